Context: an optimization exercise on an open-source flow, tuned for a short achievable clock period and few clock cycles per item. The choices shown serve that exercise and are no tape-out recipe. RTL that was checked went through simulation tests only; none was proved equivalent to the original. The runs stand in the order in which they began. Some may have run side by side, so a run need not build on the results above it, and the first need not be the original design. The series may have gaps, and a smaller design here may also do less where the tests do not look. Only the layout flow was run in runs 2, 4 to 6, 8, 11 to 17 and 19; the RTL was not checked for function there. The clock port is modelled as an ideal driver; clocking choices that lean on that would not hold on a real chip. Power is estimated from default activity; no workload was simulated.

File: design/flow/config.mk
export PLATFORM = sky130hd
export DESIGN_NAME = risc_processor
export DESIGN_NICKNAME = risc_processor
export VERILOG_FILES = /design/flow/design.v
export SDC_FILE = /design/flow/constraint.sdc
export NUM_CORES = 4
export LEC_CHECK = 0
export CAP_MARGIN = 20
export CORE_MARGIN = 2
export CORE_UTILIZATION = 40
export SLEW_MARGIN = 20
File: design/flow/run.sh
#!/bin/bash
# synth_recipe.tcl (not shown) runs the flow's synth.tcl, then flattens the netlist and writes it again
# the make line also repeats each setting of config.mk as NAME=value (left out here)
make -C /OpenROAD-flow-scripts/flow DESIGN_CONFIG=/design/flow/config.mk WORK_HOME=/design/flow/orfs CLKGATE_MAP_FILE= SYNTH_SCRIPT=/design/flow/synth_recipe.tcl finish
File: design/flow/design.v
module risc_processor (
    input clk,
    input reset,
    output [7:0] imem_addr,       
    input  [7:0] imem_data,       
    output reg [7:0] result,
    output reg result_valid       
    );
    parameter ADD = 4'b0000;  
    parameter SUB = 4'b0001;  
    parameter AND = 4'b0010;  
    parameter OR  = 4'b0011;  
    parameter LD  = 4'b0100;  
    parameter ST  = 4'b0101;  
    reg [7:0] reg_file [0:3];  
    reg [7:0] memory [0:15];   
    reg [7:0] pc;              
    reg [7:0] ir;              
    reg [7:0] alu_out;         
    reg [1:0] state;
    parameter FETCH = 2'b00, DECODE = 2'b01, EXECUTE = 2'b10, WRITE_BACK = 2'b11;
    assign imem_addr = pc;
    wire [3:0] opcode = ir[7:4];
    wire [1:0] rs = ir[3:2];
    wire [1:0] rt = ir[1:0];
    wire [1:0] rd = (opcode == LD) ? rt : rs;
    integer i;
    always @(posedge clk or posedge reset) begin
        if (reset) begin
            pc <= 0;
            state <= FETCH;
            result <= 0;
            result_valid <= 0;
            alu_out <= 0;
            ir <= 0;
            reg_file[0] <= 8'h05;  
            reg_file[1] <= 8'h00;  
            reg_file[2] <= 8'h03;  
            reg_file[3] <= 8'h00;  
            for (i = 0; i < 16; i = i + 1)
                memory[i] <= (i == 5) ? 8'h0A : 8'h00;    
        end else begin
            result_valid <= 0;
            case (state)
                FETCH: begin
                    ir <= imem_data;
                    pc <= pc + 1;
                    state <= DECODE;
                end
                DECODE: begin
                    state <= EXECUTE;
                end
                EXECUTE: begin
                    case (opcode)
                        ADD: alu_out <= reg_file[rs] + reg_file[rt];
                        SUB: alu_out <= reg_file[rs] - reg_file[rt];
                        AND: alu_out <= reg_file[rs] & reg_file[rt];
                        OR:  alu_out <= reg_file[rs] | reg_file[rt];
                        LD:  alu_out <= memory[reg_file[rs][3:0]];
                        ST:  memory[reg_file[rt][3:0]] <= reg_file[rs];
                        default: alu_out <= 0;
                    endcase
                    state <= WRITE_BACK;
                end
                WRITE_BACK: begin
                    if (opcode != ST)
                        reg_file[rd] <= alu_out;
                    result <= alu_out;
                    result_valid <= 1;
                    state <= FETCH;
                end
            endcase
        end
    end
endmodule
File: design/flow/constraint.sdc
create_clock -name core_clock -period 4.0 [get_ports {clk}]
set_input_delay 0.8000 -clock core_clock [delete_from_list [all_inputs] [get_ports {clk}]]
set_output_delay 0.8000 -clock core_clock [all_outputs]
set_load 0.01 [all_outputs]
==> results.ini, run 1 <==
[status]
outcome=no timing/DRC/antenna violations

[floorplan]
die_h_um=162
fp.dieArea_sq_mm=0.0261
rows=57
coreArea_sq_mm=0.0243
die_w_um=162
start_util=0.408
io_pins=27

[sta]
skew_ns=0.0108
relSlewSlack=0.263
finalMaxSlewViolations=0
finalHoldViolations=0
setup_viol=0
period_share=0.871
max_clock_freq_mhz=287
worst-slew-pin-transition_ns=1.10
rsz0062_at_grt=no
finalSetupTns_ns=0
period_minus_slack_ns=3.48

[yosys]
synth.top_cells.by_area=dfrtp_1, mux2_2, mux4_2
syn_nets=829
synth-seq-cells=195
synth_top_area_cell=dfrtp_1
yosysWarnings=3
synth.top_cell.area_share=0.476
synthCells=801
async_flop_share=1.00
syn_avg_cell_area_sq_um=12.4
synth-edff-count=0
synth_cell_types=68
ys.flop_type=dfrtp_1
syn_area_sq_mm=0.00993
yosysSeqAreaShare=0.492

[routing]
drt.antenna.violating_nets=0
viasPerCell=5.69
avgRoutedWirePerCell_um=22.1
drtPass1Iterations=5
drtIter0Drc=578
vias=6655
drcViolationCount=0
drt-total-wl_um=25900

[layout]
n_antenna_cell=0
multiInputGateArea_sq_mm=0.00476
postLayoutCellArea_sq_mm=0.0113
seq_area_sq_mm=0.00489
layout_common_cells=dfrtp_1, mux2_2, nand2_1
fin_cells=1170
fillers=2181
mostFrequentLayoutCell=dfrtp_1
final_nets=861
drive_above_1_share=0.332
area_growth_pct=13.9

[setup_path]
path_cells=mux4_2 -> or2_1 -> or3_4 -> nand2_1 -> xor2_1 -> ha_1 -> or4_1 -> a31oi_1 -> xnor2_1 -> xnor2_1 -> o211ai_2
cp_common_cell=xnor2_1
crit_type=reg2reg
path_max_fanout=6
cpPeakStageDelay_ns=0.60
worstSetupStartpointType=register
cpMaxStageDelayCell=mux4_2
rr_worst_depth=11
cp.required_ns=4.30
setup.worst_path.end_class=register
crit_arrival_ns=3.78

[power_and_ir_drop]
p_per_area_mw_per_mm2=456
power.switching_uw=1600
vdd_ir_drop_max_mv=0.268
sequentialPowerShare=0.426
share_comb_of_total_power=0.231
p_clk_frac=0.343
cell_internal_pwr_uw=3560
leakagePower_uw=0.00511
p_sw_frac=0.309

[min_path]
worstHoldPathType=reg2reg
hold_path_depth=1

[cts]
ctsRootBufferMaster=clkbuf_16
clk_pin_slew_worst_paths_ns=0.07
numCtsBuffers=17
post_cts_buffers=0
ctsHtreeMaxLevel=4
clock_path_buffers=2
ctsHoldBuffers=0
cts.repair.resized=0
cts_num_sinks=195
insertion_delay_ns=0.44
cts_tree=done

[flow_run]
maxCapViolCount=0

[grt]
grt_pass1_wl_um=40500
antenna_found_initial=0
grtUsageTotal=0.205
grt_max_degree=48
grt_pass1_vias=6621
overflow=0

[placed_design]
dp_hpwl_um=17400
port_buffers=26
gp_congestion=0.842
placedCellCount=1138
post_dp_cell_area_sq_mm=0.0107

## state kept, by name (all words and copies together) (netlist names)
| name | count |
|---|---|
| alu_out | 8 |
| ir | 8 |
| memory | 128 |
| pc | 8 |
| reg_file | 32 |
| result | 8 |
| result_valid | 1 |
| state | 2 |
## worst max-delay path, delay by kind of cell, from the launching register on
family	cells	cell delay, ns
AND/OR/NAND/NOR	4	1.38
adder cells (fa/ha/maj)	1	0.22
flip-flops	1	0.44
AO/OA/AOI/OAI	2	0.31
XOR/XNOR	3	0.39
multiplexers	1	0.60
## routing by layer
metal,global-route usage,vias to the layer above,part of all wire
met5,0,-,0
met4,0.0507,0,0.016
met3,0.0344,26,0.046
met2,0.314,155,0.46
met1,0.303,3437,0.47
li1,-,3037,-
## logic make-up (layout without fill, tap and decap cells)
logic type	Yosys count	after routing	share of synthesized area
xor gates and xnor gates	19	19	0.0168
buffers and inverters	62	107	0.0281
muxes	212	212	0.259
DFF	195	195	0.492
AOI/OAI and AO/OA	139	139	0.0967
adders and majority gates	23	23	0.0285
and+or+nand+nor	151	151	0.0784
## layout make-up
type                            instances  area share
Sequential cell                       195       0.432
Multi-Input combinational cell        544       0.421
Timing Repair Buffer                   59      0.0516
Clock buffer                           18      0.0388
Tap cell                              324      0.0359
Clock inverter                         14      0.0149
Inverter                               16     0.00564
## final timing paths
kind	slack, ns	to	startpoint
min	0.47	pc[7]$_DFFE_PP0N_	pc[7]$_DFFE_PP0N_
max	0.52	alu_out[7]$_DFFE_PP0P_	ir[0]$_DFFE_PP0N_
min reg2reg	0.47	pc[7]$_DFFE_PP0N_	pc[7]$_DFFE_PP0N_
max in group asynchronous	2.33	reg_file[0][2]$_DFFE_PP1P_	reset
min in group asynchronous	0.88	result[5]$_DFFE_PP0P_	reset
max reg2reg	0.52	alu_out[7]$_DFFE_PP0P_	ir[0]$_DFFE_PP0N_
## per-stage QoR
step                hold WS (ns)  setup WS [ns]  utilization  total power, uW
floorplan                  0.445          0.476            -             3050
CTS                        0.487          0.517        0.465             5190
detailed placement         0.470          0.526        0.440             3420
global placement           0.459          0.557        0.440             3410
finish                     0.474          0.517        0.465             5160
global route               0.511          0.359        0.465             5380
## power groups by stage
stage	sequential (uW)	clock (uW)	combinational (uW)
5_1_grt	2210	1890	1280
2_1_floorplan	2190	0	861
3_3_place_gp	2230	0	1180
3_5_place_dp	2230	0	1190
6_report	2200	1770	1190
4_1_cts	2190	1810	1190
## synthesized netlist by cell type (6+ instances only)
| cell | n |
|---|---|
| a32o_1 | 6 |
| ha_1 | 17 |
| inv_1 | 13 |
| nand3_1 | 14 |
| buf_2 | 10 |
| a31oi_1 | 16 |
| a22oi_1 | 11 |
| xnor2_1 | 10 |
| nand2b_1 | 8 |
| dfstp_2 | 6 |
| a32oi_1 | 6 |
| o21ai_0 | 33 |
| mux4_2 | 11 |
| a21oi_1 | 13 |
| nor3_1 | 11 |
| nor2_1 | 25 |
| mux2_2 | 177 |
| nor2b_1 | 11 |
| clkbuf_1 | 31 |
| nand2_1 | 44 |
| and3_1 | 6 |
| mux2i_1 | 17 |
| dfrtp_1 | 189 |
| o22ai_1 | 6 |
| o21ai_1 | 10 |
| xor2_1 | 9 |
Testbench counts, summed over its fixed seeds: cycles 115,200, instructions 28,800.
==> run 2, diff against run 1 <==
==> design/flow/design.v (replaced) <==
module risc_processor (
    input clk,
    input reset,
    output [7:0] imem_addr,
    input  [7:0] imem_data,
    output reg [7:0] result,   
    output reg result_valid
    );
    reg [7:0] pc;
    reg [7:0] rf [0:3];
    reg [7:0] mem [0:15];
    reg        if_valid;       
    reg [3:0]  if_rsh, if_rth; 
    reg        if_add, if_sub, if_and, if_or, if_ld, if_st;
    reg        ex_valid;
    reg [3:0]  ex_we;          
    reg        ex_wres;        
    reg [15:0] ex_sth;         
    reg        ex_stf;         
    reg [3:0]  wb_we;          
    reg [7:0]  fw;             
    reg [3:0]  fwm;            
    reg [7:0]  p0, p1, g0, g1; 
    reg [7:0]  y00, y01;       
    reg [7:0]  y10, y11;       
    reg        cin;
    reg [15:0] ex_lah;         
    reg        ex_ldf;         
    reg        ex_sfa;         
    reg [7:0]  ex_sd;          
    assign imem_addr = pc;
    wire f_ar = if_add | if_sub;
    wire [3:0] f_we = {4{if_valid & ~if_st}} & (if_ld ? if_rth : if_rsh);
    wire f_fwa = |(ex_we & if_rsh);
    wire f_fwb = |(ex_we & if_rth);
    wire [3:0] wa = wb_we & if_rsh;
    wire [3:0] wb = wb_we & if_rth;
    wire [7:0] ra = (|wa) ? fw :
                    (({8{if_rsh[0]}} & rf[0]) | ({8{if_rsh[1]}} & rf[1]) |
                     ({8{if_rsh[2]}} & rf[2]) | ({8{if_rsh[3]}} & rf[3]));
    wire [7:0] rb = (|wb) ? fw :
                    (({8{if_rth[0]}} & rf[0]) | ({8{if_rth[1]}} & rf[1]) |
                     ({8{if_rth[2]}} & rf[2]) | ({8{if_rth[3]}} & rf[3]));
    wire [7:0] a0 = f_fwa ? 8'h00 : ra;
    wire [7:0] a1 = f_fwa ? 8'hff : ra;
    wire [7:0] bl0 = f_fwb ? 8'h00 : rb;
    wire [7:0] bl1 = f_fwb ? 8'hff : rb;
    wire [7:0] b0 = bl0 ^ {8{if_sub}};
    wire [7:0] b1 = bl1 ^ {8{if_sub}};
    wire [7:0] q0 = f_ar ? (a0 ^ b0) : if_and ? (a0 & bl0) : if_or ? (a0 | bl0) : 8'h00;
    wire [7:0] q1 = f_ar ? (a1 ^ b1) : if_and ? (a1 & bl1) : if_or ? (a1 | bl1) : 8'h00;
    wire [15:0] rah = 16'd1 << ra[3:0];
    wire [15:0] rbh = 16'd1 << rb[3:0];
    wire f_fwm = (if_ld & f_fwa) | (if_st & f_fwb);
    wire [7:0] p = (fw & p1) | (~fw & p0);
    wire [7:0] g = (fw & g1) | (~fw & g0);
    wire [8:0] G0 = {g, cin};
    wire [8:0] P0 = {p, 1'b0};
    wire [8:0] G1 = G0 | (P0 & {G0[7:0], 1'b0});
    wire [8:0] P1 = P0 & {P0[7:0], 1'b0};
    wire [8:0] G2 = G1 | (P1 & {G1[6:0], 2'b0});
    wire [8:0] P2 = P1 & {P1[6:0], 2'b0};
    wire [8:0] G3 = G2 | (P2 & {G2[4:0], 4'b0});
    wire [7:0] c = G3[7:0];
    reg  [7:0] ldn;
    integer j;
    always @* begin
        ldn = 8'h00;
        for (j = 0; j < 16; j = j + 1)
            ldn = ldn | ({8{ex_lah[j]}} & mem[j]);
    end
    wire [7:0] ldf = ex_ldf ? mem[fwm] : 8'h00;
    wire [7:0] y0 = ((fw & y01) | (~fw & y00)) | ldn | ldf;
    wire [7:0] y1 = (fw & y11) | (~fw & y10);
    wire [7:0] res = (c & y1) | (~c & y0);
    wire [7:0] y0r = ex_wres ? y0 : result;
    wire [7:0] y1r = ex_wres ? y1 : result;
    wire [7:0] resr = (c & y1r) | (~c & y0r);
    wire [15:0] fwh = 16'd1 << fwm;
    wire [15:0] mwe = ex_sth | ({16{ex_stf}} & fwh);
    wire [7:0]  sd = ex_sfa ? fw : ex_sd;
    integer i;
    always @(posedge clk or posedge reset) begin
        if (reset) begin
            pc <= 8'd0;
            if_valid <= 1'b0;
            result_valid <= 1'b0;
            result <= 8'd0;
            ex_valid <= 1'b0;
            ex_we <= 4'b0000;
            ex_wres <= 1'b0;
            ex_sth <= 16'd0;
            ex_stf <= 1'b0;
            wb_we <= 4'b0000;
            rf[0] <= 8'h05;
            rf[1] <= 8'h00;
            rf[2] <= 8'h03;
            rf[3] <= 8'h00;
            for (i = 0; i < 16; i = i + 1)
                mem[i] <= (i == 5) ? 8'h0A : 8'h00;
        end else begin
            pc <= pc + 8'd1;
            if_valid <= 1'b1;
            ex_valid <= if_valid;
            ex_we <= f_we;
            ex_wres <= if_valid && !if_st;
            ex_sth <= (if_valid && if_st && !f_fwb) ? rbh : 16'd0;
            ex_stf <= if_valid && if_st && f_fwb;
            result_valid <= ex_valid;
            result <= resr;
            wb_we <= ex_we;
            for (i = 0; i < 16; i = i + 1)
                if (mwe[i])
                    mem[i] <= sd;
            for (i = 0; i < 4; i = i + 1)
                if (wb_we[i])
                    rf[i] <= fw;
        end
    end
    always @(posedge clk) begin
        if_rsh <= 4'b0001 << imem_data[3:2];
        if_rth <= 4'b0001 << imem_data[1:0];
        if_add <= imem_data[7:4] == 4'd0;
        if_sub <= imem_data[7:4] == 4'd1;
        if_and <= imem_data[7:4] == 4'd2;
        if_or  <= imem_data[7:4] == 4'd3;
        if_ld  <= imem_data[7:4] == 4'd4;
        if_st  <= imem_data[7:4] == 4'd5;
        fw  <= res;
        fwm <= f_fwm ? res[3:0] : 4'd0;
        p0  <= a0 ^ b0;
        p1  <= a1 ^ b1;
        g0  <= {8{f_ar}} & a0 & b0;
        g1  <= {8{f_ar}} & a1 & b1;
        cin <= if_sub;
        y00 <= q0;
        y01 <= q1;
        y10 <= ~q0;
        y11 <= ~q1;
        ex_lah <= (if_ld && !f_fwa) ? rah : 16'd0;
        ex_ldf <= if_ld && f_fwa;
        ex_sfa <= f_fwa;
        ex_sd  <= ra;
    end
endmodule
--- a/design/flow/config.mk
+++ b/design/flow/config.mk
@@ -5,7 +5,9 @@
 export SDC_FILE = /design/flow/constraint.sdc
 export NUM_CORES = 4
 export LEC_CHECK = 0
+export ABC_CLOCK_PERIOD_IN_PS = 1500
 export CAP_MARGIN = 20
 export CORE_MARGIN = 2
 export CORE_UTILIZATION = 40
+export SETUP_SLACK_MARGIN = 2.5
 export SLEW_MARGIN = 20
==> results.ini, run 2 <==
[status]
outcome=no timing/DRC/antenna violations  ; unchanged

[setup_path]
rr_worst_depth=7  ; was 11
cp.required_ns=4.42  ; was 4.30 ns
worstSetupStartpointType=register  ; unchanged
rr_startpoint=fwm[1]$_SDFF_PN0_  ; was ir[0]$_DFFE_PP0N_
crit_arrival_ns=2.57  ; was 3.78 ns
path_max_fanout=8  ; was 6
crit_type=reg2reg  ; unchanged
r2r_setup_slack_ns=1.85  ; was 0.52 ns
setup.worst_path.end_class=register  ; unchanged
crit_start=fwm[1]$_SDFF_PN0_  ; was ir[0]$_DFFE_PP0N_

[sta]
skew_ns=0.0213  ; was 0.0108 ns
period_share=0.537  ; was 0.871
finalMaxSlewViolations=0  ; unchanged
worst-slew-pin-transition_ns=0.703  ; was 1.10 ns
relSlewSlack=0.531  ; was 0.263
rsz0062_at_grt=yes  ; was no
max_clock_freq_mhz=466  ; was 287 MHz
period_minus_slack_ns=2.15  ; was 3.48 ns
setup_viol=0  ; unchanged
finalSetupTns_ns=0  ; unchanged
finalHoldViolations=0  ; unchanged

[grt]
grt_max_degree=52  ; was 48
grt_pass1_wl_um=79000  ; was 40500 um
overflow=0  ; unchanged
grt_pass1_vias=12300  ; was 6621
grtUsageMet3=0.0476  ; was 0.0344
antenna_found_initial=0  ; unchanged
use_met2=0.433  ; was 0.314
grt_use_met1=0.343  ; was 0.303
grt-busiest-layer=met2  ; unchanged
grtUsageTotal=0.269  ; was 0.205

[floorplan]
die_h_um=198  ; was 162 um
start_util=0.404  ; was 0.408
rows=71  ; was 57
io_pins=27  ; unchanged
die_w_um=198  ; was 162 um
fp.dieArea_sq_mm=0.0394  ; was 0.0261 sq mm
coreArea_sq_mm=0.0374  ; was 0.0243 sq mm

[yosys]
syn_avg_cell_area_sq_um=11.3  ; was 12.4 sq um
synth-seq-cells=318  ; was 195
synth.top_cells.by_area=dfrtp_1, dfxtp_1, mux2_2  ; was dfrtp_1, mux2_2, mux4_2
synthCells=1340  ; was 801
synth-edff-count=0  ; unchanged
syn_area_sq_mm=0.0151  ; was 0.00993 sq mm
synth_commonest_cells=dfrtp_1, mux2_2, dfxtp_1  ; was dfrtp_1, mux2_2, nand2_1
async_flop_share=0.645  ; was 1.00
syn_nets=1351  ; was 829
ys.flop_type=dfrtp_1  ; unchanged
synth_top_area_cell=dfrtp_1  ; unchanged
yosysSeqAreaShare=0.490  ; was 0.492
synth_most_common_cell=dfrtp_1  ; unchanged
synth_cell_types=92  ; was 68
synth.top_cell.area_share=0.329  ; was 0.476
yosysWarnings=3  ; unchanged

[cts]
cts_tree=done  ; unchanged
ctsHoldBuffers=0  ; unchanged
clk_pin_slew_worst_paths_ns=0.06  ; was 0.07 ns
cts_num_sinks=318  ; was 195
ctsRootBufferMaster=clkbuf_16  ; unchanged
ctsHtreeMaxLevel=2  ; was 4
insertion_delay_ns=0.55  ; was 0.44 ns
clock_path_buffers=3  ; was 2
numCtsBuffers=36  ; was 17

[power_and_ir_drop]
leakagePower_uw=0.00915  ; was 0.00511 uW
sequentialPowerShare=0.398  ; was 0.426
vdd_ir_drop_max_mv=0.348  ; was 0.268 mV
p_clk_frac=0.337  ; was 0.343
p_sw_frac=0.309  ; about the same
cell_internal_pwr_uw=6940  ; was 3560 uW
share_comb_of_total_power=0.265  ; was 0.231
power.switching_uw=3100  ; was 1600 uW
p_per_area_mw_per_mm2=481  ; was 456 mW/mm^2

[placed_design]
port_buffers=26  ; unchanged
gp_congestion=0.926  ; was 0.842
dp_hpwl_um=33500  ; was 17400 um
placedCellCount=1794  ; was 1138

[routing]
drtPass1Iterations=6  ; was 5
drcViolationCount=0  ; unchanged
avgRoutedWirePerCell_um=25.8  ; was 22.1 um
viasPerCell=6.02  ; was 5.69
drtIter0Drc=1085  ; was 578
drt.antenna.violating_nets=0  ; unchanged
drt-total-wl_um=53000  ; was 25900 um
vias=12400  ; was 6655

[min_path]
worstHoldPathType=reg2reg  ; unchanged

[layout]
utilization=0.558  ; was 0.465
area_growth_pct=38.1  ; was 13.9%
final_nets=1523  ; was 861
top_regs=mem (128), rf (32)  ; was memory (128), reg_file (32)
drive_above_1_share=0.476  ; was 0.332
fin_cells=2052  ; was 1170
largest_register=mem  ; was memory
mostFrequentLayoutCell=dfrtp_1  ; unchanged
largest_reg_flops=128  ; unchanged
layout_common_cells=dfrtp_1, buf_4, mux2_4  ; was dfrtp_1, mux2_2, nand2_1

[flow_run]
maxCapViolCount=0  ; unchanged

-- run 2: changes by cell type after synthesis, sizes merged, moves of 17 or more --
cell	before	now
a221oi	4	25
a21oi	13	55
nor2	29	77
nor2b	11	30
clkbuf	31	57
a22oi	11	74
dfxtp	0	113
buf	15	45
a22o	4	31
nand2	44	27
-- run 2: final cells by class --
cell class	instances	area [sq um]
inverter	20	111
fill	3061	16500
clock buffer	55	1060
timing repair inverter	1	5.00
tap	511	639
antenna	1	2.50
clock inverter	11	141
multi-input combinational	900	8960
timing repair buffer	235	2490
sequential	318	7460
-- run 2: worst min-delay path by stage --
| stage | slack [ns] | startpoint | endpoint | cells past startpoint |
|---|---|---|---|---|
| after global routing | 0.37 | ex_valid$_DFF_PP0_ | result_valid$_DFF_PP0_ | 0 |
| after detailed placement | 0.34 | ex_valid$_DFF_PP0_ | result_valid$_DFF_PP0_ | 0 |
| after floorplan | 0.33 | ex_valid$_DFF_PP0_ | result_valid$_DFF_PP0_ | 0 |
| after global placement | 0.34 | ex_valid$_DFF_PP0_ | result_valid$_DFF_PP0_ | 0 |
| after CTS | 0.35 | ex_valid$_DFF_PP0_ | result_valid$_DFF_PP0_ | 0 |
| final | 0.35 | ex_valid$_DFF_PP0_ | result_valid$_DFF_PP0_ | 0 |
-- run 2: through the flow --
stage	hold slack (ns)	setup slack, ns	cell area [sq um]	power (uW)
after global placement	0.337	1.20	16600	5950
after global routing	0.368	1.79	20900	10400
final	0.347	1.85	20900	10000
after CTS	0.348	1.90	20000	9780
after floorplan	0.331	0.547	16200	5440
after detailed placement	0.336	1.18	16600	5970
-- run 2: repair_timing --
| item | 4_1_cts | 5_1_grt |
|---|---|---|
| endpoints found under the setup margin | 269 | 267 |
| resized for setup | 273 | 105 |
| setup buffers | 140 | 46 |
| cloned | 5 | 0 |
| pin swaps | 85 | 58 |
-- run 2: worst max-delay path, stage by stage, from the launching register on --
cell	delay [ns]
dfxtp_4	0.43
buf_8	0.17
mux2_2	0.37
nand3_1	0.08
o21ai_1	0.08
a311oi_2	0.42
a32oi_2	0.18
mux2_4	0.28
-- run 2: kinds of logic after synthesis --
family	count (synthesis)	synth area share
flip-flops	318	0.490
other	1	0.000248
multiplexers	221	0.162
AND/OR/NAND/NOR	283	0.102
AO/OA/AOI/OAI	366	0.192
buffers and inverters	122	0.0368
XOR/XNOR	28	0.0162
adder cells (fa/ha/maj)	1	0.000828
-- run 2: power groups by stage --
stage / logic, uW / clock network, uW / registers, uW
floorplan: 1600 / 0 / 3840
global placement: 1870 / 0 / 4080
detailed placement: 1900 / 0 / 4080
CTS: 2360 / 3430 / 3980
global route: 2840 / 3570 / 4030
finish: 2660 / 3380 / 3990
-- run 2: per-layer routing --
layer | share of wire | wire length, um | vias to the layer above
li1 | - | - | 5418
met5 | 0 | 0 | -
met3 | 0.067 | 3540 | 197
met1 | 0.41 | 21600 | 6172
met4 | 0.063 | 3330 | 0
met2 | 0.46 | 24500 | 569
==> run 3, diff against run 2 <==
==> design/flow/design.v (replaced) <==
module risc_processor (
    input clk,
    input reset,
    output [7:0] imem_addr,
    input  [7:0] imem_data,
    output reg [7:0] result,   
    output reg result_valid
    );
    reg [7:0] pc;
    reg [7:0] rf [0:3];
    reg [7:0] mem [0:15];
    reg        ex_valid;
    reg [3:0]  ex_we;          
    reg        ex_wres;        
    reg [15:0] ex_sth;         
    reg        ex_stf;         
    reg [7:0]  fw;             
    reg [7:0]  p0, p1, g0, g1; 
    reg [7:0]  y00, y01;       
    reg [7:0]  y10, y11;       
    reg        cin;
    reg [15:0] ex_lah;         
    reg        ex_ldf;         
    reg        ex_sfa;         
    reg [7:0]  ex_sd;          
    assign imem_addr = pc;
    wire [3:0] f_op = imem_data[7:4];
    wire [1:0] f_rs = imem_data[3:2];
    wire [1:0] f_rt = imem_data[1:0];
    wire f_add = (f_op == 4'd0);
    wire f_sub = (f_op == 4'd1);
    wire f_and = (f_op == 4'd2);
    wire f_or  = (f_op == 4'd3);
    wire f_ld  = (f_op == 4'd4);
    wire f_st  = (f_op == 4'd5);
    wire f_ar  = f_add | f_sub;
    wire [1:0] f_rd = f_ld ? f_rt : f_rs;
    wire [3:0] f_we = f_st ? 4'b0000 : (4'b0001 << f_rd);
    wire f_fwa = ex_we[f_rs];
    wire f_fwb = ex_we[f_rt];
    wire [7:0] ra = rf[f_rs];
    wire [7:0] rb = rf[f_rt];
    wire [7:0] a0 = f_fwa ? 8'h00 : ra;
    wire [7:0] a1 = f_fwa ? 8'hff : ra;
    wire [7:0] b0 = (f_fwb ? 8'h00 : rb) ^ {8{f_sub}};
    wire [7:0] b1 = (f_fwb ? 8'hff : rb) ^ {8{f_sub}};
    wire [7:0] bl0 = f_fwb ? 8'h00 : rb;
    wire [7:0] bl1 = f_fwb ? 8'hff : rb;
    wire [7:0] q0 = f_ar ? (a0 ^ b0) : f_and ? (a0 & bl0) : f_or ? (a0 | bl0) : 8'h00;
    wire [7:0] q1 = f_ar ? (a1 ^ b1) : f_and ? (a1 & bl1) : f_or ? (a1 | bl1) : 8'h00;
    wire [15:0] rah = 16'd1 << ra[3:0];
    wire [15:0] rbh = 16'd1 << rb[3:0];
    wire [7:0] p = (fw & p1) | (~fw & p0);
    wire [7:0] g = (fw & g1) | (~fw & g0);
    wire [8:0] G0 = {g, cin};
    wire [8:0] P0 = {p, 1'b0};
    wire [8:0] G1 = G0 | (P0 & {G0[7:0], 1'b0});
    wire [8:0] P1 = P0 & {P0[7:0], 1'b0};
    wire [8:0] G2 = G1 | (P1 & {G1[6:0], 2'b0});
    wire [8:0] P2 = P1 & {P1[6:0], 2'b0};
    wire [8:0] G3 = G2 | (P2 & {G2[4:0], 4'b0});
    wire [7:0] c = G3[7:0];
    reg  [7:0] ldn;
    integer j;
    always @* begin
        ldn = 8'h00;
        for (j = 0; j < 16; j = j + 1)
            ldn = ldn | ({8{ex_lah[j]}} & mem[j]);
    end
    wire [7:0] ldf = ex_ldf ? mem[fw[3:0]] : 8'h00;
    wire [7:0] y0 = ((fw & y01) | (~fw & y00)) | ldn | ldf;
    wire [7:0] y1 = (fw & y11) | (~fw & y10);
    wire [7:0] res = (c & y1) | (~c & y0);
    wire [15:0] fwh = 16'd1 << fw[3:0];
    wire [15:0] mwe = ex_sth | ({16{ex_stf}} & fwh);
    wire [7:0]  sd = ex_sfa ? fw : ex_sd;
    integer i;
    always @(posedge clk or posedge reset) begin
        if (reset) begin
            pc <= 8'd0;
            result_valid <= 1'b0;
            result <= 8'd0;
            ex_valid <= 1'b0;
            ex_we <= 4'b0000;
            ex_wres <= 1'b0;
            ex_sth <= 16'd0;
            ex_stf <= 1'b0;
            rf[0] <= 8'h05;
            rf[1] <= 8'h00;
            rf[2] <= 8'h03;
            rf[3] <= 8'h00;
            for (i = 0; i < 16; i = i + 1)
                mem[i] <= (i == 5) ? 8'h0A : 8'h00;
        end else begin
            pc <= pc + 8'd1;
            ex_valid <= 1'b1;
            ex_we <= f_we;
            ex_wres <= !f_st;
            ex_sth <= (f_st && !f_fwb) ? rbh : 16'd0;
            ex_stf <= f_st && f_fwb;
            result_valid <= ex_valid;
            if (ex_wres)
                result <= res;
            for (i = 0; i < 4; i = i + 1)
                if (ex_we[i])
                    rf[i] <= res;
            for (i = 0; i < 16; i = i + 1)
                if (mwe[i])
                    mem[i] <= sd;
        end
    end
    always @(posedge clk) begin
        fw  <= res;
        p0  <= a0 ^ b0;
        p1  <= a1 ^ b1;
        g0  <= {8{f_ar}} & a0 & b0;
        g1  <= {8{f_ar}} & a1 & b1;
        cin <= f_sub;
        y00 <= q0;
        y01 <= q1;
        y10 <= ~q0;
        y11 <= ~q1;
        ex_lah <= (f_ld && !f_fwa) ? rah : 16'd0;
        ex_ldf <= f_ld && f_fwa;
        ex_sfa <= f_fwa;
        ex_sd  <= ra;
    end
endmodule
==> results.ini, run 3 <==
[layout]
layout_common_cells=dfrtp_1, mux2_4, buf_4  ; was dfrtp_1, buf_4, mux2_4
mostFrequentLayoutCell=dfrtp_1  ; unchanged
drive_above_1_share=0.504  ; was 0.476
area_growth_pct=43.6  ; was 38.1%
top_regs=mem (128), rf (32)  ; unchanged
utilization=0.580  ; was 0.558
largest_register=mem  ; unchanged
final_nets=1455  ; was 1523
n_antenna_cell=0  ; was 1
largest_reg_flops=128  ; unchanged
postLayoutCellArea_sq_mm=0.0205  ; was 0.0209 sq mm

[sta]
period_share=0.588  ; was 0.537
skew_ns=0.0297  ; was 0.0213 ns
whs_ns=0.351  ; was 0.347 ns
finalSetupTns_ns=0  ; unchanged
max_clock_freq_mhz=425  ; was 466 MHz
relSlewSlack=0.485  ; was 0.531
period_minus_slack_ns=2.35  ; was 2.15 ns
worst-slew-pin-transition_ns=0.771  ; was 0.703 ns
finalMaxSlewViolations=0  ; unchanged
rsz0062_at_grt=yes  ; unchanged
setup_viol=0  ; unchanged
finalHoldViolations=0  ; unchanged

[cts]
numCtsBuffers=35  ; was 36
cts_num_sinks=295  ; was 318
insertion_delay_ns=0.55  ; about the same
clk_pin_slew_worst_paths_ns=0.06  ; about the same
ctsRootBufferMaster=clkbuf_16  ; unchanged
ctsHtreeMaxLevel=2  ; unchanged
cts_tree=done  ; unchanged
clock_path_buffers=3  ; unchanged
ctsHoldBuffers=0  ; unchanged

[floorplan]
rows=69  ; was 71
io_pins=27  ; unchanged
coreArea_sq_mm=0.0354  ; was 0.0374 sq mm
die_w_um=193  ; was 198 um
start_util=0.404  ; about the same
die_h_um=193  ; was 198 um
fp.dieArea_sq_mm=0.0373  ; was 0.0394 sq mm

[power_and_ir_drop]
leakagePower_uw=0.00894  ; was 0.00915 uW
p_per_area_mw_per_mm2=560  ; was 481 mW/mm^2
vdd_ir_drop_max_mv=0.549  ; was 0.348 mV
total_power_uw=11500  ; was 10000 uW

[yosys]
syn_nets=1261  ; was 1351
synth.top_cell.area_share=0.340  ; was 0.329
synth_cell_types=90  ; was 92
synth-edff-count=0  ; unchanged
yosysWarnings=3  ; unchanged
syn_area_sq_mm=0.0143  ; was 0.0151 sq mm
async_flop_share=0.678  ; was 0.645
yosysSeqAreaShare=0.484  ; was 0.490
synth-seq-cells=295  ; was 318
synth.top_cells.by_area=dfrtp_1, dfxtp_1, mux2_2  ; unchanged
synth_top_area_cell=dfrtp_1  ; unchanged
synth_commonest_cells=dfrtp_1, mux2_2, dfxtp_1  ; unchanged
synth_most_common_cell=dfrtp_1  ; unchanged
synthCells=1250  ; was 1340
ys.flop_type=dfrtp_1  ; unchanged
syn_avg_cell_area_sq_um=11.4  ; was 11.3 sq um

[grt]
antenna_found_initial=1  ; was 0
grt_max_degree=72  ; was 52
grt_pass1_wl_um=76000  ; was 79000 um
grt_pass1_vias=11900  ; was 12300
grtUsageTotal=0.276  ; was 0.269
overflow=0  ; unchanged

[flow_run]
maxCapViolCount=0  ; unchanged

[setup_path]
worstSetupStartpointType=register  ; unchanged
crit_type=reg2reg  ; unchanged
cp.required_ns=4.48  ; was 4.42 ns
path_cells=buf_8 -> buf_6 -> buf_4 -> buf_6 -> nor2b_4 -> buf_4 -> a22o_1 -> nand2_1 -> a41o_1 -> a32oi_4 -> mux2_4  ; was buf_8 -> mux2_2 -> nand3_1 -> o21ai_1 -> a311oi_2 -> a32oi_2 -> mux2_4
path_max_fanout=6  ; was 8
cpMaxStageDelayCell=a32oi_4  ; was dfxtp_4
cpPeakStageDelay_ns=0.40  ; was 0.43 ns
setup.worst_path.end_class=register  ; unchanged
crit_arrival_ns=2.83  ; was 2.57 ns

[routing]
drt-total-wl_um=51100  ; was 53000 um
vias=11600  ; was 12400
drtPass1Iterations=5  ; was 6
avgRoutedWirePerCell_um=26.4  ; was 25.8 um
drtIter0Drc=1143  ; was 1085
drt.antenna.violating_nets=0  ; unchanged
viasPerCell=6.02  ; about the same
drcViolationCount=0  ; unchanged

[placed_design]
gp_congestion=0.888  ; was 0.926
post_dp_cell_area_sq_mm=0.0159  ; was 0.0166 sq mm
dp_hpwl_um=29400  ; was 33500 um
port_buffers=26  ; unchanged

[min_path]
worstHoldPathType=reg2reg  ; unchanged

[status]
outcome=no timing/DRC/antenna violations  ; unchanged

-- run 3: cell types whose count changed in the layout (fill, tap and decap cells not counted), sizes merged, moves of 13 or more --
| cell | delta |
|---|---|
| dfxtp | -18 |
| nand2 | +23 |
| mux4 | +20 |
| nand3 | -14 |
| xnor2 | +30 |
| inv | +20 |
| a22oi | -23 |
| a21oi | -20 |
| o311ai | -13 |
| mux2 | -25 |
-- run 3: what timing repair did --
item | in CTS | in global routing
setup buffers | 149 | 35
gates resized for setup | 278 | 153
pin swaps | 75 | 59
gates cloned | 11 | 0
endpoints found under the setup margin | 489 | 297
-- run 3: routing by layer --
| layer | track usage | part of all wire | wire length (um) | vias up |
|---|---|---|---|---|
| met5 | 0 | 0.00023 | 12 | - |
| met4 | 0.139 | 0.053 | 2730 | 2 |
| met3 | 0.0563 | 0.082 | 4170 | 176 |
| met2 | 0.434 | 0.46 | 23500 | 593 |
| met1 | 0.360 | 0.40 | 20700 | 5896 |
| li1 | - | - | - | 4962 |
-- run 3: logic make-up (layout without fill, tap and decap cells) --
group                    count (synthesis)  in the layout  share of synthesized area
flip-flops                             295            295                      0.484
AND/OR/NAND/NOR                        277            278                      0.103
AO/OA/AOI/OAI                          268            268                      0.146
multiplexers                           213            214                      0.180
buffers and inverters                  120            339                     0.0392
XOR/XNOR                                66             66                     0.0404
adder cells (fa/ha/maj)                 10             10                    0.00726
other                                    1              1                   0.000262
-- run 3: final timing paths --
path,start,end,slack [ns],cells after the start
min in group asynchronous,reset,ex_sth[15]$_DFF_PP0_,0.56,2
worst min-delay path,ex_valid$_DFF_PP0_,result_valid$_DFF_PP0_,0.35,0
worst max-delay path,fw[1]$_DFF_P_,rf[2][0]$_DFFE_PP1P_,1.65,11
max in group asynchronous,reset,ex_stf$_DFF_PP0_,2.66,3
worst max register to register,fw[1]$_DFF_P_,rf[2][0]$_DFFE_PP1P_,1.65,11
worst min register to register,ex_valid$_DFF_PP0_,result_valid$_DFF_PP0_,0.35,0
-- run 3: metrics by stage --
step                setup WS, ns  std cells
floorplan                  0.617       1250
global placement           0.578       1673
detailed placement         0.512       1673
CTS                         1.67       1897
global route                1.61       1932
finish                      1.65       1932
-- run 3: critical path, delay by kind of cell, from the launching register on --
| kind | cells | cell delay (ns) |
|---|---|---|
| and+or+nand+nor | 2 | 0.23 |
| AOI/OAI and AO/OA | 3 | 0.83 |
| DFF | 1 | 0.36 |
| muxes | 1 | 0.23 |
| buffers and inverters | 5 | 0.65 |
-- run 3: where the power goes --
group	internal, uW	switching (uW)
Clock	1970	1330
Sequential	3390	342
Combinational	2150	2320
Total	7510	3990
-- run 3: cell type report --
type | count | area [sq um]
Clock inverter | 15 | 154
Timing Repair Buffer | 241 | 2800
Multi-Input combinational cell | 837 | 8880
Sequential cell | 295 | 6940
Fill cell | 2786 | 14900
Clock buffer | 49 | 1040
Tap cell | 461 | 577
Inverter | 34 | 135
Testbench counts for the RTL of run 3, summed over its fixed seeds: cycles 28,848, instructions 28,800.
==> run 4, diff against run 3 <==
==> design/flow/design.v (replaced) <==
module risc_processor (
    input clk,
    input reset,
    output [7:0] imem_addr,
    input  [7:0] imem_data,
    output reg [7:0] result,   
    output reg result_valid
    );
    reg [7:0] pc;
    reg [7:0] rf [0:3];
    reg [7:0] mem [0:15];
    reg        if_valid;       
    reg [3:0]  if_rsh, if_rth; 
    reg [3:0]  if_sa, if_sb;   
    reg        if_wa, if_wb;   
    reg        if_fa, if_fb;   
    reg        if_add, if_sub, if_and, if_or, if_ld, if_st;
    reg        ex_valid;
    reg [3:0]  ex_we;          
    reg        ex_wres;        
    reg [15:0] ex_sth;         
    reg        ex_stf;         
    reg [3:0]  wb_we;          
    reg [7:0]  fw;             
    reg [3:0]  fwm;            
    reg [7:0]  p0, p1, g0, g1; 
    reg [7:0]  y00, y01;       
    reg [7:0]  y10, y11;       
    reg        cin;
    reg [15:0] ex_lah;         
    reg        ex_ldf;         
    reg        ex_sfa;         
    reg [7:0]  ex_sd;          
    assign imem_addr = pc;
    wire f_ar = if_add | if_sub;
    wire [3:0] f_we = {4{if_valid & ~if_st}} & (if_ld ? if_rth : if_rsh);
    wire f_fwa = if_fa;
    wire f_fwb = if_fb;
    wire [7:0] ra = ({8{if_wa}} & fw) |
                    ({8{if_sa[0]}} & rf[0]) | ({8{if_sa[1]}} & rf[1]) |
                    ({8{if_sa[2]}} & rf[2]) | ({8{if_sa[3]}} & rf[3]);
    wire [7:0] rb = ({8{if_wb}} & fw) |
                    ({8{if_sb[0]}} & rf[0]) | ({8{if_sb[1]}} & rf[1]) |
                    ({8{if_sb[2]}} & rf[2]) | ({8{if_sb[3]}} & rf[3]);
    wire [7:0] a0 = ra;
    wire [7:0] a1 = ra | {8{f_fwa}};
    wire [7:0] bl0 = rb;
    wire [7:0] bl1 = rb | {8{f_fwb}};
    wire [7:0] b0 = bl0 ^ {8{if_sub}};
    wire [7:0] b1 = bl1 ^ {8{if_sub}};
    wire [7:0] q0 = f_ar ? (a0 ^ b0) : if_and ? (a0 & bl0) : if_or ? (a0 | bl0) : 8'h00;
    wire [7:0] q1 = f_ar ? (a1 ^ b1) : if_and ? (a1 & bl1) : if_or ? (a1 | bl1) : 8'h00;
    wire [15:0] rah = 16'd1 << ra[3:0];
    wire [15:0] rbh = 16'd1 << rb[3:0];
    wire f_fwm = (if_ld & f_fwa) | (if_st & f_fwb);
    wire [7:0] p = (fw & p1) | (~fw & p0);
    wire [7:0] g = (fw & g1) | (~fw & g0);
    wire [8:0] G0 = {g, cin};
    wire [8:0] P0 = {p, 1'b0};
    wire [8:0] G1 = G0 | (P0 & {G0[7:0], 1'b0});
    wire [8:0] P1 = P0 & {P0[7:0], 1'b0};
    wire [8:0] G2 = G1 | (P1 & {G1[6:0], 2'b0});
    wire [8:0] P2 = P1 & {P1[6:0], 2'b0};
    wire [8:0] G3 = G2 | (P2 & {G2[4:0], 4'b0});
    wire [7:0] c = G3[7:0];
    reg  [7:0] ldn;
    integer j;
    always @* begin
        ldn = 8'h00;
        for (j = 0; j < 16; j = j + 1)
            ldn = ldn | ({8{ex_lah[j]}} & mem[j]);
    end
    wire [7:0] ldf = ex_ldf ? mem[fwm] : 8'h00;
    wire [7:0] y0 = ((fw & y01) | (~fw & y00)) | ldn | ldf;
    wire [7:0] y1 = (fw & y11) | (~fw & y10);
    wire [7:0] res = (c & y1) | (~c & y0);
    wire [7:0] y0r = ex_wres ? y0 : result;
    wire [7:0] y1r = ex_wres ? y1 : result;
    wire [7:0] resr = (c & y1r) | (~c & y0r);
    wire [15:0] fwh = 16'd1 << fwm;
    wire [15:0] mwe = ex_sth | ({16{ex_stf}} & fwh);
    wire [7:0]  sd = ex_sfa ? fw : ex_sd;
    integer i;
    always @(posedge clk or posedge reset) begin
        if (reset) begin
            pc <= 8'd0;
            if_valid <= 1'b0;
            result_valid <= 1'b0;
            result <= 8'd0;
            ex_valid <= 1'b0;
            ex_we <= 4'b0000;
            ex_wres <= 1'b0;
            ex_sth <= 16'd0;
            ex_stf <= 1'b0;
            wb_we <= 4'b0000;
            rf[0] <= 8'h05;
            rf[1] <= 8'h00;
            rf[2] <= 8'h03;
            rf[3] <= 8'h00;
            for (i = 0; i < 16; i = i + 1)
                mem[i] <= (i == 5) ? 8'h0A : 8'h00;
        end else begin
            pc <= pc + 8'd1;
            if_valid <= 1'b1;
            ex_valid <= if_valid;
            ex_we <= f_we;
            ex_wres <= if_valid && !if_st;
            ex_sth <= (if_valid && if_st && !f_fwb) ? rbh : 16'd0;
            ex_stf <= if_valid && if_st && f_fwb;
            result_valid <= ex_valid;
            result <= resr;
            wb_we <= ex_we;
            for (i = 0; i < 16; i = i + 1)
                if (mwe[i])
                    mem[i] <= sd;
            for (i = 0; i < 4; i = i + 1)
                if (wb_we[i])
                    rf[i] <= fw;
        end
    end
    wire [3:0] i_rsh = 4'b0001 << imem_data[3:2];
    wire [3:0] i_rth = 4'b0001 << imem_data[1:0];
    wire i_fa = |(f_we & i_rsh);
    wire i_fb = |(f_we & i_rth);
    wire i_wa = |(ex_we & i_rsh);
    wire i_wb = |(ex_we & i_rth);
    always @(posedge clk) begin
        if_rsh <= i_rsh;
        if_rth <= i_rth;
        if_fa  <= i_fa;
        if_fb  <= i_fb;
        if_wa  <= i_wa & ~i_fa;
        if_wb  <= i_wb & ~i_fb;
        if_sa  <= (i_fa | i_wa) ? 4'b0000 : i_rsh;
        if_sb  <= (i_fb | i_wb) ? 4'b0000 : i_rth;
        if_add <= imem_data[7:4] == 4'd0;
        if_sub <= imem_data[7:4] == 4'd1;
        if_and <= imem_data[7:4] == 4'd2;
        if_or  <= imem_data[7:4] == 4'd3;
        if_ld  <= imem_data[7:4] == 4'd4;
        if_st  <= imem_data[7:4] == 4'd5;
        fw  <= res;
        fwm <= f_fwm ? res[3:0] : 4'd0;
        p0  <= a0 ^ b0;
        p1  <= a1 ^ b1;
        g0  <= {8{f_ar}} & a0 & b0;
        g1  <= {8{f_ar}} & a1 & b1;
        cin <= if_sub;
        y00 <= q0;
        y01 <= q1;
        y10 <= ~q0;
        y11 <= ~q1;
        ex_lah <= (if_ld && !f_fwa) ? rah : 16'd0;
        ex_ldf <= if_ld && f_fwa;
        ex_sfa <= f_fwa;
        ex_sd  <= ra;
    end
endmodule
==> results.ini, run 4 <==
[floorplan]
rows=70  ; was 69
coreArea_sq_mm=0.0366  ; was 0.0354 sq mm
start_util=0.405  ; was 0.404
io_pins=27  ; unchanged
fp.dieArea_sq_mm=0.0387  ; was 0.0373 sq mm
die_w_um=197  ; was 193 um
die_h_um=197  ; was 193 um

[grt]
use_met2=0.408  ; was 0.434
grt-busiest-layer=met2  ; unchanged
grt_pass1_wl_um=79700  ; was 76000 um
overflow=0  ; unchanged
grt_use_met1=0.390  ; was 0.360
grtUsageMet3=0.0613  ; was 0.0563
antenna_found_initial=0  ; was 1
grt_pass1_vias=12400  ; was 11900
grt_max_degree=53  ; was 72
grtUsageTotal=0.275  ; was 0.276

[min_path]
hold_path_depth=0  ; unchanged
hp-start=ex_valid$_DFF_PP0_  ; unchanged
worstHoldPathType=reg2reg  ; unchanged
min_to=result_valid$_DFF_PP0_  ; unchanged

[layout]
layout_common_cells=dfrtp_1, mux2_4, buf_4  ; unchanged
multiInputGateArea_sq_mm=0.00862  ; was 0.00888 sq mm
fillers=2887  ; was 2786
fin_cells=2055  ; was 1932
mostFrequentLayoutCell=dfrtp_1  ; unchanged
postLayoutCellArea_sq_mm=0.0212  ; was 0.0205 sq mm
seq_area_sq_mm=0.00774  ; was 0.00694 sq mm
utilization=0.578  ; was 0.580
n_antenna_cell=0  ; unchanged
top_regs=mem (128), rf (32)  ; unchanged
largest_register=mem  ; unchanged
largest_reg_flops=128  ; unchanged
area_growth_pct=42.6  ; was 43.6%
drive_above_1_share=0.480  ; was 0.504
final_nets=1570  ; was 1455

[sta]
period_share=0.564  ; was 0.588
worst-slew-pin-transition_ns=0.882  ; was 0.771 ns
final.setup.worst_slack_ns=1.74  ; was 1.65 ns
finalSetupTns_ns=0  ; unchanged
period_minus_slack_ns=2.26  ; was 2.35 ns
finalHoldViolations=0  ; unchanged
rsz0062_at_grt=yes  ; unchanged
setup_viol=0  ; unchanged
skew_ns=0.0249  ; was 0.0297 ns
relSlewSlack=0.412  ; was 0.485
max_clock_freq_mhz=443  ; was 425 MHz
finalMaxSlewViolations=0  ; unchanged

[yosys]
synth_commonest_cells=dfrtp_1, mux2_2, dfxtp_1  ; unchanged
syn_area_sq_mm=0.0148  ; was 0.0143 sq mm
async_flop_share=0.621  ; was 0.678
synthCells=1353  ; was 1250
yosysSeqAreaShare=0.515  ; was 0.484
syn_nets=1364  ; was 1261
synth-seq-cells=330  ; was 295
ys.flop_type=dfrtp_1  ; unchanged
synth.top_cell.area_share=0.335  ; was 0.340
synth_cell_types=79  ; was 90
synth_top_area_cell=dfrtp_1  ; unchanged
syn_avg_cell_area_sq_um=11.0  ; was 11.4 sq um
yosysWarnings=3  ; unchanged
synth_most_common_cell=dfrtp_1  ; unchanged
synth.top_cells.by_area=dfrtp_1, dfxtp_1, mux2_2  ; unchanged
synth-edff-count=0  ; unchanged

[routing]
drtPass1Iterations=7  ; was 5
viasPerCell=6.13  ; was 6.02
vias=12600  ; was 11600
drt.antenna.violating_nets=0  ; unchanged
drtIter0Drc=1361  ; was 1143
avgRoutedWirePerCell_um=26.4  ; about the same
drcViolationCount=0  ; unchanged
drt-total-wl_um=54300  ; was 51100 um

[power_and_ir_drop]
vdd_ir_drop_max_mv=0.348  ; was 0.549 mV
sequentialPowerShare=0.386  ; was 0.324
leakagePower_uw=0.00931  ; was 0.00894 uW
p_sw_frac=0.321  ; was 0.347
p_clk_frac=0.312  ; was 0.287
power.switching_uw=3580  ; was 3990 uW
cell_internal_pwr_uw=7570  ; was 7510 uW
p_per_area_mw_per_mm2=527  ; was 560 mW/mm^2
share_comb_of_total_power=0.303  ; was 0.389

[cts]
insertion_delay_ns=0.54  ; was 0.55 ns
clock_path_buffers=3  ; unchanged
clk_pin_slew_worst_paths_ns=0.06  ; about the same
ctsHtreeMaxLevel=2  ; unchanged
cts_tree=done  ; unchanged
cts_num_sinks=330  ; was 295
ctsHoldBuffers=0  ; unchanged
numCtsBuffers=37  ; was 35
ctsRootBufferMaster=clkbuf_16  ; unchanged

[placed_design]
post_dp_cell_area_sq_mm=0.0162  ; was 0.0159 sq mm
post-place-ws_ns=1.09  ; was 0.512 ns
placedCellCount=1769  ; was 1673
port_buffers=26  ; unchanged
gp_congestion=0.939  ; was 0.888
dp_hpwl_um=32000  ; was 29400 um

[setup_path]
path_max_fanout=4  ; was 6
setup.worst_path.end_class=register  ; unchanged
cp.required_ns=4.40  ; was 4.48 ns
rr_startpoint=cin$_DFF_P_  ; was fw[1]$_DFF_P_
r2r_setup_slack_ns=1.74  ; was 1.65 ns
crit_type=reg2reg  ; unchanged
crit_arrival_ns=2.66  ; was 2.83 ns
rr_worst_depth=7  ; was 11
worstSetupStartpointType=register  ; unchanged

[status]
outcome=no timing/DRC/antenna violations  ; unchanged

[flow_run]
maxCapViolCount=0  ; unchanged

## run 4: area by class of cell
| type | instances | area share |
|---|---|---|
| Clock buffer | 55 | 0.0523 |
| Clock inverter | 12 | 0.00674 |
| Inverter | 23 | 0.00556 |
| Multi-Input combinational cell | 906 | 0.407 |
| Sequential cell | 330 | 0.366 |
| Tap cell | 468 | 0.0277 |
| Timing Repair Buffer | 260 | 0.134 |
| Timing Repair inverter | 1 | 0.000355 |
## run 4: what timing repair did
| item | CTS | global route |
|---|---|---|
| pin swaps | 112 | 99 |
| hold endpoints to repair | 0 | 0 |
| buffers inserted | 166 | 49 |
| gates cloned | 4 | 0 |
| setup endpoints to repair | 447 | 286 |
| gates resized for setup | 374 | 152 |
## run 4: routing by layer
layer | routed length [um] | part of all wire
met4 | 2210 | 0.041
met1 | 23100 | 0.42
met5 | 0 | 0
met3 | 5080 | 0.093
met2 | 23900 | 0.44
## run 4: cell families after synthesis
| family | share of synthesized area |
|---|---|
| compound gates | 0.155 |
| other cells | 0.000253 |
| simple gates | 0.102 |
| buf+inv | 0.0307 |
| mux | 0.176 |
| fa+ha+maj | 0.000843 |
| xor+xnor | 0.0207 |
| flops | 0.515 |
## run 4: worst max-delay path, stage by stage, from the launching register on
cell	delay (ns)
dfxtp_4	0.37
a211oi_4	0.39
a211oi_4	0.10
o221ai_4	0.24
a32oi_4	0.18
a2111o_1	0.41
and3_4	0.16
a221o_1	0.28
## run 4: worst max-delay path by stage
stage                                  from                    endpoint  slack [ns]
after floorplan                       reset  asynchronous set/reset pin        0.55
after global placement    fwm[0]$_SDFF_PN0_                    register        1.19
after detailed placement  fwm[0]$_SDFF_PN0_                    register        1.09
after CTS                       cin$_DFF_P_                    register        1.78
after global routing            cin$_DFF_P_                    register        1.69
final                           cin$_DFF_P_                    register        1.74
## run 4: stage by stage
| stage | hold slack [ns] | power, uW |
|---|---|---|
| floorplan | 0.331 | 5780 |
| global placement | 0.339 | 6350 |
| detailed placement | 0.345 | 6400 |
| CTS | 0.364 | 10700 |
| global route | 0.375 | 11600 |
| finish | 0.363 | 11100 |
## run 4: power groups by stage
stage | Sequential (uW) | Clock, uW | Combinational (uW)
floorplan | 4070 | 0 | 1710
global placement | 4340 | 0 | 2010
detailed placement | 4340 | 0 | 2060
CTS | 4270 | 3510 | 2910
global route | 4330 | 3670 | 3600
finish | 4300 | 3470 | 3380
==> run 5, diff against run 4 <==
==> design/flow/flow/run.sh (new file) <==
#!/bin/bash
# Own layout flow: the standard layout (standard.sh), with one change to
# synthesis: the combinational logic is mapped by ABC with flow/abc_fast.script
# (delay-oriented choice mapping) in place of ORFS's abc_speed.script, and
# Yosys's extract_fa (full/half adder cell extraction) is skipped.  Everything
# else -- the standard synthesis script (synth_recipe.tcl, so registers keep the
# standard names and cells), floorplan, placement, CTS, routing -- is unchanged.
# Each tool's full output stays in this folder: flow_make.log (make and every
# ORFS step) and orfs/logs/.
set -euo pipefail
W=$(pwd)
cat > "$W/own_synth.tcl" <<EOT
proc extract_fa {args} { puts "own flow: extract_fa skipped" }
proc abc {args} {
  set i [lsearch \$args -script]
  set args [lreplace \$args [expr {\$i+1}] [expr {\$i+1}] $W/flow/abc_fast.script]
  yosys abc {*}\$args
}
source $W/synth_recipe.tcl
EOT
sed "s#/synth_recipe.tcl#/own_synth.tcl#" standard.sh > own_standard.sh
grep -q own_synth.tcl own_standard.sh
bash own_standard.sh finish > flow_make.log 2>&1
test -s out/final.def
==> design/flow/flow/abc_fast.script (new file) <==
strash
dch -f
map -D 1
buffer -c
topo
stime -c
upsize -c
dnsize -c
==> design/flow/standard.sh (new file) <==
#!/bin/bash
# synth_recipe.tcl (not shown) runs the flow's synth.tcl, then flattens the netlist and writes it again
# the make line also repeats each setting of config.mk as NAME=value (left out here)
make -C /OpenROAD-flow-scripts/flow DESIGN_CONFIG=/design/flow/config.mk WORK_HOME=/design/flow/orfs CLKGATE_MAP_FILE= SYNTH_SCRIPT=/design/flow/synth_recipe.tcl "${@:-finish}"
removed: design/flow/run.sh
==> results.ini, run 5 <==
[grt]
grt_max_degree=46  ; was 53
antenna_found_initial=1  ; was 0
grtUsageTotal=0.327  ; was 0.275
overflow=0  ; unchanged
grt_pass1_vias=15100  ; was 12400
grt_pass1_wl_um=94800  ; was 79700 um

[sta]
max_clock_freq_mhz=505  ; was 443 MHz
finalSetupTns_ns=0  ; unchanged
finalHoldViolations=0  ; unchanged
skew_ns=0.0195  ; was 0.0249 ns
rsz0062_at_grt=yes  ; unchanged
finalMaxSlewViolations=0  ; unchanged
period_minus_slack_ns=1.98  ; was 2.26 ns
period_share=0.495  ; was 0.564
setup_viol=0  ; unchanged
worst-slew-pin-transition_ns=0.746  ; was 0.882 ns
relSlewSlack=0.503  ; was 0.412

[setup_path]
crit_arrival_ns=1.18  ; was 2.66 ns
cp.required_ns=3.20  ; was 4.40 ns
crit_type=reg2out  ; was reg2reg
cp.buffers_inverters=1  ; was 0
setup.worst_path.end_class=output port  ; was register
cpMaxStageDelayCell=dfrtp_2  ; was a2111o_1
path_max_fanout=2  ; was 4
cpPeakStageDelay_ns=0.47  ; was 0.41 ns
worstSetupStartpointType=register  ; unchanged
path_cells=buf_6  ; was a211oi_4 -> a211oi_4 -> o221ai_4 -> a32oi_4 -> a2111o_1 -> and3_4 -> a221o_1
cp_top_family=flip-flops  ; was compound AO/OA/AOI/OAI gates

[layout]
n_antenna_cell=0  ; unchanged
layout_common_cells=nand2_1, dfrtp_1, buf_4  ; was dfrtp_1, mux2_4, buf_4
largest_reg_flops=128  ; unchanged
top_regs=mem (128), rf (32)  ; unchanged
final_nets=2097  ; was 1570
multiInputGateArea_sq_mm=0.00870  ; was 0.00862 sq mm
mostFrequentLayoutCell=nand2_1  ; was dfrtp_1
largest_register=mem  ; unchanged
utilization=0.611  ; was 0.578
seq_area_sq_mm=0.00775  ; was 0.00774 sq mm
fillers=2962  ; was 2887
area_growth_pct=49.9  ; was 42.6%
drive_above_1_share=0.433  ; was 0.480

[yosys]
syn_nets=1838  ; was 1364
synth_most_common_cell=nand2_1  ; was dfrtp_1
synth.top_cells.by_area=dfrtp_1, dfxtp_1, nand2_1  ; was dfrtp_1, dfxtp_1, mux2_2
synthCells=1828  ; was 1353
yosysWarnings=3  ; unchanged
synth_commonest_cells=nand2_1, o21ai_0, dfrtp_1  ; was dfrtp_1, mux2_2, dfxtp_1
ys.flop_type=dfrtp_1  ; unchanged
syn_avg_cell_area_sq_um=8.21  ; was 11.0 sq um
synth_top_area_cell=dfrtp_1  ; unchanged
synth-edff-count=0  ; unchanged
synthAdderAreaFrac=0  ; was 0.000843
async_flop_share=0.621  ; unchanged
synth.area.mux_share=0.00292  ; was 0.176
yosysSeqAreaShare=0.509  ; was 0.515
synth_cell_types=64  ; was 79
syn_area_sq_mm=0.0150  ; was 0.0148 sq mm
synth_top_family_by_area=simple AND/OR/NAND/NOR gates  ; was multiplexers
synth-seq-cells=330  ; unchanged
synth_compound_area_frac=0.179  ; was 0.155
synth_xor_area_frac=0.00233  ; was 0.0207
synth.top_cell.area_share=0.332  ; was 0.335
yosys.area_share.simple=0.243  ; was 0.102

[routing]
drt.antenna.violating_nets=0  ; unchanged
avgRoutedWirePerCell_um=25.9  ; was 26.4 um
routed.top_layer=met4  ; unchanged
vias=16100  ; was 12600
drtPass1Iterations=6  ; was 7
viasPerCell=6.23  ; was 6.13
wl_met1_um=26200  ; was 23100 um
drt-total-wl_um=66900  ; was 54300 um
wl_met2_um=29500  ; was 23900 um
met3_length_um=7980  ; was 5080 um
drtIter0Drc=2037  ; was 1361
drcViolationCount=0  ; unchanged

[cts]
ctsRootBufferMaster=clkbuf_16  ; unchanged
cts_tree=done  ; unchanged
clk_pin_slew_worst_paths_ns=0.06  ; about the same
numCtsBuffers=38  ; was 37
insertion_delay_ns=0.57  ; was 0.54 ns
ctsHtreeMaxLevel=2  ; unchanged
cts_num_sinks=330  ; unchanged
clock_path_buffers=3  ; unchanged

[placed_design]
port_buffers=26  ; unchanged
dp_hpwl_um=39000  ; was 32000 um
gp_congestion=0.939  ; about the same

[floorplan]
die_w_um=198  ; was 197 um
start_util=0.408  ; was 0.405
fp.dieArea_sq_mm=0.0391  ; was 0.0387 sq mm
die_h_um=198  ; was 197 um
rows=70  ; unchanged
io_pins=27  ; unchanged
coreArea_sq_mm=0.0368  ; was 0.0366 sq mm

[power_and_ir_drop]
vdd_ir_drop_max_mv=0.270  ; was 0.348 mV
total_power_uw=9180  ; was 11100 uW
leakagePower_uw=0.00918  ; was 0.00931 uW
p_per_area_mw_per_mm2=408  ; was 527 mW/mm^2

[flow_run]
maxCapViolCount=0  ; unchanged

[status]
outcome=no timing/DRC/antenna violations  ; unchanged

[min_path]
worstHoldPathType=reg2reg  ; unchanged

## run 5: worst paths after layout
path / from / endpoint / slack, ns / cells past startpoint
hold reg to reg: ex_valid$_DFF_PP0_ / result_valid$_DFF_PP0_ / 0.35 / 0
min in group asynchronous: reset / mem[10][7]$_DFFE_PP0P_ / 0.89 / 2
setup reg to reg: fwm[2]$_SDFF_PN0_ / mem[2][2]$_DFFE_PP0P_ / 2.04 / 12
setup / recovery: register / result[0] / 2.02 / 1
hold / removal: ex_valid$_DFF_PP0_ / result_valid$_DFF_PP0_ / 0.35 / 0
max in group asynchronous: reset / mem[5][3]$_DFFE_PP1P_ / 2.66 / 4
## run 5: what timing repair did
action	CTS	global route
endpoints found under the setup margin	441	278
hold buffers	0	0
buffers inserted	157	76
endpoints found under the hold margin	0	0
resized for setup	558	493
gates cloned	23	6
pin swaps	121	159
## run 5: metrics by stage
step	instance area (sq um)	hold slack [ns]	cells	setup WS, ns
2_1_floorplan	15200	0.331	1828	0.547
3_3_place_gp	15900	0.343	2253	1.44
3_5_place_dp	15900	0.336	2253	1.42
4_1_cts	20200	0.349	2503	2.02
5_1_grt	22500	0.366	2585	1.99
6_report	22500	0.351	2585	2.02
## run 5: routing by layer
metal / vias up / GRT usage
li1: 6865 / -
met1: 7835 / 0.442
met2: 1106 / 0.490
met3: 308 / 0.0861
met4: 0 / 0.155
met5: - / 0
## run 5: logic make-up after synthesis
logic type / after synthesis
flops: 330
xor+xnor: 4
simple gates: 822
mux: 4
buf+inv: 235
compound gates: 432
other cells: 1
## run 5: layout make-up
cell class,count,share of cell area
well taps,468,0.0260
repair inverters,5,0.00156
inverters,133,0.0281
flip-flops and latches,330,0.345
multi-input cells,1270,0.387
repair buffers,309,0.155
clock buffers,52,0.0482
clock inverters,18,0.00957
## run 5: power by group
| part | switching, uW | internal (uW) | leakage [uW] |
|---|---|---|---|
| sequential | 258 | 3570 | 0.00382 |
| clock | 1470 | 2170 | 0.000646 |
| combinational | 1020 | 679 | 0.00472 |
| total | 2750 | 6430 | 0.00918 |
==> run 6, diff against run 5 <==
--- a/design/flow/flow/run.sh
+++ b/design/flow/flow/run.sh
@@ -14,6 +14,7 @@
 proc abc {args} {
   set i [lsearch \$args -script]
   set args [lreplace \$args [expr {\$i+1}] [expr {\$i+1}] $W/flow/abc_fast.script]
+  puts "own flow: abc -script [lindex \$args [expr {\$i+1}]]"
   yosys abc {*}\$args
 }
 source $W/synth_recipe.tcl
==> design/flow/flow/abc_fast.script (replaced) <==
strash
&get -n
&st
&dch
&nf
&st
&syn2
&if -g -K 6
&synch2
&nf
&put
strash
dch -f
map -D 1
buffer -c
topo
stime -c
upsize -c
dnsize -c
==> results.ini, run 6 <==
[status]
outcome=no timing/DRC/antenna violations  ; unchanged

[min_path]
worstHoldPathType=reg2reg  ; unchanged

[sta]
skew_ns=0.0308  ; was 0.0195 ns
max_clock_freq_mhz=515  ; was 505 MHz
relSlewSlack=0.429  ; was 0.503
worst-slew-pin-transition_ns=0.856  ; was 0.746 ns
period_minus_slack_ns=1.94  ; was 1.98 ns
rsz0062_at_grt=yes  ; unchanged
setup_viol=0  ; unchanged
period_share=0.485  ; was 0.495
finalMaxSlewViolations=0  ; unchanged
finalSetupTns_ns=0  ; unchanged
finalHoldViolations=0  ; unchanged

[routing]
drtIter0Drc=1361  ; was 2037
drt.antenna.violating_nets=0  ; unchanged
drt-total-wl_um=56900  ; was 66900 um
viasPerCell=5.82  ; was 6.23
drcViolationCount=0  ; unchanged
drtPass1Iterations=6  ; unchanged
avgRoutedWirePerCell_um=24.0  ; was 25.9 um
vias=13800  ; was 16100

[cts]
insertion_delay_ns=0.57  ; about the same
cts_tree=done  ; unchanged
numCtsBuffers=37  ; was 38
clk_pin_slew_worst_paths_ns=0.06  ; about the same
clock_path_buffers=3  ; unchanged
ctsHtreeMaxLevel=2  ; unchanged
ctsRootBufferMaster=clkbuf_16  ; unchanged
cts_num_sinks=330  ; unchanged

[grt]
grtUsageTotal=0.292  ; was 0.327
grt_max_degree=87  ; was 46
grt_pass1_vias=13300  ; was 15100
antenna_found_initial=0  ; was 1
overflow=0  ; unchanged
grt_pass1_wl_um=83300  ; was 94800 um

[setup_path]
r2r_setup_slack_ns=2.06  ; was 2.04 ns
endpoint=fwm[0]$_SDFF_PN0_  ; was result[0]
setup.worst_path.end_class=register  ; was output port
rr_worst_depth=10  ; was 12
cp.required_ns=4.41  ; was 3.20 ns
crit_arrival_ns=2.35  ; was 1.18 ns
crit_type=reg2reg  ; was reg2out
path_max_fanout=5  ; was 2
worstSetupStartpointType=register  ; unchanged
crit_start=fwm[2]$_SDFF_PN0_
rr_startpoint=fwm[2]$_SDFF_PN0_  ; unchanged
rr_endpoint=fwm[0]$_SDFF_PN0_  ; was mem[2][2]$_DFFE_PP0P_

[power_and_ir_drop]
leakagePower_uw=0.00863  ; was 0.00918 uW
p_clk_frac=0.318  ; was 0.397
cell_internal_pwr_uw=7190  ; was 6430 uW
p_sw_frac=0.354  ; was 0.300
sequentialPowerShare=0.402  ; was 0.418
vdd_ir_drop_max_mv=0.369  ; was 0.270 mV
power.switching_uw=3930  ; was 2750 uW
share_comb_of_total_power=0.280  ; was 0.185
p_per_area_mw_per_mm2=549  ; was 408 mW/mm^2

[yosys]
syn_nets=1711  ; was 1838
synth_most_common_cell=nand2_1  ; unchanged
synth-seq-cells=330  ; unchanged
synth_commonest_cells=nand2_1, dfrtp_1, nor2_1  ; was nand2_1, o21ai_0, dfrtp_1
yosysWarnings=3  ; unchanged
synth_top_area_cell=dfrtp_1  ; unchanged
synth.top_cells.by_area=dfrtp_1, dfxtp_1, nand2_1  ; unchanged
syn_area_sq_mm=0.0144  ; was 0.0150 sq mm
ys.flop_type=dfrtp_1  ; unchanged
async_flop_share=0.621  ; unchanged
synthCells=1701  ; was 1828
syn_avg_cell_area_sq_um=8.44  ; was 8.21 sq um
synth.top_cell.area_share=0.347  ; was 0.332
synth-edff-count=0  ; unchanged
yosysSeqAreaShare=0.532  ; was 0.509
synth_cell_types=60  ; was 64

[layout]
area_growth_pct=41.2  ; was 49.9%
top_regs=mem (128), rf (32)  ; unchanged
layout_common_cells=nand2_1, dfrtp_1, nor2_1  ; was nand2_1, dfrtp_1, buf_4
final_nets=1896  ; was 2097
largest_reg_flops=128  ; unchanged
mostFrequentLayoutCell=nand2_1  ; unchanged
postLayoutCellArea_sq_mm=0.0203  ; was 0.0225 sq mm
n_antenna_cell=0  ; unchanged
drive_above_1_share=0.381  ; was 0.433
largest_register=mem  ; unchanged

[placed_design]
dp_hpwl_um=37800  ; was 39000 um
port_buffers=26  ; unchanged
gp_congestion=0.978  ; was 0.939
post_dp_cell_area_sq_mm=0.0152  ; was 0.0159 sq mm

[floorplan]
die_h_um=193  ; was 198 um
rows=69  ; was 70
io_pins=27  ; unchanged
die_w_um=193  ; was 198 um
start_util=0.404  ; was 0.408
fp.dieArea_sq_mm=0.0374  ; was 0.0391 sq mm
coreArea_sq_mm=0.0355  ; was 0.0368 sq mm

[flow_run]
maxCapViolCount=0  ; unchanged

## run 6: cell types whose count changed after synthesis, moves of 18 or more
cell	change
a21oi_1	+30
a22oi_1	+24
and2_1	-19
buf_2	-19
nand2_1	+18
nand3_1	-118
nand4_1	-36
nor2_1	+27
o21ai_0	-32
## run 6: cell families after synthesis
logic type | Yosys count | share of synthesized area
AND/OR/NAND/NOR | 699 | 0.205
AO/OA/AOI/OAI | 447 | 0.195
flip-flops | 330 | 0.532
buffers and inverters | 212 | 0.0600
XOR/XNOR | 12 | 0.00732
other | 1 | 0.000261
## run 6: area by class of cell
cell class | instances | area (sq um)
timing repair buffer | 227 | 2330
sequential | 330 | 7750
multi-input combinational | 1160 | 7780
inverter | 129 | 548
fill | 3032 | 15200
clock inverter | 17 | 171
clock buffer | 51 | 1090
tap | 461 | 577
timing repair inverter | 1 | 7.51
## run 6: how the worst min path moves through the flow
stage	startpoint	to	slack, ns	cells after the start
floorplan	if_sub$_DFF_P_	cin$_DFF_P_	0.33	0
global placement	ex_valid$_DFF_PP0_	result_valid$_DFF_PP0_	0.34	0
detailed placement	ex_valid$_DFF_PP0_	result_valid$_DFF_PP0_	0.34	0
CTS	ex_valid$_DFF_PP0_	result_valid$_DFF_PP0_	0.36	0
global route	ex_valid$_DFF_PP0_	result_valid$_DFF_PP0_	0.37	0
finish	ex_valid$_DFF_PP0_	result_valid$_DFF_PP0_	0.36	0
## run 6: repair_timing
action | 4_1_cts | 5_1_grt
resized for setup | 435 | 301
endpoints found under the setup margin | 265 | 255
cloned | 5 | 2
pin swaps | 110 | 140
hold buffers | 0 | 0
buffers inserted | 119 | 66
## run 6: layer usage
layer | track usage | wire length, um | vias up
met2 | 0.466 | 26600 | 680
met3 | 0.0530 | 4330 | 179
met4 | 0.125 | 2440 | 0
met1 | 0.390 | 23600 | 6791
met5 | 0 | 0 | -
li1 | - | - | 6171
## run 6: worst max-delay path, stage by stage, from the launching register on
cell and delay [ns]:
dfxtp_4 0.39, clkinvlp_4 0.19, nand2_4 0.21, nor2_4 0.10, buf_12 0.14, a21oi_2 0.11, nand3_1 0.12, nor2_4 0.12
a31oi_4 0.10, o21ai_4 0.25, nor2_1 0.07
## run 6: power by group through the flow
stage	sequential [uW]	clock [uW]	combinational (uW)
2_1_floorplan	4180	0	1560
3_3_place_gp	4470	0	1980
3_5_place_dp	4460	0	2030
4_1_cts	4440	3580	2520
5_1_grt	4520	3710	3370
6_report	4470	3540	3110
## run 6: through the flow
step           hold slack (ns)  power, uW  utilization  worst slack [ns]  cells
2_1_floorplan            0.329       5750            -             0.547   1701
3_5_place_dp             0.337       6490        0.428              1.39   2116
5_1_grt                  0.374      11600        0.571              2.03   2376
6_report                 0.361      11100        0.571              2.06   2376
4_1_cts                  0.364      10500        0.526              2.04   2308
3_3_place_gp             0.342       6450        0.428              1.42   2116
==> run 7, diff against run 6 <==
--- a/design/flow/design.v
+++ b/design/flow/design.v
@@ -6,7 +6,8 @@
     output reg [7:0] result,   
     output reg result_valid
     );
-    reg [7:0] pc;
+    reg [7:0] pcn;             
+    reg [7:0] ia;              
     reg [7:0] rf [0:3];
     reg [7:0] mem [0:15];
     reg        if_valid;       
@@ -21,6 +22,7 @@
     reg [15:0] ex_sth;         
     reg        ex_stf;         
     reg [3:0]  wb_we;          
+    reg [7:0]  last;           
     reg [7:0]  fw;             
     reg [3:0]  fwm;            
     reg [7:0]  p0, p1, g0, g1; 
@@ -31,7 +33,8 @@
     reg        ex_ldf;         
     reg        ex_sfa;         
     reg [7:0]  ex_sd;          
-    assign imem_addr = pc;
+    assign imem_addr = ia;
+    wire [7:0] pcn_next = pcn - 8'd1;
     wire f_ar = if_add | if_sub;
     wire [3:0] f_we = {4{if_valid & ~if_st}} & (if_ld ? if_rth : if_rsh);
     wire f_fwa = if_fa;
@@ -74,8 +77,8 @@
     wire [7:0] y0 = ((fw & y01) | (~fw & y00)) | ldn | ldf;
     wire [7:0] y1 = (fw & y11) | (~fw & y10);
     wire [7:0] res = (c & y1) | (~c & y0);
-    wire [7:0] y0r = ex_wres ? y0 : result;
-    wire [7:0] y1r = ex_wres ? y1 : result;
+    wire [7:0] y0r = ex_wres ? y0 : last;
+    wire [7:0] y1r = ex_wres ? y1 : last;
     wire [7:0] resr = (c & y1r) | (~c & y0r);
     wire [15:0] fwh = 16'd1 << fwm;
     wire [15:0] mwe = ex_sth | ({16{ex_stf}} & fwh);
@@ -83,10 +86,11 @@
     integer i;
     always @(posedge clk or posedge reset) begin
         if (reset) begin
-            pc <= 8'd0;
+            pcn <= 8'hff;
+            ia <= 8'h00;
             if_valid <= 1'b0;
             result_valid <= 1'b0;
-            result <= 8'd0;
+            last <= 8'd0;
             ex_valid <= 1'b0;
             ex_we <= 4'b0000;
             ex_wres <= 1'b0;
@@ -100,7 +104,8 @@
             for (i = 0; i < 16; i = i + 1)
                 mem[i] <= (i == 5) ? 8'h0A : 8'h00;
         end else begin
-            pc <= pc + 8'd1;
+            pcn <= pcn_next;
+            ia <= ~pcn_next;
             if_valid <= 1'b1;
             ex_valid <= if_valid;
             ex_we <= f_we;
@@ -108,7 +113,7 @@
             ex_sth <= (if_valid && if_st && !f_fwb) ? rbh : 16'd0;
             ex_stf <= if_valid && if_st && f_fwb;
             result_valid <= ex_valid;
-            result <= resr;
+            last <= resr;
             wb_we <= ex_we;
             for (i = 0; i < 16; i = i + 1)
                 if (mwe[i])
@@ -140,6 +145,7 @@
         if_ld  <= imem_data[7:4] == 4'd4;
         if_st  <= imem_data[7:4] == 4'd5;
         fw  <= res;
+        result <= resr;
         fwm <= f_fwm ? res[3:0] : 4'd0;
         p0  <= a0 ^ b0;
         p1  <= a1 ^ b1;
==> results.ini, run 7 <==
[routing]
drt-total-wl_um=67400  ; was 56900 um
drcViolationCount=0  ; unchanged
vias=15100  ; was 13800
avgRoutedWirePerCell_um=26.0  ; was 24.0 um
drtPass1Iterations=6  ; unchanged
drtIter0Drc=1384  ; was 1361
viasPerCell=5.83  ; was 5.82
drt.antenna.violating_nets=0  ; unchanged

[sta]
setup_viol=0  ; unchanged
finalSetupTns_ns=0  ; unchanged
relSlewSlack=0.552  ; was 0.429
period_share=0.472  ; was 0.485
skew_ns=0.0264  ; was 0.0308 ns
finalHoldViolations=0  ; unchanged
period_minus_slack_ns=1.89  ; was 1.94 ns
rsz0062_at_grt=yes  ; unchanged
worst-slew-pin-transition_ns=0.672  ; was 0.856 ns
max_clock_freq_mhz=530  ; was 515 MHz
finalMaxSlewViolations=0  ; unchanged

[power_and_ir_drop]
leakagePower_uw=0.00922  ; was 0.00863 uW
total_power_uw=11100  ; about the same
vdd_ir_drop_max_mv=0.373  ; was 0.369 mV
p_per_area_mw_per_mm2=504  ; was 549 mW/mm^2

[layout]
n_antenna_cell=0  ; unchanged
drive_above_1_share=0.397  ; was 0.381
final_nets=2060  ; was 1896
top_regs=mem (128), rf (32)  ; unchanged
largest_register=mem  ; unchanged
largest_reg_flops=128  ; unchanged
layout_common_cells=nand2_1, dfrtp_1, inv_1  ; was nand2_1, dfrtp_1, nor2_1
postLayoutCellArea_sq_mm=0.0220  ; was 0.0203 sq mm
utilization=0.585  ; was 0.571
mostFrequentLayoutCell=nand2_1  ; unchanged
area_growth_pct=44.2  ; was 41.2%

[cts]
insertion_delay_ns=0.58  ; was 0.57 ns
cts_num_sinks=346  ; was 330
clock_path_buffers=3  ; unchanged
ctsRootBufferMaster=clkbuf_16  ; unchanged
numCtsBuffers=39  ; was 37
ctsHoldBuffers=0  ; unchanged
clk_pin_slew_worst_paths_ns=0.06  ; about the same
cts_tree=done  ; unchanged
ctsHtreeMaxLevel=2  ; unchanged

[setup_path]
path_cells=buf_2  ; was clkinvlp_4 -> nand2_4 -> nor2_4 -> buf_12 -> a21oi_2 -> nand3_1 -> nor2_4 -> a31oi_4 -> o21ai_4 -> nor2_1
r2r_setup_slack_ns=2.11  ; was 2.06 ns
rr_startpoint=ex_stf$_DFF_PP0_  ; was fwm[2]$_SDFF_PN0_
cp.depth=1  ; was 10
crit_start=ia[0]$_DFF_PP0_  ; was fwm[2]$_SDFF_PN0_
setup.worst_path.end_class=output port  ; was register
cpPeakStageDelay_ns=0.37  ; was 0.39 ns
crit_type=reg2out  ; was reg2reg
rr_worst_depth=7  ; was 10
cp.required_ns=3.20  ; was 4.41 ns
crit_arrival_ns=1.09  ; was 2.35 ns
cp.buffers_inverters=1  ; was 2
worstSetupStartpointType=register  ; unchanged
path_max_fanout=1  ; was 5
rr_endpoint=mem[11][7]$_DFFE_PP0P_  ; was fwm[0]$_SDFF_PN0_
cp_top_family=flip-flops  ; was simple AND/OR/NAND/NOR gates
cpMaxStageDelayCell=dfrtp_1  ; was dfxtp_4

[min_path]
worstHoldPathType=reg2reg  ; unchanged
hold_path_depth=0  ; unchanged
hp-start=ex_valid$_DFF_PP0_  ; unchanged
min_to=result_valid$_DFF_PP0_  ; unchanged

[floorplan]
die_h_um=199  ; was 193 um
die_w_um=199  ; was 193 um
start_util=0.406  ; was 0.404
rows=71  ; was 69
io_pins=27  ; unchanged
coreArea_sq_mm=0.0376  ; was 0.0355 sq mm
fp.dieArea_sq_mm=0.0397  ; was 0.0374 sq mm

[flow_run]
maxCapViolCount=0  ; unchanged

[yosys]
yosysSeqAreaShare=0.526  ; was 0.532
syn_area_sq_mm=0.0152  ; was 0.0144 sq mm
syn_nets=1863  ; was 1711
synth_most_common_cell=nand2_1  ; unchanged
synth_top_area_cell=dfrtp_1  ; unchanged
syn_avg_cell_area_sq_um=8.22  ; was 8.44 sq um
synth-edff-count=0  ; unchanged
synthCells=1853  ; was 1701
synth_commonest_cells=nand2_1, dfrtp_1, o21ai_0  ; was nand2_1, dfrtp_1, nor2_1
synth.top_cells.by_area=dfrtp_1, dfxtp_1, nand2_1  ; unchanged
async_flop_share=0.616  ; was 0.621
ys.flop_type=dfrtp_1  ; unchanged
synth.top_cell.area_share=0.327  ; was 0.347
synth_cell_types=60  ; unchanged
synth-seq-cells=346  ; was 330
yosysWarnings=3  ; unchanged

[grt]
overflow=0  ; unchanged
grt_pass1_vias=14400  ; was 13300
grt_pass1_wl_um=94700  ; was 83300 um
grtUsageTotal=0.332  ; was 0.292
antenna_found_initial=0  ; unchanged
grt_max_degree=155  ; was 87

[placed_design]
dp_hpwl_um=42400  ; was 37800 um
post_dp_cell_area_sq_mm=0.0159  ; was 0.0152 sq mm
port_buffers=26  ; unchanged
gp_congestion=0.995  ; was 0.978

[status]
outcome=no timing/DRC/antenna violations  ; unchanged

[run 7: area by class of cell]
type | instances | area (sq um)
repair inverters | 1 | 7.51
clock buffers | 56 | 1090
well taps | 511 | 639
clock inverters | 16 | 228
repair buffers | 238 | 2670
flip-flops and latches | 346 | 8150
multi-input cells | 1251 | 8440
fillers | 3233 | 15600
inverters | 173 | 752
[run 7: how the worst max path moves through the flow]
stage	to
detailed placement	fwm[3]$_SDFF_PN0_
CTS	imem_addr[0]
global placement	fwm[3]$_SDFF_PN0_
finish	imem_addr[0]
floorplan	ex_stf$_DFF_PP0_
global route	result[3]$_DFF_P_
[run 7: per-layer routing]
layer | vias to the layer above | part of all wire | global-route usage
met3 | 206 | 0.092 | 0.0596
met5 | - | 0 | 0
li1 | 6669 | - | -
met4 | 0 | 0.054 | 0.164
met2 | 821 | 0.44 | 0.495
met1 | 7427 | 0.42 | 0.463
[run 7: timing repair]
item | 4_1_cts | 5_1_grt
setup endpoints to repair | 385 | 471
cloned | 11 | 6
hold endpoints to repair | 0 | 0
pin swaps | 87 | 148
gates resized for setup | 535 | 472
setup buffers | 113 | 65
[run 7: per-stage QoR]
stage               hold slack, ns  std cells  setup WS [ns]
finish                       0.358       2592           2.11
global placement             0.346       2325          0.930
detailed placement           0.339       2325           1.03
global route                 0.379       2592           2.06
floorplan                    0.326       1853          0.441
CTS                          0.363       2521           2.09
[run 7: cells by family after synthesis]
| logic type | Yosys count | synth area share |
|---|---|---|
| DFF | 346 | 0.526 |
| muxes | 6 | 0.00427 |
| buffers and inverters | 258 | 0.0695 |
| xor gates and xnor gates | 2 | 0.00115 |
| other | 1 | 0.000246 |
| AOI/OAI and AO/OA | 464 | 0.186 |
| and+or+nand+nor | 776 | 0.213 |
[run 7: power breakdown]
part	internal, uW	switching [uW]
sequential	4000	488
clock	2180	1550
combinational	1100	1760
total	7280	3790
[run 7: worst register-to-register path, delay by kind of cell, from the launching register on]
kind	cells	cell delay, ns
buffers and inverters	3	0.48
and+or+nand+nor	2	0.24
DFF	1	0.70
AOI/OAI and AO/OA	2	0.37
Testbench counts for the RTL of run 7, summed over its fixed seeds: cycles 28,896, instructions 28,800.
==> run 8, diff against run 7 <==
--- a/design/flow/design.v
+++ b/design/flow/design.v
@@ -24,7 +24,9 @@
     reg [3:0]  wb_we;          
     reg [7:0]  last;           
     reg [7:0]  fw;             
-    reg [3:0]  fwm;            
+    reg [3:0]  fwmn;           
+    reg        wb_wres;        
+    reg        wb_valid;
     reg [7:0]  p0, p1, g0, g1; 
     reg [7:0]  y00, y01;       
     reg [7:0]  y10, y11;       
@@ -55,7 +57,6 @@
     wire [7:0] q1 = f_ar ? (a1 ^ b1) : if_and ? (a1 & bl1) : if_or ? (a1 | bl1) : 8'h00;
     wire [15:0] rah = 16'd1 << ra[3:0];
     wire [15:0] rbh = 16'd1 << rb[3:0];
-    wire f_fwm = (if_ld & f_fwa) | (if_st & f_fwb);
     wire [7:0] p = (fw & p1) | (~fw & p0);
     wire [7:0] g = (fw & g1) | (~fw & g0);
     wire [8:0] G0 = {g, cin};
@@ -73,14 +74,12 @@
         for (j = 0; j < 16; j = j + 1)
             ldn = ldn | ({8{ex_lah[j]}} & mem[j]);
     end
-    wire [7:0] ldf = ex_ldf ? mem[fwm] : 8'h00;
+    wire [7:0] ldf = ex_ldf ? mem[~fwmn] : 8'h00;
     wire [7:0] y0 = ((fw & y01) | (~fw & y00)) | ldn | ldf;
     wire [7:0] y1 = (fw & y11) | (~fw & y10);
     wire [7:0] res = (c & y1) | (~c & y0);
-    wire [7:0] y0r = ex_wres ? y0 : last;
-    wire [7:0] y1r = ex_wres ? y1 : last;
-    wire [7:0] resr = (c & y1r) | (~c & y0r);
-    wire [15:0] fwh = 16'd1 << fwm;
+    wire [7:0] resr = wb_wres ? fw : last;
+    wire [15:0] fwh = 16'd1 << ~fwmn;
     wire [15:0] mwe = ex_sth | ({16{ex_stf}} & fwh);
     wire [7:0]  sd = ex_sfa ? fw : ex_sd;
     integer i;
@@ -90,6 +89,8 @@
             ia <= 8'h00;
             if_valid <= 1'b0;
             result_valid <= 1'b0;
+            wb_valid <= 1'b0;
+            wb_wres <= 1'b0;
             last <= 8'd0;
             ex_valid <= 1'b0;
             ex_we <= 4'b0000;
@@ -112,9 +113,11 @@
             ex_wres <= if_valid && !if_st;
             ex_sth <= (if_valid && if_st && !f_fwb) ? rbh : 16'd0;
             ex_stf <= if_valid && if_st && f_fwb;
-            result_valid <= ex_valid;
+            wb_valid <= ex_valid;
+            wb_wres <= ex_wres;
+            wb_we <= ex_we;
+            result_valid <= wb_valid;
             last <= resr;
-            wb_we <= ex_we;
             for (i = 0; i < 16; i = i + 1)
                 if (mwe[i])
                     mem[i] <= sd;
@@ -146,7 +149,7 @@
         if_st  <= imem_data[7:4] == 4'd5;
         fw  <= res;
         result <= resr;
-        fwm <= f_fwm ? res[3:0] : 4'd0;
+        fwmn <= ~res[3:0];
         p0  <= a0 ^ b0;
         p1  <= a1 ^ b1;
         g0  <= {8{f_ar}} & a0 & b0;
==> results.ini, run 8 <==
[sta]
setup_viol=0  ; unchanged
finalMaxSlewViolations=0  ; unchanged
finalSetupTns_ns=0  ; unchanged
rsz0062_at_grt=yes  ; unchanged
period_minus_slack_ns=1.88  ; was 1.89 ns
max_clock_freq_mhz=533  ; was 530 MHz
relSlewSlack=0.502  ; was 0.552
worst-slew-pin-transition_ns=0.747  ; was 0.672 ns
whs_ns=0.349  ; was 0.358 ns
period_share=0.469  ; was 0.472
skew_ns=0.0143  ; was 0.0264 ns
finalHoldViolations=0  ; unchanged
final.setup.worst_slack_ns=2.12  ; was 2.11 ns

[cts]
ctsRootBufferMaster=clkbuf_16  ; unchanged
ctsHoldBuffers=0  ; unchanged
insertion_delay_ns=0.58  ; about the same
clk_pin_slew_worst_paths_ns=0.06  ; about the same
cts_num_sinks=348  ; was 346
clock_path_buffers=3  ; unchanged
numCtsBuffers=38  ; was 39
cts_tree=done  ; unchanged
ctsHtreeMaxLevel=2  ; unchanged

[routing]
routed.top_layer=met4  ; unchanged
avgRoutedWirePerCell_um=24.1  ; was 26.0 um
met3_length_um=4720  ; was 6220 um
drt.antenna.violating_nets=0  ; unchanged
wl_met1_um=24100  ; was 28100 um
vias=14600  ; was 15100
drtPass1Iterations=7  ; was 6
wl_met2_um=27900  ; was 29400 um
viasPerCell=5.77  ; was 5.83
drcViolationCount=0  ; unchanged
drt-total-wl_um=61100  ; was 67400 um
drtIter0Drc=1351  ; was 1384

[setup_path]
rr_endpoint=fwmn[3]$_DFF_P_  ; was mem[11][7]$_DFFE_PP0P_
crit_type=reg2out  ; unchanged
cp.required_ns=3.20  ; about the same
cpPeakStageDelay_ns=0.38  ; was 0.37 ns
path_cells=buf_6  ; was buf_2
worstSetupStartpointType=register  ; unchanged
crit_arrival_ns=1.08  ; was 1.09 ns
endpoint=imem_addr[2]  ; was imem_addr[0]
r2r_setup_slack_ns=2.17  ; was 2.11 ns
cpMaxStageDelayCell=dfrtp_1  ; unchanged
rr_startpoint=fwmn[2]$_DFF_P_  ; was ex_stf$_DFF_PP0_
cp.depth=1  ; unchanged
cp.buffers_inverters=1  ; unchanged
setup.worst_path.end_class=output port  ; unchanged
cp_top_family=flip-flops  ; unchanged
rr_worst_depth=10  ; was 7
crit_start=ia[2]$_DFF_PP0_  ; was ia[0]$_DFF_PP0_
path_max_fanout=1  ; unchanged

[grt]
overflow=0  ; unchanged
grt_pass1_vias=14000  ; was 14400
grtUsageTotal=0.303  ; was 0.332
grt_max_degree=74  ; was 155
antenna_found_initial=0  ; unchanged
grt_pass1_wl_um=88600  ; was 94700 um

[floorplan]
start_util=0.406  ; about the same
rows=71  ; unchanged
fp.dieArea_sq_mm=0.0399  ; was 0.0397 sq mm
die_h_um=200  ; was 199 um
io_pins=27  ; unchanged
die_w_um=200  ; was 199 um
coreArea_sq_mm=0.0378  ; was 0.0376 sq mm

[yosys]
syn_area_sq_mm=0.0153  ; was 0.0152 sq mm
synthCells=1820  ; was 1853
synth_cell_types=67  ; was 60
synth.top_cell.area_share=0.328  ; was 0.327
synth-seq-cells=348  ; was 346
yosysWarnings=3  ; unchanged
async_flop_share=0.618  ; was 0.616
ys.flop_type=dfrtp_1  ; unchanged
synth_top_area_cell=dfrtp_1  ; unchanged
synth_most_common_cell=nand2_1  ; unchanged
yosysSeqAreaShare=0.526  ; about the same
synth-edff-count=0  ; unchanged
synth_commonest_cells=nand2_1, dfrtp_1, o21ai_0  ; unchanged
syn_avg_cell_area_sq_um=8.43  ; was 8.22 sq um
synth.top_cells.by_area=dfrtp_1, dfxtp_1, nand2_1  ; unchanged
syn_nets=1830  ; was 1863

[layout]
n_antenna_cell=0  ; unchanged
drive_above_1_share=0.356  ; was 0.397
largest_reg_flops=128  ; unchanged
fillers=3377  ; was 3233
layout_common_cells=nand2_1, dfrtp_1, nor2_1  ; was nand2_1, dfrtp_1, inv_1
area_growth_pct=38.3  ; was 44.2%
seq_area_sq_mm=0.00817  ; was 0.00815 sq mm
top_regs=mem (128), rf (32)  ; unchanged
largest_register=mem  ; unchanged
multiInputGateArea_sq_mm=0.00807  ; was 0.00844 sq mm
mostFrequentLayoutCell=nand2_1  ; unchanged
final_nets=2004  ; was 2060

[placed_design]
port_buffers=26  ; unchanged
post-place-ws_ns=1.08  ; was 1.03 ns
gp_congestion=0.973  ; was 0.995
dp_hpwl_um=40400  ; was 42400 um

[power_and_ir_drop]
vdd_ir_drop_max_mv=0.355  ; was 0.373 mV
leakagePower_uw=0.00905  ; was 0.00922 uW
p_per_area_mw_per_mm2=580  ; was 504 mW/mm^2

[min_path]
worstHoldPathType=reg2reg  ; unchanged

[flow_run]
maxCapViolCount=0  ; unchanged

[status]
outcome=no timing/DRC/antenna violations  ; unchanged

run 8: cell types whose count changed after synthesis, moves of 9 or more:
cell | before | now
nor2_1 | 189 | 149
or2_2 | 4 | 13
a22oi_1 | 73 | 63
buf_2 | 25 | 44
nand2_1 | 417 | 438
o21ai_0 | 194 | 160
inv_1 | 169 | 122
mux2_2 | 4 | 19
nand3_1 | 74 | 86
a21oi_1 | 88 | 66
o21ai_1 | 8 | 35
run 8: cell type report:
class | instances | area share
timing repair buffer | 223 | 0.119
multi-input combinational | 1251 | 0.381
clock buffer | 53 | 0.0513
clock inverter | 15 | 0.00478
sequential | 348 | 0.385
timing repair inverter | 3 | 0.00106
tap | 511 | 0.0301
inverter | 129 | 0.0277
run 8: logic make-up after synthesis:
logic type | Yosys count | share of synthesized area
and+or+nand+nor | 780 | 0.216
other | 1 | 0.000245
DFF | 348 | 0.526
xor gates and xnor gates | 3 | 0.00171
buffers and inverters | 225 | 0.0613
AOI/OAI and AO/OA | 440 | 0.179
muxes | 23 | 0.0166
run 8: routing by layer:
metal / global-route usage / vias up
met1: 0.378 / 7100
met5: 0 / -
met4: 0.197 / 0
met3: 0.0610 / 265
met2: 0.479 / 698
li1: - / 6564
run 8: through the flow:
stage                     area, sq um  std cells  total power [uW]  utilization
after floorplan                 15400       1820              6090            -
after global placement          16000       2279              7020        0.423
after detailed placement        16000       2279              7040        0.423
after CTS                       19200       2463             11400        0.509
after global routing            21200       2533             12800        0.562
final                           21200       2533             12300        0.562
run 8: worst min-delay path by stage:
stage          cells past startpoint  slack, ns               start                 end
4_1_cts                            0       0.35   ex_wres$_DFF_PP0_   wb_wres$_DFF_PP0_
3_3_place_gp                       0       0.34       if_fa$_DFF_P_      ex_sfa$_DFF_P_
2_1_floorplan                      0       0.33      if_sub$_DFF_P_         cin$_DFF_P_
3_5_place_dp                       0       0.35  ex_valid$_DFF_PP0_  wb_valid$_DFF_PP0_
5_1_grt                            0       0.35   ex_wres$_DFF_PP0_   wb_wres$_DFF_PP0_
6_report                           0       0.35   ex_wres$_DFF_PP0_   wb_wres$_DFF_PP0_
run 8: timing repair:
action | CTS | global route
buffers inserted | 104 | 65
gates resized for setup | 354 | 407
pin swaps | 79 | 110
endpoints found under the setup margin | 456 | 299
cloned | 12 | 5
run 8: where the power goes:
part           total, uW  switching, uW  internal, uW
Clock               3400           1490          1910
Sequential          4560            513          4050
Combinational       4330           2530          1800
Total              12300           4540          7750
==> run 9, diff against run 8 <==
--- a/design/flow/design.v
+++ b/design/flow/design.v
@@ -16,6 +16,8 @@
     reg        if_wa, if_wb;   
     reg        if_fa, if_fb;   
     reg        if_add, if_sub, if_and, if_or, if_ld, if_st;
+    reg [3:0]  if_we;          
+    reg [3:0]  t_p0, t_p1, t_g0, t_g1, t_y00, t_y01, t_y10, t_y11;
     reg        ex_valid;
     reg [3:0]  ex_we;          
     reg        ex_wres;        
@@ -25,6 +27,7 @@
     reg [7:0]  last;           
     reg [7:0]  fw;             
     reg [3:0]  fwmn;           
+    reg [15:0] fwmh;           
     reg        wb_wres;        
     reg        wb_valid;
     reg [7:0]  p0, p1, g0, g1; 
@@ -32,13 +35,11 @@
     reg [7:0]  y10, y11;       
     reg        cin;
     reg [15:0] ex_lah;         
-    reg        ex_ldf;         
     reg        ex_sfa;         
     reg [7:0]  ex_sd;          
     assign imem_addr = ia;
     wire [7:0] pcn_next = pcn - 8'd1;
-    wire f_ar = if_add | if_sub;
-    wire [3:0] f_we = {4{if_valid & ~if_st}} & (if_ld ? if_rth : if_rsh);
+    wire [3:0] f_we = if_we;
     wire f_fwa = if_fa;
     wire f_fwb = if_fb;
     wire [7:0] ra = ({8{if_wa}} & fw) |
@@ -47,14 +48,20 @@
     wire [7:0] rb = ({8{if_wb}} & fw) |
                     ({8{if_sb[0]}} & rf[0]) | ({8{if_sb[1]}} & rf[1]) |
                     ({8{if_sb[2]}} & rf[2]) | ({8{if_sb[3]}} & rf[3]);
-    wire [7:0] a0 = ra;
-    wire [7:0] a1 = ra | {8{f_fwa}};
-    wire [7:0] bl0 = rb;
-    wire [7:0] bl1 = rb | {8{f_fwb}};
-    wire [7:0] b0 = bl0 ^ {8{if_sub}};
-    wire [7:0] b1 = bl1 ^ {8{if_sub}};
-    wire [7:0] q0 = f_ar ? (a0 ^ b0) : if_and ? (a0 & bl0) : if_or ? (a0 | bl0) : 8'h00;
-    wire [7:0] q1 = f_ar ? (a1 ^ b1) : if_and ? (a1 & bl1) : if_or ? (a1 | bl1) : 8'h00;
+    reg [7:0] d_p0, d_p1, d_g0, d_g1, d_y00, d_y01, d_y10, d_y11;
+    integer k;
+    always @* begin
+        for (k = 0; k < 8; k = k + 1) begin
+            d_p0[k]  = t_p0[{ra[k], rb[k]}];
+            d_p1[k]  = t_p1[{ra[k], rb[k]}];
+            d_g0[k]  = t_g0[{ra[k], rb[k]}];
+            d_g1[k]  = t_g1[{ra[k], rb[k]}];
+            d_y00[k] = t_y00[{ra[k], rb[k]}];
+            d_y01[k] = t_y01[{ra[k], rb[k]}];
+            d_y10[k] = t_y10[{ra[k], rb[k]}];
+            d_y11[k] = t_y11[{ra[k], rb[k]}];
+        end
+    end
     wire [15:0] rah = 16'd1 << ra[3:0];
     wire [15:0] rbh = 16'd1 << rb[3:0];
     wire [7:0] p = (fw & p1) | (~fw & p0);
@@ -74,7 +81,12 @@
         for (j = 0; j < 16; j = j + 1)
             ldn = ldn | ({8{ex_lah[j]}} & mem[j]);
     end
-    wire [7:0] ldf = ex_ldf ? mem[~fwmn] : 8'h00;
+    reg  [7:0] ldf;
+    always @* begin
+        ldf = 8'h00;
+        for (j = 0; j < 16; j = j + 1)
+            ldf = ldf | ({8{fwmh[j]}} & mem[j]);
+    end
     wire [7:0] y0 = ((fw & y01) | (~fw & y00)) | ldn | ldf;
     wire [7:0] y1 = (fw & y11) | (~fw & y10);
     wire [7:0] res = (c & y1) | (~c & y0);
@@ -82,12 +94,37 @@
     wire [15:0] fwh = 16'd1 << ~fwmn;
     wire [15:0] mwe = ex_sth | ({16{ex_stf}} & fwh);
     wire [7:0]  sd = ex_sfa ? fw : ex_sd;
+    wire [3:0] i_rsh = 4'b0001 << imem_data[3:2];
+    wire [3:0] i_rth = 4'b0001 << imem_data[1:0];
+    wire i_fa = |(f_we & i_rsh);
+    wire i_fb = |(f_we & i_rth);
+    wire i_wa = |(ex_we & i_rsh);
+    wire i_wb = |(ex_we & i_rth);
+    wire [3:0] i_we = (imem_data[7:4] == 4'd5) ? 4'b0000 :
+                      (imem_data[7:4] == 4'd4) ? i_rth : i_rsh;
+    wire [3:0] i_op = imem_data[7:4];
+    wire i_ar  = (i_op == 4'd0) | (i_op == 4'd1);
+    wire i_sub = (i_op == 4'd1);
+    wire i_and = (i_op == 4'd2);
+    wire i_or  = (i_op == 4'd3);
+    wire [3:0] tb_p = {4{i_ar}} & ({4{i_sub}} ^ 4'b0110);             
+    wire [3:0] tb_g = {4{i_ar}} & (i_sub ? 4'b0100 : 4'b1000);        
+    wire [3:0] tb_y = tb_p | ({4{i_and}} & 4'b1000) | ({4{i_or}} & 4'b1110);
+    wire [3:0] tb_n = {4{i_ar}} & ~tb_p;
+    function [3:0] fwd1(input [3:0] t, input fa, input fb);
+        reg [3:0] u;
+        begin
+            u = fa ? {t[3:2], t[3:2]} : t;
+            fwd1 = fb ? {u[3], u[3], u[1], u[1]} : u;
+        end
+    endfunction
     integer i;
     always @(posedge clk or posedge reset) begin
         if (reset) begin
             pcn <= 8'hff;
             ia <= 8'h00;
             if_valid <= 1'b0;
+            if_we <= 4'b0000;
             result_valid <= 1'b0;
             wb_valid <= 1'b0;
             wb_wres <= 1'b0;
@@ -108,6 +145,7 @@
             pcn <= pcn_next;
             ia <= ~pcn_next;
             if_valid <= 1'b1;
+            if_we <= i_we;
             ex_valid <= if_valid;
             ex_we <= f_we;
             ex_wres <= if_valid && !if_st;
@@ -126,12 +164,6 @@
                     rf[i] <= fw;
         end
     end
-    wire [3:0] i_rsh = 4'b0001 << imem_data[3:2];
-    wire [3:0] i_rth = 4'b0001 << imem_data[1:0];
-    wire i_fa = |(f_we & i_rsh);
-    wire i_fb = |(f_we & i_rth);
-    wire i_wa = |(ex_we & i_rsh);
-    wire i_wb = |(ex_we & i_rth);
     always @(posedge clk) begin
         if_rsh <= i_rsh;
         if_rth <= i_rth;
@@ -150,17 +182,25 @@
         fw  <= res;
         result <= resr;
         fwmn <= ~res[3:0];
-        p0  <= a0 ^ b0;
-        p1  <= a1 ^ b1;
-        g0  <= {8{f_ar}} & a0 & b0;
-        g1  <= {8{f_ar}} & a1 & b1;
+        fwmh <= (if_ld && f_fwa) ? (16'd1 << res[3:0]) : 16'd0;
+        t_p0  <= tb_p;
+        t_p1  <= fwd1(tb_p, i_fa, i_fb);
+        t_g0  <= tb_g;
+        t_g1  <= fwd1(tb_g, i_fa, i_fb);
+        t_y00 <= tb_y;
+        t_y01 <= fwd1(tb_y, i_fa, i_fb);
+        t_y10 <= tb_n;
+        t_y11 <= fwd1(tb_n, i_fa, i_fb);
+        p0  <= d_p0;
+        p1  <= d_p1;
+        g0  <= d_g0;
+        g1  <= d_g1;
         cin <= if_sub;
-        y00 <= q0;
-        y01 <= q1;
-        y10 <= ~q0;
-        y11 <= ~q1;
+        y00 <= d_y00;
+        y01 <= d_y01;
+        y10 <= d_y10;
+        y11 <= d_y11;
         ex_lah <= (if_ld && !f_fwa) ? rah : 16'd0;
-        ex_ldf <= if_ld && f_fwa;
         ex_sfa <= f_fwa;
         ex_sd  <= ra;
     end
==> results.ini, run 9 <==
[floorplan]
rows=72  ; was 71
start_util=0.408  ; was 0.406
io_pins=27  ; unchanged
coreArea_sq_mm=0.0388  ; was 0.0378 sq mm
die_w_um=203  ; was 200 um
fp.dieArea_sq_mm=0.0412  ; was 0.0399 sq mm
die_h_um=203  ; was 200 um

[yosys]
ys.flop_type=dfrtp_1  ; unchanged
synth.top_cells.by_area=dfrtp_1, dfxtp_1, nand2_1  ; unchanged
synth.top_cell.area_share=0.324  ; was 0.328
async_flop_share=0.587  ; was 0.618
synth_cell_types=64  ; was 67
synthCells=1838  ; was 1820
syn_area_sq_mm=0.0158  ; was 0.0153 sq mm
synth-seq-cells=373  ; was 348
synth_commonest_cells=nand2_1, o21ai_0, dfrtp_1  ; was nand2_1, dfrtp_1, o21ai_0
synth_most_common_cell=nand2_1  ; unchanged
synth_top_area_cell=dfrtp_1  ; unchanged
yosysWarnings=3  ; unchanged
synth-edff-count=0  ; unchanged
syn_nets=1848  ; was 1830
yosysSeqAreaShare=0.542  ; was 0.526
syn_avg_cell_area_sq_um=8.62  ; was 8.43 sq um

[cts]
ctsHoldBuffers=0  ; unchanged
clock_path_buffers=3  ; unchanged
ctsRootBufferMaster=clkbuf_16  ; unchanged
ctsHtreeMaxLevel=2  ; unchanged
cts_tree=done  ; unchanged
cts_num_sinks=373  ; was 348
insertion_delay_ns=0.56  ; was 0.58 ns
numCtsBuffers=40  ; was 38
clk_pin_slew_worst_paths_ns=0.06  ; about the same

[sta]
finalMaxSlewViolations=0  ; unchanged
skew_ns=0.0263  ; was 0.0143 ns
relSlewSlack=0.581  ; was 0.502
finalSetupTns_ns=0  ; unchanged
period_share=0.466  ; was 0.469
setup_viol=0  ; unchanged
max_clock_freq_mhz=537  ; was 533 MHz
final.setup.worst_slack_ns=2.14  ; was 2.12 ns
period_minus_slack_ns=1.86  ; was 1.88 ns
rsz0062_at_grt=yes  ; unchanged
worst-slew-pin-transition_ns=0.628  ; was 0.747 ns
finalHoldViolations=0  ; unchanged

[placed_design]
post_dp_cell_area_sq_mm=0.0166  ; was 0.0160 sq mm
port_buffers=26  ; unchanged
dp_hpwl_um=35200  ; was 40400 um
gp_congestion=0.953  ; was 0.973
post-place-ws_ns=1.33  ; was 1.08 ns

[power_and_ir_drop]
vdd_ir_drop_max_mv=0.376  ; was 0.355 mV
leakagePower_uw=0.00914  ; was 0.00905 uW
p_per_area_mw_per_mm2=647  ; was 580 mW/mm^2
total_power_uw=13800  ; was 12300 uW

[layout]
largest_register=mem  ; unchanged
fillers=3264  ; was 3377
multiInputGateArea_sq_mm=0.00794  ; was 0.00807 sq mm
mostFrequentLayoutCell=nand2_1  ; unchanged
area_growth_pct=35.1  ; was 38.3%
utilization=0.551  ; was 0.562
largest_reg_flops=128  ; unchanged
seq_area_sq_mm=0.00875  ; was 0.00817 sq mm
drive_above_1_share=0.336  ; was 0.356
n_antenna_cell=0  ; unchanged
postLayoutCellArea_sq_mm=0.0214  ; was 0.0212 sq mm
layout_common_cells=nand2_1, dfrtp_1, o21ai_0  ; was nand2_1, dfrtp_1, nor2_1
final_nets=2022  ; was 2004
top_regs=mem (128), rf (32)  ; unchanged

[grt]
grt_pass1_wl_um=82700  ; was 88600 um
antenna_found_initial=0  ; unchanged
overflow=0  ; unchanged
grtUsageTotal=0.265  ; was 0.303
grt_max_degree=73  ; was 74
grt_pass1_vias=13500  ; was 14000

[routing]
viasPerCell=5.63  ; was 5.77
drt.antenna.violating_nets=0  ; unchanged
avgRoutedWirePerCell_um=22.3  ; was 24.1 um
drtPass1Iterations=6  ; was 7
drcViolationCount=0  ; unchanged
vias=14400  ; was 14600
drtIter0Drc=1759  ; was 1351
drt-total-wl_um=57100  ; was 61100 um

[min_path]
worstHoldPathType=reg2reg  ; unchanged

[setup_path]
rr_startpoint=fw[1]$_DFF_P_  ; was fwmn[2]$_DFF_P_
rr_endpoint=y01[1]$_DFF_P_  ; was fwmn[3]$_DFF_P_
rr_worst_depth=10  ; unchanged
setup.worst_path.end_class=output port  ; unchanged
crit_arrival_ns=1.06  ; was 1.08 ns
cpPeakStageDelay_ns=0.38  ; about the same
cp.depth=1  ; unchanged
crit_start=result_valid$_DFF_PP0_  ; was ia[2]$_DFF_PP0_
path_max_fanout=1  ; unchanged
r2r_setup_slack_ns=2.26  ; was 2.17 ns
crit_type=reg2out  ; unchanged
cp.buffers_inverters=1  ; unchanged
endpoint=result_valid  ; was imem_addr[2]
worstSetupStartpointType=register  ; unchanged
path_cells=buf_2  ; was buf_6
cp_top_family=flip-flops  ; unchanged
cpMaxStageDelayCell=dfrtp_1  ; unchanged
cp.required_ns=3.20  ; about the same

[flow_run]
maxCapViolCount=0  ; unchanged

[status]
outcome=no timing/DRC/antenna violations  ; unchanged

run 9: cell types whose count changed in the layout (fill, tap and decap cells not counted), moves of 18 or more:
| cell | previous run | this run |
|---|---|---|
| o21ai_0 | 82 | 147 |
| nand3_1 | 59 | 23 |
| inv_1 | 98 | 128 |
| nor2_1 | 109 | 139 |
| a21oi_1 | 55 | 83 |
| nor2_2 | 15 | 42 |
| nand2_1 | 338 | 312 |
| nand2_2 | 66 | 44 |
| o21ai_2 | 57 | 37 |
| nand2_4 | 33 | 15 |
run 9: power breakdown:
group	leakage (uW)	switching [uW]	internal, uW
registers	0.00419	680	4530
clock network	0.000652	1580	2130
logic	0.00430	2850	2070
total	0.00914	5120	8720
run 9: timing repair:
item                                    4_1_cts  5_1_grt
pin swaps                                    97      102
gates resized for setup                     425      305
gates cloned                                  7        2
endpoints found under the setup margin      374      254
buffers inserted                            106       54
run 9: routing by layer:
layer	global-route usage	up-vias	part of all wire
met4	0.108	0	0.049
met1	0.359	6897	0.41
met3	0.0546	185	0.093
li1	-	6530	-
met2	0.416	806	0.45
met5	0	-	0
run 9: how the worst min path moves through the flow:
stage                  startpoint                  to  depth (start not counted)
6_report           if_sub$_DFF_P_         cin$_DFF_P_                          0
5_1_grt            if_sub$_DFF_P_         cin$_DFF_P_                          0
3_3_place_gp   ex_valid$_DFF_PP0_  wb_valid$_DFF_PP0_                          0
2_1_floorplan      if_sub$_DFF_P_         cin$_DFF_P_                          0
3_5_place_dp       if_sub$_DFF_P_         cin$_DFF_P_                          0
4_1_cts        ex_valid$_DFF_PP0_  wb_valid$_DFF_PP0_                          0
run 9: worst reg2reg max path, cell delays in order (launching register included):
cell      delay, ns
dfxtp_4        0.38
buf_12         0.14
buf_6          0.11
a22oi_2        0.19
nand2_2        0.10
nor2_4         0.11
buf_12         0.15
buf_8          0.12
inv_8          0.06
o211ai_1       0.17
o21ai_1        0.09
run 9: logic make-up (layout without fill, tap and decap cells):
logic type             count (synthesis)  after routing  synth area share
AO/OA/AOI/OAI                        495            497             0.184
XOR/XNOR                               9              9           0.00735
buffers and inverters                236            438            0.0602
flip-flops                           373            373             0.542
multiplexers                          25             25            0.0171
other                                  1              1          0.000237
AND/OR/NAND/NOR                      699            701             0.189
run 9: through the flow:
stage | hold slack [ns] | std cells
after floorplan | 0.310 | 1838
final | 0.348 | 2562
after CTS | 0.360 | 2506
after global placement | 0.333 | 2319
after global routing | 0.364 | 2562
after detailed placement | 0.335 | 2319
run 9: final cells by class:
class	instances	share of cell area
sequential	373	0.409
multi-input combinational	1233	0.371
timing repair buffer	195	0.0955
clock buffer	62	0.0574
inverter	167	0.0325
tap	518	0.0303
clock inverter	12	0.00374
timing repair inverter	2	0.000585
Testbench counts for the RTL of run 9, summed over its fixed seeds: cycles 28,944, instructions 28,800.
==> run 10, diff against run 9 <==
==> design/flow/flow/run.sh (replaced) <==
#!/bin/bash
set -euo pipefail
W=$(pwd)
cat > "$W/own_synth.tcl" <<EOT
proc extract_fa {args} { puts "own flow: extract_fa skipped" }
proc abc {args} {
  set i [lsearch \$args -script]
  set args [lreplace \$args [expr {\$i+1}] [expr {\$i+1}] $W/flow/abc_fast.script]
  puts "own flow: abc -script [lindex \$args [expr {\$i+1}]]"
  yosys abc {*}\$args
}
source $W/synth_recipe.tcl
EOT
sed -e "s#/synth_recipe.tcl#/own_synth.tcl#" \
    -e "s#^make \(.*\) \"\${@:-finish}\"#make \1 POST_CTS_TCL=$W/flow/post_cts.tcl \"\${@:-finish}\"#" \
    standard.sh > own_standard.sh
grep -q own_synth.tcl own_standard.sh
grep -q POST_CTS_TCL own_standard.sh
bash own_standard.sh finish > flow_make.log 2>&1
test -s out/final.def
==> design/flow/flow/post_cts.tcl (new file) <==
set block [ord::get_db_block]
set root [$block findInst clkbuf_0_clk]
if {$root == "NULL"} {
  puts "own flow: no root clock buffer clkbuf_0_clk; clock tree kept"
} else {
  set innet [[$root findITerm A] getNet]
  set onet [[$root findITerm X] getNet]
  set loads {}
  foreach it [$onet getITerms] {
    if {[$it getInst] != $root} { lappend loads $it }
  }
  if {[llength $loads] > 4 || [llength [$innet getITerms]] != 1 || [llength [$innet getBTerms]] != 1} {
    puts "own flow: root clock buffer drives [llength $loads] pins; clock tree kept"
  } else {
    foreach it $loads {
      puts "own flow: clock port now drives [[$it getInst] getName]"
      $it disconnect
      $it connect $innet
    }
    [$root findITerm A] disconnect
    [$root findITerm X] disconnect
    odb::dbInst_destroy $root
    odb::dbNet_destroy $onet
    estimate_parasitics -placement
    report_clock_latency
    repair_timing_helper
    detailed_placement
    check_placement -verbose
    estimate_parasitics -placement
    report_clock_latency
  }
}
==> results.ini, run 10 <==
[layout]
largest_reg_flops=128  ; unchanged
top_regs=mem (128), rf (32)  ; unchanged
n_antenna_cell=0  ; unchanged
mostFrequentLayoutCell=nand2_1  ; unchanged
utilization=0.559  ; was 0.551
drive_above_1_share=0.343  ; was 0.336
area_growth_pct=37.0  ; was 35.1%
final_nets=2029  ; was 2022
layout_common_cells=nand2_1, dfrtp_1, nor2_1  ; was nand2_1, dfrtp_1, o21ai_0
largest_register=mem  ; unchanged

[floorplan]
fp.dieArea_sq_mm=0.0412  ; unchanged
start_util=0.408  ; unchanged
rows=72  ; unchanged
coreArea_sq_mm=0.0388  ; unchanged
io_pins=27  ; unchanged
die_h_um=203  ; unchanged
die_w_um=203  ; unchanged

[power_and_ir_drop]
sequentialPowerShare=0.378  ; was 0.376
p_sw_frac=0.371  ; was 0.370
p_clk_frac=0.262  ; was 0.268
p_per_area_mw_per_mm2=635  ; was 647 mW/mm^2
share_comb_of_total_power=0.361  ; was 0.356
leakagePower_uw=0.00925  ; was 0.00914 uW
cell_internal_pwr_uw=8680  ; was 8720 uW
vdd_ir_drop_max_mv=0.360  ; was 0.376 mV
power.switching_uw=5110  ; was 5120 uW

[yosys]
synth.top_cells.by_area=dfrtp_1, dfxtp_1, nand2_1  ; unchanged
synth_most_common_cell=nand2_1  ; unchanged
synth_top_area_cell=dfrtp_1  ; unchanged
syn_area_sq_mm=0.0158  ; unchanged
async_flop_share=0.587  ; unchanged
yosysSeqAreaShare=0.542  ; unchanged
synth_commonest_cells=nand2_1, o21ai_0, dfrtp_1  ; unchanged
syn_avg_cell_area_sq_um=8.62  ; unchanged
yosysWarnings=3  ; unchanged
synth-edff-count=0  ; unchanged
synth_cell_types=64  ; unchanged
ys.flop_type=dfrtp_1  ; unchanged
synth-seq-cells=373  ; unchanged
synth.top_cell.area_share=0.324  ; unchanged
synthCells=1838  ; unchanged
syn_nets=1848  ; unchanged

[routing]
drtIter0Drc=1614  ; was 1759
drtPass1Iterations=6  ; unchanged
vias=14600  ; was 14400
drt.antenna.violating_nets=0  ; unchanged
drt-total-wl_um=58000  ; was 57100 um
avgRoutedWirePerCell_um=22.6  ; was 22.3 um
drcViolationCount=0  ; unchanged
viasPerCell=5.70  ; was 5.63

[grt]
overflow=0  ; unchanged
grt_max_degree=65  ; was 73
grt_pass1_vias=13900  ; was 13500
antenna_found_initial=0  ; unchanged
grtUsageTotal=0.269  ; was 0.265
grt_pass1_wl_um=84300  ; was 82700 um

[setup_path]
crit_type=reg2reg  ; was reg2out
worstSetupStartpointType=register  ; unchanged
r2r_setup_slack_ns=2.27  ; was 2.26 ns
cp_top_family=compound AO/OA/AOI/OAI gates  ; was flip-flops
cp.buffers_inverters=4  ; was 1
cpPeakStageDelay_ns=0.39  ; was 0.38 ns
path_max_fanout=7  ; was 1
cpMaxStageDelayCell=dfxtp_4  ; was dfrtp_1
crit_arrival_ns=1.97  ; was 1.06 ns
cp.required_ns=4.24  ; was 3.20 ns
setup.worst_path.end_class=register  ; was output port
path_cells=buf_6 -> a22oi_2 -> nand2_2 -> nor2_4 -> buf_12 -> buf_8 -> inv_8 -> o211ai_1 -> o21ai_1  ; was buf_2

[status]
outcome=no timing/DRC/antenna violations  ; unchanged

[sta]
whs_ns=0.350  ; was 0.348 ns
rsz0062_at_grt=yes  ; unchanged
setup_viol=0  ; unchanged
finalSetupTns_ns=0  ; unchanged
period_minus_slack_ns=1.73  ; was 1.86 ns
max_clock_freq_mhz=578  ; was 537 MHz
final.setup.worst_slack_ns=2.27  ; was 2.14 ns
relSlewSlack=0.566  ; was 0.581
skew_ns=0.0295  ; was 0.0263 ns
worst-slew-pin-transition_ns=0.651  ; was 0.628 ns
finalMaxSlewViolations=0  ; unchanged
finalHoldViolations=0  ; unchanged
period_share=0.433  ; was 0.466

[placed_design]
port_buffers=26  ; unchanged
post-place-ws_ns=1.33  ; unchanged
gp_congestion=0.953  ; unchanged
dp_hpwl_um=35200  ; unchanged

[cts]
cts_num_sinks=373  ; unchanged
clk_pin_slew_worst_paths_ns=0.06  ; about the same
insertion_delay_ns=0.38  ; was 0.56 ns
cts_tree=done  ; unchanged

[flow_run]
maxCapViolCount=0  ; unchanged

[min_path]
worstHoldPathType=reg2reg  ; unchanged

[run 10: cell counts after synthesis]
Identical to the previous run, type by type.
[run 10: area by class of cell]
class,instances,area (sq um)
clock buffer,61,1200
clock inverter,12,80.1
fill,3207,17100
inverter,167,691
multi-input combinational,1233,8110
sequential,373,8740
tap,518,648
timing repair buffer,202,2220
timing repair inverter,3,18.8
[run 10: final timing paths]
path	depth (start not counted)	end	startpoint
min reg2reg	0	cin$_DFF_P_	if_sub$_DFF_P_
max	9	y01[1]$_DFF_P_	if_wb$_DFF_P_
min in group asynchronous	2	ex_sth[12]$_DFF_PP0_	reset
max in group asynchronous	4	pcn[1]$_DFF_PP1_	reset
max reg2reg	9	y01[1]$_DFF_P_	if_wb$_DFF_P_
min	0	cin$_DFF_P_	if_sub$_DFF_P_
[run 10: power by group through the flow]
stage	logic, uW	clock network [uW]	registers, uW
6_report	4970	3610	5210
2_1_floorplan	2090	0	4890
3_3_place_gp	2650	0	5200
5_1_grt	5270	3780	5270
3_5_place_dp	2690	0	5200
[run 10: metal layers]
metal | vias to the layer above | track usage | wire length, um
li1 | 6567 | - | -
met1 | 7104 | 0.360 | 23500
met2 | 776 | 0.427 | 26600
met3 | 197 | 0.0547 | 5100
met4 | 0 | 0.114 | 2790
met5 | - | 0 | 0
[run 10: metrics by stage]
stage	cells	cell area [sq um]	power (uW)
finish	2569	21700	13800
global route	2569	21700	14300
detailed placement	2319	16600	7900
global placement	2319	16600	7840
floorplan	1838	15900	6990
[run 10: cells by family after synthesis]
group           after synthesis  synth area share
mux                          25            0.0171
flops                       373             0.542
other cells                   1          0.000237
xor+xnor                      9           0.00735
compound gates              495             0.184
simple gates                699             0.189
buf+inv                     236            0.0602
==> run 11, diff against run 10 <==
--- a/design/flow/design.v
+++ b/design/flow/design.v
@@ -12,7 +12,7 @@
     reg [7:0] mem [0:15];
     reg        if_valid;       
     reg [3:0]  if_rsh, if_rth; 
-    reg [3:0]  if_sa, if_sb;   
+    reg [7:0]  if_ra, if_rb;   
     reg        if_wa, if_wb;   
     reg        if_fa, if_fb;   
     reg        if_add, if_sub, if_and, if_or, if_ld, if_st;
@@ -42,12 +42,8 @@
     wire [3:0] f_we = if_we;
     wire f_fwa = if_fa;
     wire f_fwb = if_fb;
-    wire [7:0] ra = ({8{if_wa}} & fw) |
-                    ({8{if_sa[0]}} & rf[0]) | ({8{if_sa[1]}} & rf[1]) |
-                    ({8{if_sa[2]}} & rf[2]) | ({8{if_sa[3]}} & rf[3]);
-    wire [7:0] rb = ({8{if_wb}} & fw) |
-                    ({8{if_sb[0]}} & rf[0]) | ({8{if_sb[1]}} & rf[1]) |
-                    ({8{if_sb[2]}} & rf[2]) | ({8{if_sb[3]}} & rf[3]);
+    wire [7:0] ra = ({8{if_wa}} & fw) | if_ra;
+    wire [7:0] rb = ({8{if_wb}} & fw) | if_rb;
     reg [7:0] d_p0, d_p1, d_g0, d_g1, d_y00, d_y01, d_y10, d_y11;
     integer k;
     always @* begin
@@ -100,6 +96,13 @@
     wire i_fb = |(f_we & i_rth);
     wire i_wa = |(ex_we & i_rsh);
     wire i_wb = |(ex_we & i_rth);
+    wire [3:0] i_sa = (i_fa | i_wa) ? 4'b0000 : i_rsh;
+    wire [3:0] i_sb = (i_fb | i_wb) ? 4'b0000 : i_rth;
+    wire [7:0] rf_n [0:3];
+    assign rf_n[0] = wb_we[0] ? fw : rf[0];
+    assign rf_n[1] = wb_we[1] ? fw : rf[1];
+    assign rf_n[2] = wb_we[2] ? fw : rf[2];
+    assign rf_n[3] = wb_we[3] ? fw : rf[3];
     wire [3:0] i_we = (imem_data[7:4] == 4'd5) ? 4'b0000 :
                       (imem_data[7:4] == 4'd4) ? i_rth : i_rsh;
     wire [3:0] i_op = imem_data[7:4];
@@ -171,8 +174,10 @@
         if_fb  <= i_fb;
         if_wa  <= i_wa & ~i_fa;
         if_wb  <= i_wb & ~i_fb;
-        if_sa  <= (i_fa | i_wa) ? 4'b0000 : i_rsh;
-        if_sb  <= (i_fb | i_wb) ? 4'b0000 : i_rth;
+        if_ra  <= ({8{i_sa[0]}} & rf_n[0]) | ({8{i_sa[1]}} & rf_n[1]) |
+                  ({8{i_sa[2]}} & rf_n[2]) | ({8{i_sa[3]}} & rf_n[3]);
+        if_rb  <= ({8{i_sb[0]}} & rf_n[0]) | ({8{i_sb[1]}} & rf_n[1]) |
+                  ({8{i_sb[2]}} & rf_n[2]) | ({8{i_sb[3]}} & rf_n[3]);
         if_add <= imem_data[7:4] == 4'd0;
         if_sub <= imem_data[7:4] == 4'd1;
         if_and <= imem_data[7:4] == 4'd2;
==> results.ini, run 11 <==
[status]
outcome=no timing/DRC/antenna violations  ; unchanged

[grt]
antenna_found_initial=1  ; was 0
grt_pass1_vias=13300  ; was 13900
overflow=0  ; unchanged
grtUsageTotal=0.262  ; was 0.269
grt_pass1_wl_um=81600  ; was 84300 um
grt_max_degree=77  ; was 65

[placed_design]
post_dp_cell_area_sq_mm=0.0164  ; was 0.0166 sq mm
post-place-ws_ns=1.04  ; was 1.33 ns
dp_hpwl_um=35300  ; was 35200 um
gp_congestion=0.954  ; was 0.953
port_buffers=26  ; unchanged

[setup_path]
worstSetupStartpointType=register  ; unchanged
path_max_fanout=6  ; was 7
endpoint=fwmh[2]$_SDFF_PP0_  ; was y01[1]$_DFF_P_
rr_endpoint=fwmh[2]$_SDFF_PP0_  ; was y01[1]$_DFF_P_
cp.depth=6  ; was 9
cp.buffers_inverters=0  ; was 4
crit_type=reg2reg  ; unchanged
cp_top_family=simple AND/OR/NAND/NOR gates  ; was compound AO/OA/AOI/OAI gates
rr_worst_depth=6  ; was 9
r2r_setup_slack_ns=2.26  ; was 2.27 ns
cpMaxStageDelayCell=dfxtp_4  ; unchanged
cpPeakStageDelay_ns=0.40  ; was 0.39 ns
path_cells=nor2_4 -> o2111ai_2 -> nand3b_1 -> o22ai_4 -> nand3_4 -> nor2_2  ; was buf_6 -> a22oi_2 -> nand2_2 -> nor2_4 -> buf_12 -> buf_8 -> inv_8 -> o211ai_1 -> o21ai_1
cp.required_ns=4.31  ; was 4.24 ns
crit_start=fwmh[1]$_SDFF_PP0_  ; was if_wb$_DFF_P_
setup.worst_path.end_class=register  ; unchanged
crit_arrival_ns=2.05  ; was 1.97 ns
rr_startpoint=fwmh[1]$_SDFF_PP0_  ; was if_wb$_DFF_P_

[power_and_ir_drop]
power.switching_uw=4620  ; was 5110 uW
leakagePower_uw=0.00883  ; was 0.00925 uW
vdd_ir_drop_max_mv=0.340  ; was 0.360 mV
p_clk_frac=0.292  ; was 0.262
sequentialPowerShare=0.402  ; was 0.378
cell_internal_pwr_uw=8370  ; was 8680 uW
p_per_area_mw_per_mm2=627  ; was 635 mW/mm^2
p_sw_frac=0.356  ; was 0.371
total_power_uw=13000  ; was 13800 uW
share_comb_of_total_power=0.306  ; was 0.361

[floorplan]
die_h_um=201  ; was 203 um
die_w_um=201  ; was 203 um
rows=72  ; unchanged
start_util=0.404  ; was 0.408
fp.dieArea_sq_mm=0.0404  ; was 0.0412 sq mm
coreArea_sq_mm=0.0385  ; was 0.0388 sq mm
io_pins=27  ; unchanged

[cts]
insertion_delay_ns=0.38  ; about the same
cts_num_sinks=381  ; was 373
cts_tree=done  ; unchanged
clk_pin_slew_worst_paths_ns=0.06  ; about the same

[routing]
drcViolationCount=0  ; unchanged
drt-total-wl_um=55800  ; was 58000 um
viasPerCell=5.65  ; was 5.70
vias=14100  ; was 14600
avgRoutedWirePerCell_um=22.3  ; was 22.6 um
drt.antenna.violating_nets=0  ; unchanged
drtIter0Drc=1586  ; was 1614
drtPass1Iterations=10  ; was 6

[yosys]
syn_nets=1813  ; was 1848
yosysWarnings=3  ; unchanged
syn_avg_cell_area_sq_um=8.62  ; about the same
syn_area_sq_mm=0.0155  ; was 0.0158 sq mm
synth_commonest_cells=nand2_1, o21ai_0, dfrtp_1  ; unchanged
synth.area.mux_share=0.00258  ; was 0.0171
synth.top_cell.area_share=0.330  ; was 0.324
synth_top_family_by_area=compound AO/OA/AOI/OAI gates  ; was simple AND/OR/NAND/NOR gates
synthAdderAreaFrac=0  ; unchanged
yosysSeqAreaShare=0.562  ; was 0.542
yosys.area_share.simple=0.169  ; was 0.189
synth-seq-cells=381  ; was 373
synth_xor_area_frac=0.00395  ; was 0.00735
synth_cell_types=52  ; was 64
synth-edff-count=0  ; unchanged
synth_most_common_cell=nand2_1  ; unchanged
synthCells=1803  ; was 1838
synth_compound_area_frac=0.204  ; was 0.184
synth.top_cells.by_area=dfrtp_1, dfxtp_1, nand2_1  ; unchanged
ys.flop_type=dfrtp_1  ; unchanged
synth_top_area_cell=dfrtp_1  ; unchanged
async_flop_share=0.575  ; was 0.587

[layout]
layout_common_cells=nand2_1, dfrtp_1, o21ai_0  ; was nand2_1, dfrtp_1, nor2_1
drive_above_1_share=0.277  ; was 0.343
seq_area_sq_mm=0.00890  ; was 0.00874 sq mm
top_regs=mem (128), rf (32)  ; unchanged
largest_reg_flops=128  ; unchanged
postLayoutCellArea_sq_mm=0.0207  ; was 0.0217 sq mm
largest_register=mem  ; unchanged
fillers=3378  ; was 3207
mostFrequentLayoutCell=nand2_1  ; unchanged
area_growth_pct=33.3  ; was 37.0%
utilization=0.538  ; was 0.559
final_nets=1961  ; was 2029
multiInputGateArea_sq_mm=0.00734  ; was 0.00811 sq mm

[min_path]
worstHoldPathType=reg2reg  ; unchanged
hold_path_depth=0  ; unchanged

[sta]
finalHoldViolations=0  ; unchanged
finalMaxSlewViolations=0  ; unchanged
rsz0062_at_grt=yes  ; unchanged
finalSetupTns_ns=0  ; unchanged
skew_ns=0.0209  ; was 0.0295 ns
period_minus_slack_ns=1.74  ; was 1.73 ns
period_share=0.435  ; was 0.433
worst-slew-pin-transition_ns=0.717  ; was 0.651 ns
max_clock_freq_mhz=575  ; was 578 MHz
setup_viol=0  ; unchanged
relSlewSlack=0.522  ; was 0.566
final.setup.worst_slack_ns=2.26  ; was 2.27 ns

[flow_run]
maxCapViolCount=0  ; unchanged

[run 11: power groups by stage]
| stage | logic [uW] | clock network (uW) | registers [uW] |
|---|---|---|---|
| 2_1_floorplan | 1830 | 0 | 4910 |
| 3_3_place_gp | 2450 | 0 | 5180 |
| 3_5_place_dp | 2500 | 0 | 5190 |
| 5_1_grt | 4280 | 4000 | 5290 |
| 6_report | 3970 | 3790 | 5220 |
[run 11: metrics by stage]
step,hold WS [ns],std cells
floorplan,0.310,1803
global placement,0.315,2289
detailed placement,0.320,2289
global route,0.327,2503
finish,0.325,2503
[run 11: metal layers]
metal	global-route usage	up-vias	share of wire
met3	0.0441	173	0.079
met2	0.414	670	0.46
met1	0.351	6851	0.41
li1	-	6443	-
met4	0.126	0	0.053
met5	0	-	0
[run 11: worst min path at each step]
stage,startpoint,endpoint
2_1_floorplan,if_sub$_DFF_P_,cin$_DFF_P_
3_3_place_gp,if_sub$_DFF_P_,cin$_DFF_P_
3_5_place_dp,if_sub$_DFF_P_,cin$_DFF_P_
5_1_grt,if_sub$_DFF_P_,cin$_DFF_P_
6_report,if_sub$_DFF_P_,cin$_DFF_P_
[run 11: area by class of cell]
type | instances | area share
Timing Repair inverter | 1 | 0.000362
Clock inverter | 12 | 0.00779
Multi-Input combinational cell | 1197 | 0.355
Clock buffer | 63 | 0.0574
Sequential cell | 381 | 0.430
Inverter | 152 | 0.0318
Antenna cell | 1 | 0.000121
Tap cell | 518 | 0.0313
Timing Repair Buffer | 178 | 0.0871
[run 11: cells by family after synthesis]
group                  Yosys count
multiplexers                     4
buffers and inverters          227
AO/OA/AOI/OAI                  544
other                            1
flip-flops                     381
AND/OR/NAND/NOR                639
XOR/XNOR                         7
[run 11: worst register-to-register path: cells and delay by family (launching register included)]
kind / cells / cell delay [ns]
compound gates: 2 / 0.45
simple gates: 4 / 0.81
flops: 1 / 0.40
==> run 12, diff against run 11 <==
--- a/design/flow/design.v
+++ b/design/flow/design.v
@@ -26,7 +26,7 @@
     reg [3:0]  wb_we;          
     reg [7:0]  last;           
     reg [7:0]  fw;             
-    reg [3:0]  fwmn;           
+    reg [7:0]  fwn;            
     reg [15:0] fwmh;           
     reg        wb_wres;        
     reg        wb_valid;
@@ -42,8 +42,8 @@
     wire [3:0] f_we = if_we;
     wire f_fwa = if_fa;
     wire f_fwb = if_fb;
-    wire [7:0] ra = ({8{if_wa}} & fw) | if_ra;
-    wire [7:0] rb = ({8{if_wb}} & fw) | if_rb;
+    wire [7:0] ra = ({8{if_wa}} & ~fwn) | if_ra;
+    wire [7:0] rb = ({8{if_wb}} & ~fwn) | if_rb;
     reg [7:0] d_p0, d_p1, d_g0, d_g1, d_y00, d_y01, d_y10, d_y11;
     integer k;
     always @* begin
@@ -86,8 +86,8 @@
     wire [7:0] y0 = ((fw & y01) | (~fw & y00)) | ldn | ldf;
     wire [7:0] y1 = (fw & y11) | (~fw & y10);
     wire [7:0] res = (c & y1) | (~c & y0);
-    wire [7:0] resr = wb_wres ? fw : last;
-    wire [15:0] fwh = 16'd1 << ~fwmn;
+    wire [7:0] resr = wb_wres ? ~fwn : last;
+    wire [15:0] fwh = 16'd1 << ~fwn[3:0];
     wire [15:0] mwe = ex_sth | ({16{ex_stf}} & fwh);
     wire [7:0]  sd = ex_sfa ? fw : ex_sd;
     wire [3:0] i_rsh = 4'b0001 << imem_data[3:2];
@@ -99,10 +99,10 @@
     wire [3:0] i_sa = (i_fa | i_wa) ? 4'b0000 : i_rsh;
     wire [3:0] i_sb = (i_fb | i_wb) ? 4'b0000 : i_rth;
     wire [7:0] rf_n [0:3];
-    assign rf_n[0] = wb_we[0] ? fw : rf[0];
-    assign rf_n[1] = wb_we[1] ? fw : rf[1];
-    assign rf_n[2] = wb_we[2] ? fw : rf[2];
-    assign rf_n[3] = wb_we[3] ? fw : rf[3];
+    assign rf_n[0] = wb_we[0] ? ~fwn : rf[0];
+    assign rf_n[1] = wb_we[1] ? ~fwn : rf[1];
+    assign rf_n[2] = wb_we[2] ? ~fwn : rf[2];
+    assign rf_n[3] = wb_we[3] ? ~fwn : rf[3];
     wire [3:0] i_we = (imem_data[7:4] == 4'd5) ? 4'b0000 :
                       (imem_data[7:4] == 4'd4) ? i_rth : i_rsh;
     wire [3:0] i_op = imem_data[7:4];
@@ -164,7 +164,7 @@
                     mem[i] <= sd;
             for (i = 0; i < 4; i = i + 1)
                 if (wb_we[i])
-                    rf[i] <= fw;
+                    rf[i] <= ~fwn;
         end
     end
     always @(posedge clk) begin
@@ -186,7 +186,7 @@
         if_st  <= imem_data[7:4] == 4'd5;
         fw  <= res;
         result <= resr;
-        fwmn <= ~res[3:0];
+        fwn  <= ~res;
         fwmh <= (if_ld && f_fwa) ? (16'd1 << res[3:0]) : 16'd0;
         t_p0  <= tb_p;
         t_p1  <= fwd1(tb_p, i_fa, i_fb);
==> results.ini, run 12 <==
[setup_path]
path_max_fanout=7  ; was 6
cpMaxStageDelayCell=dfxtp_2  ; was dfxtp_4
cpPeakStageDelay_ns=0.42  ; was 0.40 ns
path_cells=nand2_1 -> nand4_1 -> nor3_2 -> nand4_1 -> o221ai_2 -> nand4_1 -> nor2_2  ; was nor2_4 -> o2111ai_2 -> nand3b_1 -> o22ai_4 -> nand3_4 -> nor2_2
rr_worst_depth=7  ; was 6
cp_top_family=simple AND/OR/NAND/NOR gates  ; unchanged
cp_common_cell=nand4_1
cp.depth=7  ; was 6
crit_type=reg2reg  ; unchanged
worstSetupStartpointType=register  ; unchanged
crit_arrival_ns=2.08  ; was 2.05 ns
cp.required_ns=4.28  ; was 4.31 ns
cp.buffers_inverters=0  ; unchanged
setup.worst_path.end_class=register  ; unchanged

[routing]
drtPass1Iterations=7  ; was 10
drt-total-wl_um=56600  ; was 55800 um
viasPerCell=5.61  ; was 5.65
drtIter0Drc=1446  ; was 1586
avgRoutedWirePerCell_um=22.2  ; was 22.3 um
vias=14300  ; was 14100
drcViolationCount=0  ; unchanged
drt.antenna.violating_nets=0  ; unchanged

[min_path]
hold_path_depth=0  ; unchanged
worstHoldPathType=reg2reg  ; unchanged

[flow_run]
maxCapViolCount=0  ; unchanged

[yosys]
syn_avg_cell_area_sq_um=8.61  ; was 8.62 sq um
synthCells=1825  ; was 1803
synth_most_common_cell=nand2_1  ; unchanged
yosysSeqAreaShare=0.561  ; was 0.562
synth_cell_types=62  ; was 52
yosysWarnings=3  ; unchanged
synth-edff-count=0  ; unchanged
synth.top_cell.area_share=0.326  ; was 0.330
synth_commonest_cells=nand2_1, o21ai_0, dfrtp_1  ; unchanged
synth-seq-cells=385  ; was 381
ys.flop_type=dfrtp_1  ; unchanged
syn_area_sq_mm=0.0157  ; was 0.0155 sq mm
synth.top_cells.by_area=dfrtp_1, dfxtp_1, nand2_1  ; unchanged
syn_nets=1835  ; was 1813
synth_top_area_cell=dfrtp_1  ; unchanged
async_flop_share=0.569  ; was 0.575

[grt]
antenna_found_initial=0  ; was 1
overflow=0  ; unchanged
grt_max_degree=59  ; was 77
grtUsageTotal=0.269  ; was 0.262
grt_pass1_vias=13800  ; was 13300
grt_pass1_wl_um=83400  ; was 81600 um

[layout]
area_growth_pct=33.2  ; was 33.3%
layout_common_cells=nand2_1, dfrtp_1, o21ai_0  ; unchanged
n_antenna_cell=0  ; was 1
drive_above_1_share=0.286  ; was 0.277
largest_reg_flops=128  ; unchanged
mostFrequentLayoutCell=nand2_1  ; unchanged
final_nets=2005  ; was 1961
largest_register=mem  ; unchanged
utilization=0.541  ; was 0.538
top_regs=mem (128), rf (32)  ; unchanged

[floorplan]
start_util=0.406  ; was 0.404
rows=72  ; unchanged
io_pins=27  ; unchanged
coreArea_sq_mm=0.0387  ; was 0.0385 sq mm
die_h_um=202  ; was 201 um
fp.dieArea_sq_mm=0.0409  ; was 0.0404 sq mm
die_w_um=202  ; was 201 um

[power_and_ir_drop]
total_power_uw=13000  ; about the same
vdd_ir_drop_max_mv=0.314  ; was 0.340 mV
leakagePower_uw=0.00897  ; was 0.00883 uW
p_per_area_mw_per_mm2=621  ; was 627 mW/mm^2

[sta]
setup_viol=0  ; unchanged
whs_ns=0.325  ; about the same
period_minus_slack_ns=1.79  ; was 1.74 ns
rsz0062_at_grt=yes  ; unchanged
finalHoldViolations=0  ; unchanged
final.setup.worst_slack_ns=2.21  ; was 2.26 ns
finalSetupTns_ns=0  ; unchanged
relSlewSlack=0.594  ; was 0.522
max_clock_freq_mhz=557  ; was 575 MHz
worst-slew-pin-transition_ns=0.608  ; was 0.717 ns
skew_ns=0.0250  ; was 0.0209 ns
finalMaxSlewViolations=0  ; unchanged
period_share=0.449  ; was 0.435

[placed_design]
post-place-ws_ns=1.20  ; was 1.04 ns
port_buffers=26  ; unchanged
dp_hpwl_um=36800  ; was 35300 um
gp_congestion=0.934  ; was 0.954

[status]
outcome=no timing/DRC/antenna violations  ; unchanged

[cts]
clk_pin_slew_worst_paths_ns=0.06  ; about the same
cts_tree=done  ; unchanged
cts_num_sinks=385  ; was 381
insertion_delay_ns=0.38  ; about the same

[run 12: metal layers]
layer / vias up / GRT usage / part of all wire
met1: 6961 / 0.343 / 0.40
met5: - / 0 / 0
met2: 605 / 0.446 / 0.48
li1: 6564 / - / -
met4: 0 / 0.123 / 0.044
met3: 149 / 0.0456 / 0.072
[run 12: final timing paths]
kind | slack (ns) | start | endpoint
setup / recovery | 2.21 | fwmh[4]$_SDFF_PP0_ | fwmh[1]$_SDFF_PP0_
hold / removal | 0.33 | if_sub$_DFF_P_ | cin$_DFF_P_
setup reg to reg | 2.21 | fwmh[4]$_SDFF_PP0_ | fwmh[1]$_SDFF_PP0_
hold reg to reg | 0.33 | if_sub$_DFF_P_ | cin$_DFF_P_
max in group asynchronous | 2.57 | reset | mem[5][3]$_DFFE_PP1P_
min in group asynchronous | 0.99 | reset | mem[6][6]$_DFFE_PP0P_
[run 12: cells by family after synthesis]
family	count (synthesis)	synth area share
AOI/OAI and AO/OA	523	0.196
xor gates and xnor gates	3	0.00167
buffers and inverters	235	0.0594
DFF	385	0.561
muxes	1	0.000637
other	1	0.000239
and+or+nand+nor	677	0.181
[run 12: metrics by stage]
step,cell area (sq um),std cells
floorplan,15800,1825
finish,20900,2546
detailed placement,16600,2320
global route,20900,2546
global placement,16600,2320
[run 12: area by class of cell]
class | instances | area (sq um)
Sequential cell | 385 | 8980
Tap cell | 518 | 648
Timing Repair inverter | 2 | 11.3
Fill cell | 3448 | 17800
Inverter | 170 | 706
Clock inverter | 16 | 198
Timing Repair Buffer | 190 | 1930
Clock buffer | 59 | 1260
Multi-Input combinational cell | 1206 | 7210
[run 12: worst reg2reg max path: cells and delay by family (launching register included)]
| kind | cells | cell delay, ns |
|---|---|---|
| AND/OR/NAND/NOR | 6 | 1.15 |
| flip-flops | 1 | 0.42 |
| AO/OA/AOI/OAI | 1 | 0.14 |
[run 12: power by group]
part	switching [uW]	internal [uW]
logic	2330	1410
registers	608	4650
clock network	1540	2460
==> run 13, diff against run 12 <==
--- a/design/flow/config.mk
+++ b/design/flow/config.mk
@@ -9,5 +9,6 @@
 export CAP_MARGIN = 20
 export CORE_MARGIN = 2
 export CORE_UTILIZATION = 40
-export SETUP_SLACK_MARGIN = 2.5
+export SETUP_SLACK_MARGIN = 2.35
 export SLEW_MARGIN = 20
+export TNS_END_PERCENT = 100
==> results.ini, run 13 <==
[power_and_ir_drop]
p_per_area_mw_per_mm2=619  ; was 621 mW/mm^2
vdd_ir_drop_max_mv=0.318  ; was 0.314 mV
leakagePower_uw=0.00858  ; was 0.00897 uW

[yosys]
syn_avg_cell_area_sq_um=8.61  ; unchanged
ys.flop_type=dfrtp_1  ; unchanged
synthCells=1825  ; unchanged
synth-seq-cells=385  ; unchanged
syn_area_sq_mm=0.0157  ; unchanged
syn_nets=1835  ; unchanged
synth_top_area_cell=dfrtp_1  ; unchanged
yosysSeqAreaShare=0.561  ; unchanged
synth_commonest_cells=nand2_1, o21ai_0, dfrtp_1  ; unchanged
async_flop_share=0.569  ; unchanged
synth.top_cell.area_share=0.326  ; unchanged
synth_cell_types=62  ; unchanged
yosysWarnings=3  ; unchanged
synth-edff-count=0  ; unchanged
synth_most_common_cell=nand2_1  ; unchanged
synth.top_cells.by_area=dfrtp_1, dfxtp_1, nand2_1  ; unchanged

[cts]
clk_pin_slew_worst_paths_ns=0.06  ; about the same
insertion_delay_ns=0.37  ; was 0.38 ns
cts_tree=done  ; unchanged
cts_num_sinks=385  ; unchanged

[routing]
vias=14200  ; was 14300
drtPass1Iterations=8  ; was 7
wl_met2_um=25400  ; was 27100 um
met3_length_um=4420  ; was 4100 um
drtIter0Drc=1457  ; was 1446
routed.top_layer=met4  ; unchanged
wl_met1_um=22200  ; was 22900 um
drcViolationCount=0  ; unchanged
viasPerCell=5.65  ; was 5.61
drt.antenna.violating_nets=0  ; unchanged
drt-total-wl_um=54900  ; was 56600 um
avgRoutedWirePerCell_um=21.9  ; was 22.2 um

[layout]
largest_reg_flops=128  ; unchanged
drive_above_1_share=0.236  ; was 0.286
top_regs=mem (128), rf (32)  ; unchanged
layout_common_cells=nand2_1, o21ai_0, dfrtp_1  ; was nand2_1, dfrtp_1, o21ai_0
final_nets=1972  ; was 2005
mostFrequentLayoutCell=nand2_1  ; unchanged
fillers=3563  ; was 3448
area_growth_pct=27.0  ; was 33.2%
n_antenna_cell=0  ; unchanged
largest_register=mem  ; unchanged
utilization=0.515  ; was 0.541

[floorplan]
io_pins=27  ; unchanged
die_h_um=202  ; unchanged
rows=72  ; unchanged
coreArea_sq_mm=0.0387  ; unchanged
die_w_um=202  ; unchanged
start_util=0.406  ; unchanged
fp.dieArea_sq_mm=0.0409  ; unchanged

[grt]
grt_pass1_vias=13500  ; was 13800
grt_max_degree=59  ; unchanged
grt_pass1_wl_um=81300  ; was 83400 um
grtUsageTotal=0.260  ; was 0.269
overflow=0  ; unchanged
antenna_found_initial=1  ; was 0

[min_path]
worstHoldPathType=reg2reg  ; unchanged

[setup_path]
setup.worst_path.end_class=register  ; unchanged
worstSetupStartpointType=input pin  ; was register
crit_arrival_ns=2.06  ; was 2.08 ns
path_max_fanout=3  ; was 7
crit_type=in2reg  ; was reg2reg
cp.required_ns=4.27  ; was 4.28 ns

[placed_design]
dp_hpwl_um=36200  ; was 36800 um
gp_congestion=0.947  ; was 0.934
port_buffers=26  ; unchanged

[sta]
period_minus_slack_ns=1.79  ; about the same
setup_viol=0  ; unchanged
whs_ns=0.329  ; was 0.325 ns
relSlewSlack=0.524  ; was 0.594
worst-slew-pin-transition_ns=0.710  ; was 0.608 ns
rsz0062_at_grt=yes  ; unchanged
finalHoldViolations=0  ; unchanged
skew_ns=0.0114  ; was 0.0250 ns
period_share=0.448  ; was 0.449
finalMaxSlewViolations=0  ; unchanged
max_clock_freq_mhz=558  ; was 557 MHz
finalSetupTns_ns=0  ; unchanged

[flow_run]
maxCapViolCount=0  ; unchanged

[status]
outcome=no timing/DRC/antenna violations  ; unchanged

==> run 13: cell counts after synthesis <==
Identical to the previous run, type by type.
==> run 13: cell type report <==
| cell class | count | area [sq um] | area share |
|---|---|---|---|
| clock inverter | 13 | 129 | 0.00645 |
| inverter | 170 | 687 | 0.0344 |
| sequential | 385 | 8960 | 0.449 |
| timing repair buffer | 154 | 1410 | 0.0707 |
| timing repair inverter | 4 | 23.8 | 0.00119 |
| clock buffer | 60 | 1180 | 0.0590 |
| multi-input combinational | 1208 | 6930 | 0.347 |
| tap | 518 | 648 | 0.0325 |
==> run 13: critical path: stages <==
cell	delay, ns
buf_12	0.10
clkinvlp_4	0.08
buf_6	0.10
nor2_4	0.03
buf_4	0.12
buf_4	0.12
a22oi_1	0.20
nand4_1	0.17
nand3_2	0.15
nand2_1	0.07
nand2_1	0.06
nor2_1	0.04
==> run 13: stage by stage <==
step / power [uW] / setup WS (ns) / area (sq um) / instances
2_1_floorplan: 6770 / 0.357 / 15800 / 1825
3_3_place_gp: 7720 / 1.25 / 16600 / 2321
3_5_place_dp: 7760 / 1.20 / 16600 / 2321
5_1_grt: 12900 / 2.17 / 20000 / 2512
6_report: 12400 / 2.21 / 20000 / 2512
==> run 13: path summary, 6_finish.rpt <==
check,endpoint,cells past startpoint,slack (ns),start
max in group asynchronous,rf[0][0]$_DFF_PP1_,4,2.60,reset
min in group asynchronous,mem[10][6]$_DFFE_PP0P_,2,0.95,reset
min reg2reg,cin$_DFF_P_,0,0.33,if_sub$_DFF_P_
max reg2reg,fwmh[6]$_SDFF_PP0_,8,2.25,ex_lah[9]$_SDFF_PN0_
min,cin$_DFF_P_,0,0.33,if_sub$_DFF_P_
max,t_y01[0]$_DFF_P_,12,2.21,imem_data[3]
==> run 13: cells by family after synthesis <==
kind of cell,count (synthesis),share of synthesized area
compound gates,523,0.196
simple gates,677,0.181
xor+xnor,3,0.00167
mux,1,0.000637
other cells,1,0.000239
buf+inv,235,0.0594
flops,385,0.561
==> run 13: routing by layer <==
metal | vias to the layer above | global-route usage
met1 | 6813 | 0.346
met3 | 195 | 0.0400
met2 | 699 | 0.414
met5 | - | 0
li1 | 6492 | -
met4 | 0 | 0.129
==> run 13: report_power, final <==
group | internal, uW | switching (uW) | total (uW)
clock | 2170 | 1490 | 3670
sequential | 4640 | 603 | 5240
combinational | 1260 | 2200 | 3460
==> run 14, diff against run 13 <==
--- a/design/flow/design.v
+++ b/design/flow/design.v
@@ -27,7 +27,7 @@
     reg [7:0]  last;           
     reg [7:0]  fw;             
     reg [7:0]  fwn;            
-    reg [15:0] fwmh;           
+    reg [3:0]  fwml, fwmu;     
     reg        wb_wres;        
     reg        wb_valid;
     reg [7:0]  p0, p1, g0, g1; 
@@ -38,7 +38,8 @@
     reg        ex_sfa;         
     reg [7:0]  ex_sd;          
     assign imem_addr = ia;
-    wire [7:0] pcn_next = pcn - 8'd1;
+    wire       pcn_wrap = (pcn[3:0] == 4'h0);
+    wire [7:0] pcn_next = {pcn_wrap ? pcn[7:4] - 4'd1 : pcn[7:4], pcn[3:0] - 4'd1};
     wire [3:0] f_we = if_we;
     wire f_fwa = if_fa;
     wire f_fwb = if_fb;
@@ -81,7 +82,7 @@
     always @* begin
         ldf = 8'h00;
         for (j = 0; j < 16; j = j + 1)
-            ldf = ldf | ({8{fwmh[j]}} & mem[j]);
+            ldf = ldf | ({8{fwml[j % 4] & fwmu[j / 4]}} & mem[j]);
     end
     wire [7:0] y0 = ((fw & y01) | (~fw & y00)) | ldn | ldf;
     wire [7:0] y1 = (fw & y11) | (~fw & y10);
@@ -187,7 +188,8 @@
         fw  <= res;
         result <= resr;
         fwn  <= ~res;
-        fwmh <= (if_ld && f_fwa) ? (16'd1 << res[3:0]) : 16'd0;
+        fwml <= (if_ld && f_fwa) ? (4'd1 << res[1:0]) : 4'd0;
+        fwmu <= 4'd1 << res[3:2];
         t_p0  <= tb_p;
         t_p1  <= fwd1(tb_p, i_fa, i_fb);
         t_g0  <= tb_g;
--- a/design/flow/config.mk
+++ b/design/flow/config.mk
@@ -9,6 +9,5 @@
 export CAP_MARGIN = 20
 export CORE_MARGIN = 2
 export CORE_UTILIZATION = 40
-export SETUP_SLACK_MARGIN = 2.35
+export SETUP_SLACK_MARGIN = 2.5
 export SLEW_MARGIN = 20
-export TNS_END_PERCENT = 100
==> results.ini, run 14 <==
[yosys]
synthCells=1850  ; was 1825
synth_top_area_cell=dfrtp_1  ; unchanged
synth-seq-cells=377  ; was 385
ys.flop_type=dfrtp_1  ; unchanged
synth_cell_types=70  ; was 62
syn_area_sq_mm=0.0159  ; was 0.0157 sq mm
synth_most_common_cell=nand2_1  ; unchanged
synth.area.mux_share=0.00770  ; was 0.000637
synth.top_cell.area_share=0.322  ; was 0.326
synth_top_family_by_area=compound AO/OA/AOI/OAI gates  ; unchanged
syn_avg_cell_area_sq_um=8.61  ; about the same
synthAdderAreaFrac=0  ; unchanged
syn_nets=1860  ; was 1835
yosysSeqAreaShare=0.544  ; was 0.561
synth_commonest_cells=nand2_1, dfrtp_1, o21ai_0  ; was nand2_1, o21ai_0, dfrtp_1
async_flop_share=0.581  ; was 0.569
yosys.area_share.simple=0.183  ; was 0.181
yosysWarnings=3  ; unchanged
synth_compound_area_frac=0.194  ; was 0.196
synth_xor_area_frac=0.00220  ; was 0.00167
synth-edff-count=0  ; unchanged
synth.top_cells.by_area=dfrtp_1, dfxtp_1, nand2_1  ; unchanged

[routing]
drtPass1Iterations=6  ; was 8
drt-total-wl_um=67100  ; was 54900 um
drtIter0Drc=2052  ; was 1457
drt.antenna.violating_nets=0  ; unchanged
vias=15800  ; was 14200
drcViolationCount=0  ; unchanged
avgRoutedWirePerCell_um=25.4  ; was 21.9 um
viasPerCell=5.97  ; was 5.65

[power_and_ir_drop]
vdd_ir_drop_max_mv=0.453  ; was 0.318 mV
cell_internal_pwr_uw=8980  ; was 8070 uW
p_sw_frac=0.366  ; was 0.348
power.switching_uw=5190  ; was 4300 uW
p_per_area_mw_per_mm2=601  ; was 619 mW/mm^2
leakagePower_uw=0.00983  ; was 0.00858 uW
share_comb_of_total_power=0.355  ; was 0.280
p_clk_frac=0.274  ; was 0.296
sequentialPowerShare=0.371  ; was 0.424

[setup_path]
crit_arrival_ns=2.10  ; was 2.06 ns
path_max_fanout=6  ; was 3
cp.required_ns=4.31  ; was 4.27 ns
rr_worst_depth=8  ; unchanged
cpMaxStageDelayCell=dfxtp_2  ; was a22oi_1
crit_type=reg2reg  ; was in2reg
cp_top_family=simple AND/OR/NAND/NOR gates  ; was buffers and inverters
cpPeakStageDelay_ns=0.35  ; was 0.20 ns
worstSetupStartpointType=register  ; was input pin
cp.buffers_inverters=2  ; was 5
r2r_setup_slack_ns=2.21  ; was 2.25 ns
rr_startpoint=fwmu[3]$_SDFF_PN0_  ; was ex_lah[9]$_SDFF_PN0_
rr_endpoint=fwn[7]$_DFF_P_  ; was fwmh[6]$_SDFF_PP0_
path_cells=buf_12 -> a21oi_4 -> buf_4 -> nor2_1 -> nor3_1 -> nand4_1 -> o21bai_1 -> nand3_1  ; was buf_12 -> clkinvlp_4 -> buf_6 -> nor2_4 -> buf_4 -> buf_4 -> a22oi_1 -> nand4_1 -> nand3_2 -> nand2_1 -> nand2_1 -> nor2_1
setup.worst_path.end_class=register  ; unchanged

[cts]
insertion_delay_ns=0.41  ; was 0.37 ns
cts_tree=done  ; unchanged
cts_num_sinks=377  ; was 385
clk_pin_slew_worst_paths_ns=0.06  ; about the same

[layout]
largest_register=mem  ; unchanged
mostFrequentLayoutCell=nand2_1  ; unchanged
layout_common_cells=nand2_1, dfrtp_1, inv_1  ; was nand2_1, o21ai_0, dfrtp_1
area_growth_pct=48.0  ; was 27.0%
fin_cells=2645  ; was 2512
final_nets=2096  ; was 1972
top_regs=mem (128), rf (32)  ; unchanged
largest_reg_flops=128  ; unchanged
drive_above_1_share=0.413  ; was 0.236

[min_path]
hold_path_depth=0  ; unchanged
hp-start=if_sub$_DFF_P_  ; unchanged
worstHoldPathType=reg2reg  ; unchanged
min_to=cin$_DFF_P_  ; unchanged

[grt]
grt_pass1_wl_um=93400  ; was 81300 um
antenna_found_initial=1  ; unchanged
grt_pass1_vias=14900  ; was 13500
grt_max_degree=50  ; was 59
grtUsageTotal=0.302  ; was 0.260
grtUsageMet3=0.0797  ; was 0.0400
grt-busiest-layer=met2  ; unchanged
grt_use_met1=0.370  ; was 0.346
use_met2=0.468  ; was 0.414
overflow=0  ; unchanged

[sta]
whs_ns=0.331  ; was 0.329 ns
period_minus_slack_ns=1.79  ; about the same
max_clock_freq_mhz=559  ; was 558 MHz
rsz0062_at_grt=yes  ; unchanged
skew_ns=0.0319  ; was 0.0114 ns
relSlewSlack=0.476  ; was 0.524
setup_viol=0  ; unchanged
worst-slew-pin-transition_ns=0.783  ; was 0.710 ns
finalSetupTns_ns=0  ; unchanged
finalHoldViolations=0  ; unchanged
finalMaxSlewViolations=0  ; unchanged
period_share=0.447  ; was 0.448

[floorplan]
die_h_um=204  ; was 202 um
start_util=0.403  ; was 0.406
io_pins=27  ; unchanged
fp.dieArea_sq_mm=0.0414  ; was 0.0409 sq mm
coreArea_sq_mm=0.0395  ; was 0.0387 sq mm
rows=73  ; was 72
die_w_um=204  ; was 202 um

[placed_design]
placedCellCount=2325  ; was 2321
dp_hpwl_um=34400  ; was 36200 um
port_buffers=26  ; unchanged
gp_congestion=0.914  ; was 0.947

[flow_run]
maxCapViolCount=0  ; unchanged

[status]
outcome=no timing/DRC/antenna violations  ; unchanged

[run 14: changes by cell type in the layout (fill, tap and decap cells not counted), sizes merged, moves of 11 or more]
cell / before / now
nand4: 56 / 37
o21ai: 266 / 222
nor3: 26 / 13
nor2: 179 / 164
o221ai: 17 / 6
buf: 147 / 271
o22ai: 24 / 38
nand2: 364 / 338
nand3: 37 / 102
[run 14: per-stage QoR]
step,setup slack (ns),cell area (sq um),power [uW],utilization
floorplan,0.357,16000,6790,-
global placement,1.20,16700,7710,0.422
detailed placement,1.13,16700,7750,0.422
global route,2.16,23600,14700,0.596
finish,2.21,23600,14200,0.596
[run 14: worst max-delay path by stage]
| stage | endpoint | slack (ns) | from | cells past startpoint |
|---|---|---|---|---|
| floorplan | ex_stf$_DFF_PP0_ | 0.36 | reset | 1 |
| global placement | if_ra[7]$_DFF_P_ | 1.20 | imem_data[2] | 7 |
| detailed placement | if_ra[0]$_DFF_P_ | 1.13 | imem_data[2] | 7 |
| global route | y11[3]$_DFF_P_ | 2.16 | fwn[3]$_DFF_P_ | 9 |
| finish | fwn[7]$_DFF_P_ | 2.21 | fwmu[3]$_SDFF_PN0_ | 8 |
[run 14: area by class of cell]
class | instances | area, sq um
multi-input combinational | 1211 | 8630
tap | 525 | 657
timing repair buffer | 282 | 3400
antenna | 1 | 2.50
clock inverter | 17 | 234
sequential | 377 | 8760
fill | 3065 | 16000
clock buffer | 58 | 1140
inverter | 173 | 732
timing repair inverter | 1 | 7.51
[run 14: kinds of logic (layout without fill, tap and decap cells)]
logic type             after synthesis  after routing
other                                1              2
multiplexers                        12             12
XOR/XNOR                             4              4
AO/OA/AOI/OAI                      510            518
AND/OR/NAND/NOR                    676            676
buffers and inverters              270            531
flip-flops                         377            377
[run 14: layer usage]
layer | vias up | wire (um)
met3 | 339 | 7470
met4 | 0 | 5310
met5 | - | 0
met2 | 1028 | 30300
met1 | 7608 | 24100
li1 | 6818 | -
[run 14: worst register-to-register path, stage by stage, from the launching register on]
cell	delay, ns
dfxtp_2	0.35
buf_12	0.15
a21oi_4	0.24
buf_4	0.15
nor2_1	0.03
nor3_1	0.18
nand4_1	0.28
o21bai_1	0.26
nand3_1	0.07
[run 14: power groups by stage]
| stage | clock network, uW | registers, uW | logic, uW |
|---|---|---|---|
| 2_1_floorplan | 0 | 4860 | 1920 |
| 3_3_place_gp | 0 | 5190 | 2520 |
| 3_5_place_dp | 0 | 5200 | 2560 |
| 5_1_grt | 4080 | 5320 | 5280 |
| 6_report | 3890 | 5260 | 5030 |
==> run 15, diff against run 14 <==
--- a/design/flow/design.v
+++ b/design/flow/design.v
@@ -13,11 +13,12 @@
     reg        if_valid;       
     reg [3:0]  if_rsh, if_rth; 
     reg [7:0]  if_ra, if_rb;   
+    reg        if_ua, if_ub;   
     reg        if_wa, if_wb;   
     reg        if_fa, if_fb;   
     reg        if_add, if_sub, if_and, if_or, if_ld, if_st;
     reg [3:0]  if_we;          
-    reg [3:0]  t_p0, t_p1, t_g0, t_g1, t_y00, t_y01, t_y10, t_y11;
+    reg [3:0]  t_p0, t_g0, t_y00, t_y10;
     reg        ex_valid;
     reg [3:0]  ex_we;          
     reg        ex_wres;        
@@ -43,8 +44,19 @@
     wire [3:0] f_we = if_we;
     wire f_fwa = if_fa;
     wire f_fwb = if_fb;
-    wire [7:0] ra = ({8{if_wa}} & ~fwn) | if_ra;
-    wire [7:0] rb = ({8{if_wb}} & ~fwn) | if_rb;
+    wire [7:0] ra = ({8{if_wa}} & ~fwn) | ({8{if_ua}} & if_ra);
+    wire [7:0] rb = ({8{if_wb}} & ~fwn) | ({8{if_ub}} & if_rb);
+    function [3:0] fwd1(input [3:0] t, input fa, input fb);
+        reg [3:0] u;
+        begin
+            u = fa ? {t[3:2], t[3:2]} : t;
+            fwd1 = fb ? {u[3], u[3], u[1], u[1]} : u;
+        end
+    endfunction
+    wire [3:0] t_p1  = fwd1(t_p0, f_fwa, f_fwb);
+    wire [3:0] t_g1  = fwd1(t_g0, f_fwa, f_fwb);
+    wire [3:0] t_y01 = fwd1(t_y00, f_fwa, f_fwb);
+    wire [3:0] t_y11 = fwd1(t_y10, f_fwa, f_fwb);
     reg [7:0] d_p0, d_p1, d_g0, d_g1, d_y00, d_y01, d_y10, d_y11;
     integer k;
     always @* begin
@@ -97,8 +109,6 @@
     wire i_fb = |(f_we & i_rth);
     wire i_wa = |(ex_we & i_rsh);
     wire i_wb = |(ex_we & i_rth);
-    wire [3:0] i_sa = (i_fa | i_wa) ? 4'b0000 : i_rsh;
-    wire [3:0] i_sb = (i_fb | i_wb) ? 4'b0000 : i_rth;
     wire [7:0] rf_n [0:3];
     assign rf_n[0] = wb_we[0] ? ~fwn : rf[0];
     assign rf_n[1] = wb_we[1] ? ~fwn : rf[1];
@@ -115,13 +125,6 @@
     wire [3:0] tb_g = {4{i_ar}} & (i_sub ? 4'b0100 : 4'b1000);        
     wire [3:0] tb_y = tb_p | ({4{i_and}} & 4'b1000) | ({4{i_or}} & 4'b1110);
     wire [3:0] tb_n = {4{i_ar}} & ~tb_p;
-    function [3:0] fwd1(input [3:0] t, input fa, input fb);
-        reg [3:0] u;
-        begin
-            u = fa ? {t[3:2], t[3:2]} : t;
-            fwd1 = fb ? {u[3], u[3], u[1], u[1]} : u;
-        end
-    endfunction
     integer i;
     always @(posedge clk or posedge reset) begin
         if (reset) begin
@@ -175,10 +178,10 @@
         if_fb  <= i_fb;
         if_wa  <= i_wa & ~i_fa;
         if_wb  <= i_wb & ~i_fb;
-        if_ra  <= ({8{i_sa[0]}} & rf_n[0]) | ({8{i_sa[1]}} & rf_n[1]) |
-                  ({8{i_sa[2]}} & rf_n[2]) | ({8{i_sa[3]}} & rf_n[3]);
-        if_rb  <= ({8{i_sb[0]}} & rf_n[0]) | ({8{i_sb[1]}} & rf_n[1]) |
-                  ({8{i_sb[2]}} & rf_n[2]) | ({8{i_sb[3]}} & rf_n[3]);
+        if_ra  <= rf_n[imem_data[3:2]];
+        if_rb  <= rf_n[imem_data[1:0]];
+        if_ua  <= ~(i_fa | i_wa);
+        if_ub  <= ~(i_fb | i_wb);
         if_add <= imem_data[7:4] == 4'd0;
         if_sub <= imem_data[7:4] == 4'd1;
         if_and <= imem_data[7:4] == 4'd2;
@@ -191,13 +194,9 @@
         fwml <= (if_ld && f_fwa) ? (4'd1 << res[1:0]) : 4'd0;
         fwmu <= 4'd1 << res[3:2];
         t_p0  <= tb_p;
-        t_p1  <= fwd1(tb_p, i_fa, i_fb);
         t_g0  <= tb_g;
-        t_g1  <= fwd1(tb_g, i_fa, i_fb);
         t_y00 <= tb_y;
-        t_y01 <= fwd1(tb_y, i_fa, i_fb);
         t_y10 <= tb_n;
-        t_y11 <= fwd1(tb_n, i_fa, i_fb);
         p0  <= d_p0;
         p1  <= d_p1;
         g0  <= d_g0;
==> results.ini, run 15 <==
[status]
outcome=no timing/DRC/antenna violations  ; unchanged

[setup_path]
crit_arrival_ns=2.05  ; was 2.10 ns
crit_type=reg2reg  ; unchanged
worstSetupStartpointType=register  ; unchanged
cp.required_ns=4.31  ; about the same
cpPeakStageDelay_ns=0.39  ; was 0.35 ns
path_cells=a21oi_4 -> buf_6 -> buf_12 -> nor2_1 -> a211oi_2 -> nand4_1 -> o21ai_2 -> o21a_1  ; was buf_12 -> a21oi_4 -> buf_4 -> nor2_1 -> nor3_1 -> nand4_1 -> o21bai_1 -> nand3_1
setup.worst_path.end_class=register  ; unchanged
path_max_fanout=8  ; was 6
cpMaxStageDelayCell=dfxtp_4  ; was dfxtp_2
rr_worst_depth=8  ; unchanged

[flow_run]
maxCapViolCount=0  ; unchanged

[yosys]
synth_top_area_cell=dfrtp_1  ; unchanged
synth_cell_types=70  ; unchanged
synth_commonest_cells=nand2_1, o21ai_0, dfrtp_1  ; was nand2_1, dfrtp_1, o21ai_0
syn_avg_cell_area_sq_um=8.65  ; was 8.61 sq um
synth.top_cells.by_area=dfrtp_1, dfxtp_1, nand2_1  ; unchanged
syn_nets=1779  ; was 1860
synth_most_common_cell=nand2_1  ; unchanged
syn_area_sq_mm=0.0153  ; was 0.0159 sq mm
yosysWarnings=3  ; unchanged
async_flop_share=0.600  ; was 0.581
synth-edff-count=0  ; unchanged
synth.top_cell.area_share=0.335  ; was 0.322
yosysSeqAreaShare=0.550  ; was 0.544
synth-seq-cells=365  ; was 377
synthCells=1769  ; was 1850
ys.flop_type=dfrtp_1  ; unchanged

[grt]
antenna_found_initial=0  ; was 1
grt_pass1_wl_um=78700  ; was 93400 um
grt_pass1_vias=13200  ; was 14900
overflow=0  ; unchanged
grtUsageTotal=0.264  ; was 0.302
grt_max_degree=52  ; was 50

[placed_design]
port_buffers=26  ; unchanged
dp_hpwl_um=32800  ; was 34400 um
gp_congestion=0.937  ; was 0.914

[sta]
max_clock_freq_mhz=572  ; was 559 MHz
period_minus_slack_ns=1.75  ; was 1.79 ns
skew_ns=0.0149  ; was 0.0319 ns
finalHoldViolations=0  ; unchanged
finalMaxSlewViolations=0  ; unchanged
rsz0062_at_grt=yes  ; unchanged
relSlewSlack=0.624  ; was 0.476
setup_viol=0  ; unchanged
worst-slew-pin-transition_ns=0.562  ; was 0.783 ns
period_share=0.437  ; was 0.447
finalSetupTns_ns=0  ; unchanged

[routing]
routed.top_layer=met4  ; unchanged
drt-total-wl_um=52400  ; was 67100 um
met3_length_um=4270  ; was 7470 um
vias=13500  ; was 15800
wl_met1_um=21800  ; was 24100 um
drt.antenna.violating_nets=0  ; unchanged
viasPerCell=5.50  ; was 5.97
wl_met2_um=23900  ; was 30300 um
avgRoutedWirePerCell_um=21.3  ; was 25.4 um
drcViolationCount=0  ; unchanged
drtIter0Drc=1439  ; was 2052
drtPass1Iterations=7  ; was 6

[layout]
n_antenna_cell=0  ; was 1
area_growth_pct=29.6  ; was 48.0%
top_regs=mem (128), rf (32)  ; unchanged
utilization=0.527  ; was 0.596
largest_reg_flops=128  ; unchanged
mostFrequentLayoutCell=nand2_1  ; unchanged
drive_above_1_share=0.260  ; was 0.413
largest_register=mem  ; unchanged
layout_common_cells=nand2_1, o21ai_0, dfrtp_1  ; was nand2_1, dfrtp_1, inv_1
final_nets=1931  ; was 2096

[floorplan]
fp.dieArea_sq_mm=0.0398  ; was 0.0414 sq mm
coreArea_sq_mm=0.0377  ; was 0.0395 sq mm
start_util=0.406  ; was 0.403
io_pins=27  ; unchanged
die_h_um=200  ; was 204 um
die_w_um=200  ; was 204 um
rows=71  ; was 73

[cts]
insertion_delay_ns=0.37  ; was 0.41 ns
cts_tree=done  ; unchanged
cts_num_sinks=365  ; was 377
clk_pin_slew_worst_paths_ns=0.06  ; about the same

[power_and_ir_drop]
sequentialPowerShare=0.436  ; was 0.371
vdd_ir_drop_max_mv=0.395  ; was 0.453 mV
leakagePower_uw=0.00852  ; was 0.00983 uW
cell_internal_pwr_uw=7250  ; was 8980 uW
p_per_area_mw_per_mm2=524  ; was 601 mW/mm^2
p_sw_frac=0.303  ; was 0.366
p_clk_frac=0.373  ; was 0.274
power.switching_uw=3160  ; was 5190 uW
share_comb_of_total_power=0.191  ; was 0.355

[min_path]
hold_path_depth=0  ; unchanged
worstHoldPathType=reg2reg  ; unchanged

run 15: cell count changes in the layout (fill, tap and decap cells not counted), moves of 24 or more:
| cell | before | now |
|---|---|---|
| o21ai_2 | 57 | 8 |
| buf_12 | 53 | 24 |
| o21ai_0 | 95 | 203 |
| inv_1 | 129 | 153 |
| nand2_2 | 76 | 9 |
| buf_6 | 81 | 30 |
| a21oi_2 | 37 | 10 |
| nand2_1 | 220 | 328 |
| nand2_4 | 40 | 7 |
| o21ai_1 | 67 | 22 |
| nor2_1 | 109 | 134 |
run 15: logic make-up (layout without fill, tap and decap cells):
| family | count (synthesis) | count (layout) | synth area share |
|---|---|---|---|
| buffers and inverters | 269 | 453 | 0.0731 |
| muxes | 4 | 4 | 0.00311 |
| other | 1 | 1 | 0.000245 |
| DFF | 365 | 365 | 0.550 |
| xor gates and xnor gates | 18 | 18 | 0.0108 |
| AOI/OAI and AO/OA | 476 | 477 | 0.189 |
| and+or+nand+nor | 636 | 636 | 0.173 |
run 15: metal layers:
layer,up-vias,track usage
li1,6269,-
met1,6480,0.357
met2,642,0.414
met3,157,0.0437
met4,0,0.124
met5,-,0
run 15: power groups by stage:
| stage | logic [uW] | registers, uW | clock network, uW |
|---|---|---|---|
| final | 1990 | 4540 | 3880 |
| after global routing | 2160 | 4570 | 4070 |
| after detailed placement | 1380 | 4620 | 0 |
| after global placement | 1350 | 4620 | 0 |
| after floorplan | 1120 | 4330 | 0 |
run 15: final timing paths:
| check | startpoint | end | slack [ns] |
|---|---|---|---|
| max | fwml[3]$_SDFF_PN0_ | fwmu[0]$_SDFF_PP0_ | 2.25 |
| min in group asynchronous | reset | ex_sth[12]$_DFF_PP0_ | 0.90 |
| max reg2reg | fwml[3]$_SDFF_PN0_ | fwmu[0]$_SDFF_PP0_ | 2.25 |
| max in group asynchronous | reset | rf[2][1]$_DFF_PP1_ | 2.58 |
| min reg2reg | ex_valid$_DFF_PP0_ | wb_valid$_DFF_PP0_ | 0.35 |
| min | ex_valid$_DFF_PP0_ | wb_valid$_DFF_PP0_ | 0.35 |
run 15: critical path: cells and delay by family (launching register included):
family / cells / cell delay, ns
AND/OR/NAND/NOR: 2 / 0.25
buffers and inverters: 2 / 0.25
flip-flops: 1 / 0.39
AO/OA/AOI/OAI: 4 / 0.78
run 15: area by class of cell:
cell class | count | area [sq um]
clock buffers | 56 | 1170
clock inverters | 19 | 234
fillers | 3388 | 17800
inverters | 189 | 762
multi-input cells | 1136 | 6640
flip-flops and latches | 365 | 8560
well taps | 511 | 639
repair buffers | 185 | 1800
repair inverters | 4 | 30.0
run 15: stage by stage:
step / setup slack [ns] / hold WS, ns / std cells / cell area, sq um / power (uW)
floorplan: 0.357 / 0.331 / 1769 / 15300 / 5460
global placement: 1.28 / 0.334 / 2240 / 16000 / 5970
detailed placement: 1.31 / 0.342 / 2240 / 16000 / 6000
global route: 2.17 / 0.371 / 2465 / 19800 / 10800
finish: 2.25 / 0.352 / 2465 / 19800 / 10400
==> run 16, diff against run 15 <==
--- a/design/flow/config.mk
+++ b/design/flow/config.mk
@@ -8,6 +8,6 @@
 export ABC_CLOCK_PERIOD_IN_PS = 1500
 export CAP_MARGIN = 20
 export CORE_MARGIN = 2
-export CORE_UTILIZATION = 40
+export CORE_UTILIZATION = 60
 export SETUP_SLACK_MARGIN = 2.5
 export SLEW_MARGIN = 20
==> results.ini, run 16 <==
[yosys]
ys.flop_type=dfrtp_1  ; unchanged
synth_cell_types=70  ; unchanged
synth-seq-cells=365  ; unchanged
synth.top_cells.by_area=dfrtp_1, dfxtp_1, nand2_1  ; unchanged
yosysWarnings=3  ; unchanged
syn_area_sq_mm=0.0153  ; unchanged
syn_nets=1779  ; unchanged
synth.top_cell.area_share=0.335  ; unchanged
synthCells=1769  ; unchanged
synth_top_area_cell=dfrtp_1  ; unchanged
synth_most_common_cell=nand2_1  ; unchanged
yosysSeqAreaShare=0.550  ; unchanged
async_flop_share=0.600  ; unchanged
synth_commonest_cells=nand2_1, o21ai_0, dfrtp_1  ; unchanged
synth-edff-count=0  ; unchanged
syn_avg_cell_area_sq_um=8.65  ; unchanged

[routing]
avgRoutedWirePerCell_um=23.3  ; was 21.3 um
drtPass1Iterations=7  ; unchanged
drt.antenna.violating_nets=0  ; unchanged
wl_met1_um=20400  ; was 21800 um
viasPerCell=6.27  ; was 5.50
drt-total-wl_um=53100  ; was 52400 um
wl_met2_um=22900  ; was 23900 um
met3_length_um=6640  ; was 4270 um
drtIter0Drc=2217  ; was 1439
vias=14300  ; was 13500
drcViolationCount=0  ; unchanged
routed.top_layer=met4  ; unchanged

[cts]
cts_tree=done  ; unchanged
insertion_delay_ns=0.36  ; was 0.37 ns
clk_pin_slew_worst_paths_ns=0.06  ; about the same
cts_num_sinks=365  ; unchanged

[flow_run]
maxCapViolCount=0  ; unchanged

[grt]
grt_pass1_wl_um=77400  ; was 78700 um
antenna_found_initial=0  ; unchanged
grt_max_degree=73  ; was 52
grtUsageTotal=0.383  ; was 0.264
grt_pass1_vias=13300  ; was 13200
overflow=0  ; unchanged

[setup_path]
path_max_fanout=8  ; unchanged
crit_arrival_ns=2.05  ; about the same
setup.worst_path.end_class=register  ; unchanged
crit_type=reg2reg  ; unchanged
cp.required_ns=4.30  ; was 4.31 ns
worstSetupStartpointType=register  ; unchanged

[sta]
rsz0062_at_grt=yes  ; unchanged
max_clock_freq_mhz=572  ; about the same
relSlewSlack=0.630  ; was 0.624
period_share=0.437  ; about the same
finalMaxSlewViolations=0  ; unchanged
finalHoldViolations=0  ; unchanged
finalSetupTns_ns=0  ; unchanged
worst-slew-pin-transition_ns=0.555  ; was 0.562 ns
setup_viol=0  ; unchanged
skew_ns=0.0168  ; was 0.0149 ns
period_minus_slack_ns=1.75  ; about the same

[floorplan]
coreArea_sq_mm=0.0251  ; was 0.0377 sq mm
fp.dieArea_sq_mm=0.0268  ; was 0.0398 sq mm
die_w_um=164  ; was 200 um
start_util=0.610  ; was 0.406
die_h_um=164  ; was 200 um
io_pins=27  ; unchanged
rows=58  ; was 71

[power_and_ir_drop]
leakagePower_uw=0.00842  ; was 0.00852 uW
vdd_ir_drop_max_mv=0.508  ; was 0.395 mV
total_power_uw=10200  ; was 10400 uW
p_per_area_mw_per_mm2=524  ; about the same

[layout]
mostFrequentLayoutCell=nand2_1  ; unchanged
final_nets=1924  ; was 1931
utilization=0.776  ; was 0.527
drive_above_1_share=0.259  ; was 0.260
area_growth_pct=27.3  ; was 29.6%
top_regs=mem (128), rf (32)  ; unchanged
layout_common_cells=nand2_1, dfrtp_1, o21ai_0  ; was nand2_1, o21ai_0, dfrtp_1
n_antenna_cell=0  ; unchanged
largest_reg_flops=128  ; unchanged
largest_register=mem  ; unchanged

[status]
outcome=no timing/DRC/antenna violations  ; unchanged

[placed_design]
dp_hpwl_um=32100  ; was 32800 um
port_buffers=26  ; unchanged
gp_congestion=1.04  ; was 0.937

[min_path]
worstHoldPathType=reg2reg  ; unchanged

-- run 16: cell counts after synthesis --
No cell type changed its count.
-- run 16: cell families (layout without fill, tap and decap cells) --
logic type / after synthesis / after routing / synth area share
compound gates: 476 / 479 / 0.189
mux: 4 / 4 / 0.00311
flops: 365 / 365 / 0.550
xor+xnor: 18 / 18 / 0.0108
simple gates: 636 / 636 / 0.173
other cells: 1 / 1 / 0.000245
buf+inv: 269 / 441 / 0.0731
-- run 16: final timing paths --
check | start | to | cells past startpoint | slack (ns)
max | fwml[3]$_SDFF_PN0_ | fwmu[0]$_SDFF_PP0_ | 9 | 2.25
min | wb_valid$_DFF_PP0_ | result_valid$_DFF_PP0_ | 0 | 0.35
max reg2reg | fwml[3]$_SDFF_PN0_ | fwmu[0]$_SDFF_PP0_ | 9 | 2.25
min reg2reg | wb_valid$_DFF_PP0_ | result_valid$_DFF_PP0_ | 0 | 0.35
max in group asynchronous | reset | mem[5][1]$_DFFE_PP1P_ | 3 | 2.62
min in group asynchronous | reset | result_valid$_DFF_PP0_ | 2 | 0.72
-- run 16: worst max-delay path: stages, from the launching register on --
cell and delay [ns]:
dfxtp_4 0.39, a21oi_2 0.16, buf_6 0.15, buf_6 0.11, buf_6 0.09, nor2_2 0.03, a211oi_2 0.16, nand4_1 0.28
o21ai_4 0.17, o21a_1 0.14
-- run 16: through the flow --
| stage | worst slack, ns | cell area, sq um | cells | hold WS [ns] |
|---|---|---|---|---|
| 2_1_floorplan | 0.357 | 15300 | 1769 | 0.331 |
| 3_3_place_gp | 1.38 | 15800 | 2061 | 0.337 |
| 3_5_place_dp | 1.38 | 15800 | 2061 | 0.340 |
| 5_1_grt | 2.17 | 19500 | 2274 | 0.358 |
| 6_report | 2.25 | 19500 | 2274 | 0.349 |
-- run 16: power breakdown --
part / internal [uW] / total, uW / switching [uW]
registers: 4130 / 4560 / 430
logic: 808 / 2120 / 1310
clock network: 2120 / 3520 / 1410
total: 7060 / 10200 / 3150
-- run 16: final cells by class --
class / count / area, sq um
flip-flops and latches: 365 / 8540
multi-input cells: 1138 / 6680
fillers: 1696 / 5620
repair buffers: 179 / 1790
clock buffers: 61 / 1200
inverters: 189 / 772
well taps: 330 / 413
clock inverters: 8 / 68.8
repair inverters: 4 / 27.5
-- run 16: layer usage --
| layer | track usage | vias to the layer above |
|---|---|---|
| li1 | - | 6246 |
| met2 | 0.584 | 990 |
| met3 | 0.0778 | 255 |
| met1 | 0.530 | 6769 |
| met4 | 0.173 | 0 |
| met5 | 0 | - |
==> run 17, diff against run 16 <==
--- a/design/flow/config.mk
+++ b/design/flow/config.mk
@@ -8,6 +8,7 @@
 export ABC_CLOCK_PERIOD_IN_PS = 1500
 export CAP_MARGIN = 20
 export CORE_MARGIN = 2
-export CORE_UTILIZATION = 60
+export CORE_UTILIZATION = 40
+export PLACE_DENSITY = 0.8
 export SETUP_SLACK_MARGIN = 2.5
 export SLEW_MARGIN = 20
==> results.ini, run 17 <==
[sta]
finalMaxSlewViolations=0  ; unchanged
worst-slew-pin-transition_ns=0.871  ; was 0.555 ns
setup_viol=0  ; unchanged
period_minus_slack_ns=1.95  ; was 1.75 ns
skew_ns=0.0374  ; was 0.0168 ns
finalHoldViolations=0  ; unchanged
max_clock_freq_mhz=513  ; was 572 MHz
rsz0062_at_grt=yes  ; unchanged
finalSetupTns_ns=0  ; unchanged
period_share=0.487  ; was 0.437
relSlewSlack=0.413  ; was 0.630

[layout]
top_regs=mem (128), rf (32)  ; unchanged
largest_register=mem  ; unchanged
area_growth_pct=34.6  ; was 27.3%
fillers=3009  ; was 1696
layout_common_cells=nand2_1, dfrtp_1, o21ai_0  ; unchanged
mostFrequentLayoutCell=nand2_1  ; unchanged
utilization=0.547  ; was 0.776
largest_reg_flops=128  ; unchanged
postLayoutCellArea_sq_mm=0.0206  ; was 0.0195 sq mm
drive_above_1_share=0.299  ; was 0.259
final_nets=1970  ; was 1924

[floorplan]
die_w_um=200  ; was 164 um
fp.dieArea_sq_mm=0.0398  ; was 0.0268 sq mm
coreArea_sq_mm=0.0377  ; was 0.0251 sq mm
die_h_um=200  ; was 164 um
start_util=0.406  ; was 0.610
io_pins=27  ; unchanged
rows=71  ; was 58

[setup_path]
path_cells=buf_4 -> a21oi_4 -> inv_4 -> buf_6 -> a221oi_4 -> nand4_1 -> nand2_1 -> o21ai_0  ; was a21oi_2 -> buf_6 -> buf_6 -> buf_6 -> nor2_2 -> a211oi_2 -> nand4_1 -> o21ai_4 -> o21a_1
cpMaxStageDelayCell=a221oi_4  ; was dfxtp_4
rr_endpoint=fw[5]$_DFF_P_  ; was fwmu[0]$_SDFF_PP0_
endpoint=fw[5]$_DFF_P_  ; was fwmu[0]$_SDFF_PP0_
cpPeakStageDelay_ns=0.39  ; about the same
crit_start=fwmu[3]$_SDFF_PN0_  ; was fwml[3]$_SDFF_PN0_
rr_worst_depth=8  ; was 9
path_max_fanout=7  ; was 8
r2r_setup_slack_ns=2.05  ; was 2.25 ns
cp.buffers_inverters=3  ; unchanged
worstSetupStartpointType=register  ; unchanged
cp_top_family=compound AO/OA/AOI/OAI gates  ; unchanged
crit_type=reg2reg  ; unchanged
cp.required_ns=4.23  ; was 4.30 ns
cp.depth=8  ; was 9
setup.worst_path.end_class=register  ; unchanged
crit_arrival_ns=2.18  ; was 2.05 ns
rr_startpoint=fwmu[3]$_SDFF_PN0_  ; was fwml[3]$_SDFF_PN0_

[routing]
drcViolationCount=0  ; unchanged
drt.antenna.violating_nets=0  ; unchanged
drt-total-wl_um=61100  ; was 53100 um
drtIter0Drc=2530  ; was 2217
drtPass1Iterations=8  ; was 7
avgRoutedWirePerCell_um=24.4  ; was 23.3 um
vias=15300  ; was 14300
viasPerCell=6.11  ; was 6.27

[placed_design]
dp_hpwl_um=32100  ; about the same
gp_congestion=0.971  ; was 1.04
port_buffers=26  ; unchanged
post_dp_cell_area_sq_mm=0.0160  ; was 0.0158 sq mm

[yosys]
synth.top_cell.area_share=0.335  ; unchanged
yosys.area_share.simple=0.173  ; unchanged
synth.area.mux_share=0.00311  ; unchanged
synth_cell_types=70  ; unchanged
yosysWarnings=3  ; unchanged
synth-seq-cells=365  ; unchanged
synthCells=1769  ; unchanged
synth-edff-count=0  ; unchanged
synth_top_family_by_area=compound AO/OA/AOI/OAI gates  ; unchanged
synth_commonest_cells=nand2_1, o21ai_0, dfrtp_1  ; unchanged
ys.flop_type=dfrtp_1  ; unchanged
yosysSeqAreaShare=0.550  ; unchanged
synth_xor_area_frac=0.0108  ; unchanged
synth_most_common_cell=nand2_1  ; unchanged
synthAdderAreaFrac=0  ; unchanged
synth_compound_area_frac=0.189  ; unchanged
synth.top_cells.by_area=dfrtp_1, dfxtp_1, nand2_1  ; unchanged
syn_area_sq_mm=0.0153  ; unchanged
synth_top_area_cell=dfrtp_1  ; unchanged
async_flop_share=0.600  ; unchanged
syn_nets=1779  ; unchanged
syn_avg_cell_area_sq_um=8.65  ; unchanged

[cts]
insertion_delay_ns=0.39  ; was 0.36 ns
cts_tree=done  ; unchanged
cts_num_sinks=365  ; unchanged
clk_pin_slew_worst_paths_ns=0.06  ; about the same

[flow_run]
maxCapViolCount=0  ; unchanged

[status]
outcome=no timing/DRC/antenna violations  ; unchanged

[power_and_ir_drop]
leakagePower_uw=0.00879  ; was 0.00842 uW
p_per_area_mw_per_mm2=522  ; was 524 mW/mm^2
vdd_ir_drop_max_mv=0.596  ; was 0.508 mV

[grt]
overflow=0  ; unchanged
grt_pass1_wl_um=81800  ; was 77400 um
grt_max_degree=85  ; was 73
grtUsageTotal=0.270  ; was 0.383
antenna_found_initial=0  ; unchanged
grt_pass1_vias=14300  ; was 13300

[min_path]
worstHoldPathType=reg2reg  ; unchanged

-- run 17: cell count changes in the layout (fill, tap and decap cells not counted), sizes merged, moves of 2 or more --
| cell | delta |
|---|---|
| buf | +35 |
| clkinvlp | +7 |
| clkbuf | +6 |
| bufinv | +2 |
-- run 17: logic make-up (layout without fill, tap and decap cells) --
family	after synthesis	in the layout
compound gates	476	479
xor+xnor	18	18
buf+inv	269	489
flops	365	365
mux	4	4
other cells	1	2
simple gates	636	636
-- run 17: where the power goes --
group	switching (uW)	internal, uW
sequential	420	4140
combinational	1510	891
clock	1520	2280
-- run 17: cell type report --
cell class	instances	area [sq um]	share of cell area
repair buffers	218	2280	0.111
multi-input cells	1138	6910	0.335
repair inverters	9	60.1	0.00291
diodes	1	2.50	0.000121
inverters	189	792	0.0384
clock buffers	62	1200	0.0584
flip-flops and latches	365	8550	0.415
well taps	511	639	0.0310
clock inverters	11	168	0.00814
-- run 17: metal layers --
metal / up-vias / global-route usage / part of all wire
li1: 6337 / - / -
met1: 7174 / 0.337 / 0.34
met2: 1337 / 0.428 / 0.43
met3: 459 / 0.0599 / 0.14
met4: 2 / 0.162 / 0.088
met5: - / 0 / 0.00083
-- run 17: worst min-delay path by stage --
stage	from	end	slack (ns)	cells after the start
2_1_floorplan	wb_valid$_DFF_PP0_	result_valid$_DFF_PP0_	0.33	0
3_5_place_dp	wb_valid$_DFF_PP0_	result_valid$_DFF_PP0_	0.34	0
3_3_place_gp	ex_valid$_DFF_PP0_	wb_valid$_DFF_PP0_	0.34	0
5_1_grt	ex_valid$_DFF_PP0_	wb_valid$_DFF_PP0_	0.36	0
6_report	wb_valid$_DFF_PP0_	result_valid$_DFF_PP0_	0.35	0
-- run 17: metrics by stage --
step                      instances  total power (uW)  setup WS [ns]  hold slack [ns]
after floorplan                1769              5460          0.357            0.331
final                          2504             10800           2.05            0.346
after detailed placement       2241              5980           1.35            0.336
after global routing           2503             11000           2.02            0.357
after global placement         2241              5920           1.41            0.335
==> run 18, diff against run 17 <==
--- a/design/flow/design.v
+++ b/design/flow/design.v
@@ -35,7 +35,6 @@
     reg [7:0]  y00, y01;       
     reg [7:0]  y10, y11;       
     reg        cin;
-    reg [15:0] ex_lah;         
     reg        ex_sfa;         
     reg [7:0]  ex_sd;          
     assign imem_addr = ia;
@@ -71,7 +70,6 @@
             d_y11[k] = t_y11[{ra[k], rb[k]}];
         end
     end
-    wire [15:0] rah = 16'd1 << ra[3:0];
     wire [15:0] rbh = 16'd1 << rb[3:0];
     wire [7:0] p = (fw & p1) | (~fw & p0);
     wire [7:0] g = (fw & g1) | (~fw & g0);
@@ -83,20 +81,14 @@
     wire [8:0] P2 = P1 & {P1[6:0], 2'b0};
     wire [8:0] G3 = G2 | (P2 & {G2[4:0], 4'b0});
     wire [7:0] c = G3[7:0];
-    reg  [7:0] ldn;
     integer j;
-    always @* begin
-        ldn = 8'h00;
-        for (j = 0; j < 16; j = j + 1)
-            ldn = ldn | ({8{ex_lah[j]}} & mem[j]);
-    end
     reg  [7:0] ldf;
     always @* begin
         ldf = 8'h00;
         for (j = 0; j < 16; j = j + 1)
             ldf = ldf | ({8{fwml[j % 4] & fwmu[j / 4]}} & mem[j]);
     end
-    wire [7:0] y0 = ((fw & y01) | (~fw & y00)) | ldn | ldf;
+    wire [7:0] y0 = ((fw & y01) | (~fw & y00)) | ldf;
     wire [7:0] y1 = (fw & y11) | (~fw & y10);
     wire [7:0] res = (c & y1) | (~c & y0);
     wire [7:0] resr = wb_wres ? ~fwn : last;
@@ -191,8 +183,8 @@
         fw  <= res;
         result <= resr;
         fwn  <= ~res;
-        fwml <= (if_ld && f_fwa) ? (4'd1 << res[1:0]) : 4'd0;
-        fwmu <= 4'd1 << res[3:2];
+        fwml <= !if_ld ? 4'd0 : f_fwa ? (4'd1 << res[1:0]) : (4'd1 << ra[1:0]);
+        fwmu <= f_fwa ? (4'd1 << res[3:2]) : (4'd1 << ra[3:2]);
         t_p0  <= tb_p;
         t_g0  <= tb_g;
         t_y00 <= tb_y;
@@ -206,7 +198,6 @@
         y01 <= d_y01;
         y10 <= d_y10;
         y11 <= d_y11;
-        ex_lah <= (if_ld && !f_fwa) ? rah : 16'd0;
         ex_sfa <= f_fwa;
         ex_sd  <= ra;
     end
--- a/design/flow/config.mk
+++ b/design/flow/config.mk
@@ -9,6 +9,5 @@
 export CAP_MARGIN = 20
 export CORE_MARGIN = 2
 export CORE_UTILIZATION = 40
-export PLACE_DENSITY = 0.8
 export SETUP_SLACK_MARGIN = 2.5
 export SLEW_MARGIN = 20
==> results.ini, run 18 <==
[floorplan]
fp.dieArea_sq_mm=0.0382  ; was 0.0398 sq mm
start_util=0.403  ; was 0.406
die_h_um=195  ; was 200 um
coreArea_sq_mm=0.0363  ; was 0.0377 sq mm
die_w_um=195  ; was 200 um
rows=70  ; was 71
io_pins=27  ; unchanged

[routing]
drt.antenna.violating_nets=0  ; unchanged
drcViolationCount=0  ; unchanged
drtPass1Iterations=5  ; was 8
viasPerCell=5.43  ; was 6.11
vias=12600  ; was 15300
avgRoutedWirePerCell_um=19.1  ; was 24.4 um
drt-total-wl_um=44400  ; was 61100 um
drtIter0Drc=1026  ; was 2530

[placed_design]
dp_hpwl_um=27400  ; was 32100 um
port_buffers=26  ; unchanged
gp_congestion=0.860  ; was 0.971

[layout]
mostFrequentLayoutCell=nand2_1  ; unchanged
n_antenna_cell=0  ; was 1
layout_common_cells=nand2_1, dfrtp_1, o21ai_0  ; unchanged
fillers=3241  ; was 3009
drive_above_1_share=0.246  ; was 0.299
largest_register=mem  ; unchanged
top_regs=mem (128), rf (32), ex_sth (16)  ; was mem (128), rf (32)
area_growth_pct=27.3  ; was 34.6%
largest_reg_flops=128  ; unchanged
final_nets=1836  ; was 1970

[grt]
antenna_found_initial=0  ; unchanged
grt_pass1_wl_um=68700  ; was 81800 um
grt_max_degree=51  ; was 85
grt_pass1_vias=12100  ; was 14300
grtUsageTotal=0.230  ; was 0.270
overflow=0  ; unchanged

[cts]
cts_tree=done  ; unchanged
clk_pin_slew_worst_paths_ns=0.06  ; about the same
insertion_delay_ns=0.38  ; was 0.39 ns
cts_num_sinks=349  ; was 365

[sta]
setup_viol=0  ; unchanged
rsz0062_at_grt=yes  ; unchanged
finalMaxSlewViolations=0  ; unchanged
whs_ns=0.350  ; was 0.346 ns
period_minus_slack_ns=1.69  ; was 1.95 ns
max_clock_freq_mhz=591  ; was 513 MHz
relSlewSlack=0.550  ; was 0.413
finalSetupTns_ns=0  ; unchanged
skew_ns=0.0265  ; was 0.0374 ns
worst-slew-pin-transition_ns=0.668  ; was 0.871 ns
period_share=0.423  ; was 0.487
finalHoldViolations=0  ; unchanged

[yosys]
synth.top_cells.by_area=dfrtp_1, dfxtp_1, nand2_1  ; unchanged
synth_cell_types=61  ; was 70
syn_avg_cell_area_sq_um=8.58  ; was 8.65 sq um
syn_area_sq_mm=0.0146  ; was 0.0153 sq mm
syn_nets=1718  ; was 1779
async_flop_share=0.628  ; was 0.600
synth_commonest_cells=nand2_1, o21ai_0, dfrtp_1  ; unchanged
synth-seq-cells=349  ; was 365
yosysWarnings=3  ; unchanged
synth_top_area_cell=dfrtp_1  ; unchanged
synthCells=1708  ; was 1769
synth-edff-count=0  ; unchanged
yosysSeqAreaShare=0.553  ; was 0.550
synth.top_cell.area_share=0.350  ; was 0.335
synth_most_common_cell=nand2_1  ; unchanged
ys.flop_type=dfrtp_1  ; unchanged

[setup_path]
setup.worst_path.end_class=register  ; unchanged
crit_type=reg2reg  ; unchanged
worstSetupStartpointType=register  ; unchanged
path_max_fanout=5  ; was 7
cp.required_ns=4.27  ; was 4.23 ns
crit_arrival_ns=1.96  ; was 2.18 ns

[power_and_ir_drop]
leakagePower_uw=0.00816  ; was 0.00879 uW
p_per_area_mw_per_mm2=611  ; was 522 mW/mm^2
vdd_ir_drop_max_mv=0.382  ; was 0.596 mV

[flow_run]
maxCapViolCount=0  ; unchanged

[min_path]
worstHoldPathType=reg2reg  ; unchanged

[status]
outcome=no timing/DRC/antenna violations  ; unchanged

[run 18: cell count changes after synthesis, moves of 13 or more]
cell / previous run / this run
nand2_1: 345 / 365
o22ai_1: 24 / 37
o21ai_1: 10 / 31
inv_1: 180 / 164
dfxtp_1: 146 / 130
a31oi_1: 1 / 15
a22oi_1: 43 / 12
[run 18: routing by layer]
layer | wire (um) | track usage
met2 | 20800 | 0.372
met4 | 1600 | 0.0834
met5 | 0 | 0
met1 | 19100 | 0.318
met3 | 2830 | 0.0285
[run 18: critical path: stages, from the launching register on]
cell and delay [ns]:
dfxtp_4 0.40, buf_12 0.15, buf_12 0.13, buf_6 0.11, nand3_2 0.06, nand3_2 0.08
nor2_4 0.14, nand2_2 0.08, o22ai_4 0.19, a21oi_2 0.10, nor3_1 0.14
[run 18: layout make-up]
| class | instances | area [sq um] | share of cell area |
|---|---|---|---|
| sequential | 349 | 8210 | 0.440 |
| multi-input combinational | 1107 | 6260 | 0.336 |
| timing repair buffer | 155 | 1580 | 0.0845 |
| clock buffer | 60 | 1200 | 0.0642 |
| inverter | 171 | 691 | 0.0370 |
| tap | 468 | 586 | 0.0314 |
| clock inverter | 9 | 96.3 | 0.00517 |
| timing repair inverter | 5 | 35.0 | 0.00188 |
[run 18: worst paths after layout]
path | endpoint | cells past startpoint | start | slack (ns)
worst max-delay path | fwml[0]$_SDFF_PP0_ | 10 | fwmu[2]$_SDFF_PN0_ | 2.31
worst min-delay path | result_valid$_DFF_PP0_ | 0 | wb_valid$_DFF_PP0_ | 0.35
worst max register to register | fwml[0]$_SDFF_PP0_ | 10 | fwmu[2]$_SDFF_PN0_ | 2.31
worst min register to register | result_valid$_DFF_PP0_ | 0 | wb_valid$_DFF_PP0_ | 0.35
max in group asynchronous | rf[2][1]$_DFF_PP1_ | 4 | reset | 2.53
min in group asynchronous | mem[3][0]$_DFFE_PP0P_ | 2 | reset | 0.99
[run 18: power by group]
group / switching (uW) / total (uW) / internal, uW / leakage [uW]
registers: 519 / 4720 / 4200 / 0.00395
logic: 1910 / 3130 / 1220 / 0.00358
clock network: 1410 / 3530 / 2130 / 0.000636
[run 18: kinds of logic (layout without fill, tap and decap cells)]
family	after synthesis	after routing	synth area share
compound gates	454	456	0.185
other cells	1	1	0.000256
flops	349	349	0.553
mux	5	5	0.00367
simple gates	634	634	0.179
buf+inv	254	400	0.0724
xor+xnor	11	11	0.00658
[run 18: metrics by stage]
step / utilization / instance area (sq um) / instances / total power (uW) / worst slack (ns)
floorplan: - / 14700 / 1708 / 6170 / 0.357
global placement: 0.420 / 15300 / 2136 / 6890 / 1.30
detailed placement: 0.420 / 15300 / 2136 / 6940 / 1.26
global route: 0.513 / 18600 / 2324 / 11900 / 2.26
finish: 0.513 / 18600 / 2324 / 11400 / 2.31
Testbench counts for the RTL of run 18, summed over its fixed seeds: cycles 28,944, instructions 28,800.
==> run 19, diff against run 18 <==
--- a/design/flow/design.v
+++ b/design/flow/design.v
@@ -29,6 +29,7 @@
     reg [7:0]  fw;             
     reg [7:0]  fwn;            
     reg [3:0]  fwml, fwmu;     
+    reg [3:0]  fwmln, fwmun;
     reg        wb_wres;        
     reg        wb_valid;
     reg [7:0]  p0, p1, g0, g1; 
@@ -86,7 +87,8 @@
     always @* begin
         ldf = 8'h00;
         for (j = 0; j < 16; j = j + 1)
-            ldf = ldf | ({8{fwml[j % 4] & fwmu[j / 4]}} & mem[j]);
+            ldf = ldf | ({{4{~fwmln[j % 4] & ~fwmun[j / 4]}},
+                          {4{fwml[j % 4] & fwmu[j / 4]}}} & mem[j]);
     end
     wire [7:0] y0 = ((fw & y01) | (~fw & y00)) | ldf;
     wire [7:0] y1 = (fw & y11) | (~fw & y10);
@@ -185,6 +187,8 @@
         fwn  <= ~res;
         fwml <= !if_ld ? 4'd0 : f_fwa ? (4'd1 << res[1:0]) : (4'd1 << ra[1:0]);
         fwmu <= f_fwa ? (4'd1 << res[3:2]) : (4'd1 << ra[3:2]);
+        fwmln <= ~(!if_ld ? 4'd0 : f_fwa ? (4'd1 << res[1:0]) : (4'd1 << ra[1:0]));
+        fwmun <= ~(f_fwa ? (4'd1 << res[3:2]) : (4'd1 << ra[3:2]));
         t_p0  <= tb_p;
         t_g0  <= tb_g;
         t_y00 <= tb_y;
==> results.ini, run 19 <==
[status]
outcome=no timing/DRC/antenna violations  ; unchanged

[yosys]
synth-edff-count=0  ; unchanged
yosysWarnings=3  ; unchanged
syn_nets=1686  ; was 1718
async_flop_share=0.613  ; was 0.628
synth.top_cells.by_area=dfrtp_1, dfxtp_1, nand2_1  ; unchanged
synth_commonest_cells=nand2_1, dfrtp_1, o21ai_0  ; was nand2_1, o21ai_0, dfrtp_1
yosysSeqAreaShare=0.551  ; was 0.553
syn_area_sq_mm=0.0150  ; was 0.0146 sq mm
syn_avg_cell_area_sq_um=8.94  ; was 8.58 sq um
ys.flop_type=dfrtp_1  ; unchanged
synthCells=1676  ; was 1708
synth_most_common_cell=nand2_1  ; unchanged
synth.top_cell.area_share=0.342  ; was 0.350
synth-seq-cells=357  ; was 349
synth_top_area_cell=dfrtp_1  ; unchanged
synth_cell_types=70  ; was 61

[floorplan]
coreArea_sq_mm=0.0368  ; was 0.0363 sq mm
die_w_um=198  ; was 195 um
fp.dieArea_sq_mm=0.0390  ; was 0.0382 sq mm
rows=70  ; unchanged
die_h_um=198  ; was 195 um
io_pins=27  ; unchanged
start_util=0.407  ; was 0.403

[sta]
setup_viol=0  ; unchanged
max_clock_freq_mhz=594  ; was 591 MHz
skew_ns=0.0216  ; was 0.0265 ns
finalHoldViolations=0  ; unchanged
finalMaxSlewViolations=0  ; unchanged
rsz0062_at_grt=yes  ; unchanged
period_share=0.421  ; was 0.423
relSlewSlack=0.641  ; was 0.550
finalSetupTns_ns=0  ; unchanged
period_minus_slack_ns=1.68  ; was 1.69 ns
worst-slew-pin-transition_ns=0.535  ; was 0.668 ns

[routing]
avgRoutedWirePerCell_um=19.9  ; was 19.1 um
drtPass1Iterations=7  ; was 5
drtIter0Drc=1139  ; was 1026
drt.antenna.violating_nets=0  ; unchanged
vias=12400  ; was 12600
drt-total-wl_um=46000  ; was 44400 um
viasPerCell=5.38  ; was 5.43
drcViolationCount=0  ; unchanged

[layout]
layout_common_cells=nand2_1, dfrtp_1, o21ai_0  ; unchanged
drive_above_1_share=0.280  ; was 0.246
final_nets=1819  ; was 1836
largest_reg_flops=128  ; unchanged
mostFrequentLayoutCell=nand2_1  ; unchanged
area_growth_pct=28.7  ; was 27.3%
top_regs=mem (128), rf (32), ex_sth (16)  ; unchanged
largest_register=mem  ; unchanged
n_antenna_cell=0  ; unchanged
postLayoutCellArea_sq_mm=0.0193  ; was 0.0186 sq mm

[placed_design]
port_buffers=26  ; unchanged
post_dp_cell_area_sq_mm=0.0155  ; was 0.0153 sq mm
dp_hpwl_um=28000  ; was 27400 um
gp_congestion=0.883  ; was 0.860

[flow_run]
maxCapViolCount=0  ; unchanged

[power_and_ir_drop]
cell_internal_pwr_uw=7740  ; was 7550 uW
p_per_area_mw_per_mm2=613  ; was 611 mW/mm^2
leakagePower_uw=0.00847  ; was 0.00816 uW
vdd_ir_drop_max_mv=0.296  ; was 0.382 mV
p_sw_frac=0.345  ; was 0.337
power.switching_uw=4080  ; was 3840 uW
sequentialPowerShare=0.415  ; about the same
p_clk_frac=0.305  ; was 0.310
share_comb_of_total_power=0.280  ; was 0.275

[setup_path]
path_max_fanout=8  ; was 5
crit_type=reg2reg  ; unchanged
crit_start=fwmu[3]$_DFF_P_  ; was fwmu[2]$_SDFF_PN0_
worstSetupStartpointType=register  ; unchanged
rr_startpoint=fwmu[3]$_DFF_P_  ; was fwmu[2]$_SDFF_PN0_
crit_arrival_ns=1.99  ; was 1.96 ns
setup.worst_path.end_class=register  ; unchanged
cp.required_ns=4.30  ; was 4.27 ns

[grt]
overflow=0  ; unchanged
grt_pass1_wl_um=72100  ; was 68700 um
antenna_found_initial=0  ; unchanged
grt_max_degree=75  ; was 51
grt_pass1_vias=12500  ; was 12100
grtUsageTotal=0.240  ; was 0.230

[cts]
clk_pin_slew_worst_paths_ns=0.06  ; about the same
insertion_delay_ns=0.37  ; was 0.38 ns
cts_tree=done  ; unchanged
cts_num_sinks=357  ; was 349

[min_path]
worstHoldPathType=reg2reg  ; unchanged
hp-start=wb_valid$_DFF_PP0_  ; unchanged

-- run 19: cell count changes after synthesis, moves of 6 or more --
cell / change
a21oi_1: +12
a21oi_2: +11
a22oi_1: +10
buf_2: -12
dfxtp_1: +8
inv_1: -17
nand2_1: -35
nor2_2: +6
o21ai_0: -22
o21ai_1: -6
o22ai_1: -8
-- run 19: cells by family (layout without fill, tap and decap cells) --
kind of cell	Yosys count	after routing	synth area share
buffers and inverters	236	400	0.0680
AOI/OAI and AO/OA	450	451	0.191
other	1	1	0.000250
xor gates and xnor gates	10	10	0.00635
muxes	8	8	0.00576
DFF	357	357	0.551
and+or+nand+nor	614	614	0.177
-- run 19: worst paths after layout --
| kind | cells after the start | to | slack, ns |
|---|---|---|---|
| min in group asynchronous | 3 | mem[6][4]$_DFFE_PP0P_ | 0.80 |
| max in group asynchronous | 4 | ex_sth[10]$_DFF_PP0_ | 2.61 |
| max | 9 | fwmu[0]$_DFF_P_ | 2.32 |
| min | 0 | result_valid$_DFF_PP0_ | 0.35 |
| min reg2reg | 0 | result_valid$_DFF_PP0_ | 0.35 |
| max reg2reg | 9 | fwmu[0]$_DFF_P_ | 2.32 |
-- run 19: final cells by class --
class                           count  area (sq um)
Multi-Input combinational cell   1084          6590
Tap cell                          468           586
Inverter                          160           643
Sequential cell                   357          8400
Timing Repair inverter              3          22.5
Fill cell                        3221         17500
Clock inverter                     14           138
Clock buffer                       59          1160
Timing Repair Buffer              164          1750
-- run 19: worst max-delay path, stage by stage (launching register included) --
cell and delay, ns:
dfxtp_4 0.36, buf_12 0.14, buf_6 0.11, a22oi_2 0.13, a2bb2oi_2 0.16, nand4_1 0.21, nand3_2 0.16, buf_6 0.11
a31oi_4 0.09, nor2_1 0.11
-- run 19: metal layers --
metal / routed length, um / GRT usage
met2: 21800 / 0.396
met5: 0 / 0
met1: 19200 / 0.315
met3: 3330 / 0.0432
met4: 1650 / 0.0919
-- run 19: power by group through the flow --
stage               registers, uW  logic, uW  clock network [uW]
finish                       4910       3310                3600
floorplan                    4590       1870                   0
global route                 4980       3590                3820
detailed placement           4950       2290                   0
global placement             4950       2240                   0
-- run 19: through the flow --
stage	setup slack (ns)	util	hold slack, ns	instances	total power [uW]
after floorplan	0.357	-	0.331	1676	6460
after global placement	1.54	0.423	0.332	2106	7190
after global routing	2.25	0.524	0.359	2309	12400
after detailed placement	1.47	0.423	0.338	2106	7240
final	2.32	0.524	0.351	2309	11800

## what the ideal ports hide
Ports are ideal in the flow. The routed layouts listed here were re-timed in OpenROAD.
Step 1: set_driving_cell puts a clkbuf_16 on clk and a buf_2 on each other input, an assumption about the parent block.
Step 2 times the ports against the registers' clock, not the clock port: input delays grow and output delays shrink by t, the midpoint of the rising clock arrivals with the driver on.
Three values: ideal ports, drivers, drivers and shift; two values: the first two.
run	t (ns)	setup slack, ns	worst hold slack (ns)
run 1	0.476	0.517 / 0.517 / 0.517	0.474 / 0.474 / 0.474
run 2	0.591	1.853 / 1.853 / 1.853	0.347 / 0.347 / 0.347
run 3	0.585	1.648 / 1.648 / 1.323	0.351 / 0.351 / 0.351
run 4	0.583	1.743 / 1.743 / 1.743	0.363 / 0.363 / 0.363
run 5	0.614	2.020 / 1.965 / 1.930	0.351 / 0.351 / 0.351
run 6	0.612	2.060 / 2.023 / 1.878	0.361 / 0.361 / 0.361
run 7	0.626	2.112 / 2.057 / 1.951	0.358 / 0.358 / 0.358
run 8	0.623	2.124 / 2.070 / 2.063	0.349 / 0.349 / 0.349
run 9	0.613	2.137 / 2.077 / 1.988	0.348 / 0.348 / 0.348
run 10	0.483	2.269 / 2.206 / 2.114	0.350 / 0.351 / 0.351
run 11	0.495	2.261 / 2.204 / 1.997	0.325 / 0.325 / 0.325
run 12	0.487	2.206 / 2.205 / 1.937	0.325 / 0.325 / 0.325
run 13	0.473	2.206 / 2.214 / 1.793	0.329 / 0.329 / 0.329
run 14	0.509	2.212 / 2.183 / 1.852	0.331 / 0.331 / 0.331
run 15	0.484	2.253 / 2.190 / 2.189	0.352 / 0.352 / 0.352
run 16	0.453	2.251 / 2.234 / 2.217	0.349 / 0.349 / 0.349
run 17	0.488	2.051 / 2.051 / 2.051	0.346 / 0.346 / 0.346
run 18	0.463	2.309 / 2.237 / 2.152	0.350 / 0.350 / 0.350
run 19	0.481	2.316 / 2.226 / 2.120	0.351 / 0.351 / 0.351
After both steps every run listed still meets setup and hold. For run 13, which loses most, drivers alone change the setup slack by +0.008 ns; drivers and shift together by -0.413 ns. Setup slack includes reset recovery checks.
